What follows belongs to an exercise in optimizing a design on an open flow for small area; a production flow would make more cautious choices. RTL that was checked went through simulation tests only; none was proved equivalent to the original. Order is by start time. A run may have started before the one above it ended, and the first run may already hold edits. The series may have gaps, and a smaller design here may also do less where the tests do not look. For runs 1 to 6 and 15, only the layout was checked, not whether the RTL still works. Power is estimated from default activity; no workload was simulated.

[flow/sdio_cis_rom.hex]
20
04
00
01
00
00
21
02
0C
00
22
06
00
08
00
02
00
00
FF
21
02
0C
00
21
02
00
00
00
01
00
00
00
00
00
00
00
64
02
08
00
22
2A
01
08
00
02
FF
00
0A
0A
0A
0A
0A
0A
00
00
00
00
00
00
0A
0A
00
32
00
32
00
14
00
14
FF
FF
FF
FF
FF
FF
FF
00
00
00
[flow/run.sh]
#!/bin/bash
# synth_recipe.tcl (not shown) runs the flow's synth.tcl, then flattens the netlist and writes it again
# the make line also repeats each setting of config.mk as NAME=value (left out here)
make -C /OpenROAD-flow-scripts/flow DESIGN_CONFIG=/design/flow/config.mk WORK_HOME=/design/flow/orfs CLKGATE_MAP_FILE= SYNTH_SCRIPT=/design/flow/synth_recipe.tcl finish
[flow/config.mk]
export PLATFORM = sky130hd
export DESIGN_NAME = sdio_device_stack
export DESIGN_NICKNAME = sdio_device_stack
export VERILOG_FILES = /design/flow/design.v
export SDC_FILE = /design/flow/constraint.sdc
export NUM_CORES = 4
export LEC_CHECK = 0
export CAP_MARGIN = 20
export CORE_MARGIN = 2
export CORE_UTILIZATION = 40
export SLEW_MARGIN = 20
[flow/constraint.sdc]
create_clock -name core_clock -period 10.0 [get_ports {sdio_clk}]
set_input_delay 2.0000 -clock core_clock [delete_from_list [all_inputs] [get_ports {sdio_clk}]]
set_output_delay 2.0000 -clock core_clock [all_outputs]
set_load 0.01 [all_outputs]
[flow/design.v]
module crc7 #(
  parameter             POLYNOMIAL  =   8'h09,
  parameter             SEED        =   8'h00
)(
  input                 clk,
  input                 rst,
  input                 i_bit,
  output reg    [6:0]   crc,
  input                 en
);
wire          inv;
assign  inv = i_bit ^ crc[6];                    
always @ (posedge clk) begin
  if (rst) begin
    crc  <=  SEED;
  end
  else begin
    if (en) begin
      crc[6] <=  crc[5];
      crc[5] <=  crc[4];
      crc[4] <=  crc[3];
      crc[3] <=  crc[2] ^ inv;
      crc[2] <=  crc[1];
      crc[1] <=  crc[0];
      crc[0] <=  inv;
    end
  end
end
endmodule
module crc16_2bit #(
  parameter             POLYNOMIAL  =   16'h1021,
  parameter             SEED        =   16'h0000
)(
  input                 clk,
  input                 rst,
  input                 en,
  input                 bit0,
  input                 bit1,
  output  reg   [15:0]  crc
);
wire         inv0;
wire         inv1;
assign inv1 = bit1 ^ crc[15];
assign inv0 = (bit0 ^ crc[14]);
always @ (posedge clk) begin
  if (rst) begin
    crc  <=  0;
  end
  else begin
    if (en) begin
      crc[15] <= crc[13];
      crc[14] <= crc[12];
      crc[13] <= crc[11] ^ inv1;
      crc[12] <= crc[10] ^ inv0;
      crc[11] <= crc[9];
      crc[10] <= crc[8];
      crc[9]  <= crc[7];
      crc[8]  <= crc[6];
      crc[7]  <= crc[5];
      crc[6]  <= crc[4] ^ inv1;
      crc[5]  <= crc[3] ^ inv0;
      crc[4]  <= crc[2];
      crc[3]  <= crc[1];
      crc[2]  <= crc[0];
      crc[1]  <= inv1;
      crc[0]  <= inv0;
    end
  end
end
endmodule
module sdio_data_phy (
  input                   clk,
  input                   rst,
  input                   i_posedge_stb,
  input                   i_interrupt,
  input                   i_ddr_en,
  input                   i_spi_phy,
  input                   i_sd1_phy,
  input                   i_sd4_phy,
  input                   i_activate,
  output  reg             o_finished,
  input                   i_write_flag,
  input           [12:0]  i_data_count,
  output  reg             o_data_wr_stb,
  output          [7:0]   o_data_wr_data,
  input                   i_data_rd_stb,
  input           [7:0]   i_data_rd_data,
  output  reg             o_data_hst_rdy,  
  input                   i_data_com_rdy,
  output  reg             o_data_crc_good,
  output  reg             o_sdio_data_dir,
  input           [7:0]   i_sdio_data_in,
  output  reg     [7:0]   o_sdio_data_out
);
localparam      IDLE      = 4'h0;
localparam      START     = 4'h1;
localparam      WRITE     = 4'h2;
localparam      READ      = 4'h3;
localparam      CRC       = 4'h4;
localparam      WRITE_CRC = 4'h5;
localparam      FINISHED  = 4'h6;
localparam      PROCESS_CRC = 4'h1;
reg               [3:0]   state;
reg               [3:0]   crc_state;
reg               [12:0]  data_count;
wire                      data_crc_good;
reg               [3:0]   crc_bit;
wire              [15:0]  crc_out [0:3];
reg                       crc_rst;
wire                      crc_main_rst;
wire                      crc_main_en;
reg               [15:0]  host_crc [0:3];
wire              [15:0]  host_crc0;
wire              [15:0]  host_crc1;
wire              [15:0]  host_crc2;
wire              [15:0]  host_crc3;
wire              [15:0]  crc_out0;
wire              [15:0]  crc_out1;
wire              [15:0]  crc_out2;
wire              [15:0]  crc_out3;
reg               [7:0]   read_data;
reg               [7:0]   crc_data;
wire                      sdio_data1;
wire                      sdio_data2;
wire                      sdio_data3;
reg                       capture_crc;
reg                       enable_crc;
reg                       prev_clk_edge;
wire                      posege_clk;
reg                       buffered_read_stb;
reg               [7:0]   buffered_read_data;
integer                   i;
genvar g;
generate
for (g = 0; g < 4; g = g + 1) begin : data_crc
crc16_2bit crc(
  .clk                (clk                          ),
  .rst                (crc_main_rst                 ),
  .en                 (crc_main_en                  ),
  .bit1               (crc_data[g]                  ),
  .bit0               (crc_data[g + 4]              ),
  .crc                (crc_out[g]                   )
);
end
endgenerate
assign  crc_main_rst  = i_data_rd_stb ? 1'b0 : crc_rst;
assign  crc_main_en   = i_data_rd_stb ? 1'b1 : enable_crc;
assign  crc_out0      = crc_out[0];
assign  crc_out1      = crc_out[1];
assign  crc_out2      = crc_out[2];
assign  crc_out3      = crc_out[3];
assign  host_crc0     = host_crc[0];
assign  host_crc1     = host_crc[1];
assign  host_crc2     = host_crc[2];
assign  host_crc3     = host_crc[3];
assign  o_data_wr_data= o_sdio_data_dir ? 8'h00 : i_sdio_data_in;
assign  data_crc_good =  ( (host_crc[0] == crc_out[0]) &&
                           (host_crc[1] == crc_out[1]) &&
                           (host_crc[2] == crc_out[2]) &&
                           (host_crc[3] == crc_out[3]));
reg     top_flag;
always @ (posedge clk) begin
  if (rst) begin
    crc_rst                   <=  1;
    crc_state                 <=  IDLE;
    enable_crc                <=  0;
    crc_data                  <=  0;
    top_flag                  <=  0;
  end
  else begin
    case (crc_state)
      IDLE: begin
        crc_rst               <=  1;
        crc_data              <=  0;
        if (capture_crc) begin
          top_flag            <=  1;
          crc_rst             <=  0;
          crc_state           <=  PROCESS_CRC;
          enable_crc          <=  1;
        end
      end
      PROCESS_CRC: begin
        if (i_write_flag) begin
          crc_data[0]         <=  i_sdio_data_in[4'h3];
          crc_data[1]         <=  i_sdio_data_in[4'h2];
          crc_data[2]         <=  i_sdio_data_in[4'h1];
          crc_data[3]         <=  i_sdio_data_in[4'h0];
          crc_data[4]         <=  i_sdio_data_in[4'h7];
          crc_data[5]         <=  i_sdio_data_in[4'h6];
          crc_data[6]         <=  i_sdio_data_in[4'h5];
          crc_data[7]         <=  i_sdio_data_in[4'h4];
        end
        else begin
          crc_data[0]         <=  i_data_rd_data[4'h3];
          crc_data[1]         <=  i_data_rd_data[4'h3];
          crc_data[2]         <=  i_data_rd_data[4'h1];
          crc_data[3]         <=  i_data_rd_data[4'h0];
          crc_data[4]         <=  i_data_rd_data[4'h7];
          crc_data[5]         <=  i_data_rd_data[4'h6];
          crc_data[6]         <=  i_data_rd_data[4'h5];
          crc_data[7]         <=  i_data_rd_data[4'h4];
        end
        if (!capture_crc) begin
          crc_state           <=  FINISHED;
          enable_crc          <=  0;
        end
      end
      FINISHED: begin
        if (state == IDLE) begin
          crc_state           <=  IDLE;
        end
      end
    endcase
    top_flag                  <=  ~top_flag;
  end
end
always @ (posedge clk)begin
  if (rst) begin
    buffered_read_stb         <=  1'b0;
    buffered_read_data        <=  8'h00;
  end
  else begin
    buffered_read_stb         <=  i_data_rd_stb;
    buffered_read_data        <=  i_data_rd_data;
  end
end
always @ (posedge clk) begin
  if (rst) begin
    o_sdio_data_out           <=  8'hFF;
  end
  else begin
    o_sdio_data_out           <=  read_data;
  end
end
always @ (posedge clk) begin
  o_data_wr_stb               <=  0;
  if (rst) begin
    o_data_crc_good           <=  0;
    state                     <=  IDLE;
    o_data_hst_rdy            <=  0;
    data_count                <=  0;
    o_sdio_data_dir           <=  0;
    capture_crc               <=  0;
    read_data                 <=  0;
    o_finished                <=  0;
    for (i = 0; i < 4; i = i + 1) begin
      host_crc[i]             <=  0;
    end
  end
  else begin
    read_data                 <=  i_data_rd_data;
    case (state)
      IDLE: begin
        o_finished            <=  0;
        data_count            <=  0;
        if (i_interrupt) begin
          o_sdio_data_dir     <=  1;
          read_data           <=  8'hFD;
        end
        else begin
          o_sdio_data_dir     <=  0;
          read_data           <=  8'hFF;
        end
        o_data_hst_rdy        <=  0;
        if (i_activate) begin
          o_sdio_data_dir     <=  0;
          o_data_crc_good     <=  0;
          for (i = 0; i < 4; i = i + 1) begin
            host_crc[i]       <=  0;
          end
          state               <=  START;
        end
      end
      START: begin
        read_data             <=  8'hFF;
        if (i_write_flag) begin
          o_data_hst_rdy      <= 1;
          if (i_sdio_data_in[0] == 0) begin
            capture_crc       <= 1;
            state             <=  WRITE;
          end
          else begin
          end
        end
        else begin
          if (i_sdio_data_in[2]) begin
            o_data_hst_rdy      <=  1;
            if (i_data_com_rdy) begin
              o_sdio_data_dir   <=  1;
              state             <=  READ;
            end
          end
        end
        if (!i_activate) begin
          state               <=  IDLE;
        end
      end
      WRITE: begin
        o_data_wr_stb           <=  1;
        if (data_count == i_data_count - 1) begin
        end
        if (data_count < i_data_count) begin
          data_count            <= data_count + 1;
        end
        else begin
          o_data_wr_stb         <= 0;
          capture_crc           <= 0;
          state                 <= CRC;
          data_count            <= 0;
          host_crc[0]           <=  {host_crc[0][13:0], i_sdio_data_in[7], i_sdio_data_in[3]};
          host_crc[1]           <=  {host_crc[1][13:0], i_sdio_data_in[6], i_sdio_data_in[2]};
          host_crc[2]           <=  {host_crc[2][13:0], i_sdio_data_in[5], i_sdio_data_in[1]};
          host_crc[3]           <=  {host_crc[3][13:0], i_sdio_data_in[4], i_sdio_data_in[0]};
        end
        if (!i_activate) begin
          state                 <=  IDLE;
        end
      end
      READ: begin
        if (i_data_rd_stb) begin
          host_crc[0]           <=  crc_out[0];
          host_crc[1]           <=  crc_out[1];
          host_crc[2]           <=  crc_out[2];
          host_crc[3]           <=  crc_out[3];
        end
        if (!i_activate) begin
          state                 <=  IDLE;
        end
        if (data_count < i_data_count) begin
          if (!buffered_read_stb) begin
            read_data           <=  8'hFF;
          end
          if (i_data_rd_stb && !buffered_read_stb) begin
            read_data           <=  8'h00;
          end
          if (buffered_read_stb) begin
            read_data           <=  buffered_read_data;
            data_count          <=  data_count + 1;
          end
        end
        if (data_count >= i_data_count) begin
          capture_crc           <=  0;
          state                 <=  WRITE_CRC;
          data_count            <=  0;
          read_data             <=  {host_crc0[15], host_crc1[15], host_crc2[15], host_crc3[15],
                                     host_crc0[14], host_crc1[14], host_crc2[14], host_crc3[14]};
          host_crc[0]           <=  {host_crc[0][13:0], 2'b00};
          host_crc[1]           <=  {host_crc[1][13:0], 2'b00};
          host_crc[2]           <=  {host_crc[2][13:0], 2'b00};
          host_crc[3]           <=  {host_crc[3][13:0], 2'b00};
        end
      end
      CRC: begin
        if (data_count < (8 - 1)) begin
          data_count            <=  data_count + 1;
          host_crc[0]           <=  {host_crc[0][13:0], i_sdio_data_in[7], i_sdio_data_in[3]};
          host_crc[1]           <=  {host_crc[1][13:0], i_sdio_data_in[6], i_sdio_data_in[2]};
          host_crc[2]           <=  {host_crc[2][13:0], i_sdio_data_in[5], i_sdio_data_in[1]};
          host_crc[3]           <=  {host_crc[3][13:0], i_sdio_data_in[4], i_sdio_data_in[0]};
        end
        else begin
          state                 <=  FINISHED;
        end
      end
      WRITE_CRC: begin
        if (data_count < 8) begin
          data_count            <=  data_count + 1;
          read_data             <=  {host_crc[0][15], host_crc[1][15], host_crc[2][15], host_crc[3][15],
                                     host_crc[0][14], host_crc[1][14], host_crc[2][14], host_crc[3][14]};
          host_crc[0]           <=  {host_crc[0][13:0], 2'b00};
          host_crc[1]           <=  {host_crc[1][13:0], 2'b00};
          host_crc[2]           <=  {host_crc[2][13:0], 2'b00};
          host_crc[3]           <=  {host_crc[3][13:0], 2'b00};
        end
        else begin
          read_data             <=  8'hFF;
          state                 <=  FINISHED;
        end
      end
      FINISHED: begin
        o_finished              <=  1;
        o_data_hst_rdy          <=  0;
        read_data               <=  8'hFF;
        o_sdio_data_dir         <=  0;
        o_data_crc_good         <=  data_crc_good;
        if (!i_activate) begin
          state                 <=  IDLE;
        end
      end
      default: begin
        if (!i_activate) begin
          state                 <=  IDLE;
        end
      end
    endcase
  end
end
endmodule
module sdio_device_phy (
  input               rst,
  input               i_posedge_stb,
  input               i_ddr_en,
  input               i_spi_phy,
  input               i_sd1_phy,
  input               i_sd4_phy,
  output              o_cmd_phy_idle,
  output  reg         o_cmd_phy,
  output  reg         o_cmd_stb,
  output  reg         o_cmd_crc_good_stb,
  output  reg [5:0]   o_cmd,
  output  reg [31:0]  o_cmd_arg,
  input               i_rsps_stb,
  input       [39:0]  i_rsps,
  input       [7:0]   i_rsps_len,
  input               i_rsps_fail,
  output  reg         o_rsps_idle,
  input               i_interrupt,
  input               i_data_activate,
  output              o_data_finished,
  input               i_write_flag,
  input       [12:0]  i_data_count,
  output              o_data_wr_stb,
  output      [7:0]   o_data_wr_data,
  input               i_data_rd_stb,
  input       [7:0]   i_data_rd_data,
  output              o_data_hst_rdy,
  input               i_data_com_rdy,
  input               i_sdio_clk,
  input               i_sdio_clk_x2,
  output  reg         o_sdio_cmd_dir,
  input               i_sdio_cmd_in,
  output  reg         o_sdio_cmd_out,
  output              o_sdio_data_dir,
  input   [7:0]       i_sdio_data_in,
  output  [7:0]       o_sdio_data_out
);
localparam            IDLE              = 4'h0;
localparam            READ_COMMAND      = 4'h1;
localparam            RESPONSE_DIR_BIT  = 4'h2;
localparam            WAIT_FOR_RESPONSE = 4'h3;
localparam            RESPONSE          = 4'h4;
localparam            RESPONSE_FIRST_CRC= 4'h5;
localparam            RESPONSE_CRC      = 4'h6;
localparam            RESPONSE_FINISHED = 4'h7;
reg   [3:0]           state;
reg   [3:0]           phy_mode;
reg   [7:0]           bit_count;
reg                   txrx_dir;
reg   [6:0]           r_crc;
wire  [6:0]           crc;
wire  [6:0]           crc_good;
wire                  busy;
wire                  crc_bit;
reg                   crc_en;
reg                   crc_rst;
reg   [39:0]          lcl_rsps;
crc7 crc_gen (
  .clk                (i_sdio_clk      ),
  .rst                (crc_rst         ),
  .i_bit              (crc_bit         ),
  .crc                (crc             ),
  .en                 (crc_en          )
);
sdio_data_phy data_phy(
  .clk                (i_sdio_clk      ),
  .rst                (rst             ),
  .i_interrupt        (i_interrupt     ),
  .i_posedge_stb      (i_posedge_stb   ),
  .i_ddr_en           (i_ddr_en        ),
  .i_spi_phy          (i_spi_phy       ),
  .i_sd1_phy          (i_sd1_phy       ),
  .i_sd4_phy          (i_sd4_phy       ),
  .i_activate         (i_data_activate ),
  .o_finished         (o_data_finished ),
  .i_write_flag       (i_write_flag    ),
  .i_data_count       (i_data_count    ),
  .o_data_wr_stb      (o_data_wr_stb   ),
  .o_data_wr_data     (o_data_wr_data  ),
  .i_data_rd_stb      (i_data_rd_stb   ),
  .i_data_rd_data     (i_data_rd_data  ),
  .o_data_hst_rdy     (o_data_hst_rdy  ),
  .i_data_com_rdy     (i_data_com_rdy  ),
  .o_sdio_data_dir    (o_sdio_data_dir ),
  .i_sdio_data_in     (i_sdio_data_in  ),
  .o_sdio_data_out    (o_sdio_data_out )
);
assign  busy          = ((state != IDLE) || !i_sdio_cmd_in);
assign  crc_bit       = o_sdio_cmd_dir ? o_sdio_cmd_out: i_sdio_cmd_in;
assign  o_cmd_phy_idle  = !busy;
always @ (posedge i_sdio_clk) begin
  if (rst) begin
    bit_count         <=  0;
    txrx_dir          <=  0;
    state             <=  IDLE;
    o_rsps_idle       <=  0;
    o_cmd_stb         <=  0;
    o_cmd             <=  0;
    o_cmd_arg         <=  0;
    r_crc             <=  0;
    o_sdio_cmd_out    <=  1;
    o_sdio_cmd_dir    <=  0;
    crc_en            <=  0;
    crc_rst           <=  1;
    lcl_rsps          <=  0;
  end
  else begin
    o_cmd_stb         <=  0;
    o_cmd_crc_good_stb<=  0;
    crc_rst           <=  0;
    if (busy) begin
      bit_count         <=  bit_count + 1;
    end
    else begin
      bit_count         <=  0;
    end
    case (state)
      IDLE: begin
        o_rsps_idle     <=  1;
        o_sdio_cmd_out  <=  1;
        o_sdio_cmd_dir  <=  0;
        crc_en          <=  0;
        crc_rst         <=  0;
        if (!i_sdio_cmd_in) begin
          o_rsps_idle   <=  0;
          crc_en        <=  1;
          state         <=  READ_COMMAND;
        end
        else begin
          crc_rst       <=  1;
        end
      end
      READ_COMMAND: begin
        if (bit_count == 39) begin
          crc_en        <=  0;
        end
        if (bit_count == 1)
          txrx_dir      <= i_sdio_cmd_in;
        else if ((bit_count >= 2) && (bit_count <= 7))
          o_cmd         <=  {o_cmd[4:0], i_sdio_cmd_in};
        else if ((bit_count >= 8) && (bit_count <= 39))
          o_cmd_arg     <=  {o_cmd_arg[30:0], i_sdio_cmd_in};
        else if ((bit_count >= 40) && (bit_count <= 46))
          r_crc         <=  {r_crc[5:0], i_sdio_cmd_in};
        else begin     
          state         <=  RESPONSE_DIR_BIT;
        end
      end
      RESPONSE_DIR_BIT: begin
        if (r_crc == crc) begin
          o_cmd_crc_good_stb    <=  1;
          crc_rst               <=  1;
        end
        o_cmd_stb               <=  1;
        o_sdio_cmd_out          <=  1;
        o_sdio_cmd_dir          <=  1;
        state                   <=  WAIT_FOR_RESPONSE;
      end
      WAIT_FOR_RESPONSE: begin
        if (i_rsps_stb) begin
          lcl_rsps                <=  i_rsps;
          state                   <=  RESPONSE;
          bit_count               <=  0;
          o_sdio_cmd_out          <=  0;   
        end
      end
      RESPONSE: begin
        crc_en                  <=  1;
        o_sdio_cmd_out          <=  lcl_rsps[39];
        lcl_rsps                <=  {lcl_rsps[38:0], 1'b0};
        if (bit_count >= i_rsps_len) begin
          crc_en                <=  0;
          state                 <=  RESPONSE_FIRST_CRC;
          bit_count             <=  0;
        end
      end
      RESPONSE_FIRST_CRC: begin
        o_sdio_cmd_out          <=  crc[6];
        r_crc                   <=  {crc[5:0], 1'b0};
        state                   <=  RESPONSE_CRC;
      end
      RESPONSE_CRC: begin
        o_sdio_cmd_out          <=  r_crc[6];
        r_crc                   <=  {r_crc[5:0], 1'b0};
        if (bit_count >= 8'h6) begin
          state                 <=  RESPONSE_FINISHED;
        end
      end
      RESPONSE_FINISHED: begin
        o_sdio_cmd_out          <=  1'b1;
        state                   <=  IDLE;
      end
      default: begin
        o_sdio_cmd_dir          <=  0;
        state                   <=  IDLE;
      end
    endcase
    if (i_rsps_fail) begin
      state                     <=  IDLE;
    end
  end
end
endmodule
module sdio_card_control (
  input                     sdio_clk,
  input                     rst,
  input                     i_soft_reset,
  input         [7:0]       i_func_interrupt,
  input         [7:0]       i_func_interrupt_en,
  output                    o_interrupt,
  output                    o_mem_en,
  output  reg               o_func_activate,
  input                     i_func_finished,
  output  reg   [3:0]       o_func_num,
  output  reg               o_func_inc_addr,
  output  reg               o_func_block_mode,
  output  reg               o_func_write_flag,       
  output  reg               o_func_rd_after_wr,
  output  reg   [17:0]      o_func_addr,
  output  reg   [12:0]      o_func_data_count,
  output  reg               o_cmd_bus_sel,
  output  reg   [7:0]       o_func_write_data,
  input         [7:0]       i_func_read_data,
  output  reg               o_tunning_block,
  input                     i_cmd_stb,
  input                     i_cmd_crc_good_stb,
  input         [5:0]       i_cmd,
  input         [31:0]      i_cmd_arg,
  input                     i_cmd_phy_idle,
  input                     i_chip_select_n,
  output  reg               o_rsps_stb,
  output        [39:0]      o_rsps,
  output        [7:0]       o_rsps_len,
  output  reg               o_rsps_fail,
  input                     i_rsps_idle
);
localparam      NORMAL_RESPONSE     = 1'b0;
localparam      EXTENDED_RESPONSE   = 1'b1;
localparam      RESET               = 4'h0;
localparam      INITIALIZE          = 4'h1;
localparam      STANDBY             = 4'h2;
localparam      COMMAND             = 4'h3;
localparam      TRANSFER            = 4'h4;
localparam      INACTIVE            = 4'h5;
localparam      R1                  = 4'h1;
localparam      R2                  = 4'h2;
localparam      R3                  = 4'h3;
localparam      R4                  = 4'h4;
localparam      R5                  = 4'h5;
localparam      R6                  = 4'h6;
localparam      R7                  = 4'h7;
reg             [3:0]       state;
reg             [47:0]      response_value;
reg                         response_type;
reg             [15:0]      register_card_address;   
reg             [23:0]      voltage_select;
reg                         v1p8_sel;
reg                         bad_crc;
reg                         cmd_arg_out_of_range;
reg                         illegal_command;
reg                         card_error;
reg             [3:0]       response_index;
wire            [1:0]       r5_cmd;
wire            [15:0]      max_f0_block_size;
wire                        enable_async_interrupt;
wire                        data_txrx_in_progress_flag;
reg             [3:0]       component_select;
reg                         rsps_stb;
reg                         direct_read_write;   
reg             [17:0]      data_count;
reg             [7:0]       cmd_data;
assign  o_rsps      = response_value[47:8];
assign  o_rsps_len  = 40;
assign  r5_cmd      = (state == RESET) || (state == INITIALIZE) || (state == STANDBY) || (state == INACTIVE) ? 2'b00 :
                      (state == COMMAND)                                                                     ? 2'b01 :
                      (state == TRANSFER)                                                                    ? 2'b10 :
                                                                                                               2'b11;
assign  o_mem_en      = 1'b0;
assign  o_interrupt   = ((i_func_interrupt & i_func_interrupt_en) > 0);
always @ (posedge sdio_clk) begin
  o_rsps_stb                <=  0;
  if (rst) begin
    response_type           <=  NORMAL_RESPONSE;
    response_value          <=  48'h00000000;
  end
  else if (rsps_stb) begin
    o_rsps_stb                                <=  1;
    case (response_index)
      R1: begin
        response_type                         <=  NORMAL_RESPONSE;
        response_value                        <=  48'h0;
        response_value[45:40]          <=  i_cmd;
        response_value[(39)]      <=  cmd_arg_out_of_range;
        response_value[(38)]     <=  bad_crc;
        response_value[(37)]   <=  illegal_command;
        response_value[(19)]             <=  card_error;
        response_value[12:9]     <=  4'hF;
      end
      R4: begin
        response_type                         <=  NORMAL_RESPONSE;
        response_value                        <=  48'h0;
        response_value[45:40]             <=  6'h3F;
        response_value[(39)       ]             <=  1'b1;
        response_value[38:36      ]         <=  1;
        response_value[(35)       ]       <=  0;
        response_value[(34)       ]   <=  0;
        response_value[(32)       ]              <=  v1p8_sel;
        response_value[31:8       ]            <=  24'hFFFF00     ;
      end
      R5: begin
        response_type                         <=  NORMAL_RESPONSE;
        response_value                        <=  48'h0;
        response_value[45:40]          <=  i_cmd;
        response_value[(15)]    <=  bad_crc;
        response_value[(14)]       <=  illegal_command;
        response_value[13:12]   <=  r5_cmd;
        response_value[(11)]        <=  card_error;
        response_value[15:8]              <=  cmd_data;
      end
      R6: begin
        response_type                         <=  NORMAL_RESPONSE;
        response_value                        <=  48'h0;
        response_value[45:40]          <=  i_cmd;
        response_value[39:24]          <=  register_card_address;
        response_value[(23)]  <=  bad_crc;
        response_value[(22)]   <=  illegal_command;
        response_value[(21)]         <=  card_error;
      end
      R7: begin
        response_type                         <=  NORMAL_RESPONSE;
        response_value                        <=  48'h0;
        response_value[45:40]          <=  i_cmd;
        response_value[19:16]               <=  i_cmd_arg[15:8];
        response_value[15:8]           <=  i_cmd_arg[7:0];
      end
      default: begin
        response_value                        <=  48'h0;
      end
    endcase
  end
end
always @ (posedge sdio_clk) begin
  rsps_stb                          <=  0;
  o_func_activate                   <=  0;
  if (rst || i_soft_reset) begin
    state                           <=  INITIALIZE;
    register_card_address           <=  16'h0001;        
    voltage_select                  <=  24'hFFFF00     ;
    v1p8_sel                        <=  0;
    bad_crc                         <=  0;
    cmd_arg_out_of_range            <=  0;
    illegal_command                 <=  0;               
    card_error                      <=  0;               
    o_func_inc_addr                 <=  0;
    o_func_block_mode               <=  0;
    o_func_num                      <=  4'h0;
    o_func_write_flag               <=  0;               
    o_func_rd_after_wr              <=  0;
    o_func_addr                     <=  18'h0;
    o_func_write_data               <=  8'h00;
    o_func_data_count               <=  12'h00;
    data_count                      <=  0;
    response_index                  <=  0;
    o_tunning_block                 <=  0;
    cmd_data                        <=  0;
    o_cmd_bus_sel                   <=  1;
    o_rsps_fail                     <=  0;
  end
  else if (i_cmd_stb && !i_cmd_crc_good_stb) begin
    bad_crc                         <=  1;
    o_rsps_fail                     <=  1;
  end
  else     
    if (rsps_stb) begin
      bad_crc                       <=  0;
      cmd_arg_out_of_range          <=  0;
      illegal_command               <=  0;
      card_error                    <=  0;   
      o_rsps_fail                   <=  0;
    end
    case (state)
      RESET: begin
        o_cmd_bus_sel               <= 1;
        state                       <= INITIALIZE;
      end
      INITIALIZE: begin
        o_cmd_bus_sel               <= 1;
        if (i_cmd_stb) begin
          case (i_cmd)
            (6'd5 ): begin
              v1p8_sel              <=  i_cmd_arg[(24)];
              voltage_select        <=  24'hFFFF00     ;
              response_index        <=  R4;
              rsps_stb              <=  1;
            end
            (6'd3 ): begin
              state                 <=  STANDBY;
              response_index        <=  R6;
              rsps_stb              <=  1;
            end
            (6'd15): begin
              state                 <=  INACTIVE;
            end
            default: begin
              illegal_command       <=  1;
              o_rsps_fail           <=  1;
            end
          endcase
        end
      end
      STANDBY: begin
        o_cmd_bus_sel               <= 1;
        if (i_cmd_stb) begin
          case (i_cmd)
            (6'd3 ): begin
              $display("SD CMD Send Relative Address");
              state                 <=  STANDBY;
              response_index        <=  R6;
              rsps_stb              <=  1;
            end
            (6'd7 ): begin
              response_index        <=  R1;
              if (register_card_address == i_cmd_arg[31:16]) begin
                $display("SD CMD Send Relative Address: Card Selected");
                state               <= COMMAND;
                rsps_stb            <=  1;
              end
              else begin
                $display("SD CMD Send Relative Address: Incorrect Address");
                o_rsps_fail         <=  1;
              end
            end
            (6'd15): begin
              $display("SD CMD Go to inactive state");
              state                 <=  INACTIVE;
            end
            default: begin
              illegal_command       <=  1;
              o_rsps_fail           <=  1;
            end
          endcase
        end
      end
      COMMAND: begin
        o_cmd_bus_sel               <= 1;
        data_count                  <= 0;
        if (i_cmd_stb) begin
          direct_read_write         <= 0;
          case (i_cmd)
            (6'd52): begin
              $display("SD CMD IO RW");
              o_func_write_flag     <= i_cmd_arg[31      ];
              o_func_rd_after_wr    <= i_cmd_arg[26     ];
              o_func_num            <= i_cmd_arg[30:27    ];
              o_func_addr           <= i_cmd_arg[25:9];
              o_func_write_data     <= i_cmd_arg[7:0 ];
              o_func_inc_addr       <= 0;
              o_func_data_count     <= 1;
              state                 <= TRANSFER;
              direct_read_write     <= 1;
              response_index        <= R5;
              cmd_data              <= 0;
              o_func_activate       <= 1;
            end
            (6'd53): begin
              $display("SD CMD IO RW Extended");
              o_func_write_flag     <= i_cmd_arg[31   ];
              o_func_rd_after_wr    <= 0;
              o_func_num            <= i_cmd_arg[30:28      ];
              o_func_addr           <= i_cmd_arg[25:9  ];
              o_func_data_count     <= {4'h0, i_cmd_arg[8:0]};
              o_func_block_mode     <= i_cmd_arg[27];
              o_func_inc_addr       <= i_cmd_arg[26  ];
              rsps_stb              <= 1;
              state                 <= TRANSFER;
              response_index        <=  R5;
              o_cmd_bus_sel         <=  0;
            end
            (6'd7 ): begin
              if (register_card_address != i_cmd_arg[31:16]) begin
                $display("Card Deselected");
                state               <= STANDBY;
              end
              response_index        <= R1;
              rsps_stb              <= 1;
            end
            (6'd19): begin
              $display("SD CMD Send tunning block");
              response_index        <= R1;
              rsps_stb              <= 1;
              o_tunning_block       <= 1;
            end
            (6'd15): begin
              $display("SD CMD Go to inactive state");
              state                 <= INACTIVE;
            end
            default: begin
              illegal_command       <= 1;
              o_rsps_fail           <= 1;
            end
          endcase
        end
      end
      TRANSFER: begin
        if (o_cmd_bus_sel) begin
          o_func_activate             <= 1;
          if (i_func_finished) begin
            o_func_activate           <= 0;
            rsps_stb                  <= 1;
            if (o_func_rd_after_wr || !o_func_write_flag) begin
              cmd_data                <= i_func_read_data;
            end
            else begin
              cmd_data                <= 0;
            end
            state                     <= COMMAND;
          end
        end
        else if (i_rsps_idle) begin
          o_func_activate           <=  1;
          if (i_func_finished) begin
            o_func_activate         <=  0;
            state                   <= COMMAND;
          end
        end
        if (i_cmd_stb) begin
          case (i_cmd)
            (6'd52): begin
              $display("Direct Read/Write");
              o_func_write_flag     <= i_cmd_arg[31      ];
              o_func_rd_after_wr    <= i_cmd_arg[26     ];
              o_func_num            <= i_cmd_arg[30:27    ];
              o_func_addr           <= i_cmd_arg[25:9];
              o_func_write_data     <= i_cmd_arg[7:0 ];
              o_func_activate       <= 0;
              rsps_stb              <= 1;
              o_func_data_count     <= 1;
              cmd_data              <= 0;
            end
            default: begin
              illegal_command       <= 1;
              o_rsps_fail           <= 1;
            end
          endcase
        end
      end
      INACTIVE: begin
        o_rsps_fail                 <= 1;
      end
      default: begin
      end
    endcase
    if (i_cmd_stb) begin
      case (i_cmd)
        (6'd0 ): begin
          $display ("Initialize SD or SPI Mode, SPI MODE NOT SUPPORTED NOW!!");
          o_rsps_fail               <=  0;
          illegal_command           <=  0;
          response_index            <=  R1;
          if (!i_chip_select_n) begin
          end
          else begin
            rsps_stb                <=  1;
          end
        end
        (6'd8 ): begin
          $display ("Send Interface Condition");
          o_rsps_fail               <=  0;
          illegal_command           <=  0;
          response_index            <=  R7;
          if (i_cmd_arg[15:8] == (4'b0001)) begin
            rsps_stb                <=  1;
          end
        end
        (6'd11): begin
          $display ("Voltage Mode Switch");
          o_rsps_fail               <=  0;
          illegal_command           <=  0;
          response_index            <=  R1;
          rsps_stb                  <=  1;
        end
        default: begin
        end
      endcase
  end
end
endmodule
module sdio_data_control #(
  parameter                 DEFAULT_MIN_READ_COOLDOWN = 400
)(
  input                     clk,
  input                     rst,
  output                    o_data_bus_busy,
  output                    o_data_read_avail,
  input                     i_write_flg,
  input                     i_block_mode_flg,
  input           [12:0]    i_data_cnt,
  output  reg     [12:0]    o_total_data_cnt,
  input                     i_inc_addr_flg,
  input           [17:0]    i_cmd_address,
  output  reg     [17:0]    o_address,
  input                     i_activate,
  output  reg               o_finished,
  input                     i_cmd_bus_sel,   
  input                     i_mem_sel,
  input           [3:0]     i_func_sel,
  input           [7:0]     i_cmd_wr_data,
  output          [7:0]     o_cmd_rd_data,
  input                     i_data_phy_wr_stb,
  input           [7:0]     i_data_phy_wr_data,
  output                    o_data_phy_rd_stb,
  output          [7:0]     o_data_phy_rd_data,
  input                     i_data_phy_hst_rdy,   
  output                    o_data_phy_com_rdy,
  output                    o_data_phy_activate,
  input                     i_data_phy_finished,
  output  reg               o_cia_wr_stb,
  output  reg     [7:0]     o_cia_wr_data,
  input                     i_cia_rd_stb,
  input           [7:0]     i_cia_rd_data,
  output  reg               o_cia_hst_rdy,
  input                     i_cia_com_rdy,
  output  reg               o_cia_activate,
  input           [15:0]    i_cia_block_size,
  output  reg               o_func1_wr_stb,
  output  reg     [7:0]     o_func1_wr_data,
  input                     i_func1_rd_stb,
  input           [7:0]     i_func1_rd_data,
  output  reg               o_func1_hst_rdy,
  input                     i_func1_com_rdy,
  output  reg               o_func1_activate,
  input           [15:0]    i_func1_block_size,
  output  reg               o_func2_wr_stb,
  output  reg     [7:0]     o_func2_wr_data,
  input                     i_func2_rd_stb,
  input           [7:0]     i_func2_rd_data,
  output  reg               o_func2_hst_rdy,
  input                     i_func2_com_rdy,
  output  reg               o_func2_activate,
  input           [15:0]    i_func2_block_size,
  output  reg               o_func3_wr_stb,
  output  reg     [7:0]     o_func3_wr_data,
  input                     i_func3_rd_stb,
  input           [7:0]     i_func3_rd_data,
  output  reg               o_func3_hst_rdy,
  input                     i_func3_com_rdy,
  output  reg               o_func3_activate,
  input           [15:0]    i_func3_block_size,
  output  reg               o_func4_wr_stb,
  output  reg     [7:0]     o_func4_wr_data,
  input                     i_func4_rd_stb,
  input           [7:0]     i_func4_rd_data,
  output  reg               o_func4_hst_rdy,
  input                     i_func4_com_rdy,
  output  reg               o_func4_activate,
  input           [15:0]    i_func4_block_size,
  output  reg               o_func5_wr_stb,
  output  reg     [7:0]     o_func5_wr_data,
  input                     i_func5_rd_stb,
  input           [7:0]     i_func5_rd_data,
  output  reg               o_func5_hst_rdy,
  input                     i_func5_com_rdy,
  output  reg               o_func5_activate,
  input           [15:0]    i_func5_block_size,
  output  reg               o_func6_wr_stb,
  output  reg     [7:0]     o_func6_wr_data,
  input                     i_func6_rd_stb,
  input           [7:0]     i_func6_rd_data,
  output  reg               o_func6_hst_rdy,
  input                     i_func6_com_rdy,
  output  reg               o_func6_activate,
  input           [15:0]    i_func6_block_size,
  output  reg               o_func7_wr_stb,
  output  reg     [7:0]     o_func7_wr_data,
  input                     i_func7_rd_stb,
  input           [7:0]     i_func7_rd_data,
  output  reg               o_func7_hst_rdy,
  input                     i_func7_com_rdy,
  output  reg               o_func7_activate,
  input           [15:0]    i_func7_block_size,
  output  reg               o_mem_wr_stb,
  output  reg     [7:0]     o_mem_wr_data,
  input                     i_mem_rd_stb,
  input           [7:0]     i_mem_rd_data,
  output  reg               o_mem_hst_rdy,
  input                     i_mem_com_rdy,
  output  reg               o_mem_activate,
  input           [15:0]    i_mem_block_size
);
localparam                  IDLE          = 4'h0;
localparam                  CONFIG        = 4'h1;
localparam                  ACTIVATE      = 4'h2;
localparam                  WRITE         = 4'h3;
localparam                  READ          = 4'h4;
localparam                  WAIT_FOR_PHY  = 4'h5;
localparam                  READ_COOLDOWN = 4'h6;
localparam                  FINISHED      = 4'h7;
reg           rd_stb;
reg   [7:0]   rd_data;
wire          wr_stb;
wire  [7:0]   wr_data;
reg           com_rdy;
wire  [3:0]   func_select;
reg   [15:0]  block_size;
reg   [9:0]   total_block_count;     
reg   [9:0]   block_count;
reg   [9:0]   data_count;            
reg           continuous;            
reg           data_cntrl_rdy;
reg           data_activate;
reg   [31:0]  read_cooldown;
reg           lcl_wr_stb;
wire          lcl_rd_stb;
reg           lcl_hst_rdy;
reg           lcl_activate;
wire          d_activate;
reg   [3:0] state;
reg   [3:0] ld_state;
assign  lcl_rd_stb          = i_cmd_bus_sel   ? rd_stb        : 1'b0;
assign  o_cmd_rd_data       = i_cmd_bus_sel   ? rd_data       : 8'h00;
assign  o_data_phy_rd_stb   = !i_cmd_bus_sel  ? rd_stb        : 1'b0;
assign  o_data_phy_rd_data  = !i_cmd_bus_sel  ? rd_data       : 8'h00;
assign  o_data_phy_com_rdy  = !i_cmd_bus_sel  ? com_rdy       : 1'b0;
assign  o_data_phy_activate = !i_cmd_bus_sel  ? data_activate : 1'b0;
assign  wr_stb              = i_cmd_bus_sel   ? lcl_wr_stb    : i_data_phy_wr_stb;
assign  wr_data             = i_cmd_bus_sel   ? i_cmd_wr_data : i_data_phy_wr_data;
assign  d_activate          = i_cmd_bus_sel   ? i_activate    : data_activate;
assign  func_select         = i_mem_sel       ? 4'h8          : {1'b0, i_func_sel};
assign  o_data_bus_busy     = (state == ACTIVATE);
assign  o_data_read_avail   = 1'b0;
always @ (*) begin
  if (rst) begin
    o_cia_wr_stb             = 0;
    o_cia_wr_data            = 0;
    o_cia_hst_rdy            = 0;
    o_func1_wr_stb           = 0;
    o_func1_wr_data          = 0;
    o_func1_hst_rdy          = 0;
    o_func2_wr_stb           = 0;
    o_func2_wr_data          = 0;
    o_func2_hst_rdy          = 0;
    o_func3_wr_stb           = 0;
    o_func3_wr_data          = 0;
    o_func3_hst_rdy          = 0;
    o_func4_wr_stb           = 0;
    o_func4_wr_data          = 0;
    o_func4_hst_rdy          = 0;
    o_func5_wr_stb           = 0;
    o_func5_wr_data          = 0;
    o_func5_hst_rdy          = 0;
    o_func6_wr_stb           = 0;
    o_func6_wr_data          = 0;
    o_func6_hst_rdy          = 0;
    o_func7_wr_stb           = 0;
    o_func7_wr_data          = 0;
    o_func7_hst_rdy          = 0;
    o_mem_wr_stb             = 0;
    o_mem_wr_data            = 0;
    o_mem_hst_rdy            = 0;
    o_cia_activate           = 0;
    o_func1_activate         = 0;
    o_func2_activate         = 0;
    o_func3_activate         = 0;
    o_func4_activate         = 0;
    o_func5_activate         = 0;
    o_func6_activate         = 0;
    o_func7_activate         = 0;
    o_mem_activate           = 0;
  end
  else begin
    o_cia_wr_stb             = 0;
    o_cia_wr_data            = 0;
    o_cia_hst_rdy            = 0;
    o_cia_activate           = 0;
    o_func1_wr_stb           = 0;
    o_func1_wr_data          = 0;
    o_func1_hst_rdy          = 0;
    o_func1_activate         = 0;
    o_func2_wr_stb           = 0;
    o_func2_wr_data          = 0;
    o_func2_hst_rdy          = 0;
    o_func2_activate         = 0;
    o_func3_wr_stb           = 0;
    o_func3_wr_data          = 0;
    o_func3_hst_rdy          = 0;
    o_func3_activate         = 0;
    o_func4_wr_stb           = 0;
    o_func4_wr_data          = 0;
    o_func4_hst_rdy          = 0;
    o_func4_activate         = 0;
    o_func5_wr_stb           = 0;
    o_func5_wr_data          = 0;
    o_func5_hst_rdy          = 0;
    o_func5_activate         = 0;
    o_func6_wr_stb           = 0;
    o_func6_wr_data          = 0;
    o_func6_hst_rdy          = 0;
    o_func6_activate         = 0;
    o_func7_wr_stb           = 0;
    o_func7_wr_data          = 0;
    o_func7_hst_rdy          = 0;
    o_func7_activate         = 0;
    o_mem_wr_stb             = 0;
    o_mem_wr_data            = 0;
    o_mem_hst_rdy            = 0;
    o_mem_activate           = 0;
    case (func_select)
      0: begin
        o_cia_wr_stb         = wr_stb;
        o_cia_wr_data        = wr_data;
        o_cia_hst_rdy        = data_cntrl_rdy;
        o_cia_activate       = d_activate;
      end
      1: begin
        o_func1_wr_stb       = wr_stb;
        o_func1_wr_data      = wr_data;
        o_func1_hst_rdy      = data_cntrl_rdy;
        o_func1_activate     = d_activate;
      end
      2: begin
        o_func2_wr_stb       = wr_stb;
        o_func2_wr_data      = wr_data;
        o_func2_hst_rdy      = data_cntrl_rdy;
        o_func2_activate     = d_activate;
      end
      3: begin
        o_func3_wr_stb       = wr_stb;
        o_func3_wr_data      = wr_data;
        o_func3_hst_rdy      = data_cntrl_rdy;
        o_func3_activate     = d_activate;
      end
      4: begin
        o_func4_wr_stb       = wr_stb;
        o_func4_wr_data      = wr_data;
        o_func4_hst_rdy      = data_cntrl_rdy;
        o_func4_activate     = d_activate;
      end
      5: begin
        o_func5_wr_stb       = wr_stb;
        o_func5_wr_data      = wr_data;
        o_func5_hst_rdy      = data_cntrl_rdy;
        o_func5_activate     = d_activate;
      end
      6: begin
        o_func6_wr_stb       = wr_stb;
        o_func6_wr_data      = wr_data;
        o_func6_hst_rdy      = data_cntrl_rdy;
        o_func6_activate     = d_activate;
      end
      7: begin
        o_func7_wr_stb       = wr_stb;
        o_func7_wr_data      = wr_data;
        o_func7_hst_rdy      = data_cntrl_rdy;
        o_func7_activate     = d_activate;
      end
      8: begin
        o_mem_wr_stb         = wr_stb;
        o_mem_wr_data        = wr_data;
        o_mem_hst_rdy        = data_cntrl_rdy;
        o_mem_activate       = d_activate;
      end
      default: begin
      end
    endcase
  end
end
always @ (*) begin
  if (rst) begin
    rd_stb                  = 0;
    rd_data                 = 0;
    com_rdy                 = 0;
    block_size              = 0;
  end
  else begin
    case (func_select)
      0: begin
        rd_stb            = i_cia_rd_stb;
        rd_data           = i_cia_rd_data;
        com_rdy           = i_cia_com_rdy & data_cntrl_rdy;
        block_size        = i_cia_block_size;
      end
      1: begin
        rd_stb            = i_func1_rd_stb;
        rd_data           = i_func1_rd_data;
        com_rdy           = i_func1_com_rdy & data_cntrl_rdy;
        block_size        = i_func1_block_size;
      end
      2: begin
        rd_stb            = i_func2_rd_stb;
        rd_data           = i_func2_rd_data;
        com_rdy           = i_func2_com_rdy & data_cntrl_rdy;
        block_size        = i_func2_block_size;
      end
      3: begin
        rd_stb            = i_func3_rd_stb;
        rd_data           = i_func3_rd_data;
        com_rdy           = i_func3_com_rdy & data_cntrl_rdy;
        block_size        = i_func3_block_size;
      end
      4: begin
        rd_stb            = i_func4_rd_stb;
        rd_data           = i_func4_rd_data;
        com_rdy           = i_func4_com_rdy & data_cntrl_rdy;
        block_size        = i_func4_block_size;
      end
      5: begin
        rd_stb            = i_func5_rd_stb;
        rd_data           = i_func5_rd_data;
        com_rdy           = i_func5_com_rdy & data_cntrl_rdy;
        block_size        = i_func5_block_size;
      end
      6: begin
        rd_stb            = i_func6_rd_stb;
        rd_data           = i_func6_rd_data;
        com_rdy           = i_func6_com_rdy & data_cntrl_rdy;
        block_size        = i_func6_block_size;
      end
      7: begin
        rd_stb            = i_func7_rd_stb;
        rd_data           = i_func7_rd_data;
        com_rdy           = i_func7_com_rdy & data_cntrl_rdy;
        block_size        = i_func7_block_size;
      end
      8: begin
        rd_stb            = i_mem_rd_stb;
        rd_data           = i_mem_rd_data;
        com_rdy           = i_mem_com_rdy & data_cntrl_rdy;
        block_size        = i_mem_block_size;
      end
      default: begin
        rd_stb            = 1'b0;
        rd_data           = 8'h0;
        com_rdy           = 1'b0;
        block_size        = 16'h0000;
      end
    endcase
  end
end
always @ (posedge clk) begin
  if (rst) begin
    state                       <=  IDLE;
    o_finished                  <=  0;
    total_block_count           <=  0;
    o_total_data_cnt            <=  0;
    block_count                 <=  0;
    data_count                  <=  0;
    continuous                  <=  0;
    data_cntrl_rdy              <=  0;
    o_address                   <=  0;
    data_activate               <=  0;
    read_cooldown               <=  DEFAULT_MIN_READ_COOLDOWN;
  end
  else begin
    case (state)
      IDLE: begin
        o_finished              <=  0;
        continuous              <=  0;
        total_block_count       <=  0;
        o_total_data_cnt        <=  0;
        data_count              <=  0;
        block_count             <=  0;
        data_cntrl_rdy          <=  0;
        o_address               <=  i_cmd_address;
        data_activate           <=  0;
        if (i_block_mode_flg) begin
          if (i_data_cnt == 0) begin
            continuous          <=  1;
            total_block_count   <=  0;
          end
          else begin
            total_block_count   <=  i_data_cnt;
          end
        end
        else begin
          total_block_count     <=  0;
        end
        if (i_activate) begin
          state                 <=  CONFIG;
        end
      end
      CONFIG: begin
        data_count              <=  0;
        if (i_block_mode_flg) begin
          o_total_data_cnt      <=  block_size;
          if (!continuous) begin
            block_count         <=  block_count + 1;
          end
        end
        else begin
          if (i_data_cnt == 0) begin
            o_total_data_cnt    <=  512;
          end
          else begin
            o_total_data_cnt    <=  i_data_cnt;
          end
        end
        state                   <=  ACTIVATE;
      end
      ACTIVATE: begin
        data_activate             <=  1;
        if (i_cmd_bus_sel || i_data_phy_hst_rdy) begin
          data_cntrl_rdy          <=  1;
          if (data_count < o_total_data_cnt) begin
            if (wr_stb || rd_stb) begin
              data_count          <=  data_count + 1;
              if (i_inc_addr_flg) begin
                o_address         <=  o_address + 1;
              end
            end
          end
          else begin
            data_cntrl_rdy        <=  0;
            if (i_block_mode_flg) begin
              if (i_write_flg) begin
                state             <= WAIT_FOR_PHY;
              end
              else begin
                data_count        <= 0;
                state             <= READ_COOLDOWN;
              end
            end
            else begin
              state               <= FINISHED;
            end
          end
        end
      end
      WAIT_FOR_PHY: begin
        if (i_data_phy_finished) begin
          if (continuous || (block_count < total_block_count)) begin
            state               <= CONFIG;
          end
          else begin
            state               <= FINISHED;
          end
          data_activate         <=  0;
        end
      end
      READ_COOLDOWN: begin
        if (data_count < read_cooldown) begin
          data_count            <=  data_count + 1;
        end
        else begin
          data_activate         <=  0;
          if (continuous || (block_count < total_block_count)) begin
            state               <= CONFIG;
          end
          else begin
            state               <= FINISHED;
          end
        end
      end
      FINISHED: begin
        data_activate           <=  0;
        o_finished              <=  1;
      end
      default: begin
        state                   <=  FINISHED;
      end
    endcase
    if (!i_activate) begin
      state                   <=  IDLE;
    end
  end
end
always @ (posedge clk) begin
  lcl_wr_stb              <=  0;
  if (rst) begin
    ld_state              <=  IDLE;
    lcl_hst_rdy           <=  0;
  end
  else begin
    case (ld_state)
      IDLE: begin
        lcl_hst_rdy       <=  0;
        if (i_cmd_bus_sel) begin
          if (i_activate) begin
            if (i_write_flg) begin
              lcl_hst_rdy <=  1;
              ld_state    <=  WRITE;
            end
            else begin
              ld_state    <=  READ;
            end
          end
        end
      end
      WRITE: begin
        if (com_rdy) begin
          lcl_wr_stb      <=  1;
          ld_state        <=  FINISHED;
        end
      end
      READ: begin
        lcl_hst_rdy       <=  1;
        if (lcl_rd_stb) begin
          ld_state        <=  FINISHED;
        end
      end
      FINISHED: begin
        lcl_hst_rdy       <=  0;
        if (!i_activate) begin
          ld_state        <=  IDLE;
        end
      end
      default: begin
        ld_state          <=  FINISHED;
      end
    endcase
  end
end
endmodule
module sdio_cccr (
  input                     clk,
  input                     rst,
  input                     i_activate,
  input                     i_write_flag,
  input         [7:0]       i_address,
  input                     i_data_stb,
  input         [7:0]       i_data_in,
  output        [7:0]       o_data_out,
  output  reg   [7:0]       o_func_enable,
  input         [7:0]       i_func_ready,
  output  reg   [7:0]       o_func_int_enable,
  input         [7:0]       i_func_int_pending,
  output  reg               o_soft_reset,
  output  reg   [2:0]       o_func_abort_stb,
  output  reg               o_en_card_detect_n,
  output  reg               o_en_4bit_block_int,  
  input                     i_data_bus_busy,
  output  reg               o_bus_release_req_stb,
  output  reg   [3:0]       o_func_select,
  input                     i_data_read_avail,
  input         [7:0]       i_func_exec_status,
  input         [7:0]       i_func_ready_for_data,
  output  reg   [15:0]      o_f0_block_size,
  output                    o_1_bit_mode,
  output                    o_4_bit_mode,
  output                    o_8_bit_mode,
  output                    o_sdr_12,
  output                    o_sdr_25,
  output                    o_sdr_50,
  output                    o_ddr_50,
  output                    o_sdr_104,
  output                    o_driver_type_a,
  output                    o_driver_type_b,
  output                    o_driver_type_c,
  output                    o_driver_type_d,
  output  reg               o_enable_spi_interrupt,
  output  reg               o_enable_async_interrupt
);
localparam     IDLE         = 4'h0;
localparam     READ         = 4'h1;
localparam     WRITE        = 4'h2;
reg             [1:0]       driver_type;
reg             [3:0]       state;
wire            [7:0]       cccr_map [0:22];
reg             [1:0]       bus_width;
reg             [2:0]       bus_speed_select;
reg             [2:0]       abort_sel;
wire            [17:0]      reg_addr;
wire            [17:0]      main_cis_addr;
assign  main_cis_addr   = (18'h01000);
assign  o_data_out      = (i_address < 8'd23) ? cccr_map[i_address[4:0]] : 8'h00;
assign  o_1_bit_mode    = (bus_width == 2'b00);
assign  o_4_bit_mode    = (bus_width == 2'b10);
assign  o_8_bit_mode    = (bus_width == 2'b11);
assign  o_sdr_12        = (bus_speed_select == 3'b000   );
assign  o_sdr_25        = (bus_speed_select == 3'b001   );
assign  o_sdr_50        = (bus_speed_select == 3'b010   );
assign  o_ddr_50        = (bus_speed_select == 3'b100   );
assign  o_sdr_104       = (bus_speed_select == 3'b011   );
assign  o_driver_type_a = (driver_type == 2'b01);
assign  o_driver_type_b = (driver_type == 2'b00);
assign  o_driver_type_c = (driver_type == 2'b10);
assign  o_driver_type_d = (driver_type == 2'b11);
assign  cccr_map[18'h000   ] = {4'h4     , 4'h3     };
assign  cccr_map[18'h001         ] = {4'h0, 4'h3     };
assign  cccr_map[18'h002  ] = o_func_enable;
assign  cccr_map[18'h003   ] = i_func_ready;
assign  cccr_map[18'h004      ] = o_func_int_enable;
assign  cccr_map[18'h005     ] = i_func_int_pending;
assign  cccr_map[18'h006        ] = {4'h0, o_soft_reset, abort_sel};
assign  cccr_map[18'h007  ] = {o_en_card_detect_n, 1'b0     , 2'b00, o_enable_spi_interrupt, 1'b0     , bus_width};
assign  cccr_map[18'h008     ] = {1'b0     , 1'b0     , o_en_4bit_block_int, 1'b1     , 1'b1     , 1'b1     , 1'b1     , 1'b1     };
assign  cccr_map[18'h009    ] = main_cis_addr[7:0];
assign  cccr_map[18'h00A    ] = main_cis_addr[15:8];
assign  cccr_map[18'h00B   ] = {6'b000000, main_cis_addr[17:16]};
assign  cccr_map[18'h00C     ] = {6'b000000, o_bus_release_req_stb, i_data_bus_busy};
assign  cccr_map[18'h00D     ] = {i_data_read_avail, 3'b000, o_func_select};
assign  cccr_map[18'h00E     ] = {i_func_exec_status};
assign  cccr_map[18'h00F    ] = {i_func_ready_for_data};
assign  cccr_map[18'h010] = {o_f0_block_size[7:0]};
assign  cccr_map[18'h011] = {o_f0_block_size[15:8]};
assign  cccr_map[18'h012   ] = {4'h0, 3'b000  ,1'b0    , 1'b0     };
assign  cccr_map[18'h013  ] = {4'h0, bus_speed_select, 1'b1     };
assign  cccr_map[18'h014   ] = {5'h0, 1'b0     , 1'b0     , 1'b0     };
assign  cccr_map[18'h015  ] = {2'b00, driver_type, 1'b0, 1'b0     , 1'b0     , 1'b0     };
assign  cccr_map[18'h016   ] = {6'h00, o_enable_async_interrupt, 1'b1     };
always @ (posedge clk) begin
  o_soft_reset              <=  0;
  o_func_abort_stb          <=  8'h0;
  abort_sel                 <=  0;
  o_bus_release_req_stb     <=  0;
  if (rst) begin
    state                   <=  IDLE;
    o_func_enable           <=  8'h0;  
    o_func_int_enable       <=  8'h0;  
    o_en_4bit_block_int     <=  0;
    o_en_card_detect_n      <=  0;
    o_en_4bit_block_int     <=  0;
    o_en_4bit_block_int     <=  0;   
    o_func_select           <=  0;
    o_f0_block_size     <=  0;   
    bus_speed_select        <=  0;
    driver_type             <=  0;
    o_enable_async_interrupt<=  0;
    o_enable_spi_interrupt  <=  0;
    bus_width               <=  0;
  end
  else begin
    if (abort_sel == 0) begin
      o_func_abort_stb                    <=  0;
    end
    else begin
      if (abort_sel < 3'd3) begin
        o_func_abort_stb[abort_sel[1:0]]  <=  1;
      end
    end
    if (i_activate) begin
      if (i_data_stb) begin
        if (i_write_flag) begin
          case (i_address)
            18'h002:
              o_func_enable             <=  i_data_in;
            18'h004:
              o_func_int_enable         <=  i_data_in;
            18'h006: begin
              o_soft_reset              <=  i_data_in[3];
              abort_sel                 <=  i_data_in[2:0];
            end
            18'h007: begin
              o_en_card_detect_n        <=  i_data_in[7];
              bus_width                 <=  i_data_in[1:0];
              o_enable_spi_interrupt    <=  i_data_in[5];
            end
            18'h00C:
              o_bus_release_req_stb     <=  i_data_in[1];
            18'h00D:
              o_func_select             <=  i_data_in[3:0];
            18'h010:
              o_f0_block_size[7:0]      <=  i_data_in;
            18'h011:
              o_f0_block_size[15:8]     <=  i_data_in;
            18'h013:
              bus_speed_select          <=  i_data_in[3:1];
            18'h015:
              driver_type               <=  i_data_in[6:4];
            18'h016:
              o_enable_async_interrupt  <=  i_data_in[1];
            default: begin
            end
          endcase
        end
      end
    end
  end
end
endmodule
module sdio_cis #(
  parameter                 FILE_LENGTH = 10,
  parameter                 FILENAME = "cis.rom"
)(
  input                     clk,
  input                     rst,
  input                     i_activate,
  input         [17:0]      i_address,
  input                     i_data_stb,
  output  reg   [7:0]       o_data_out
);
reg   [7:0]                 rom [0:FILE_LENGTH - 1];
wire  [17:0]                cis_index = i_address - (18'h01000);
initial begin
  $readmemh("sdio_cis_rom.hex", rom, 0, FILE_LENGTH - 1);
end
always @ (posedge clk) begin
  if (rst) begin
    o_data_out          <=  0;
  end
  else begin
    if (i_activate) begin
      if (i_data_stb) begin
        o_data_out      <=  (cis_index < FILE_LENGTH) ? rom[cis_index[6:0]] : 8'h00;
      end
    end
  end
end
endmodule
module sdio_fbr #(
    parameter               INDEX           =   0,
    parameter               FUNC_TYPE       =   4'h0,
    parameter               FUNC_TYPE_EXT   =   4'h0,
    parameter               SUPPORT_PWR_SEL =   1'b0,
    parameter               CSA_SUPPORT     =   0,
    parameter               CSA_OFFSET      =   0,
    parameter               CIS_OFFSET      =   0,
    parameter               BLOCK_SIZE      =   256
)(
  input                     clk,
  input                     rst,
  output  reg               o_csa_en,
  output  reg   [3:0]       o_pwr_mode,
  output  reg   [15:0]      o_block_size,
  input                     i_activate,
  input                     i_write_flag,
  input         [7:0]       i_address,
  input                     i_data_stb,
  input         [7:0]       i_data_in,
  output  reg   [7:0]       o_data_out
);
localparam     PARAM1  = 32'h00000000;
wire            [7:0]       fbr [18:0];
wire            [23:0]      cis_addr;
wire            [15:0]      vendor_id = 1;
wire            [15:0]      product_id  = 0; 
wire                        csa_support = CSA_SUPPORT;
wire            [3:0]       func_type_ext = FUNC_TYPE_EXT;
wire                        support_pwr_sel = SUPPORT_PWR_SEL;
assign  cis_addr                        = CIS_OFFSET;
assign  fbr[0]          = {o_csa_en, csa_support, 2'b00, FUNC_TYPE};
assign  fbr[1]      = {4'h0, func_type_ext};
assign  fbr[2]     = {o_pwr_mode, 3'b000, support_pwr_sel};
assign  fbr[3]    = {8'h00};
assign  fbr[4]      = {vendor_id[15:8]};
assign  fbr[5]     = {vendor_id[7:0]};
assign  fbr[6]      = {product_id[15:8]};
assign  fbr[7]     = {product_id[7:0]};
assign  fbr[8]       = {8'h00};
assign  fbr[9]          = {cis_addr[23:16]};
assign  fbr[10]          = {cis_addr[23:16]};
assign  fbr[11]         = {cis_addr[23:16]};
assign  fbr[12]          = {8'h00};  
assign  fbr[13]          = {8'h00};  
assign  fbr[14]         = {8'h00};  
assign  fbr[15]         = {8'h00};  
assign  fbr[16]   = {o_block_size[7:0]};
assign  fbr[17]  = {o_block_size[15:8]};
assign  fbr[18]                        = 8'h00;
always @ (posedge clk) begin
  if (rst) begin
    o_pwr_mode              <=  0;
    o_data_out              <=  0;
    o_csa_en                <=  0;
    o_block_size            <=  BLOCK_SIZE;
  end
  else begin
    if (i_activate) begin
      if (i_data_stb) begin
        if (i_write_flag) begin
          case(i_address)
            0:
              o_csa_en            <=  i_data_in[3];
            2:
              o_pwr_mode          <=  i_data_in[7:5];
            16:
              o_block_size[7:0]   <=  i_data_in;
            17:
              o_block_size[15:8]  <=  i_data_in;
            default: begin
            end 
          endcase
        end
        else begin
          o_data_out          <=  (i_address < 8'd18) ? fbr[i_address[4:0]] : 8'h00;
        end
      end
    end
  end
end
endmodule
module sdio_cia (
  input                     clk,     
  input                     rst,
  output  reg               o_ready,
  input                     i_activate,
  input                     i_ready,
  output  reg               o_finished,
  input                     i_write_flag,
  input                     i_inc_addr,
  input         [17:0]      i_address,
  input                     i_data_stb,
  input         [12:0]      i_data_count,
  input         [7:0]       i_data_in,
  output        [7:0]       o_data_out,
  output  reg               o_data_stb,   
  output                    o_fbr1_csa_en,
  output        [3:0]       o_fbr1_pwr_mode,
  output        [15:0]      o_fbr1_block_size,
  output                    o_fbr2_csa_en,
  output        [3:0]       o_fbr2_pwr_mode,
  output        [15:0]      o_fbr2_block_size,
  output                    o_fbr3_csa_en,
  output        [3:0]       o_fbr3_pwr_mode,
  output        [15:0]      o_fbr3_block_size,
  output                    o_fbr4_csa_en,
  output        [3:0]       o_fbr4_pwr_mode,
  output        [15:0]      o_fbr4_block_size,
  output                    o_fbr5_csa_en,
  output        [3:0]       o_fbr5_pwr_mode,
  output        [15:0]      o_fbr5_block_size,
  output                    o_fbr6_csa_en,
  output        [3:0]       o_fbr6_pwr_mode,
  output        [15:0]      o_fbr6_block_size,
  output                    o_fbr7_csa_en,
  output        [3:0]       o_fbr7_pwr_mode,
  output        [15:0]      o_fbr7_block_size,
  output                    o_fbr_activate,
  output                    o_fbr_ready,
  output                    o_fbr_write_flag,
  output                    o_fbr_addr_in,
  output        [17:0]      o_fbr_address,
  output                    o_fbr_data_stb,
  output        [12:0]      o_fbr_data_count,
  output        [7:0]       o_fbr_data_in,
  output                    o_fbr1_en,
  output                    o_fbr2_en,
  output                    o_fbr3_en,
  output                    o_fbr4_en,
  output                    o_fbr5_en,
  output                    o_fbr6_en,
  output                    o_fbr7_en,
  output        [7:0]       o_func_enable,
  input         [7:0]       i_func_ready,
  output        [7:0]       o_func_int_enable,
  input         [7:0]       i_func_int_pending,
  output                    o_soft_reset,
  output        [2:0]       o_func_abort_stb,
  output                    o_en_card_detect_n,
  output                    o_en_4bit_block_int,  
  input                     i_data_bus_busy,
  output                    o_bus_release_req_stb,
  output        [3:0]       o_func_select,
  input                     i_data_read_avail,
  input         [7:0]       i_func_exec_status,
  input         [7:0]       i_func_ready_for_data,
  output        [15:0]      o_f0_block_size,
  output                    o_1_bit_mode,
  output                    o_4_bit_mode,
  output                    o_8_bit_mode,
  output                    o_sdr_12,
  output                    o_sdr_25,
  output                    o_sdr_50,
  output                    o_ddr_50,
  output                    o_sdr_104,
  output                    o_driver_type_a,
  output                    o_driver_type_b,
  output                    o_driver_type_c,
  output                    o_driver_type_d,
  output                    o_enable_async_interrupt
);
localparam                      IDLE        = 4'h0;
localparam                      WRITE_START = 4'h1;
localparam                      WRITE       = 4'h2;
localparam                      READ_DELAY1 = 4'h3;
localparam                      READ_DELAY2 = 4'h4;
localparam                      READ_START  = 4'h5;
localparam                      READ        = 4'h6;
localparam                      FINISHED    = 4'h7;
wire                            cia_i_activate[0:9 + 1];
wire            [7:0]           cia_o_data_out[0:9 + 1];
reg             [3:0]           func_sel;
reg             [3:0]           state;
reg             [17:0]          data_count;
wire            [17:0]          address;
sdio_cccr cccr (
  .clk                          (clk                          ),
  .rst                          (rst                          ),
  .i_activate                   (cia_i_activate[0]  ),
  .i_write_flag                 (i_write_flag                 ),
  .i_address                    (i_address[7:0]               ),
  .i_data_stb                   (i_data_stb                   ),
  .i_data_in                    (i_data_in                    ),
  .o_data_out                   (cia_o_data_out[0]  ),
  .o_func_enable                (o_func_enable                ),
  .i_func_ready                 (i_func_ready                 ),
  .o_func_int_enable            (o_func_int_enable            ),
  .i_func_int_pending           (i_func_int_pending           ),
  .o_soft_reset                 (o_soft_reset                 ),
  .o_func_abort_stb             (o_func_abort_stb             ),
  .o_en_card_detect_n           (o_en_card_detect_n           ),
  .o_en_4bit_block_int          (o_en_4bit_block_int          ),
  .i_data_bus_busy              (i_data_bus_busy              ),
  .o_bus_release_req_stb        (o_bus_release_req_stb        ),
  .o_func_select                (o_func_select                ),
  .i_data_read_avail            (i_data_read_avail            ),
  .i_func_exec_status           (i_func_exec_status           ),
  .i_func_ready_for_data        (i_func_ready_for_data        ),
  .o_f0_block_size              (o_f0_block_size              ),
  .o_1_bit_mode                 (o_1_bit_mode                 ),
  .o_4_bit_mode                 (o_4_bit_mode                 ),
  .o_8_bit_mode                 (o_8_bit_mode                 ),
  .o_sdr_12                     (o_sdr_12                     ),
  .o_sdr_25                     (o_sdr_25                     ),
  .o_sdr_50                     (o_sdr_50                     ),
  .o_ddr_50                     (o_ddr_50                     ),
  .o_sdr_104                    (o_sdr_104                    ),
  .o_driver_type_a              (o_driver_type_a              ),
  .o_driver_type_b              (o_driver_type_b              ),
  .o_driver_type_c              (o_driver_type_c              ),
  .o_driver_type_d              (o_driver_type_d              ),
  .o_enable_async_interrupt     (o_enable_async_interrupt     )
);
sdio_cis #(
  .FILE_LENGTH                  (80             ),
  .FILENAME                     ("sdio_cis_rom.rom"                )
)cis(
  .clk                          (clk                          ),
  .rst                          (rst                          ),
  .i_activate                   (i_activate                   ),
  .i_address                    (i_address                    ),
  .i_data_stb                   (i_data_stb                   ),
  .o_data_out                   (cia_o_data_out[8]   )
);
generate
if (1) begin
sdio_fbr #(
  .INDEX                        (1                            ),
  .FUNC_TYPE                    (4'h0                  ),
  .FUNC_TYPE_EXT                (4'h0                         ),     
  .SUPPORT_PWR_SEL              (1'b0                         ),     
  .CSA_SUPPORT                  (0                            ),     
  .CSA_OFFSET                   (0                            ),     
  .CIS_OFFSET                   ((18'h01000) + 18),
  .BLOCK_SIZE                   (16'h0800            )
) fbr1 (
  .clk                          (clk                          ),
  .rst                          (rst                          ),
  .o_csa_en                     (o_fbr1_csa_en                ),
  .o_pwr_mode                   (o_fbr1_pwr_mode              ),
  .o_block_size                 (o_fbr1_block_size            ),
  .i_activate                   (cia_i_activate[1] ),
  .i_write_flag                 (i_write_flag                 ),
  .i_address                    (i_address[7:0]               ),
  .i_data_stb                   (i_data_stb                   ),
  .i_data_in                    (i_data_in                    ),
  .o_data_out                   (cia_o_data_out[1] )
);
end
else begin
assign  cia_o_data_out[1]  = 8'h0;
assign  o_fbr1_csa_en                 = 1'b0;
assign  o_fbr1_pwr_mode               = 4'h0;
assign  o_fbr1_block_size             = 16'h0000;
end
endgenerate
generate
if (0) begin
sdio_fbr #(
  .INDEX                        (2                 ),
  .FUNC_TYPE                    (4'h0                  ),
  .FUNC_TYPE_EXT                (4'h0                         ),     
  .SUPPORT_PWR_SEL              (1'b0                         ),     
  .CSA_SUPPORT                  (0                            ),     
  .CSA_OFFSET                   (0                            ),     
  .CIS_OFFSET                   ((18'h01000) + 70),
  .BLOCK_SIZE                   (16'h0000            )
) fbr2 (
  .clk                          (clk                          ),
  .rst                          (rst                          ),
  .o_csa_en                     (o_fbr2_csa_en                ),
  .o_pwr_mode                   (o_fbr2_pwr_mode              ),
  .o_block_size                 (o_fbr2_block_size            ),
  .i_activate                   (cia_i_activate[2] ),
  .i_write_flag                 (i_write_flag                 ),
  .i_address                    (i_address[7:0]               ),
  .i_data_stb                   (i_data_stb                   ),
  .i_data_in                    (i_data_in                    ),
  .o_data_out                   (cia_o_data_out[2] )
);
end
else begin
assign  cia_o_data_out[2]  = 8'b0;
assign  o_fbr2_csa_en                 = 1'b0;
assign  o_fbr2_pwr_mode               = 4'h0;
assign  o_fbr2_block_size             = 16'h0000;
end
endgenerate
generate
if (0) begin
sdio_fbr #(
  .INDEX                        (1                            ),
  .FUNC_TYPE                    (4'h0                  ),
  .FUNC_TYPE_EXT                (4'h0                         ),     
  .SUPPORT_PWR_SEL              (1'b0                         ),     
  .CSA_SUPPORT                  (0                            ),     
  .CSA_OFFSET                   (0                            ),     
  .CIS_OFFSET                   ((18'h01000) + 70),
  .BLOCK_SIZE                   (16'h0000            )
) fbr3 (
  .clk                          (clk                          ),
  .rst                          (rst                          ),
  .o_csa_en                     (o_fbr3_csa_en                ),
  .o_pwr_mode                   (o_fbr3_pwr_mode              ),
  .o_block_size                 (o_fbr3_block_size            ),
  .i_activate                   (cia_i_activate[3] ),
  .i_write_flag                 (i_write_flag                 ),
  .i_address                    (i_address[7:0]               ),
  .i_data_stb                   (i_data_stb                   ),
  .i_data_in                    (i_data_in                    ),
  .o_data_out                   (cia_o_data_out[3] )
);
end
else begin
assign  cia_o_data_out[3]  =  8'b0;
assign  o_fbr3_csa_en                 = 1'b0;
assign  o_fbr3_pwr_mode               = 4'h0;
assign  o_fbr3_block_size             = 16'h0000;
end
endgenerate
generate
if (0) begin
sdio_fbr #(
  .INDEX                        (1                            ),
  .FUNC_TYPE                    (4'h0                  ),
  .FUNC_TYPE_EXT                (4'h0                         ),     
  .SUPPORT_PWR_SEL              (1'b0                         ),     
  .CSA_SUPPORT                  (0                            ),     
  .CSA_OFFSET                   (0                            ),     
  .CIS_OFFSET                   ((18'h01000) + 71),
  .BLOCK_SIZE                   (16'h0000            )
) fbr4 (
  .clk                          (clk                          ),
  .rst                          (rst                          ),
  .o_csa_en                     (o_fbr4_csa_en                ),
  .o_pwr_mode                   (o_fbr4_pwr_mode              ),
  .o_block_size                 (o_fbr4_block_size            ),
  .i_activate                   (cia_i_activate[4] ),
  .i_write_flag                 (i_write_flag                 ),
  .i_address                    (i_address[7:0]               ),
  .i_data_stb                   (i_data_stb                   ),
  .i_data_in                    (i_data_in                    ),
  .o_data_out                   (cia_o_data_out[4] )
);
end
else begin
assign  cia_o_data_out[4]  =  8'b0;
assign  o_fbr4_csa_en                 = 1'b0;
assign  o_fbr4_pwr_mode               = 4'h0;
assign  o_fbr4_block_size             = 16'h0000;
end
endgenerate
generate
if (0) begin
sdio_fbr #(
  .INDEX                        (1                            ),
  .FUNC_TYPE                    (4'h0                  ),
  .FUNC_TYPE_EXT                (4'h0                         ),     
  .SUPPORT_PWR_SEL              (1'b0                         ),     
  .CSA_SUPPORT                  (0                            ),     
  .CSA_OFFSET                   (0                            ),     
  .CIS_OFFSET                   ((18'h01000) + 72),
  .BLOCK_SIZE                   (16'h0000            )
) fbr5 (
  .clk                          (clk                          ),
  .rst                          (rst                          ),
  .o_csa_en                     (o_fbr5_csa_en                ),
  .o_pwr_mode                   (o_fbr5_pwr_mode              ),
  .o_block_size                 (o_fbr5_block_size            ),
  .i_activate                   (cia_i_activate[5] ),
  .i_write_flag                 (i_write_flag                 ),
  .i_address                    (i_address[7:0]               ),
  .i_data_stb                   (i_data_stb                   ),
  .i_data_in                    (i_data_in                    ),
  .o_data_out                   (cia_o_data_out[5] )
);
end
else begin
assign  cia_o_data_out[5]  =  8'b0;
assign  o_fbr5_csa_en                 = 1'b0;
assign  o_fbr5_pwr_mode               = 4'h0;
assign  o_fbr5_block_size             = 16'h0000;
end
endgenerate
generate
if (0) begin
sdio_fbr #(
  .INDEX                        (1                            ),
  .FUNC_TYPE                    (4'h0                  ),
  .FUNC_TYPE_EXT                (4'h0                         ),     
  .SUPPORT_PWR_SEL              (1'b0                         ),     
  .CSA_SUPPORT                  (0                            ),     
  .CSA_OFFSET                   (0                            ),     
  .CIS_OFFSET                   ((18'h01000) + 73),
  .BLOCK_SIZE                   (16'h0000            )
) fbr6 (
  .clk                          (clk                          ),
  .rst                          (rst                          ),
  .o_csa_en                     (o_fbr6_csa_en                ),
  .o_pwr_mode                   (o_fbr6_pwr_mode              ),
  .o_block_size                 (o_fbr6_block_size            ),
  .i_activate                   (cia_i_activate[6] ),
  .i_write_flag                 (i_write_flag                 ),
  .i_address                    (i_address[7:0]               ),
  .i_data_stb                   (i_data_stb                   ),
  .i_data_in                    (i_data_in                    ),
  .o_data_out                   (cia_o_data_out[6] )
);
end
else begin
assign  cia_o_data_out[6]  =  8'b0;
assign  o_fbr6_csa_en                 = 1'b0;
assign  o_fbr6_pwr_mode               = 4'h0;
assign  o_fbr6_block_size             = 16'h0000;
end
endgenerate
generate
if (0) begin
sdio_fbr #(
  .INDEX                        (1                            ),
  .FUNC_TYPE                    (4'h0                  ),
  .FUNC_TYPE_EXT                (4'h0                         ),     
  .SUPPORT_PWR_SEL              (1'b0                         ),     
  .CSA_SUPPORT                  (0                            ),     
  .CSA_OFFSET                   (0                            ),     
  .CIS_OFFSET                   ((18'h01000) + 74),
  .BLOCK_SIZE                   (16'h0000            )
) fbr7 (
  .clk                          (clk                          ),
  .rst                          (rst                          ),
  .o_csa_en                     (o_fbr7_csa_en                ),
  .o_pwr_mode                   (o_fbr7_pwr_mode              ),
  .o_block_size                 (o_fbr7_block_size            ),
  .i_activate                   (cia_i_activate[7] ),
  .i_write_flag                 (i_write_flag                 ),
  .i_address                    (i_address[7:0]               ),
  .i_data_stb                   (i_data_stb                   ),
  .i_data_in                    (i_data_in                    ),
  .o_data_out                   (cia_o_data_out[7] )
);
end
else begin
assign  cia_o_data_out[7]  =  8'b0;
assign  o_fbr7_csa_en                 = 1'b0;
assign  o_fbr7_pwr_mode               = 4'h0;
assign  o_fbr7_block_size             = 16'h0000;
assign  o_data_out                        =  cia_o_data_out[func_sel];
end
endgenerate
assign  address                 =   i_address + data_count;
always @ (*) begin
  if (rst || o_soft_reset) begin
    func_sel      <=  9;
  end
  else begin
    if      ((address >= (18'h00000))  && (address <= (18'h000FF) )) begin
      func_sel      <=  0;
    end
    else if ((address >= (18'h00100))     && (address <= (18'h001FF)    )) begin
      func_sel      <=  1;
    end
    else if ((address >= (18'h00200))     && (address <= (18'h002FF)    )) begin
      func_sel      <=  2;
    end
    else if ((address >= (18'h00300))     && (address <= (18'h003FF)    )) begin
      func_sel      <=  3;
    end
    else if ((address >= (18'h00400))     && (address <= (18'h004FF)    )) begin
      func_sel      <=  4;
    end
    else if ((address >= (18'h00500))     && (address <= (18'h005FF)    )) begin
      func_sel      <=  5;
    end
    else if ((address >= (18'h00600))     && (address <= (18'h006FF)    )) begin
      func_sel      <=  6;
    end
    else if ((address >= (18'h00700))     && (address <= (18'h007FF)    )) begin
      func_sel      <=  7;
    end
    else if ((address >= (18'h01000))  && (address <= (18'h17FFF)      )) begin
      func_sel      <=  8;
    end
    else begin
      func_sel      <=  9;
    end
  end
end
assign  cia_i_activate[0 ]      = (func_sel == 0 )    ? i_activate        : 1'b0;
assign  cia_i_activate[1]      = (func_sel == 1)    ? i_activate        : 1'b0;
assign  cia_i_activate[2]      = (func_sel == 2)    ? i_activate        : 1'b0;
assign  cia_i_activate[3]      = (func_sel == 3)    ? i_activate        : 1'b0;
assign  cia_i_activate[4]      = (func_sel == 4)    ? i_activate        : 1'b0;
assign  cia_i_activate[5]      = (func_sel == 5)    ? i_activate        : 1'b0;
assign  cia_i_activate[6]      = (func_sel == 6)    ? i_activate        : 1'b0;
assign  cia_i_activate[7]      = (func_sel == 7)    ? i_activate        : 1'b0;
assign  cia_i_activate[8  ]      = (func_sel == 8  )    ? i_activate        : 1'b0;
assign  cia_i_activate[9]  = 1'b0;
assign  cia_i_activate[9 + 1] = 1'b0;
assign  cia_o_data_out[9]  = 8'h00;
assign  cia_o_data_out[9 + 1] = 8'h00;
always @ (posedge clk) begin
  o_data_stb      <=  0;
  if (rst) begin
    state               <=  IDLE;
    data_count          <=  0;
    o_ready             <=  0;
    o_finished          <=  0;
  end
  else begin
    case (state)
      IDLE: begin
        o_finished      <=  0;
        data_count      <=  0;
        o_ready         <=  0;
        if (i_activate && i_ready) begin
          if (i_write_flag) begin
            state       <=  WRITE_START;
          end
          else begin
            state       <=  READ_DELAY1;
            o_ready     <=  1;
          end
        end
      end
      WRITE_START: begin
        o_ready         <=  1;
          state         <= WRITE;
      end
      WRITE: begin
        if (data_count < i_data_count) begin
          if (i_data_stb) begin
            data_count    <=  data_count + 1;
          end
        end
        else begin
          state         <=  FINISHED;
          o_ready       <=  0;
        end
      end
      READ_DELAY1: begin
        state           <=  READ_DELAY2;
      end
      READ_DELAY2: begin
        state           <=  READ_START;
      end
      READ_START: begin
        o_data_stb      <=  1;
        data_count      <=  1;
        state           <=  READ;
      end
      READ: begin
        if (data_count < i_data_count) begin
          o_data_stb    <=  1;
          data_count    <=  data_count + 1;
        end
        else begin
          state         <=  FINISHED;
        end
      end
      FINISHED: begin
      o_finished        <=  1;
      if (!i_activate) begin
        state           <=  IDLE;
      end
      end
    endcase
  end
end
endmodule
module sdio_device_stack (
  input                     sdio_clk,
  input                     sdio_clk_x2,
  input                     rst,
  output                    o_mem_en,
  output          [7:0]     o_func_enable,           
  input           [7:0]     i_func_ready,            
  output          [2:0]     o_func_abort_stb,
  input           [7:0]     i_func_exec_status,
  input           [7:0]     i_func_ready_for_data,
  output                    o_fbr1_csa_en,
  output          [3:0]     o_fbr1_pwr_mode,
  output          [15:0]    o_fbr1_block_size,
  output                    o_fbr2_csa_en,
  output          [3:0]     o_fbr2_pwr_mode,
  output          [15:0]    o_fbr2_block_size,
  output                    o_fbr3_csa_en,
  output          [3:0]     o_fbr3_pwr_mode,
  output          [15:0]    o_fbr3_block_size,
  output                    o_fbr4_csa_en,
  output          [3:0]     o_fbr4_pwr_mode,
  output          [15:0]    o_fbr4_block_size,
  output                    o_fbr5_csa_en,
  output          [3:0]     o_fbr5_pwr_mode,
  output          [15:0]    o_fbr5_block_size,
  output                    o_fbr6_csa_en,
  output          [3:0]     o_fbr6_pwr_mode,
  output          [15:0]    o_fbr6_block_size,
  output                    o_fbr7_csa_en,
  output          [3:0]     o_fbr7_pwr_mode,
  output          [15:0]    o_fbr7_block_size,
  output                    o_func1_wr_stb,
  output          [7:0]     o_func1_wr_data,
  input                     i_func1_rd_stb,
  input           [7:0]     i_func1_rd_data,
  output                    o_func1_hst_rdy,
  input                     i_func1_com_rdy,
  output                    o_func1_activate,
  output                    o_func2_wr_stb,
  output          [7:0]     o_func2_wr_data,
  input                     i_func2_rd_stb,
  input           [7:0]     i_func2_rd_data,
  output                    o_func2_hst_rdy,
  input                     i_func2_com_rdy,
  output                    o_func2_activate,
  output                    o_func3_wr_stb,
  output          [7:0]     o_func3_wr_data,
  input                     i_func3_rd_stb,
  input           [7:0]     i_func3_rd_data,
  output                    o_func3_hst_rdy,
  input                     i_func3_com_rdy,
  output                    o_func3_activate,
  output                    o_func4_wr_stb,
  output          [7:0]     o_func4_wr_data,
  input                     i_func4_rd_stb,
  input           [7:0]     i_func4_rd_data,
  output                    o_func4_hst_rdy,
  input                     i_func4_com_rdy,
  output                    o_func4_activate,
  output                    o_func5_wr_stb,
  output          [7:0]     o_func5_wr_data,
  input                     i_func5_rd_stb,
  input           [7:0]     i_func5_rd_data,
  output                    o_func5_hst_rdy,
  input                     i_func5_com_rdy,
  output                    o_func5_activate,
  output                    o_func6_wr_stb,
  output          [7:0]     o_func6_wr_data,
  input                     i_func6_rd_stb,
  input           [7:0]     i_func6_rd_data,
  output                    o_func6_hst_rdy,
  input                     i_func6_com_rdy,
  output                    o_func6_activate,
  output                    o_func7_wr_stb,
  output          [7:0]     o_func7_wr_data,
  input                     i_func7_rd_stb,
  input           [7:0]     i_func7_rd_data,
  output                    o_func7_hst_rdy,
  input                     i_func7_com_rdy,
  output                    o_func7_activate,
  output                    o_mem_wr_stb,
  output          [7:0]     o_mem_wr_data,
  input                     i_mem_rd_stb,
  input           [7:0]     i_mem_rd_data,
  output                    o_mem_hst_rdy,
  input                     i_mem_com_rdy,
  output                    o_mem_activate,
  output                    o_func_write_flag,
  output                    o_func_block_mode,
  output          [3:0]     o_func_num,
  output                    o_func_rd_after_wr,
  output                    o_func_inc_addr,
  output          [17:0]    o_func_addr,
  output          [12:0]    o_func_data_count,
  input           [7:0]     i_interrupt,
  input                     i_phy_posedge_stb,
  output                    o_sd_cmd_dir,
  input                     i_sd_cmd_in,
  output                    o_sd_cmd_out,
  output                    o_sd_data_dir,
  output          [7:0]     o_sd_data_out,
  input           [7:0]     i_sd_data_in
);
wire        [3:0]   sdio_state;
wire                sdio_cmd_in;
wire                sdio_cmd_out;
wire                sdio_cmd_dir;
wire        [3:0]   sdio_data_in;
wire        [3:0]   sdio_data_out;
wire                sdio_data_dir;
wire                spi_phy;
wire                sd1_phy;
wire                sd4_phy;
wire                cmd_phy_idle;
wire                cmd_stb;
wire                cmd_crc_stb;
wire        [5:0]   cmd;
wire        [31:0]  cmd_arg;
wire        [17:0]  cmd_addr;
wire        [12:0]  cmd_data_cnt;
wire        [39:0]  rsps;
wire        [7:0]   rsps_len;
wire                rsps_fail;
wire                rsps_idle;
wire                interrupt;
wire                chip_select_n;
wire                cmd_bus_sel;
wire                tunning_block;
wire                soft_reset;
wire                cmd_crc_good_stb;
wire                rsps_stb;
wire                en_card_detect_n;
wire                en_4bit_block_int;
wire                bus_release_req_stb;
wire        [15:0]  f0_block_size;
wire                cfg_1_bit_mode;
wire                cfg_4_bit_mode;
wire                cfg_8_bit_mode;
wire                sdr_12;
wire                sdr_25;
wire                sdr_50;
wire                ddr_50;
wire                sdr_104;
wire                driver_type_a;
wire                driver_type_b;
wire                driver_type_c;
wire                driver_type_d;
wire                enable_async_interrupt;
wire        [7:0]   func_int_enable;
wire        [7:0]   func_int_pending;
wire                data_bus_busy;
wire                data_read_avail;
wire        [7:0]   cmd_func_write_data;
wire        [7:0]   cmd_func_read_data;
wire                cmd_func_data_rdy;
wire                cmd_func_host_rdy;
wire        [17:0]  cmd_func_data_count;
wire                cmd_func_activate;
wire                cmd_func_finished;
wire                data_phy_activate;
wire                data_phy_finished;
wire                data_phy_wr_stb;
wire        [7:0]   data_phy_wr_data;
wire                data_phy_rd_stb;
wire        [7:0]   data_phy_rd_data;
wire                data_phy_hst_rdy;
wire                data_phy_com_rdy;
wire                cia_wr_stb;
wire        [7:0]   cia_wr_data;
wire                cia_rd_stb;
wire        [7:0]   cia_rd_data;
wire                cia_hst_rdy;
wire                cia_com_rdy;
wire                cia_activate;
wire                cia_finished;
sdio_card_control card_controller (
  .sdio_clk                 (sdio_clk                   ), 
  .rst                      (rst                        ),
  .i_soft_reset             (soft_reset                 ),
  .i_func_interrupt         (i_interrupt                ),
  .i_func_interrupt_en      (func_int_enable            ),
  .o_interrupt              (interrupt                  ),
  .o_mem_en                 (o_mem_en                   ),
  .o_func_num               (o_func_num                 ), 
  .o_func_inc_addr          (o_func_inc_addr            ), 
  .o_func_block_mode        (o_func_block_mode          ), 
  .o_func_write_flag        (o_func_write_flag          ), 
  .o_func_rd_after_wr       (o_func_rd_after_wr         ), 
  .o_func_addr              (cmd_addr                   ), 
  .o_func_data_count        (cmd_data_cnt               ), 
  .o_cmd_bus_sel            (cmd_bus_sel                ), 
  .o_func_activate          (cmd_func_activate          ), 
  .i_func_finished          (cmd_func_finished          ), 
  .o_func_write_data        (cmd_func_write_data        ), 
  .i_func_read_data         (cmd_func_read_data         ), 
  .o_tunning_block          (tunning_block              ),
  .i_cmd_phy_idle           (cmd_phy_idle               ), 
  .i_cmd_stb                (cmd_stb                    ), 
  .i_cmd_crc_good_stb       (cmd_crc_good_stb           ), 
  .i_cmd                    (cmd                        ), 
  .i_cmd_arg                (cmd_arg                    ), 
  .i_chip_select_n          (chip_select_n              ), 
  .o_rsps                   (rsps                       ), 
  .o_rsps_len               (rsps_len                   ), 
  .o_rsps_stb               (rsps_stb                   ),
  .o_rsps_fail              (rsps_fail                  ),
  .i_rsps_idle              (rsps_idle                  )
);
sdio_data_control data_bus_interconnect(
  .clk                      (sdio_clk                   ),
  .rst                      (rst                        ),
  .o_data_bus_busy          (data_bus_busy              ),
  .o_data_read_avail        (data_read_avail            ),
  .i_write_flg              (o_func_write_flag          ),   
  .i_block_mode_flg         (o_func_block_mode          ),   
  .i_data_cnt               (cmd_data_cnt               ),
  .o_total_data_cnt         (o_func_data_count          ),
  .i_inc_addr_flg           (o_func_inc_addr            ),
  .i_cmd_address            (cmd_addr                   ),
  .o_address                (o_func_addr                ),
  .i_activate               (cmd_func_activate          ),   
  .o_finished               (cmd_func_finished          ),   
  .i_cmd_bus_sel            (cmd_bus_sel                ),   
  .i_mem_sel                (o_mem_en                   ),   
  .i_func_sel               (o_func_num                 ),   
  .i_cmd_wr_data            (cmd_func_write_data        ),   
  .o_cmd_rd_data            (cmd_func_read_data         ),   
  .i_data_phy_wr_stb        (data_phy_wr_stb            ),
  .i_data_phy_wr_data       (data_phy_wr_data           ),
  .o_data_phy_rd_stb        (data_phy_rd_stb            ),
  .o_data_phy_rd_data       (data_phy_rd_data           ),
  .i_data_phy_hst_rdy       (data_phy_hst_rdy           ),  
  .o_data_phy_com_rdy       (data_phy_com_rdy           ),
  .o_data_phy_activate      (data_phy_activate          ),  
  .i_data_phy_finished      (data_phy_finished          ),
  .o_cia_wr_stb             (cia_wr_stb                 ),
  .o_cia_wr_data            (cia_wr_data                ),
  .i_cia_rd_stb             (cia_rd_stb                 ),
  .i_cia_rd_data            (cia_rd_data                ),
  .o_cia_hst_rdy            (cia_hst_rdy                ),
  .i_cia_com_rdy            (cia_com_rdy                ),
  .o_cia_activate           (cia_activate               ),
  .i_cia_block_size         (f0_block_size              ),
  .o_func1_wr_stb           (o_func1_wr_stb             ),
  .o_func1_wr_data          (o_func1_wr_data            ),
  .i_func1_rd_stb           (i_func1_rd_stb             ),
  .i_func1_rd_data          (i_func1_rd_data            ),
  .o_func1_hst_rdy          (o_func1_hst_rdy            ),
  .i_func1_com_rdy          (i_func1_com_rdy            ),
  .o_func1_activate         (o_func1_activate           ),
  .i_func1_block_size       (o_fbr1_block_size          ),
  .o_func2_wr_stb           (o_func2_wr_stb             ),
  .o_func2_wr_data          (o_func2_wr_data            ),
  .i_func2_rd_stb           (i_func2_rd_stb             ),
  .i_func2_rd_data          (i_func2_rd_data            ),
  .o_func2_hst_rdy          (o_func2_hst_rdy            ),
  .i_func2_com_rdy          (i_func2_com_rdy            ),
  .o_func2_activate         (o_func2_activate           ),
  .i_func2_block_size       (o_fbr2_block_size          ),
  .o_func3_wr_stb           (o_func3_wr_stb             ),
  .o_func3_wr_data          (o_func3_wr_data            ),
  .i_func3_rd_stb           (i_func3_rd_stb             ),
  .i_func3_rd_data          (i_func3_rd_data            ),
  .o_func3_hst_rdy          (o_func3_hst_rdy            ),
  .i_func3_com_rdy          (i_func3_com_rdy            ),
  .o_func3_activate         (o_func3_activate           ),
  .i_func3_block_size       (o_fbr3_block_size          ),
  .o_func4_wr_stb           (o_func4_wr_stb             ),
  .o_func4_wr_data          (o_func4_wr_data            ),
  .i_func4_rd_stb           (i_func4_rd_stb             ),
  .i_func4_rd_data          (i_func4_rd_data            ),
  .o_func4_hst_rdy          (o_func4_hst_rdy            ),
  .i_func4_com_rdy          (i_func4_com_rdy            ),
  .o_func4_activate         (o_func4_activate           ),
  .i_func4_block_size       (o_fbr4_block_size          ),
  .o_func5_wr_stb           (o_func5_wr_stb             ),
  .o_func5_wr_data          (o_func5_wr_data            ),
  .i_func5_rd_stb           (i_func5_rd_stb             ),
  .i_func5_rd_data          (i_func5_rd_data            ),
  .o_func5_hst_rdy          (o_func5_hst_rdy            ),
  .i_func5_com_rdy          (i_func5_com_rdy            ),
  .o_func5_activate         (o_func5_activate           ),
  .i_func5_block_size       (o_fbr5_block_size          ),
  .o_func6_wr_stb           (o_func6_wr_stb             ),
  .o_func6_wr_data          (o_func6_wr_data            ),
  .i_func6_rd_stb           (i_func6_rd_stb             ),
  .i_func6_rd_data          (i_func6_rd_data            ),
  .o_func6_hst_rdy          (o_func6_hst_rdy            ),
  .i_func6_com_rdy          (i_func6_com_rdy            ),
  .o_func6_activate         (o_func6_activate           ),
  .i_func6_block_size       (o_fbr6_block_size          ),
  .o_func7_wr_stb           (o_func7_wr_stb             ),
  .o_func7_wr_data          (o_func7_wr_data            ),
  .i_func7_rd_stb           (i_func7_rd_stb             ),
  .i_func7_rd_data          (i_func7_rd_data            ),
  .o_func7_hst_rdy          (o_func7_hst_rdy            ),
  .i_func7_com_rdy          (i_func7_com_rdy            ),
  .o_func7_activate         (o_func7_activate           ),
  .i_func7_block_size       (o_fbr7_block_size          ),
  .o_mem_wr_stb             (o_mem_wr_stb               ),
  .o_mem_wr_data            (o_mem_wr_data              ),
  .i_mem_rd_stb             (i_mem_rd_stb               ),
  .i_mem_rd_data            (i_mem_rd_data              ),
  .o_mem_hst_rdy            (o_mem_hst_rdy              ),
  .i_mem_com_rdy            (i_mem_com_rdy              ),
  .o_mem_activate           (o_mem_activate             ),
  .i_mem_block_size         (16'h0000                   )
);
sdio_cia cia (
  .clk                      (sdio_clk                   ),
  .rst                      (rst                        ),
  .i_write_flag             (o_func_write_flag          ),
  .i_address                (o_func_addr                ),
  .i_inc_addr               (o_func_inc_addr            ),
  .i_data_count             (o_func_data_count          ),
  .i_activate               (cia_activate               ),
  .o_finished               (cia_finished               ),
  .i_ready                  (cia_hst_rdy                ),
  .i_data_stb               (cia_wr_stb                 ),
  .i_data_in                (cia_wr_data                ),
  .o_ready                  (cia_com_rdy                ),
  .o_data_out               (cia_rd_data                ),
  .o_data_stb               (cia_rd_stb                 ),
  .o_fbr1_csa_en            (o_fbr1_csa_en              ),
  .o_fbr1_pwr_mode          (o_fbr1_pwr_mode            ),
  .o_fbr1_block_size        (o_fbr1_block_size          ),
  .o_fbr2_csa_en            (o_fbr2_csa_en              ),
  .o_fbr2_pwr_mode          (o_fbr2_pwr_mode            ),
  .o_fbr2_block_size        (o_fbr2_block_size          ),
  .o_fbr3_csa_en            (o_fbr3_csa_en              ),
  .o_fbr3_pwr_mode          (o_fbr3_pwr_mode            ),
  .o_fbr3_block_size        (o_fbr3_block_size          ),
  .o_fbr4_csa_en            (o_fbr4_csa_en              ),
  .o_fbr4_pwr_mode          (o_fbr4_pwr_mode            ),
  .o_fbr4_block_size        (o_fbr4_block_size          ),
  .o_fbr5_csa_en            (o_fbr5_csa_en              ),
  .o_fbr5_pwr_mode          (o_fbr5_pwr_mode            ),
  .o_fbr5_block_size        (o_fbr5_block_size          ),
  .o_fbr6_csa_en            (o_fbr6_csa_en              ),
  .o_fbr6_pwr_mode          (o_fbr6_pwr_mode            ),
  .o_fbr6_block_size        (o_fbr6_block_size          ),
  .o_fbr7_csa_en            (o_fbr7_csa_en              ),
  .o_fbr7_pwr_mode          (o_fbr7_pwr_mode            ),
  .o_fbr7_block_size        (o_fbr7_block_size          ),
  .o_func_enable            (o_func_enable              ),
  .i_func_ready             (i_func_ready               ),
  .o_func_int_enable        (func_int_enable            ),
  .i_func_int_pending       (func_int_pending           ),
  .i_func_ready_for_data    (i_func_ready_for_data      ),
  .o_func_abort_stb         (o_func_abort_stb           ),
  .i_func_exec_status       (i_func_exec_status         ),
  .i_data_bus_busy          (data_bus_busy              ),
  .o_en_card_detect_n       (en_card_detect_n           ),
  .o_en_4bit_block_int      (en_4bit_block_int          ),
  .o_bus_release_req_stb    (bus_release_req_stb        ),
  .o_soft_reset             (soft_reset                 ),
  .i_data_read_avail        (data_read_avail            ),
  .o_f0_block_size          (f0_block_size              ),
  .o_1_bit_mode             (cfg_1_bit_mode             ),
  .o_4_bit_mode             (cfg_4_bit_mode             ),
  .o_8_bit_mode             (cfg_8_bit_mode             ),
  .o_sdr_12                 (sdr_12                     ),
  .o_sdr_25                 (sdr_25                     ),
  .o_sdr_50                 (sdr_50                     ),
  .o_ddr_50                 (ddr_50                     ),
  .o_sdr_104                (sdr_104                    ),
  .o_driver_type_a          (driver_type_a              ),
  .o_driver_type_b          (driver_type_b              ),
  .o_driver_type_c          (driver_type_c              ),
  .o_driver_type_d          (driver_type_d              ),
  .o_enable_async_interrupt (enable_async_interrupt     )
);
sdio_device_phy phy(
  .rst                      (rst                        ),
  .i_posedge_stb            (i_phy_posedge_stb          ),
  .i_spi_phy                (spi_phy                    ), 
  .i_sd1_phy                (sd1_phy                    ), 
  .i_sd4_phy                (sd4_phy                    ), 
  .o_cmd_phy_idle           (cmd_phy_idle               ), 
  .o_cmd_stb                (cmd_stb                    ), 
  .o_cmd_crc_good_stb       (cmd_crc_good_stb           ), 
  .o_cmd                    (cmd                        ), 
  .o_cmd_arg                (cmd_arg                    ), 
  .i_rsps_stb               (rsps_stb                   ), 
  .i_rsps                   (rsps                       ), 
  .i_rsps_len               (rsps_len                   ), 
  .i_rsps_fail              (rsps_fail                  ), 
  .o_rsps_idle              (rsps_idle                  ), 
  .i_interrupt              (interrupt                  ), 
  .i_data_count             (o_func_data_count          ), 
  .i_data_activate          (data_phy_activate          ),
  .o_data_finished          (data_phy_finished          ),
  .i_write_flag             (o_func_write_flag          ),
  .o_data_wr_stb            (data_phy_wr_stb            ),
  .o_data_wr_data           (data_phy_wr_data           ),
  .i_data_rd_stb            (data_phy_rd_stb            ),
  .i_data_rd_data           (data_phy_rd_data           ),
  .o_data_hst_rdy           (data_phy_hst_rdy           ),
  .i_data_com_rdy           (data_phy_com_rdy           ),
  .i_sdio_clk               (sdio_clk                   ),
  .i_sdio_clk_x2            (sdio_clk_x2                ),
  .o_sdio_cmd_dir           (o_sd_cmd_dir               ),
  .i_sdio_cmd_in            (i_sd_cmd_in                ),
  .o_sdio_cmd_out           (o_sd_cmd_out               ),
  .o_sdio_data_dir          (o_sd_data_dir              ),
  .i_sdio_data_in           (i_sd_data_in               ),
  .o_sdio_data_out          (o_sd_data_out              )
);
assign  func_int_pending  = i_interrupt;
assign  chip_select_n     = i_sd_data_in[3];
assign  spi_phy           = 1'b0;
assign  sd1_phy           = 1'b0;
assign  sd4_phy           = 1'b1;
endmodule
==> results.txt, run 1 <==
Detail Route Antenna Nets 0; # setup viols final 0; post-CTS setup buffers 0; Die H 277 um; chip width 277 um; I/O Buffers 291; pin count of the biggest net entering global routing 141; htree depth 3; register area share after synthesis 0.388; syn avg cell area 8.07 um2; num ports 422; crit end category primary output; IR Drop Worst-Case VDD 0.110 mV; DRC Markers 0; Tightest Hold Check Type reg -> reg; status finished clean; largest area contributor in the netlist dfxtp_1; pwr dens 149 mW/mm2; Syn-to-layout area delta 18.2%; first-pass GRT wire length 157000 um; RSZ-0062 raised after global routing no; Pre-Repair DR Iteration Count 6; Worst-path clk slew 0.05 ns; CP top delay family buffers and inverters; CP bufs+invs 4; Post-Synthesis Cells 3703; yosys warns 12; Synth area leaders dfxtp_1 39%, nand2_1 6.2%, nor2_1 6.0%, a21oi_1 4.2%, mux2i_1 4.0%; GR Util All Layers 0.259; core area 0.0742 mm2; Site Rows 100; CTS hold repair buffers 0; Clock Tree Buf Depth 3; final setup TNS 0 ns; Synth Register Bits 578; drt total wl 104000 um; CTS tree yes; FFs w/ async S/R, synth 0; fin. max-slew vios 0; Final min period 6.52 ns; share of cells above drive strength 1 0.0615; Starting DRT DRC Count 2860; synth cell count leaders 576 x dfxtp_1, 492 x nand2_1, 477 x nor2_1; wire per inst 21.2 um; Cell variety after synth 96; synthesized area 0.0299 mm2; Fin Hold WS 0.412 ns; WS Path Type in -> out; Post-synth top flop dfxtp_1; number of CTS-inserted buffers 66; detailed placement HPWL 73000 um; Worst EP arrival 4.52 ns; Max FO, Critical Path 79; Static Leak 12.6 nW; post-CTS sizing 0; startpoint types input pin; Post-synth EDFFs 2; clk root buf clkbuf_16; cell with the most instances after synthesis dfxtp_1; GP Congestion 0.916; Least-Margin Pin Slew 1.12 ns; Worst path max stage delay 0.72 ns; post-synth top area share 0.386; via-per-instance ratio 5.73; routed vias 28.0k; initial antenna violation count 5; max-cap check violation count 0; Max Clock Freq 153 MHz; Ant. Diodes 0; later-pin clock latency in the skew report 0.62 ns; Worst Skew 0.0380 ns; vias in the first global route 25.7k; fin crit share 0.652; final core utilization 0.476; worst-path cell chain buf_8 > inv_2 > buf_4 > nand2_1 > nor2_1 > clkdlybuf4s50_1; Worst slew margin 0.251; Initial Utilization 0.403; total gr overflow 0; # nets final 4077; total clock sinks 578; slowest library cell on the worst path inv_2; die area 0.0769 mm2; Final Hold Vio Count 0; required time of the critical path 8.00 ns
-- sequential cells by signal, indices dropped and copies added, names as in the netlist, 10 cells and up --
register,flops
card_controller.o_func_addr,18
card_controller.o_func_data_count,13
card_controller.response_value,26
cia.cccr.o_f0_block_size,16
cia.data_count,18
cia.genblk1.fbr1.o_block_size,16
data_bus_interconnect.block_count,10
data_bus_interconnect.data_count,10
data_bus_interconnect.o_address,18
data_bus_interconnect.o_total_data_cnt,13
data_bus_interconnect.total_block_count,10
phy.data_phy.data_count,13
phy.data_phy.data_crc.crc.crc,64
phy.data_phy.host_crc,64
phy.lcl_rsps,40
phy.o_cmd_arg,32
-- kinds of logic after synthesis --
group | Yosys count | share of synthesized area
AOI/OAI and AO/OA | 982 | 0.224
xor gates and xnor gates | 74 | 0.0217
adders and majority gates | 79 | 0.0333
buffers and inverters | 449 | 0.0735
DFF | 578 | 0.388
muxes | 129 | 0.0440
other | 1 | 0.000125
and+or+nand+nor | 1411 | 0.215
-- path summary, 6_finish.rpt --
path | slack [ns] | from | cells after the start | endpoint
hold / removal | 0.41 | phy.data_phy.read_data[4]$_SDFF_PP0_ | 1 | phy.data_phy.o_sdio_data_out[4]$_SDFF_PP1_
setup reg to reg | 5.00 | data_bus_interconnect.o_address[1]$_SDFFE_PP0P_ | 12 | phy.data_phy.crc_data[3]$_SDFFE_PP0P_
setup / recovery | 3.48 | rst | 6 | o_func6_wr_data[5]
hold reg to reg | 0.41 | phy.data_phy.read_data[4]$_SDFF_PP0_ | 1 | phy.data_phy.o_sdio_data_out[4]$_SDFF_PP1_
-- report_power, final --
group	internal, W	total [W]	switching, W
Clock	0.00147	0.00246	0.000997
Combinational	0.000145	0.000385	0.000240
Sequential	0.00234	0.00242	0.0000786
Total	0.00395	0.00527	0.00132
-- cell type report --
cell class,instances,area [um2]
Clock buffer,97,1930
Sequential cell,578,11600
Clock inverter,16,234
Multi-Input combinational cell,2804,16700
Fill cell,7272,38900
Inverter,74,278
Timing Repair Buffer,349,3370
Tap cell,969,1210
-- metrics by stage --
step	setup WS [ns]	area (um2)	instances	power [W]
2_1_floorplan	4.97	30400	3831	0.00274
3_3_place_gp	3.50	33100	4773	0.00285
3_5_place_dp	3.53	33100	4774	0.00285
4_1_cts	3.53	35300	4887	0.00531
5_1_grt	3.38	35300	4887	0.00544
6_report	3.48	35300	4887	0.00527
-- cells in the final DEF (no fill, tap or decap), drive strengths merged, types with 39 or more instances in the layout --
cell type      netlist  routed
clkdlybuf4s50        0     290
clkbuf             211      97
o21ai              164     164
inv                 74      75
and3                50      50
ha                  78      78
nor3                70      70
nand2              493     493
a22oi              158     158
a21oi              252     252
nand3               83      83
o2bb2ai             65      65
buf                164      58
dfxtp              576     576
a22o                39      39
conb                 1     129
a211oi              48      48
xnor2               48      48
mux2i              119     119
nor2               477     477
-- layer usage --
metal  vias to the layer above  track usage  share of wire
li1                      13300            -              -
met1                     13300        0.358           0.45
met2                      1169        0.397           0.44
met3                       219       0.0503          0.081
met4                         2        0.102          0.037
met5                         -            0        0.00014
==> run 2, diff against run 1 <==
--- a/flow/config.mk
+++ b/flow/config.mk
@@ -5,6 +5,7 @@
 export SDC_FILE = /design/flow/constraint.sdc
 export NUM_CORES = 4
 export LEC_CHECK = 0
+export ABC_AREA = 1
 export CAP_MARGIN = 20
 export CORE_MARGIN = 2
 export CORE_UTILIZATION = 40
==> run 2 against run 1 <==
Net effect:
- global-route usage rose by 0.77 points
- critical path depth did not move
- via count rose by 12%
- largest power group unchanged
==> results.txt, run 2 <==
max-cap check violation count 0 (unchanged); synthesized area 0.0311 mm2 (+4.2%); chip width 283 um (+2.0%); Site Rows 102 (+2.0%); final setup TNS 0 ns (unchanged); clk root buf clkbuf_16; first-pass GRT wire length 168000 um (+7.4%); Tightest Hold Check Type reg -> reg; Post-synth EDFFs 2 (unchanged); Cell variety after synth 68 (-29%); GP Congestion 0.933 (+1.8%); pwr dens 166 mW/mm2 (+11%); synth cell count leaders 840 x nand2_1, 576 x dfxtp_1, 487 x inv_1; num ports 422 (unchanged); # nets final 4927 (+21%); commonest non-fill, non-tap cell in the layout nand2_1; via-per-instance ratio 5.41 (-5.6%); syn avg cell area 6.88 um2 (-15%); crit end category primary output; die area 0.0801 mm2 (+4.1%); FFs w/ async S/R, synth 0 (unchanged); detailed placement HPWL 80100 um (+9.7%); htree depth 3 (unchanged); Worst slew margin 0.270 (+0.0193); pin count of the biggest net entering global routing 103 (-27%); fin. max-slew vios 0 (unchanged); total gr overflow 0 (unchanged); total clock sinks 578 (unchanged); largest area contributor in the netlist dfxtp_1; routed vias 31.4k (+12%); # setup viols final 0 (unchanged); post-CTS sizing 0 (unchanged); DRC Markers 0 (unchanged); Synth area leaders dfxtp_1 37%, nand2_1 10%, o21ai_0 7.4%, a21oi_1 7.0%, inv_1 5.9%; Worst-path clk slew 0.05 ns (about the same); status finished clean; post-synth top area share 0.370 (-0.0155); wire per inst 19.2 um (-9.2%); Worst Skew 0.0282 ns (-0.00982 ns); Max Clock Freq 155 MHz (+1.3%); Final Hold Vio Count 0 (unchanged); startpoint types input pin; CTS hold repair buffers 0 (unchanged); post-CTS setup buffers 0 (unchanged); WS Path Type in -> out; vias in the first global route 28.5k (+11%); Max FO, Critical Path 10 (-87%); Synth Register Bits 578 (unchanged); Starting DRT DRC Count 2895 (+1.2%); yosys warns 12 (unchanged); Least-Margin Pin Slew 1.09 ns (-0.0215 ns); Fin Hold WS 0.407 ns (-0.00472 ns); later-pin clock latency in the skew report 0.62 ns (about the same); initial antenna violation count 5 (unchanged); core area 0.0772 mm2 (+4.1%); Worst EP arrival 4.44 ns (-0.08 ns); drt total wl 112000 um (+7.9%); biggest regs phy.data_phy.data_crc.crc.crc x64, phy.data_phy.host_crc x64, phy.lcl_rsps x40; Clock Tree Buf Depth 3 (unchanged); Post-synth top flop dfxtp_1; Pre-Repair DR Iteration Count 7 (+1); Detail Route Antenna Nets 0 (unchanged); Static Leak 14.0 nW (+12%); Syn-to-layout area delta 17.7%; cell with the most instances after synthesis nand2_1; most frequent cells in the layout 839 x nand2_1, 576 x dfxtp_1, 487 x inv_1; fin crit share 0.644 (-0.00837); Post-Synthesis Cells 4525 (+22%); register area share after synthesis 0.372 (-0.0156); required time of the critical path 8.00 ns (about the same); Final min period 6.44 ns (-0.0837 ns); number of CTS-inserted buffers 69 (+4.5%); RSZ-0062 raised after global routing no; share of cells above drive strength 1 0.0447 (-0.0168); I/O Buffers 291 (unchanged); Die H 283 um (+2.0%); Initial Utilization 0.403 (+0.000523); CTS tree yes; IR Drop Worst-Case VDD 0.113 mV (+2.6%); GR Util All Layers 0.267 (+0.00774)
[run 2: cell types whose count changed after synthesis, sizes merged, moves of 61 or more]
cell and change:
o21ai +323, nand3 +70, a22oi -153, o2bb2ai -64
o211ai +61, a21oi +186, mux2i -119, nand2 +358
inv +426
[run 2: power breakdown]
| group | switching, W | internal (W) | leakage [nW] | total [W] |
|---|---|---|---|---|
| logic | 0.000717 | 0.000296 | 8.25 | 0.00101 |
| clock network | 0.00103 | 0.00152 | 1.11 | 0.00254 |
| registers | 0.000103 | 0.00243 | 4.67 | 0.00253 |
| total | 0.00185 | 0.00424 | 14.0 | 0.00609 |
[run 2: cell families after synthesis]
| family | after synthesis | share of synthesized area |
|---|---|---|
| XOR/XNOR | 55 | 0.0155 |
| buffers and inverters | 857 | 0.121 |
| flip-flops | 578 | 0.372 |
| adder cells (fa/ha/maj) | 79 | 0.0320 |
| AND/OR/NAND/NOR | 1690 | 0.228 |
| AO/OA/AOI/OAI | 1265 | 0.231 |
| other | 1 | 0.000120 |
[run 2: cell type report]
class,instances,area (um2)
fill,7930,40600
multi-input combinational,3218,16300
sequential,578,11600
timing repair buffer,328,3190
clock buffer,100,2030
inverter,528,1990
tap,1040,1300
clock inverter,17,229
antenna,1,2.50
[run 2: path summary, 6_finish.rpt]
check,start,to,cells past startpoint,slack (ns)
hold reg to reg,phy.data_phy.read_data[6]$_SDFF_PP0_,phy.data_phy.o_sdio_data_out[6]$_SDFF_PP1_,1,0.41
setup reg to reg,card_controller.o_func_num[3]$_DFF_P_,phy.data_phy.data_crc[1].crc.crc[3]$_SDFFE_PP0P_,15,4.94
setup / recovery,i_sd_data_in[2],o_func6_wr_data[2],6,3.56
hold / removal,phy.data_phy.read_data[6]$_SDFF_PP0_,phy.data_phy.o_sdio_data_out[6]$_SDFF_PP1_,1,0.41
[run 2: critical path, stage by stage]
cell and delay, ns:
clkdlybuf4s50_1 0.63, inv_1 0.23, o21ai_0 0.27, clkinv_1 0.49, nor2_1 0.23, clkdlybuf4s50_1 0.57
[run 2: routing by layer]
metal	global-route usage	routed length [um]	vias to the layer above
li1	-	-	15400
met1	0.376	50800	14600
met2	0.400	47600	1243
met3	0.0567	9480	182
met4	0.0947	3810	0
met5	0	0	-
[run 2: metrics by stage]
step	area (um2)	std cells	power (W)	utilization	setup slack, ns
2_1_floorplan	31600	4653	0.00328	-	4.93
3_3_place_gp	34400	5692	0.00357	0.445	3.74
3_5_place_dp	34400	5692	0.00357	0.445	3.68
4_1_cts	36600	5809	0.00611	0.475	3.67
5_1_grt	36600	5809	0.00635	0.475	3.52
6_report	36700	5810	0.00609	0.475	3.56
==> run 3, diff against run 2 <==
--- a/flow/config.mk
+++ b/flow/config.mk
@@ -5,8 +5,8 @@
 export SDC_FILE = /design/flow/constraint.sdc
 export NUM_CORES = 4
 export LEC_CHECK = 0
-export ABC_AREA = 1
 export CAP_MARGIN = 20
 export CORE_MARGIN = 2
-export CORE_UTILIZATION = 40
+export CORE_UTILIZATION = 60
+export CTS_BUF_LIST = sky130_fd_sc_hd__clkbuf_2 sky130_fd_sc_hd__clkbuf_4
 export SLEW_MARGIN = 20
==> run 3 against run 2 <==
Net effect:
- final cell count fell by 19%
- still clean on timing, DRC and antenna
- largest cell class unchanged
- largest power group is now registers
- synthesized cell count fell by 18%
- critical path depth fell by 1
- highest routed layer unchanged
==> results.txt, run 3 <==
Post-synth top flop dfxtp_1; Least-Margin Pin Slew 1.14 ns (+0.0416 ns); Synth Register Bits 578 (unchanged); Worst path max stage delay 0.91 ns (+0.28 ns); GR Util All Layers 0.380 (+0.113); first element of the critical path card_controller.o_func_num[0]$_DFF_P_; FILL cells 4005 (-49%); Worst-path clk slew 0.06 ns (about the same); chip width 227 um (-20%); num ports 422 (unchanged); launching point of the worst reg2reg path data_bus_interconnect.o_address[1]$_SDFFE_PP0P_; core area 0.0491 mm2 (-36%); I/O Buffers 291 (unchanged); max-cap check violation count 0 (unchanged); Tightest Hold Check Type reg -> reg; Detail Route Antenna Nets 0 (unchanged); status finished clean; Die H 227 um (-20%); Cell variety after synth 96 (+41%); final setup TNS 0 ns (unchanged); first-pass GRT wire length 153000 um (-9.2%); Final Cell Area 0.0345 mm2 (-5.7%); # setup viols final 0 (unchanged); later-pin clock latency in the skew report 1.01 ns (+0.39 ns); CTS tree yes; CP Capture Point o_func7_wr_data[5]; Worst Skew 0.0731 ns (+0.0450 ns); Worst slew margin 0.240 (-0.0297); Pre-Repair DR Iteration Count 6 (-1); Max FO, Critical Path 17 (+7); Clock Tree Buf Depth 3 (unchanged); die area 0.0516 mm2 (-36%); most frequent cells in the layout 576 x dfxtp_1, 492 x nand2_1, 472 x nor2_1; fin. max-slew vios 0 (unchanged); RSZ-0062 raised after global routing no; Post-synth EDFFs 2 (unchanged); synth cell count leaders 576 x dfxtp_1, 492 x nand2_1, 477 x nor2_1; Static Leak 12.6 nW (-10%); post-CTS setup buffers 0 (unchanged); detailed placement HPWL 70100 um (-12%); yosys warns 12 (unchanged); post-CTS sizing 0 (unchanged); clk root buf clkbuf_4; register area share after synthesis 0.388 (+0.0156); total gr overflow 0 (unchanged); htree depth 4 (+1); IR Drop Worst-Case VDD 0.122 mV (+8.5%); Initial Utilization 0.609 (+0.206); startpoint types register; R2R Setup Slk 5.18 ns (+0.24 ns); cell with the most instances after synthesis dfxtp_1; share of cells above drive strength 1 0.0905 (+0.0458); crit end category primary output; syn avg cell area 8.07 um2 (+17%); total power 0.00484 W (-21%); worst-path cell chain nand2_1 > nor2_1 > nand2_1 > nor2_1 > clkdlybuf4s50_1; required time of the critical path 8.00 ns (about the same); Worst R2R End phy.data_phy.read_data[3]$_SDFF_PP0_; WS Path Type reg -> out; GP Congestion 0.970 (+4.0%); Starting DRT DRC Count 3394 (+17%); Final Hold Vio Count 0 (unchanged); Site Rows 81 (-21%); # nets final 4156 (-16%); fin crit share 0.653 (+0.00902); pin count of the biggest net entering global routing 101 (-1.9%); post-route setup slack 3.47 ns (-0.0902 ns); post-synth top area share 0.386 (+0.0155); FFs w/ async S/R, synth 0 (unchanged); vias in the first global route 27.5k (-3.2%); pwr dens 140 mW/mm2 (-16%); number of CTS-inserted buffers 151 (+120%); commonest non-fill, non-tap cell in the layout dfxtp_1; via-per-instance ratio 6.19 (+14%); dpl cells 4462 (-22%); largest area contributor in the netlist dfxtp_1; slowest library cell on the worst path nor2_1; Worst EP arrival 4.53 ns (+0.09 ns); Post-Synthesis Cells 3703 (-18%); Synth area leaders dfxtp_1 39%, nand2_1 6.2%, nor2_1 6.0%, a21oi_1 4.2%, mux2i_1 4.0%; drt total wl 99800 um (-11%); worst reg-to-reg path cell count 12 (-3); Non-Filler Instances 4727 (-19%); routed vias 29.3k (-6.9%); Max Clock Freq 153 MHz (-1.4%); Syn-to-layout area delta 15.6%; initial antenna violation count 3 (-2); wire per inst 21.1 um (+9.8%); biggest regs phy.data_phy.data_crc.crc.crc x64, phy.data_phy.host_crc x64, phy.lcl_rsps x40; synthesized area 0.0299 mm2 (-4.0%); DRC Markers 0 (unchanged); CTS hold repair buffers 0 (unchanged); pre-CTS setup slack 3.58 ns (-0.0984 ns); total clock sinks 578 (unchanged); post-place instance area 0.0327 mm2 (-5.0%); Final min period 6.53 ns (+0.0902 ns)
run 3: cell types whose count changed after synthesis, moves of 119 or more:
cell	before	now
mux2i_1	0	119
a22oi_1	5	158
o21ai_0	462	155
nand2_1	840	492
inv_1	487	74
a21oi_1	438	250
run 3: worst min-delay path by stage:
| stage | cells past startpoint | from | slack (ns) | end |
|---|---|---|---|---|
| after detailed placement | 1 | phy.data_phy.read_data[2]$_SDFF_PP0_ | 0.40 | phy.data_phy.o_sdio_data_out[2]$_SDFF_PP1_ |
| final | 1 | phy.data_phy.read_data[6]$_SDFF_PP0_ | 0.41 | phy.data_phy.o_sdio_data_out[6]$_SDFF_PP1_ |
| after global placement | 1 | phy.data_phy.read_data[5]$_SDFF_PP0_ | 0.40 | phy.data_phy.o_sdio_data_out[5]$_SDFF_PP1_ |
| after global routing | 1 | phy.data_phy.read_data[5]$_SDFF_PP0_ | 0.42 | phy.data_phy.o_sdio_data_out[5]$_SDFF_PP1_ |
| after floorplan | 1 | phy.data_phy.read_data[0]$_SDFF_PP0_ | 0.39 | phy.data_phy.o_sdio_data_out[0]$_SDFF_PP1_ |
| after CTS | 1 | phy.data_phy.read_data[4]$_SDFF_PP0_ | 0.41 | phy.data_phy.o_sdio_data_out[4]$_SDFF_PP1_ |
run 3: metal layers:
metal | GRT usage | vias up | routed length (um)
met5 | 0 | - | 0
met4 | 0.182 | 0 | 4000
met3 | 0.0906 | 265 | 10500
met2 | 0.570 | 1605 | 44300
met1 | 0.515 | 13800 | 41000
li1 | - | 13600 | -
run 3: logic make-up (layout without fill, tap and decap cells):
kind of cell | count (synthesis) | count (layout) | synth area share
mux | 129 | 129 | 0.0440
fa+ha+maj | 79 | 79 | 0.0333
compound gates | 982 | 982 | 0.224
simple gates | 1411 | 1411 | 0.215
xor+xnor | 74 | 74 | 0.0217
other cells | 1 | 135 | 0.000125
flops | 578 | 578 | 0.388
buf+inv | 449 | 675 | 0.0735
run 3: per-stage QoR:
stage | utilization | hold slack, ns
2_1_floorplan | - | 0.389
3_3_place_gp | 0.666 | 0.396
3_5_place_dp | 0.666 | 0.396
4_1_cts | 0.703 | 0.411
5_1_grt | 0.704 | 0.422
6_report | 0.704 | 0.410
run 3: power by group:
part           switching [W]  total, W  internal [W]
clock                0.00100   0.00203       0.00103
sequential         0.0000758   0.00242       0.00234
combinational       0.000241  0.000386      0.000145
run 3: critical path, delay by kind of cell (launching register included):
family / cells / cell delay, ns
simple gates: 4 / 2.17
flops: 1 / 0.82
buf+inv: 1 / 0.57
run 3: layout make-up:
cell class,count,area [um2],share of cell area
clock buffer,219,1640,0.0476
inverter,74,278,0.00804
clock inverter,39,195,0.00565
antenna,6,15.0,0.000435
tap,664,831,0.0241
multi-input combinational,2804,16700,0.483
sequential,578,11600,0.336
timing repair buffer,343,3310,0.0959
==> run 4, diff against run 3 <==
--- a/flow/config.mk
+++ b/flow/config.mk
@@ -7,6 +7,6 @@
 export LEC_CHECK = 0
 export CAP_MARGIN = 20
 export CORE_MARGIN = 2
-export CORE_UTILIZATION = 60
-export CTS_BUF_LIST = sky130_fd_sc_hd__clkbuf_2 sky130_fd_sc_hd__clkbuf_4
+export CORE_UTILIZATION = 40
+export CTS_BUF_LIST = sky130_fd_sc_hd__clkbuf_4 sky130_fd_sc_hd__clkbuf_8
 export SLEW_MARGIN = 20
==> run 4 against run 3 <==
Net effect:
- still clean on timing, DRC and antenna
- die area up 49%
- design area rose by 2.1%
- sequential share of layout area fell by 0.70 points
- synthesized area is the same
- worst setup slack got worse by 0.020 ns
- clock skew down 0.027 ns
- global-route usage fell by 12 points
- hold slack gained 0.0034 ns
- largest cell class unchanged
- largest power group unchanged
- highest routed layer unchanged
==> results.txt, run 4 <==
most frequent cells in the layout 576 x dfxtp_1, 492 x nand2_1, 471 x nor2_1; post-CTS setup buffers 0 (unchanged); synthesized area 0.0299 mm2 (unchanged); Final Cell Area 0.0353 mm2 (+2.1%); detailed placement HPWL 73000 um (+4.1%); FFs w/ async S/R, synth 0 (unchanged); pwr dens 144 mW/mm2 (+3.1%); clk root buf clkbuf_8; FILL cells 7299 (+82%); Cell variety after synth 96 (unchanged); syn avg cell area 8.07 um2 (unchanged); Post-synth EDFFs 2 (unchanged); # setup viols final 0 (unchanged); Starting DRT DRC Count 2840 (-16%); final setup TNS 0 ns (unchanged); Least-Margin Pin Slew 1.09 ns (-0.0438 ns); Final min period 6.55 ns (+0.0205 ns); Worst EP arrival 4.55 ns (+0.02 ns); I/O Buffers 291 (unchanged); GR Util All Layers 0.259 (-0.121); share of cells above drive strength 1 0.0816 (-0.00891); Post-Synthesis Cells 3703 (unchanged); Detail Route Antenna Nets 0 (unchanged); Worst Skew 0.0459 ns (-0.0272 ns); number of CTS-inserted buffers 101 (-33%); routed vias 28.2k (-3.7%); post-synth top area share 0.386 (unchanged); Clock Tree Buf Depth 3 (unchanged); startpoint types input pin; post-CTS sizing 0 (unchanged); fin crit share 0.655 (+0.00205); Non-Filler Instances 4955 (+4.8%); Tightest Hold Check Type reg -> reg; status finished clean; pin count of the biggest net entering global routing 141 (+40%); Pre-Repair DR Iteration Count 9 (+3); Synth area leaders dfxtp_1 39%, nand2_1 6.2%, nor2_1 6.0%, a21oi_1 4.2%, mux2i_1 4.0%; CTS hold repair buffers 0 (unchanged); fin. max-slew vios 0 (unchanged); post-place instance area 0.0331 mm2 (+1.5%); wire per inst 20.9 um (-0.83%); DRC Markers 0 (unchanged); register area share after synthesis 0.388 (unchanged); crit end category primary output; Max FO, Critical Path 79 (+62); later-pin clock latency in the skew report 0.73 ns (-0.28 ns); Post-synth top flop dfxtp_1; vias in the first global route 26.1k (-5.3%); commonest non-fill, non-tap cell in the layout dfxtp_1; dpl cells 4774 (+7.0%); Final Hold Vio Count 0 (unchanged); Static Leak 12.7 nW (+0.58%); worst-path cell chain buf_8 > inv_2 > buf_4 > nand2_1 > nor2_1 > clkdlybuf4s50_1; CTS tree yes; max-cap check violation count 0 (unchanged); total gr overflow 0 (unchanged); Fin Hold WS 0.414 ns (+0.00344 ns); sequential cell area 0.0116 mm2 (unchanged); cell with the most instances after synthesis dfxtp_1; yosys warns 12 (unchanged); Site Rows 100 (+23%); required time of the critical path 8.00 ns (about the same); core area 0.0742 mm2 (+51%); Worst path max stage delay 0.73 ns (-0.18 ns); largest area contributor in the netlist dfxtp_1; num ports 422 (unchanged); Max Clock Freq 153 MHz (-0.31%); slowest library cell on the worst path inv_2; drt total wl 104000 um (+4.0%); Worst slew margin 0.267 (+0.0264); Syn-to-layout area delta 18.0%; Synth Register Bits 578 (unchanged); total power 0.00509 W (+5.3%); synth cell count leaders 576 x dfxtp_1, 492 x nand2_1, 477 x nor2_1; # nets final 4112 (-1.1%); Worst-path clk slew 0.06 ns (about the same); htree depth 3 (-1); WS Path Type in -> out; RSZ-0062 raised after global routing no; GP Congestion 0.916 (-5.5%); chip width 277 um (+22%); via-per-instance ratio 5.69 (-8.1%); total clock sinks 578 (unchanged); first-pass GRT wire length 157000 um (+2.7%); Die H 277 um (+22%); initial antenna violation count 6 (+3); die area 0.0769 mm2 (+49%); Multi-input gate area 0.0167 mm2 (+0.17%); biggest regs phy.data_phy.data_crc.crc.crc x64, phy.data_phy.host_crc x64, phy.lcl_rsps x40; IR Drop Worst-Case VDD 0.0924 mV (-24%); Initial Utilization 0.403 (-0.206)
## run 4: cell counts after synthesis
No cell type changed its count.
## run 4: final timing paths
kind                                                         from                                         end  slack, ns  cells past startpoint
setup / recovery                                              rst                          o_func6_wr_data[5]       3.45                      6
hold / removal               phy.data_phy.read_data[4]$_SDFF_PP0_  phy.data_phy.o_sdio_data_out[4]$_SDFF_PP1_       0.41                      1
setup reg to reg  data_bus_interconnect.o_address[1]$_SDFFE_PP0P_        phy.data_phy.read_data[3]$_SDFF_PP0_       5.12                     11
hold reg to reg              phy.data_phy.read_data[4]$_SDFF_PP0_  phy.data_phy.o_sdio_data_out[4]$_SDFF_PP1_       0.41                      1
## run 4: per-stage QoR
stage               setup WS (ns)  utilization
finish                       3.45        0.475
global route                 3.38        0.475
CTS                          3.53        0.475
detailed placement           3.53        0.447
global placement             3.50        0.447
floorplan                    4.97            -
## run 4: metal layers
| metal | GRT usage | wire [um] | up-vias |
|---|---|---|---|
| li1 | - | - | 13400 |
| met1 | 0.357 | 45800 | 13400 |
| met2 | 0.401 | 45600 | 1209 |
| met3 | 0.0478 | 8620 | 203 |
| met4 | 0.101 | 3650 | 0 |
| met5 | 0 | 0 | - |
## run 4: cell families after synthesis
group | Yosys count | share of synthesized area
and+or+nand+nor | 1411 | 0.215
adders and majority gates | 79 | 0.0333
AOI/OAI and AO/OA | 982 | 0.224
other | 1 | 0.000125
DFF | 578 | 0.388
muxes | 129 | 0.0440
xor gates and xnor gates | 74 | 0.0217
buffers and inverters | 449 | 0.0735
## run 4: power by group
group	switching, W	total [W]	internal (W)
clock	0.00100	0.00228	0.00128
combinational	0.000239	0.000384	0.000145
sequential	0.0000785	0.00242	0.00234
## run 4: worst max-delay path: cells and delay by family
family | cells | cell delay [ns]
buffers and inverters | 4 | 1.91
AND/OR/NAND/NOR | 2 | 0.51
## run 4: cell type report
class,instances,share of cell area
flip-flops and latches,578,0.329
repair buffers,349,0.0955
clock buffers,159,0.0551
diodes,1,0.0000709
inverters,74,0.00787
clock inverters,21,0.00490
multi-input cells,2804,0.474
well taps,969,0.0344
==> run 5, diff against run 4 <==
--- a/flow/design.v
+++ b/flow/design.v
@@ -71,8 +71,8 @@
 module sdio_data_phy (
   input                   clk,
   input                   rst,
-  input                   i_posedge_stb,
   input                   i_interrupt,
+  input                   i_posedge_stb,
   input                   i_ddr_en,
   input                   i_spi_phy,
   input                   i_sd1_phy,
@@ -87,49 +87,40 @@
   input           [7:0]   i_data_rd_data,
   output  reg             o_data_hst_rdy,  
   input                   i_data_com_rdy,
-  output  reg             o_data_crc_good,
   output  reg             o_sdio_data_dir,
   input           [7:0]   i_sdio_data_in,
   output  reg     [7:0]   o_sdio_data_out
 );
-localparam      IDLE      = 4'h0;
-localparam      START     = 4'h1;
-localparam      WRITE     = 4'h2;
-localparam      READ      = 4'h3;
-localparam      CRC       = 4'h4;
-localparam      WRITE_CRC = 4'h5;
-localparam      FINISHED  = 4'h6;
-localparam      PROCESS_CRC = 4'h1;
-reg               [3:0]   state;
-reg               [3:0]   crc_state;
+localparam      IDLE      = 3'h0;
+localparam      START     = 3'h1;
+localparam      WRITE     = 3'h2;
+localparam      READ      = 3'h3;
+localparam      CRC       = 3'h4;
+localparam      WRITE_CRC = 3'h5;
+localparam      FINISHED  = 3'h6;
+localparam      C_IDLE    = 2'h0;
+localparam      C_FRESH   = 2'h1;
+localparam      C_PROC    = 2'h2;
+localparam      C_FIN     = 2'h3;
+reg               [2:0]   state;
+reg               [1:0]   crc_state;
 reg               [12:0]  data_count;
-wire                      data_crc_good;
-reg               [3:0]   crc_bit;
 wire              [15:0]  crc_out [0:3];
-reg                       crc_rst;
+wire                      crc_rst;
+wire                      enable_crc;
 wire                      crc_main_rst;
 wire                      crc_main_en;
-reg               [15:0]  host_crc [0:3];
-wire              [15:0]  host_crc0;
-wire              [15:0]  host_crc1;
-wire              [15:0]  host_crc2;
-wire              [15:0]  host_crc3;
-wire              [15:0]  crc_out0;
-wire              [15:0]  crc_out1;
-wire              [15:0]  crc_out2;
-wire              [15:0]  crc_out3;
+reg               [15:0]  host_crc0;
+reg               [15:0]  host_crc1;
+reg               [15:0]  host_crc2;
+reg               [15:0]  host_crc3;
 reg               [7:0]   read_data;
 reg               [7:0]   crc_data;
-wire                      sdio_data1;
-wire                      sdio_data2;
-wire                      sdio_data3;
 reg                       capture_crc;
-reg                       enable_crc;
-reg                       prev_clk_edge;
-wire                      posege_clk;
 reg                       buffered_read_stb;
 reg               [7:0]   buffered_read_data;
-integer                   i;
+wire              [7:0]   host_crc_top;
+wire                      more_data;
 genvar g;
 generate
 for (g = 0; g < 4; g = g + 1) begin : data_crc
@@ -143,86 +134,49 @@
 );
 end
 endgenerate
+assign  crc_rst       = (crc_state == C_IDLE);
+assign  enable_crc    = (crc_state == C_PROC);
 assign  crc_main_rst  = i_data_rd_stb ? 1'b0 : crc_rst;
 assign  crc_main_en   = i_data_rd_stb ? 1'b1 : enable_crc;
-assign  crc_out0      = crc_out[0];
-assign  crc_out1      = crc_out[1];
-assign  crc_out2      = crc_out[2];
-assign  crc_out3      = crc_out[3];
-assign  host_crc0     = host_crc[0];
-assign  host_crc1     = host_crc[1];
-assign  host_crc2     = host_crc[2];
-assign  host_crc3     = host_crc[3];
 assign  o_data_wr_data= o_sdio_data_dir ? 8'h00 : i_sdio_data_in;
-assign  data_crc_good =  ( (host_crc[0] == crc_out[0]) &&
-                           (host_crc[1] == crc_out[1]) &&
-                           (host_crc[2] == crc_out[2]) &&
-                           (host_crc[3] == crc_out[3]));
-reg     top_flag;
+assign  host_crc_top  = {host_crc0[15], host_crc1[15], host_crc2[15], host_crc3[15],
+                         host_crc0[14], host_crc1[14], host_crc2[14], host_crc3[14]};
+assign  more_data     = (data_count < i_data_count);
 always @ (posedge clk) begin
   if (rst) begin
-    crc_rst                   <=  1;
-    crc_state                 <=  IDLE;
-    enable_crc                <=  0;
+    crc_state                 <=  C_IDLE;
     crc_data                  <=  0;
-    top_flag                  <=  0;
   end
   else begin
     case (crc_state)
-      IDLE: begin
-        crc_rst               <=  1;
+      C_IDLE, C_FRESH: begin
         crc_data              <=  0;
-        if (capture_crc) begin
-          top_flag            <=  1;
-          crc_rst             <=  0;
-          crc_state           <=  PROCESS_CRC;
-          enable_crc          <=  1;
-        end
+        crc_state             <=  capture_crc ? C_PROC : C_IDLE;
       end
-      PROCESS_CRC: begin
+      C_PROC: begin
         if (i_write_flag) begin
-          crc_data[0]         <=  i_sdio_data_in[4'h3];
-          crc_data[1]         <=  i_sdio_data_in[4'h2];
-          crc_data[2]         <=  i_sdio_data_in[4'h1];
-          crc_data[3]         <=  i_sdio_data_in[4'h0];
-          crc_data[4]         <=  i_sdio_data_in[4'h7];
-          crc_data[5]         <=  i_sdio_data_in[4'h6];
-          crc_data[6]         <=  i_sdio_data_in[4'h5];
-          crc_data[7]         <=  i_sdio_data_in[4'h4];
+          crc_data            <=  {i_sdio_data_in[4], i_sdio_data_in[5], i_sdio_data_in[6], i_sdio_data_in[7],
+                                   i_sdio_data_in[0], i_sdio_data_in[1], i_sdio_data_in[2], i_sdio_data_in[3]};
         end
         else begin
-          crc_data[0]         <=  i_data_rd_data[4'h3];
-          crc_data[1]         <=  i_data_rd_data[4'h3];
-          crc_data[2]         <=  i_data_rd_data[4'h1];
-          crc_data[3]         <=  i_data_rd_data[4'h0];
-          crc_data[4]         <=  i_data_rd_data[4'h7];
-          crc_data[5]         <=  i_data_rd_data[4'h6];
-          crc_data[6]         <=  i_data_rd_data[4'h5];
-          crc_data[7]         <=  i_data_rd_data[4'h4];
+          crc_data            <=  {i_data_rd_data[4], i_data_rd_data[5], i_data_rd_data[6], i_data_rd_data[7],
+                                   i_data_rd_data[0], i_data_rd_data[1], i_data_rd_data[3], i_data_rd_data[3]};
         end
         if (!capture_crc) begin
-          crc_state           <=  FINISHED;
-          enable_crc          <=  0;
+          crc_state           <=  C_FIN;
         end
       end
-      FINISHED: begin
+      C_FIN: begin
         if (state == IDLE) begin
-          crc_state           <=  IDLE;
+          crc_state           <=  C_FRESH;
         end
       end
     endcase
-    top_flag                  <=  ~top_flag;
   end
 end
 always @ (posedge clk)begin
-  if (rst) begin
-    buffered_read_stb         <=  1'b0;
-    buffered_read_data        <=  8'h00;
-  end
-  else begin
-    buffered_read_stb         <=  i_data_rd_stb;
-    buffered_read_data        <=  i_data_rd_data;
-  end
+  buffered_read_stb           <=  i_data_rd_stb;
+  buffered_read_data          <=  i_data_rd_data;
 end
 always @ (posedge clk) begin
   if (rst) begin
@@ -233,19 +187,36 @@
   end
 end
 always @ (posedge clk) begin
+  if (state == IDLE) begin
+    if (i_activate) begin
+      host_crc0               <=  0;
+      host_crc1               <=  0;
+      host_crc2               <=  0;
+      host_crc3               <=  0;
+    end
+  end
+  else if ((state == READ && !more_data) || (state == WRITE_CRC && data_count < 8)) begin
+    host_crc0                 <=  {host_crc0[13:0], 2'b00};
+    host_crc1                 <=  {host_crc1[13:0], 2'b00};
+    host_crc2                 <=  {host_crc2[13:0], 2'b00};
+    host_crc3                 <=  {host_crc3[13:0], 2'b00};
+  end
+  else if (state == READ && i_data_rd_stb) begin
+    host_crc0                 <=  crc_out[0];
+    host_crc1                 <=  crc_out[1];
+    host_crc2                 <=  crc_out[2];
+    host_crc3                 <=  crc_out[3];
+  end
+end
+always @ (posedge clk) begin
   o_data_wr_stb               <=  0;
   if (rst) begin
-    o_data_crc_good           <=  0;
     state                     <=  IDLE;
     o_data_hst_rdy            <=  0;
-    data_count                <=  0;
     o_sdio_data_dir           <=  0;
     capture_crc               <=  0;
     read_data                 <=  0;
     o_finished                <=  0;
-    for (i = 0; i < 4; i = i + 1) begin
-      host_crc[i]             <=  0;
-    end
   end
   else begin
     read_data                 <=  i_data_rd_data;
@@ -264,10 +235,6 @@
         o_data_hst_rdy        <=  0;
         if (i_activate) begin
           o_sdio_data_dir     <=  0;
-          o_data_crc_good     <=  0;
-          for (i = 0; i < 4; i = i + 1) begin
-            host_crc[i]       <=  0;
-          end
           state               <=  START;
         end
       end
@@ -279,8 +246,6 @@
             capture_crc       <= 1;
             state             <=  WRITE;
           end
-          else begin
-          end
         end
         else begin
           if (i_sdio_data_in[2]) begin
@@ -297,9 +262,7 @@
       end
       WRITE: begin
         o_data_wr_stb           <=  1;
-        if (data_count == i_data_count - 1) begin
-        end
-        if (data_count < i_data_count) begin
+        if (more_data) begin
           data_count            <= data_count + 1;
         end
         else begin
@@ -307,56 +270,37 @@
           capture_crc           <= 0;
           state                 <= CRC;
           data_count            <= 0;
-          host_crc[0]           <=  {host_crc[0][13:0], i_sdio_data_in[7], i_sdio_data_in[3]};
-          host_crc[1]           <=  {host_crc[1][13:0], i_sdio_data_in[6], i_sdio_data_in[2]};
-          host_crc[2]           <=  {host_crc[2][13:0], i_sdio_data_in[5], i_sdio_data_in[1]};
-          host_crc[3]           <=  {host_crc[3][13:0], i_sdio_data_in[4], i_sdio_data_in[0]};
         end
         if (!i_activate) begin
           state                 <=  IDLE;
         end
       end
       READ: begin
-        if (i_data_rd_stb) begin
-          host_crc[0]           <=  crc_out[0];
-          host_crc[1]           <=  crc_out[1];
-          host_crc[2]           <=  crc_out[2];
-          host_crc[3]           <=  crc_out[3];
-        end
         if (!i_activate) begin
           state                 <=  IDLE;
         end
-        if (data_count < i_data_count) begin
-          if (!buffered_read_stb) begin
-            read_data           <=  8'hFF;
-          end
-          if (i_data_rd_stb && !buffered_read_stb) begin
-            read_data           <=  8'h00;
-          end
+        if (more_data) begin
           if (buffered_read_stb) begin
             read_data           <=  buffered_read_data;
             data_count          <=  data_count + 1;
           end
+          else if (i_data_rd_stb) begin
+            read_data           <=  8'h00;
+          end
+          else begin
+            read_data           <=  8'hFF;
+          end
         end
-        if (data_count >= i_data_count) begin
+        else begin
           capture_crc           <=  0;
           state                 <=  WRITE_CRC;
           data_count            <=  0;
-          read_data             <=  {host_crc0[15], host_crc1[15], host_crc2[15], host_crc3[15],
-                                     host_crc0[14], host_crc1[14], host_crc2[14], host_crc3[14]};
-          host_crc[0]           <=  {host_crc[0][13:0], 2'b00};
-          host_crc[1]           <=  {host_crc[1][13:0], 2'b00};
-          host_crc[2]           <=  {host_crc[2][13:0], 2'b00};
-          host_crc[3]           <=  {host_crc[3][13:0], 2'b00};
+          read_data             <=  host_crc_top;
         end
       end
       CRC: begin
         if (data_count < (8 - 1)) begin
           data_count            <=  data_count + 1;
-          host_crc[0]           <=  {host_crc[0][13:0], i_sdio_data_in[7], i_sdio_data_in[3]};
-          host_crc[1]           <=  {host_crc[1][13:0], i_sdio_data_in[6], i_sdio_data_in[2]};
-          host_crc[2]           <=  {host_crc[2][13:0], i_sdio_data_in[5], i_sdio_data_in[1]};
-          host_crc[3]           <=  {host_crc[3][13:0], i_sdio_data_in[4], i_sdio_data_in[0]};
         end
         else begin
           state                 <=  FINISHED;
@@ -365,12 +309,7 @@
       WRITE_CRC: begin
         if (data_count < 8) begin
           data_count            <=  data_count + 1;
-          read_data             <=  {host_crc[0][15], host_crc[1][15], host_crc[2][15], host_crc[3][15],
-                                     host_crc[0][14], host_crc[1][14], host_crc[2][14], host_crc[3][14]};
-          host_crc[0]           <=  {host_crc[0][13:0], 2'b00};
-          host_crc[1]           <=  {host_crc[1][13:0], 2'b00};
-          host_crc[2]           <=  {host_crc[2][13:0], 2'b00};
-          host_crc[3]           <=  {host_crc[3][13:0], 2'b00};
+          read_data             <=  host_crc_top;
         end
         else begin
           read_data             <=  8'hFF;
@@ -382,7 +321,6 @@
         o_data_hst_rdy          <=  0;
         read_data               <=  8'hFF;
         o_sdio_data_dir         <=  0;
-        o_data_crc_good         <=  data_crc_good;
         if (!i_activate) begin
           state                 <=  IDLE;
         end
@@ -410,6 +348,7 @@
   output  reg [5:0]   o_cmd,
   output  reg [31:0]  o_cmd_arg,
   input               i_rsps_stb,
+  input               i_rsps_load_req,
   input       [39:0]  i_rsps,
   input       [7:0]   i_rsps_len,
   input               i_rsps_fail,
@@ -453,7 +392,12 @@
 wire                  crc_bit;
 reg                   crc_en;
 reg                   crc_rst;
-reg   [39:0]          lcl_rsps;
+reg   [2:0]           rsps_type;
+reg                   rsps_crc_err;
+reg                   rsps_illegal;
+reg   [7:0]           rsps_data;
+reg   [47:0]          rsps_value;
+wire  [63:0]          rsps_bits;
 crc7 crc_gen (
   .clk                (i_sdio_clk      ),
   .rst                (crc_rst         ),
@@ -487,6 +431,48 @@
 assign  busy          = ((state != IDLE) || !i_sdio_cmd_in);
 assign  crc_bit       = o_sdio_cmd_dir ? o_sdio_cmd_out: i_sdio_cmd_in;
 assign  o_cmd_phy_idle  = !busy;
+wire                  rsps_load = i_rsps_load_req && !rst && !i_rsps_fail &&
+                                  ((state == RESPONSE_DIR_BIT) || ((state == WAIT_FOR_RESPONSE) && !i_rsps_stb));
+always @ (posedge i_sdio_clk) begin
+  if (rsps_load)
+    {rsps_type, rsps_crc_err, rsps_illegal, rsps_data} <= i_rsps[12:0];
+end
+always @ (*) begin
+  rsps_value                    = 48'h0;
+  case (rsps_type)
+    3'h1: begin
+      rsps_value[45:40]         = o_cmd;
+      rsps_value[38]            = rsps_crc_err;
+      rsps_value[37]            = rsps_illegal;
+      rsps_value[12:9]          = 4'hF;
+    end
+    3'h4: begin
+      rsps_value[45:40]         = 6'h3F;
+      rsps_value[39]            = 1'b1;
+      rsps_value[38:36]         = 3'h1;
+      rsps_value[32]            = rsps_data[0];
+      rsps_value[31:8]          = 24'hFFFF00;
+    end
+    3'h5: begin
+      rsps_value[45:40]         = o_cmd;
+      rsps_value[15:8]          = rsps_data;
+    end
+    3'h6: begin
+      rsps_value[45:40]         = o_cmd;
+      rsps_value[39:24]         = 16'h0001;
+      rsps_value[23]            = rsps_crc_err;
+      rsps_value[22]            = rsps_illegal;
+    end
+    3'h7: begin
+      rsps_value[45:40]         = o_cmd;
+      rsps_value[19:16]         = o_cmd_arg[11:8];
+      rsps_value[15:8]          = o_cmd_arg[7:0];
+    end
+    default: begin
+    end
+  endcase
+end
+assign  rsps_bits     = {rsps_value[47:8], 24'h0};
 always @ (posedge i_sdio_clk) begin
   if (rst) begin
     bit_count         <=  0;
@@ -501,7 +487,6 @@
     o_sdio_cmd_dir    <=  0;
     crc_en            <=  0;
     crc_rst           <=  1;
-    lcl_rsps          <=  0;
   end
   else begin
     o_cmd_stb         <=  0;
@@ -557,7 +542,6 @@
       end
       WAIT_FOR_RESPONSE: begin
         if (i_rsps_stb) begin
-          lcl_rsps                <=  i_rsps;
           state                   <=  RESPONSE;
           bit_count               <=  0;
           o_sdio_cmd_out          <=  0;   
@@ -565,8 +549,7 @@
       end
       RESPONSE: begin
         crc_en                  <=  1;
-        o_sdio_cmd_out          <=  lcl_rsps[39];
-        lcl_rsps                <=  {lcl_rsps[38:0], 1'b0};
+        o_sdio_cmd_out          <=  rsps_bits[6'd63 - bit_count[5:0]];
         if (bit_count >= i_rsps_len) begin
           crc_en                <=  0;
           state                 <=  RESPONSE_FIRST_CRC;
@@ -628,6 +611,7 @@
   input                     i_cmd_phy_idle,
   input                     i_chip_select_n,
   output  reg               o_rsps_stb,
+  output                    o_rsps_load_req,
   output        [39:0]      o_rsps,
   output        [7:0]       o_rsps_len,
   output  reg               o_rsps_fail,
@@ -649,7 +633,6 @@
 localparam      R6                  = 4'h6;
 localparam      R7                  = 4'h7;
 reg             [3:0]       state;
-reg             [47:0]      response_value;
 reg                         response_type;
 reg             [15:0]      register_card_address;   
 reg             [23:0]      voltage_select;
@@ -668,74 +651,20 @@
 reg                         direct_read_write;   
 reg             [17:0]      data_count;
 reg             [7:0]       cmd_data;
-assign  o_rsps      = response_value[47:8];
 assign  o_rsps_len  = 40;
+assign  o_rsps_load_req = !rst && rsps_stb;
 assign  r5_cmd      = (state == RESET) || (state == INITIALIZE) || (state == STANDBY) || (state == INACTIVE) ? 2'b00 :
                       (state == COMMAND)                                                                     ? 2'b01 :
                       (state == TRANSFER)                                                                    ? 2'b10 :
                                                                                                                2'b11;
 assign  o_mem_en      = 1'b0;
 assign  o_interrupt   = ((i_func_interrupt & i_func_interrupt_en) > 0);
+assign  o_rsps      = {27'h0, response_index[2:0], bad_crc, illegal_command,
+                       (response_index == R4) ? {7'h0, v1p8_sel} : cmd_data};
 always @ (posedge sdio_clk) begin
   o_rsps_stb                <=  0;
-  if (rst) begin
-    response_type           <=  NORMAL_RESPONSE;
-    response_value          <=  48'h00000000;
-  end
-  else if (rsps_stb) begin
-    o_rsps_stb                                <=  1;
-    case (response_index)
-      R1: begin
-        response_type                         <=  NORMAL_RESPONSE;
-        response_value                        <=  48'h0;
-        response_value[45:40]          <=  i_cmd;
-        response_value[(39)]      <=  cmd_arg_out_of_range;
-        response_value[(38)]     <=  bad_crc;
-        response_value[(37)]   <=  illegal_command;
-        response_value[(19)]             <=  card_error;
-        response_value[12:9]     <=  4'hF;
-      end
-      R4: begin
-        response_type                         <=  NORMAL_RESPONSE;
-        response_value                        <=  48'h0;
-        response_value[45:40]             <=  6'h3F;
-        response_value[(39)       ]             <=  1'b1;
-        response_value[38:36      ]         <=  1;
-        response_value[(35)       ]       <=  0;
-        response_value[(34)       ]   <=  0;
-        response_value[(32)       ]              <=  v1p8_sel;
-        response_value[31:8       ]            <=  24'hFFFF00     ;
-      end
-      R5: begin
-        response_type                         <=  NORMAL_RESPONSE;
-        response_value                        <=  48'h0;
-        response_value[45:40]          <=  i_cmd;
-        response_value[(15)]    <=  bad_crc;
-        response_value[(14)]       <=  illegal_command;
-        response_value[13:12]   <=  r5_cmd;
-        response_value[(11)]        <=  card_error;
-        response_value[15:8]              <=  cmd_data;
-      end
-      R6: begin
-        response_type                         <=  NORMAL_RESPONSE;
-        response_value                        <=  48'h0;
-        response_value[45:40]          <=  i_cmd;
-        response_value[39:24]          <=  register_card_address;
-        response_value[(23)]  <=  bad_crc;
-        response_value[(22)]   <=  illegal_command;
-        response_value[(21)]         <=  card_error;
-      end
-      R7: begin
-        response_type                         <=  NORMAL_RESPONSE;
-        response_value                        <=  48'h0;
-        response_value[45:40]          <=  i_cmd;
-        response_value[19:16]               <=  i_cmd_arg[15:8];
-        response_value[15:8]           <=  i_cmd_arg[7:0];
-      end
-      default: begin
-        response_value                        <=  48'h0;
-      end
-    endcase
+  if (!rst && rsps_stb) begin
+    o_rsps_stb              <=  1;
   end
 end
 always @ (posedge sdio_clk) begin
@@ -1869,7 +1798,7 @@
 wire            [7:0]           cia_o_data_out[0:9 + 1];
 reg             [3:0]           func_sel;
 reg             [3:0]           state;
-reg             [17:0]          data_count;
+reg             [12:0]          data_count;
 wire            [17:0]          address;
 sdio_cccr cccr (
   .clk                          (clk                          ),
@@ -2396,6 +2325,7 @@
 wire                soft_reset;
 wire                cmd_crc_good_stb;
 wire                rsps_stb;
+wire                rsps_load_req;
 wire                en_card_detect_n;
 wire                en_4bit_block_int;
 wire                bus_release_req_stb;
@@ -2470,6 +2400,7 @@
   .o_rsps                   (rsps                       ), 
   .o_rsps_len               (rsps_len                   ), 
   .o_rsps_stb               (rsps_stb                   ),
+  .o_rsps_load_req          (rsps_load_req              ),
   .o_rsps_fail              (rsps_fail                  ),
   .i_rsps_idle              (rsps_idle                  )
 );
@@ -2649,6 +2580,7 @@
   .o_cmd                    (cmd                        ), 
   .o_cmd_arg                (cmd_arg                    ), 
   .i_rsps_stb               (rsps_stb                   ), 
+  .i_rsps_load_req          (rsps_load_req              ),
   .i_rsps                   (rsps                       ), 
   .i_rsps_len               (rsps_len                   ), 
   .i_rsps_fail              (rsps_fail                  ), 
--- a/flow/config.mk
+++ b/flow/config.mk
@@ -8,5 +8,4 @@
 export CAP_MARGIN = 20
 export CORE_MARGIN = 2
 export CORE_UTILIZATION = 40
-export CTS_BUF_LIST = sky130_fd_sc_hd__clkbuf_4 sky130_fd_sc_hd__clkbuf_8
 export SLEW_MARGIN = 20
==> run 5 against run 4 <==
Net effect:
- synthesized cell count down 8.9%
- global-route usage up 0.13 points
- non-clock buffer count up 4
- register-to-register slack worse by 0.40 ns
- final cell count down 8.2%
- synthesized area down 6.0%
- die area down 5.9%
- first-iteration DRC count up 0.35%
- sequential power down 8%
- critical path depth unchanged
- clock-buffer cell count down 84
- clock power down 4%
- largest power group unchanged
==> results.txt, run 5 <==
worst-path cell chain buf_6 > inv_2 > buf_4 > nand2_1 > nor2_1 > clkdlybuf4s50_1; Final Hold Vio Count 0 (unchanged); Worst slew margin 0.261 (-0.00585); clk root buf clkbuf_16; Starting DRT DRC Count 2850 (+0.35%); GP Congestion 0.947 (+3.4%); Worst R2R End phy.data_phy.crc_data[7]$_SDFFE_PP0P_; Fin Hold WS 0.412 ns (-0.00165 ns); Max Clock Freq 154 MHz (+0.96%); commonest non-fill, non-tap cell in the layout dfxtp_1; CP bufs+invs 4 (unchanged); largest family of logic cells by synthesized area simple AND/OR/NAND/NOR gates; dpl cells 4443 (-6.9%); core area 0.0698 mm2 (-5.9%); Post-synth EDFFs 92 (+90); slowest library cell on the worst path clkdlybuf4s50_1; total gr overflow 0 (unchanged); status finished clean; drt total wl 97300 um (-6.1%); # setup viols final 0 (unchanged); Worst-path clk slew 0.06 ns (about the same); first-pass GRT wire length 145000 um (-7.6%); num ports 422 (unchanged); Worst Hold Depth 1 (unchanged); xor-xnor portion of the synthesized cell area 0.0221 (+0.000440); via-per-instance ratio 5.71 (+0.37%); Least-Margin Pin Slew 1.11 ns (+0.0172 ns); max-cap check violation count 0 (unchanged); largest area contributor in the netlist dfxtp_1; mux cell area share after synthesis 0.0455 (+0.00150); WS Path Type in -> out; post-CTS setup buffers 0 (unchanged); Detail Route Antenna Nets 0 (unchanged); biggest regs phy.data_phy.data_crc.crc.crc x64, phy.o_cmd_arg x32; Worst Skew 0.0426 ns (-0.00328 ns); # nets final 3758 (-8.6%); routed vias 26.0k (-7.8%); Non-Filler Instances 4551 (-8.2%); fin crit share 0.649 (-0.00624); launching point of the worst reg2reg path data_bus_interconnect.o_address[0]$_SDFFE_PP0P_; total clock sinks 517 (-11%); Synth area leaders dfxtp_1 30%, edfxtp_1 9.8%, nor2_1 5.5%, nand2_1 5.3%, a21oi_1 4.5%; Tightest Hold Check Type reg -> reg; Adder-Cell Fraction of Synth Area 0.0319 (-0.00145); vias in the first global route 23.6k (-9.5%); IR Drop Worst-Case VDD 0.109 mV (+18%); DRC Markers 0 (unchanged); Static Leak 12.0 nW (-5.6%); later-pin clock latency in the skew report 0.64 ns (-0.09 ns); crit end category primary output; synth cell count leaders 425 x dfxtp_1, 410 x nor2_1, 399 x nand2_1; yosys warns 10 (-2); Die H 269 um (-3.0%); number of CTS-inserted buffers 56 (-45%); worst reg-to-reg path cell count 13 (+2); most frequent cells in the layout 425 x dfxtp_1, 408 x nor2_1, 398 x nand2_1; detailed placement HPWL 70900 um (-2.9%); wire per inst 21.4 um (+2.2%); Worst EP arrival 4.49 ns (-0.06 ns); GR Util All Layers 0.261 (+0.00127); I/O Buffers 291 (unchanged); Final min period 6.49 ns (-0.0624 ns); R2R Setup Slk 4.72 ns (-0.40 ns); Pre-Repair DR Iteration Count 6 (-3); CTS hold repair buffers 0 (unchanged); Max FO, Critical Path 76 (-3.8%); cell with the most instances after synthesis dfxtp_1; syn avg cell area 8.33 um2 (+3.2%); Synth Register Bits 517 (-11%); Syn-to-layout area delta 18.8%; pin count of the biggest net entering global routing 78 (-45%); startpoint types input pin; CTS tree yes; register area share after synthesis 0.401 (+0.0132); htree depth 2 (-1); final core utilization 0.478 (+0.00288); Initial Utilization 0.403 (about the same); die area 0.0724 mm2 (-5.9%); pwr dens 142 mW/mm2 (-1.6%); initial antenna violation count 1 (-5); max reg flops 64; Synth Area in Compound Gates 0.211 (-0.0131); Post-Synthesis Cells 3374 (-8.9%); Site Rows 97 (-3.0%); required time of the critical path 8.00 ns (about the same); Cell variety after synth 92 (-4.2%); Clock Tree Buf Depth 3 (unchanged); register with the most flip-flops phy.data_phy.data_crc.crc.crc; chip width 269 um (-3.0%); RSZ-0062 raised after global routing no; Worst path max stage delay 0.57 ns (-0.16 ns); final setup TNS 0 ns (unchanged); Post-synth top flop dfxtp_1; fin. max-slew vios 0 (unchanged); hold path startpoint phy.data_phy.read_data[3]$_SDFF_PP0_; share of cells above drive strength 1 0.0662 (-0.0154); post-synth top area share 0.303 (-0.0831); Endpoint, Worst Hold phy.data_phy.o_sdio_data_out[3]$_SDFF_PP1_; synthesized area 0.0281 mm2 (-6.0%); FFs w/ async S/R, synth 0 (unchanged); CP top delay family buffers and inverters; post-synthesis simple-gate area fraction 0.214 (-0.00153); post-CTS sizing 0 (unchanged)
## run 5: cell types whose count changed after synthesis, sizes merged, moves of 55 or more
| cell | change |
|---|---|
| a22o | +55 |
| o2bb2ai | -64 |
| nand2 | -94 |
| dfxtp | -151 |
| edfxtp | +90 |
| a22oi | -90 |
| nor2 | -67 |
## run 5: through the flow
| stage | area [um2] | power [W] | worst slack [ns] |
|---|---|---|---|
| floorplan | 28600 | 0.00250 | 5.16 |
| global placement | 31400 | 0.00259 | 3.60 |
| detailed placement | 31400 | 0.00259 | 3.59 |
| CTS | 33300 | 0.00477 | 3.59 |
| global route | 33400 | 0.00489 | 3.50 |
| finish | 33400 | 0.00474 | 3.51 |
## run 5: how the worst max path moves through the flow
stage,from,to,cells past startpoint
finish,rst,o_func4_activate,6
global route,rst,o_func4_activate,6
CTS,rst,o_func4_activate,6
detailed placement,rst,o_func4_activate,6
global placement,rst,o_func4_activate,6
floorplan,i_func2_rd_stb,phy.data_phy.host_crc0[0]$_SDFFCE_PN0P_,8
## run 5: layout make-up
class	count	area [um2]
antenna	1	2.50
clock buffer	75	1590
clock inverter	31	353
fill	6851	36400
inverter	72	270
multi-input combinational	2562	15300
sequential	517	11300
tap	940	1180
timing repair buffer	353	3400
## run 5: where the power goes
part	switching, W	leakage (nW)	total, W	internal (W)
logic	0.000191	6.80	0.000333	0.000142
registers	0.0000723	4.20	0.00222	0.00215
clock network	0.000912	0.952	0.00219	0.00128
## run 5: logic make-up after synthesis
kind of cell / after synthesis
adders and majority gates: 71
DFF: 517
AOI/OAI and AO/OA: 877
and+or+nand+nor: 1293
buffers and inverters: 423
muxes: 121
other: 1
xor gates and xnor gates: 71
## run 5: per-layer routing
layer | wire length, um | GRT usage
met5 | 0 | 0
met3 | 7690 | 0.0451
met4 | 3210 | 0.0902
met2 | 44600 | 0.421
met1 | 41800 | 0.351
==> run 6, diff against run 5 <==
==> flow/flow/run.sh (new file) <==
#!/bin/bash
# Standard ORFS layout, with the port buffers made of the smallest buffer cell
# and clock-tree leaf clusters sized for fewer, larger clusters.
set -euo pipefail
bash standard.sh "BUFFER_PORTS_ARGS=-buffer_cell sky130_fd_sc_hd__buf_1" \
  "CTS_ARGS=-sink_clustering_enable -repair_clock_nets -sink_clustering_size 30 -sink_clustering_max_diameter 120 -dont_use_dummy_load" \
  finish > standard_flow.log 2>&1
==> flow/standard.sh (new file) <==
#!/bin/bash
# synth_recipe.tcl (not shown) runs the flow's synth.tcl, then flattens the netlist and writes it again
# the make line also repeats each setting of config.mk as NAME=value (left out here)
make -C /OpenROAD-flow-scripts/flow DESIGN_CONFIG=/design/flow/config.mk WORK_HOME=/design/flow/orfs CLKGATE_MAP_FILE= SYNTH_SCRIPT=/design/flow/synth_recipe.tcl "${@:-finish}"
removed: flow/run.sh
==> run 6 against run 5 <==
Net effect:
- largest cell class unchanged
- worst setup slack better by 0.31 ns
- flip-flop and latch count is the same
- clock skew rose by 0.0047 ns
- sequential power about the same
- routed wire length shrank 1.2%
- critical path depth is 4 higher
- synthesized cell count is the same
==> results.txt, run 6 <==
status finished clean; htree depth 1 (-1); first element of the critical path rst; Worst Skew 0.0473 ns (+0.00467 ns); Worst slew margin 0.212 (-0.0492); post-route setup slack 3.82 ns (+0.308 ns); core area 0.0698 mm2 (unchanged); synth cell count leaders 425 x dfxtp_1, 410 x nor2_1, 399 x nand2_1; required time of the critical path 10.46 ns (+2.46 ns); chip width 269 um (unchanged); Detail Route Antenna Nets 0 (unchanged); RSZ-0062 raised after global routing no; GP Congestion 0.949 (+0.19%); max-cap check violation count 0 (unchanged); share of cells above drive strength 1 0.0488 (-0.0174); routed vias 25.7k (-0.93%); clk root buf clkbuf_16; pwr dens 118 mW/mm2 (-17%); register area share after synthesis 0.401 (unchanged); R2R Setup Slk 4.58 ns (-0.14 ns); Static Leak 10.6 nW (-12%); total clock sinks 517 (unchanged); I/O Buffers 291 (unchanged); synthesized area 0.0281 mm2 (unchanged); later-pin clock latency in the skew report 0.60 ns (-0.04 ns); register with the most flip-flops phy.data_phy.data_crc.crc.crc; IR Drop Worst-Case VDD 0.0940 mV (-14%); launching point of the worst reg2reg path data_bus_interconnect.o_address[1]$_SDFFE_PP0P_; drt total wl 96200 um (-1.2%); GR Util All Layers 0.257 (-0.00348); biggest regs phy.data_phy.data_crc.crc.crc x64, phy.o_cmd_arg x32; Cell variety after synth 92 (unchanged); # nets final 3725 (-0.88%); die area 0.0724 mm2 (unchanged); Synth Register Bits 517 (unchanged); largest area contributor in the netlist dfxtp_1; Worst R2R End phy.data_phy.crc_data[7]$_SDFFE_PP0P_; FFs w/ async S/R, synth 0 (unchanged); total gr overflow 0 (unchanged); Clock Tree Buf Depth 3 (unchanged); fin. max-slew vios 0 (unchanged); Fin Hold WS 0.451 ns (+0.0387 ns); # setup viols final 0 (unchanged); most frequent cells in the layout 425 x dfxtp_1, 407 x nor2_1, 397 x nand2_1; DRC Markers 0 (unchanged); crit end category register; post-place instance area 0.0296 mm2 (-5.8%); Post-synth top flop dfxtp_1; worst reg-to-reg path cell count 12 (-1); first-pass GRT wire length 144000 um (-0.94%); Syn-to-layout area delta 7.31%; post-synth top area share 0.303 (unchanged); vias in the first global route 23.1k (-2.1%); num ports 422 (unchanged); wire per inst 21.5 um (+0.59%); max reg flops 64 (unchanged); Max Clock Freq 162 MHz (+5.0%); initial antenna violation count 2 (+1); Worst EP arrival 6.64 ns (+2.15 ns); final core utilization 0.432 (-0.0462); fin crit share 0.618 (-0.0308); Worst-path clk slew 0.12 ns (+0.06 ns); Post-synth EDFFs 92 (unchanged); Final Hold Vio Count 0 (unchanged); Die H 269 um (unchanged); syn avg cell area 8.33 um2 (unchanged); Initial Utilization 0.403 (unchanged); Max FO, Critical Path 33 (-57%); Least-Margin Pin Slew 1.17 ns (+0.0659 ns); Pre-Repair DR Iteration Count 6 (unchanged); Tightest Hold Check Type reg -> reg; via-per-instance ratio 5.76 (+0.89%); pin count of the biggest net entering global routing 81 (+3.8%); number of CTS-inserted buffers 21 (-63%); post-CTS sizing 0 (unchanged); Synth area leaders dfxtp_1 30%, edfxtp_1 9.8%, nor2_1 5.5%, nand2_1 5.3%, a21oi_1 4.5%; detailed placement HPWL 70900 um (about the same); cell with the most instances after synthesis dfxtp_1; Site Rows 97 (unchanged); Final min period 6.18 ns (-0.308 ns); Starting DRT DRC Count 3062 (+7.4%); post-CTS setup buffers 0 (unchanged); WS Path Type in -> reg; Final Cell Area 0.0302 mm2 (-9.6%); final setup TNS 0 ns (unchanged); pre-CTS setup slack 3.51 ns (-0.0779 ns); CTS hold repair buffers 0 (unchanged); CP Capture Point cia.cccr.o_f0_block_size[13]$_SDFFE_PP0P_; startpoint types input pin; Post-Synthesis Cells 3374 (unchanged); CTS tree yes; commonest non-fill, non-tap cell in the layout dfxtp_1; yosys warns 10 (unchanged)
[run 6: cell counts after synthesis]
Identical to the previous run, type by type.
[run 6: how the worst min path moves through the flow]
stage	startpoint	endpoint	slack, ns	cells after the start
2_1_floorplan	phy.data_phy.read_data[0]$_SDFF_PP0_	phy.data_phy.o_sdio_data_out[0]$_SDFF_PP1_	0.39	1
5_1_grt	card_controller.bad_crc$_SDFFE_PP0P_	phy.rsps_crc_err$_DFFE_PP_	0.47	0
6_report	card_controller.illegal_command$_DFF_P_	phy.rsps_illegal$_DFFE_PP_	0.45	0
4_1_cts	card_controller.illegal_command$_DFF_P_	phy.rsps_illegal$_DFFE_PP_	0.45	0
3_5_place_dp	card_controller.illegal_command$_DFF_P_	phy.rsps_illegal$_DFFE_PP_	0.42	0
3_3_place_gp	card_controller.bad_crc$_SDFFE_PP0P_	phy.rsps_crc_err$_DFFE_PP_	0.42	0
[run 6: per-stage QoR]
stage / total power (W) / instances
global route: 0.00370 / 4467
CTS: 0.00358 / 4464
global placement: 0.00256 / 4442
floorplan: 0.00250 / 3502
finish: 0.00356 / 4469
detailed placement: 0.00256 / 4443
[run 6: metal layers]
layer	global-route usage	up-vias	wire length, um
met2	0.416	1054	43900
met4	0.0824	0	3110
li1	-	12200	-
met3	0.0300	134	6830
met1	0.357	12400	42300
met5	0	-	0
[run 6: kinds of logic (layout without fill, tap and decap cells)]
| kind of cell | after synthesis | after routing | share of synthesized area |
|---|---|---|---|
| fa+ha+maj | 71 | 71 | 0.0319 |
| compound gates | 877 | 877 | 0.211 |
| xor+xnor | 71 | 71 | 0.0221 |
| other cells | 1 | 131 | 0.000133 |
| mux | 121 | 121 | 0.0455 |
| buf+inv | 423 | 448 | 0.0744 |
| flops | 517 | 517 | 0.401 |
| simple gates | 1293 | 1293 | 0.214 |
[run 6: critical path, stage by stage]
cell	delay [ns]
clkbuf_4	0.35
nor2_2	0.80
o211ai_1	0.23
a211oi_1	0.82
nand4_1	0.33
nor2_1	0.23
o31a_1	0.91
nand4_2	0.54
mux2i_1	0.30
nor2_1	0.05
[run 6: cell type report]
cell class	count	area [um2]
clock buffer	21	526
tap	940	1180
fill	7144	39600
inverter	72	270
sequential	517	11300
multi-input combinational	2562	15300
timing repair buffer	355	1600
antenna	2	5.00
[run 6: power by group]
part           total, W  switching [W]  leakage (nW)  internal (W)
registers       0.00222      0.0000733          4.20       0.00214
clock network   0.00105       0.000665         0.259      0.000382
logic          0.000301       0.000191          6.10      0.000110
==> run 7, diff against run 6 <==
--- a/flow/design.v
+++ b/flow/design.v
@@ -480,9 +480,6 @@
     state             <=  IDLE;
     o_rsps_idle       <=  0;
     o_cmd_stb         <=  0;
-    o_cmd             <=  0;
-    o_cmd_arg         <=  0;
-    r_crc             <=  0;
     o_sdio_cmd_out    <=  1;
     o_sdio_cmd_dir    <=  0;
     crc_en            <=  0;
@@ -598,8 +595,8 @@
   output  reg               o_func_block_mode,
   output  reg               o_func_write_flag,       
   output  reg               o_func_rd_after_wr,
-  output  reg   [17:0]      o_func_addr,
-  output  reg   [12:0]      o_func_data_count,
+  output        [17:0]      o_func_addr,
+  output        [12:0]      o_func_data_count,
   output  reg               o_cmd_bus_sel,
   output  reg   [7:0]       o_func_write_data,
   input         [7:0]       i_func_read_data,
@@ -632,7 +629,9 @@
 localparam      R5                  = 4'h5;
 localparam      R6                  = 4'h6;
 localparam      R7                  = 4'h7;
-reg             [3:0]       state;
+reg             [2:0]       state;
+reg             [8:0]       func_data_count;
+reg             [16:0]      func_addr;
 reg                         response_type;
 reg             [15:0]      register_card_address;   
 reg             [23:0]      voltage_select;
@@ -641,7 +640,7 @@
 reg                         cmd_arg_out_of_range;
 reg                         illegal_command;
 reg                         card_error;
-reg             [3:0]       response_index;
+reg             [2:0]       response_index;
 wire            [1:0]       r5_cmd;
 wire            [15:0]      max_f0_block_size;
 wire                        enable_async_interrupt;
@@ -658,8 +657,10 @@
                       (state == TRANSFER)                                                                    ? 2'b10 :
                                                                                                                2'b11;
 assign  o_mem_en      = 1'b0;
+assign  o_func_data_count = {4'h0, func_data_count};
+assign  o_func_addr   = {1'b0, func_addr};
 assign  o_interrupt   = ((i_func_interrupt & i_func_interrupt_en) > 0);
-assign  o_rsps      = {27'h0, response_index[2:0], bad_crc, illegal_command,
+assign  o_rsps      = {27'h0, response_index, bad_crc, illegal_command,
                        (response_index == R4) ? {7'h0, v1p8_sel} : cmd_data};
 always @ (posedge sdio_clk) begin
   o_rsps_stb                <=  0;
@@ -684,9 +685,9 @@
     o_func_num                      <=  4'h0;
     o_func_write_flag               <=  0;               
     o_func_rd_after_wr              <=  0;
-    o_func_addr                     <=  18'h0;
+    func_addr                     <=  17'h0;
     o_func_write_data               <=  8'h00;
-    o_func_data_count               <=  12'h00;
+    func_data_count               <=  12'h00;
     data_count                      <=  0;
     response_index                  <=  0;
     o_tunning_block                 <=  0;
@@ -780,10 +781,10 @@
               o_func_write_flag     <= i_cmd_arg[31      ];
               o_func_rd_after_wr    <= i_cmd_arg[26     ];
               o_func_num            <= i_cmd_arg[30:27    ];
-              o_func_addr           <= i_cmd_arg[25:9];
+              func_addr           <= i_cmd_arg[25:9];
               o_func_write_data     <= i_cmd_arg[7:0 ];
               o_func_inc_addr       <= 0;
-              o_func_data_count     <= 1;
+              func_data_count     <= 1;
               state                 <= TRANSFER;
               direct_read_write     <= 1;
               response_index        <= R5;
@@ -795,8 +796,8 @@
               o_func_write_flag     <= i_cmd_arg[31   ];
               o_func_rd_after_wr    <= 0;
               o_func_num            <= i_cmd_arg[30:28      ];
-              o_func_addr           <= i_cmd_arg[25:9  ];
-              o_func_data_count     <= {4'h0, i_cmd_arg[8:0]};
+              func_addr           <= i_cmd_arg[25:9  ];
+              func_data_count     <= i_cmd_arg[8:0];
               o_func_block_mode     <= i_cmd_arg[27];
               o_func_inc_addr       <= i_cmd_arg[26  ];
               rsps_stb              <= 1;
@@ -858,11 +859,11 @@
               o_func_write_flag     <= i_cmd_arg[31      ];
               o_func_rd_after_wr    <= i_cmd_arg[26     ];
               o_func_num            <= i_cmd_arg[30:27    ];
-              o_func_addr           <= i_cmd_arg[25:9];
+              func_addr           <= i_cmd_arg[25:9];
               o_func_write_data     <= i_cmd_arg[7:0 ];
               o_func_activate       <= 0;
               rsps_stb              <= 1;
-              o_func_data_count     <= 1;
+              func_data_count     <= 1;
               cmd_data              <= 0;
             end
             default: begin
@@ -1030,8 +1031,8 @@
 reg           com_rdy;
 wire  [3:0]   func_select;
 reg   [15:0]  block_size;
-reg   [9:0]   total_block_count;     
-reg   [9:0]   block_count;
+reg   [8:0]   total_block_count;     
+reg   [8:0]   block_count;
 reg   [9:0]   data_count;            
 reg           continuous;            
 reg           data_cntrl_rdy;
@@ -1268,11 +1269,7 @@
   if (rst) begin
     state                       <=  IDLE;
     o_finished                  <=  0;
-    total_block_count           <=  0;
     o_total_data_cnt            <=  0;
-    block_count                 <=  0;
-    data_count                  <=  0;
-    continuous                  <=  0;
     data_cntrl_rdy              <=  0;
     o_address                   <=  0;
     data_activate               <=  0;
@@ -1452,7 +1449,7 @@
   output  reg   [7:0]       o_func_int_enable,
   input         [7:0]       i_func_int_pending,
   output  reg               o_soft_reset,
-  output  reg   [2:0]       o_func_abort_stb,
+  output        [2:0]       o_func_abort_stb,
   output  reg               o_en_card_detect_n,
   output  reg               o_en_4bit_block_int,  
   input                     i_data_bus_busy,
@@ -1486,10 +1483,12 @@
 reg             [1:0]       bus_width;
 reg             [2:0]       bus_speed_select;
 reg             [2:0]       abort_sel;
+reg             [2:1]       abort_stb;
 wire            [17:0]      reg_addr;
 wire            [17:0]      main_cis_addr;
 assign  main_cis_addr   = (18'h01000);
 assign  o_data_out      = (i_address < 8'd23) ? cccr_map[i_address[4:0]] : 8'h00;
+assign  o_func_abort_stb= {abort_stb, 1'b0};
 assign  o_1_bit_mode    = (bus_width == 2'b00);
 assign  o_4_bit_mode    = (bus_width == 2'b10);
 assign  o_8_bit_mode    = (bus_width == 2'b11);
@@ -1527,7 +1526,7 @@
 assign  cccr_map[18'h016   ] = {6'h00, o_enable_async_interrupt, 1'b1     };
 always @ (posedge clk) begin
   o_soft_reset              <=  0;
-  o_func_abort_stb          <=  8'h0;
+  abort_stb                 <=  2'h0;
   abort_sel                 <=  0;
   o_bus_release_req_stb     <=  0;
   if (rst) begin
@@ -1547,14 +1546,8 @@
     bus_width               <=  0;
   end
   else begin
-    if (abort_sel == 0) begin
-      o_func_abort_stb                    <=  0;
-    end
-    else begin
-      if (abort_sel < 3'd3) begin
-        o_func_abort_stb[abort_sel[1:0]]  <=  1;
-      end
-    end
+    abort_stb[1]                          <=  (abort_sel == 3'd1);
+    abort_stb[2]                          <=  (abort_sel == 3'd2);
     if (i_activate) begin
       if (i_data_stb) begin
         if (i_write_flag) begin
==> flow/run.sh (new file) <==
#!/bin/bash
# synth_recipe.tcl (not shown) runs the flow's synth.tcl, then flattens the netlist and writes it again
# the make line also repeats each setting of config.mk as NAME=value (left out here)
make -C /OpenROAD-flow-scripts/flow DESIGN_CONFIG=/design/flow/config.mk WORK_HOME=/design/flow/orfs CLKGATE_MAP_FILE= SYNTH_SCRIPT=/design/flow/synth_recipe.tcl finish
--- a/flow/config.mk
+++ b/flow/config.mk
@@ -7,5 +7,5 @@
 export LEC_CHECK = 0
 export CAP_MARGIN = 20
 export CORE_MARGIN = 2
-export CORE_UTILIZATION = 40
+export CORE_UTILIZATION = 60
 export SLEW_MARGIN = 20
removed: flow/flow/run.sh
removed: flow/standard.sh
==> run 7 against run 6 <==
Net effect:
- worst setup slack worse by 0.15 ns
- final cell count down 9.7%
- total power up 30%
- fmax down 2.4%
- clock-buffer cell count up 40
- die area down 35%
- critical path type is now in -> out
- largest cell class unchanged
==> results.txt, run 7 <==
status finished clean; drt total wl 94200 um (-2.0%); FILL cells 3521 (-51%); max-cap check violation count 0 (unchanged); Least-Margin Pin Slew 1.16 ns (-0.0120 ns); Final Cell Area 0.0318 mm2 (+5.5%); Non-Filler Instances 4035 (-9.7%); # nets final 3588 (-3.7%); Clock Tree Buf Depth 3 (unchanged); vias in the first global route 23.6k (+2.0%); Post-synth top flop dfxtp_1; register area share after synthesis 0.432 (+0.0312); yosys warns 10 (unchanged); Worst-path clk slew 0.06 ns (-0.06 ns); largest area contributor in the netlist dfxtp_1; post-place instance area 0.0301 mm2 (+1.6%); Site Rows 78 (-20%); Worst Skew 0.0214 ns (-0.0258 ns); CTS tree yes; post-synth top area share 0.250 (-0.0529); most frequent cells in the layout 417 x nand2_1, 341 x dfxtp_1, 331 x nor2_1; Worst path max stage delay 0.77 ns (-0.14 ns); commonest non-fill, non-tap cell in the layout nand2_1; Tightest Hold Check Type reg -> reg; synthesized area 0.0273 mm2 (-2.8%); routed vias 25.9k (+0.61%); # setup viols final 0 (unchanged); core area 0.0452 mm2 (-35%); via-per-instance ratio 6.42 (+11%); post-CTS setup buffers 0 (unchanged); detailed placement HPWL 67100 um (-5.3%); Max FO, Critical Path 36 (+9.1%); htree depth 2 (+1); fin. max-slew vios 0 (unchanged); Post-Synthesis Cells 3222 (-4.5%); total clock sinks 507 (-1.9%); wire per inst 23.4 um (+8.5%); worst-path cell chain buf_4 > clkinv_2 > nand2_1 > nor2_1 > clkdlybuf4s50_1; first-pass GRT wire length 139000 um (-3.1%); Cell variety after synth 90 (-2.2%); crit end category primary output; biggest regs phy.data_phy.data_crc.crc.crc x64, phy.o_cmd_arg x32, data_bus_interconnect.o_address x18; initial antenna violation count 0 (-2); pin count of the biggest net entering global routing 72 (-11%); Detail Route Antenna Nets 0 (unchanged); GR Util All Layers 0.384 (+0.127); Synth Register Bits 507 (-1.9%); later-pin clock latency in the skew report 0.61 ns (about the same); share of cells above drive strength 1 0.0652 (+0.0164); IR Drop Worst-Case VDD 0.124 mV (+32%); CP top delay family buffers and inverters; post-CTS sizing 0 (unchanged); Starting DRT DRC Count 3975 (+30%); hold path startpoint phy.data_phy.read_data[5]$_SDFF_PP0_; first element of the critical path rst; CTS hold repair buffers 0 (unchanged); max reg flops 64 (unchanged); final setup TNS 0 ns (unchanged); CP bufs+invs 3 (+2); clk root buf clkbuf_16; Pre-Repair DR Iteration Count 7 (+1); Worst slew margin 0.225 (+0.0132); launching point of the worst reg2reg path data_bus_interconnect.o_address[0]$_SDFFE_PP0P_; Syn-to-layout area delta 16.5%; Synth area leaders dfxtp_1 25%, edfxtp_1 18%, nand2_1 5.8%, nor2_1 4.6%, o21ai_0 3.9%; Die H 217 um (-19%); pwr dens 145 mW/mm2 (+23%); Final Hold Vio Count 0 (unchanged); required time of the critical path 8.00 ns (-2.46 ns); GP Congestion 1.01 (+6.1%); Static Leak 11.2 nW (+6.2%); num ports 422 (unchanged); I/O Buffers 290 (-0.34%); total gr overflow 0 (unchanged); Worst EP arrival 4.33 ns (-2.31 ns); RSZ-0062 raised after global routing no; startpoint types input pin; chip width 217 um (-19%); syn avg cell area 8.48 um2 (+1.8%); Ant. Diodes 0 (-2); fin crit share 0.633 (+0.0153); slowest library cell on the worst path nand2_1; register with the most flip-flops phy.data_phy.data_crc.crc.crc; synth cell count leaders 420 x nand2_1, 341 x dfxtp_1, 335 x nor2_1; FFs w/ async S/R, synth 0 (unchanged); cell with the most instances after synthesis nand2_1; Initial Utilization 0.605 (+0.202); die area 0.0473 mm2 (-35%); Post-synth EDFFs 166 (+80%); DRC Markers 0 (unchanged); WS Path Type in -> out; dpl cells 3936 (-11%); Final min period 6.33 ns (+0.153 ns); number of CTS-inserted buffers 51 (+140%); Max Clock Freq 158 MHz (-2.4%)
## run 7: cells by family (layout without fill, tap and decap cells)
family          Yosys count  count (layout)  share of synthesized area
compound gates          794             794                      0.189
xor+xnor                 89              89                     0.0285
fa+ha+maj                70              70                     0.0323
buf+inv                 409             494                     0.0744
flops                   507             507                      0.432
mux                      68              68                     0.0271
other cells               1             129                   0.000137
simple gates           1284            1284                      0.217
## run 7: layer usage
metal | up-vias | global-route usage | routed length (um)
li1 | 11700 | - | -
met1 | 12300 | 0.514 | 36800
met2 | 1666 | 0.590 | 41600
met3 | 227 | 0.0965 | 11800
met4 | 0 | 0.168 | 4060
met5 | - | 0 | 0
## run 7: worst reg2reg max path, cell delays in order (launching register included)
cell and delay [ns]:
dfxtp_1 0.44, ha_1 0.30, fa_1 0.37, a211oi_1 0.28, o21a_1 0.17, o21ai_0 0.11, xor2_1 0.26, nor4_2 0.91
nand3_1 0.18, nor4_2 0.77, nand2_1 0.52, nand3_1 0.20, o21ai_0 0.12
## run 7: report_power, final
| part | internal (W) | leakage [nW] | total (W) | switching, W |
|---|---|---|---|---|
| registers | 0.00216 | 4.24 | 0.00225 | 0.0000912 |
| logic | 0.000162 | 6.12 | 0.000377 | 0.000215 |
| clock network | 0.00115 | 0.845 | 0.00200 | 0.000847 |
## run 7: final timing paths
| kind | to | slack, ns | cells past startpoint |
|---|---|---|---|
| setup / recovery | o_func4_wr_data[7] | 3.67 | 5 |
| hold / removal | phy.data_phy.o_sdio_data_out[5]$_SDFF_PP1_ | 0.44 | 1 |
| setup reg to reg | cia.cccr.o_f0_block_size[10]$_SDFFE_PP0P_ | 5.19 | 12 |
| hold reg to reg | phy.data_phy.o_sdio_data_out[5]$_SDFF_PP1_ | 0.44 | 1 |
## run 7: final cells by class
class                      count  area (um2)  area share
timing repair buffer         338        3260       0.102
clock inverter                34         369      0.0116
multi-input combinational   2434       14100       0.442
inverter                      61         230     0.00723
clock buffer                  61        1350      0.0425
sequential                   507       11800       0.371
tap                          600         751      0.0236
## run 7: through the flow
step,worst slack (ns),power [W],hold WS [ns],util
after global placement,3.77,0.00264,0.399,0.665
after CTS,3.70,0.00461,0.430,0.703
after global routing,3.62,0.00474,0.448,0.704
after detailed placement,3.72,0.00266,0.400,0.665
after floorplan,4.65,0.00256,0.389,-
final,3.67,0.00462,0.437,0.704
==> run 8, diff against run 7 <==
==> flow/flow/run.sh (new file) <==
#!/bin/bash
# The standard ORFS layout (standard.sh, unchanged synthesis), with two
# layout settings changed:
#  - the port buffers that buffer_ports inserts on every input and output are
#    the smallest buffer cell instead of the default clkdlybuf4s50_1;
#  - clock-tree leaf clusters are larger (fewer leaf buffers) and no dummy
#    loads are added for balancing.
# The full make output goes to standard_flow.log in the work folder; ORFS
# keeps its per-step logs under orfs/logs.
set -euo pipefail
bash standard.sh \
  "BUFFER_PORTS_ARGS=-buffer_cell sky130_fd_sc_hd__buf_1" \
  "CTS_ARGS=-sink_clustering_enable -repair_clock_nets -sink_clustering_size 25 -sink_clustering_max_diameter 100 -dont_use_dummy_load" \
  finish > standard_flow.log 2>&1
==> flow/standard.sh (new file) <==
#!/bin/bash
# synth_recipe.tcl (not shown) runs the flow's synth.tcl, then flattens the netlist and writes it again
# the make line also repeats each setting of config.mk as NAME=value (left out here)
make -C /OpenROAD-flow-scripts/flow DESIGN_CONFIG=/design/flow/config.mk WORK_HOME=/design/flow/orfs CLKGATE_MAP_FILE= SYNTH_SCRIPT=/design/flow/synth_recipe.tcl "${@:-finish}"
removed: flow/run.sh
==> run 8 against run 7 <==
Net effect:
- critical endpoint is now o_func4_wr_data[3]
- flip-flop and latch count stayed put
- largest cell class unchanged
- sequential share of layout area is 3.7 points higher
- still clean
- fmax is 1.5% lower
- sequential power hardly changed
==> results.txt, run 8 <==
# nets final 3565 (-0.64%); Final Hold Vio Count 0 (unchanged); startpoint types input pin; total power 0.00366 W (-21%); I/O Buffers 290 (unchanged); post-CTS sizing 0 (unchanged); num ports 422 (unchanged); post-CTS setup buffers 0 (unchanged); syn avg cell area 8.48 um2 (unchanged); status finished clean; most frequent cells in the layout 418 x nand2_1, 341 x dfxtp_1, 332 x nor2_1; later-pin clock latency in the skew report 0.60 ns (about the same); Cell variety after synth 90 (unchanged); FFs w/ async S/R, synth 0 (unchanged); die area 0.0473 mm2 (unchanged); worst-path cell chain clkbuf_4 > clkinv_2 > buf_4 > nand2_1 > nor2_1 > buf_1; first-pass GRT wire length 135000 um (-3.3%); via-per-instance ratio 6.35 (-1.1%); chip width 217 um (unchanged); slowest library cell on the worst path clkinv_2; biggest regs phy.data_phy.data_crc.crc.crc x64, phy.o_cmd_arg x32, data_bus_interconnect.o_address x18; DRC Markers 0 (unchanged); post-synth top area share 0.250 (unchanged); largest area contributor in the netlist dfxtp_1; Clock Tree Buf Depth 3 (unchanged); R2R Setup Slk 5.34 ns (+0.15 ns); Post-synth top flop dfxtp_1; Site Rows 78 (unchanged); core area 0.0452 mm2 (unchanged); launching point of the worst reg2reg path data_bus_interconnect.o_address[1]$_SDFFE_PP0P_; register with the most flip-flops phy.data_phy.data_crc.crc.crc; pin count of the biggest net entering global routing 65 (-9.7%); Max FO, Critical Path 53 (+47%); synthesized area 0.0273 mm2 (unchanged); hold path startpoint phy.data_phy.read_data[5]$_SDFF_PP0_; clk root buf clkbuf_16; number of CTS-inserted buffers 24 (-53%); CP top delay family buffers and inverters; CP bufs+invs 4 (+1); fin crit share 0.643 (+0.00972); WS Path Type in -> out; routed vias 25.2k (-2.8%); Worst EP arrival 4.43 ns (+0.10 ns); pwr dens 127 mW/mm2 (-13%); cell with the most instances after synthesis nand2_1; commonest non-fill, non-tap cell in the layout nand2_1; vias in the first global route 22.6k (-4.1%); RSZ-0062 raised after global routing no; htree depth 1 (-1); Pre-Repair DR Iteration Count 9 (+2); total clock sinks 507 (unchanged); Final min period 6.43 ns (+0.0972 ns); Worst Skew 0.0646 ns (+0.0431 ns); GP Congestion 0.993 (-1.4%); Die H 217 um (unchanged); Syn-to-layout area delta 5.83%; # setup viols final 0 (unchanged); IR Drop Worst-Case VDD 0.145 mV (+16%); max reg flops 64 (unchanged); first element of the critical path rst; drt total wl 90800 um (-3.7%); CTS hold repair buffers 0 (unchanged); Worst path max stage delay 0.65 ns (-0.12 ns); Starting DRT DRC Count 3067 (-23%); Synth Register Bits 507 (unchanged); Max Clock Freq 156 MHz (-1.5%); Post-synth EDFFs 166 (unchanged); sequential cell area 0.0118 mm2 (unchanged); GR Util All Layers 0.370 (-0.0135); wire per inst 22.9 um (-2.0%); Synth area leaders dfxtp_1 25%, edfxtp_1 18%, nand2_1 5.8%, nor2_1 4.6%, o21ai_0 3.9%; Post-Synthesis Cells 3222 (unchanged); crit end category primary output; required time of the critical path 8.00 ns (about the same); Ant. Diodes 0 (unchanged); Initial Utilization 0.605 (unchanged); final setup TNS 0 ns (unchanged); Tightest Hold Check Type reg -> reg; detailed placement HPWL 66600 um (-0.86%); CTS tree yes; Detail Route Antenna Nets 0 (unchanged); initial antenna violation count 4 (+4); yosys warns 10 (unchanged); FILL cells 3935 (+12%); Least-Margin Pin Slew 1.14 ns (-0.0243 ns); register area share after synthesis 0.432 (unchanged); total gr overflow 0 (unchanged); Multi-input gate area 0.0140 mm2 (about the same); Worst slew margin 0.241 (+0.0162); fin. max-slew vios 0 (unchanged); Worst-path clk slew 0.10 ns (+0.04 ns); share of cells above drive strength 1 0.0502 (-0.0150); synth cell count leaders 420 x nand2_1, 341 x dfxtp_1, 335 x nor2_1; Static Leak 9.96 nW (-11%); max-cap check violation count 0 (unchanged)
## run 8: cell counts after synthesis
Identical to the previous run, type by type.
## run 8: where the power goes
| part | internal (W) | leakage [nW] | switching (W) | total, W |
|---|---|---|---|---|
| Combinational | 0.000127 | 5.43 | 0.000213 | 0.000340 |
| Clock | 0.000431 | 0.296 | 0.000647 | 0.00108 |
| Sequential | 0.00215 | 4.24 | 0.0000887 | 0.00224 |
| Total | 0.00271 | 9.96 | 0.000950 | 0.00366 |
## run 8: worst register-to-register path: stages (launching register included)
cell      delay [ns]
dfxtp_1         0.73
ha_1            0.35
a211oi_2        0.22
o21ai_1         0.14
a211oi_2        0.31
nor3_1          0.12
or3_1           0.52
a211oi_4        0.50
nand2_4         0.24
or4_1           0.81
or3_1           0.47
a21oi_1         0.17
## run 8: final cells by class
class / instances / share of cell area
timing repair buffer: 342 / 0.0512
sequential: 507 / 0.408
multi-input combinational: 2434 / 0.486
clock buffer: 24 / 0.0208
inverter: 61 / 0.00796
tap: 600 / 0.0260
## run 8: final timing paths
check                                                              endpoint  cells after the start
worst max-delay path                                     o_func4_wr_data[3]                      6
worst min register to register   phy.data_phy.o_sdio_data_out[5]$_SDFF_PP1_                      1
worst max register to register  cia.genblk1.fbr1.o_data_out[7]$_SDFFE_PP0P_                     11
worst min-delay path             phy.data_phy.o_sdio_data_out[5]$_SDFF_PP1_                      1
## run 8: metal layers
layer	vias up	track usage	wire (um)
li1	11500	-	-
met1	12100	0.523	37700
met2	1338	0.551	39000
met3	213	0.0629	9250
met4	0	0.182	4810
met5	-	0	0
## run 8: cells by family after synthesis
| kind of cell | after synthesis | share of synthesized area |
|---|---|---|
| DFF | 507 | 0.432 |
| other | 1 | 0.000137 |
| adders and majority gates | 70 | 0.0323 |
| AOI/OAI and AO/OA | 794 | 0.189 |
| and+or+nand+nor | 1284 | 0.217 |
| muxes | 68 | 0.0271 |
| xor gates and xnor gates | 89 | 0.0285 |
| buffers and inverters | 409 | 0.0744 |
## run 8: per-stage QoR
stage | utilization | hold slack (ns) | instances | worst slack [ns] | instance area (um2)
final | 0.640 | 0.441 | 3968 | 3.57 | 28900
after global routing | 0.640 | 0.459 | 3968 | 3.45 | 28900
after CTS | 0.639 | 0.450 | 3963 | 3.62 | 28900
after detailed placement | 0.626 | 0.422 | 3939 | 3.62 | 28300
after global placement | 0.625 | 0.414 | 3936 | 3.65 | 28300
after floorplan | - | 0.389 | 3350 | 4.65 | 27800
==> run 9, diff against run 8 <==
--- a/flow/flow/run.sh
+++ b/flow/flow/run.sh
@@ -11,4 +11,5 @@
 bash standard.sh \
   "BUFFER_PORTS_ARGS=-buffer_cell sky130_fd_sc_hd__buf_1" \
   "CTS_ARGS=-sink_clustering_enable -repair_clock_nets -sink_clustering_size 25 -sink_clustering_max_diameter 100 -dont_use_dummy_load" \
+  "SKIP_REPAIR_TIE_FANOUT=1" \
   finish > standard_flow.log 2>&1
==> run 9 against run 8 <==
Net effect:
- sequential power is essentially flat
- synthesized area is the same
- fmax down 1.3%
- flip-flop and latch count unchanged
- non-clock buffer count did not move
- highest routed layer is now met5
- via count down 0.94%
- clock skew is 0.012 ns lower
- clock power barely moved
- combinational power is 2% higher
==> results.txt, run 9 <==
Worst-path clk slew 0.10 ns (about the same); most frequent cells in the layout 419 x nand2_1, 341 x dfxtp_1, 333 x nor2_1; htree depth 1 (unchanged); synthesized area 0.0273 mm2 (unchanged); synth cell count leaders 420 x nand2_1, 341 x dfxtp_1, 335 x nor2_1; Pre-Repair DR Iteration Count 8 (-1); Worst Hold Depth 1 (unchanged); worst reg-to-reg path cell count 12 (+1); CP top delay family buffers and inverters; biggest regs phy.data_phy.data_crc.crc.crc x64, phy.o_cmd_arg x32, data_bus_interconnect.o_address x18; Post-synth top flop dfxtp_1; Static Leak 9.57 nW (-4.0%); Max FO, Critical Path 57 (+7.5%); Worst path max stage delay 0.96 ns (+0.31 ns); vias in the first global route 22.8k (+0.95%); WS Path Type in -> out; post-CTS sizing 0 (unchanged); Synth Register Bits 507 (unchanged); Clock Tree Buf Depth 3 (unchanged); final core utilization 0.630 (-0.00972); pwr dens 130 mW/mm2 (+2.4%); Final Hold Vio Count 0 (unchanged); required time of the critical path 8.00 ns (about the same); post-CTS setup buffers 0 (unchanged); worst-path cell chain clkbuf_4 > clkinv_2 > nand4_1 > nor2_1 > buf_1; GP Congestion 0.994 (+0.15%); Final Cell Area 0.0285 mm2 (-1.5%); launching point of the worst reg2reg path card_controller.o_func_num[0]$_DFF_P_; Worst slew margin 0.204 (-0.0367); syn avg cell area 8.48 um2 (unchanged); pin count of the biggest net entering global routing 130 (+100%); fin. max-slew vios 0 (unchanged); Post-synth EDFFs 166 (unchanged); CP bufs+invs 3 (-1); RSZ-0062 raised after global routing no; final setup TNS 0 ns (unchanged); R2R Setup Slk 5.08 ns (-0.26 ns); initial antenna violation count 2 (-2); detailed placement HPWL 65000 um (-2.3%); CTS tree yes; drt total wl 90400 um (-0.44%); Ant. Diodes 0 (unchanged); Post-Synthesis Cells 3222 (unchanged); Cell variety after synth 90 (unchanged); Site Rows 78 (unchanged); Synth area leaders dfxtp_1 25%, edfxtp_1 18%, nand2_1 5.8%, nor2_1 4.6%, o21ai_0 3.9%; fin crit share 0.651 (+0.00848); total gr overflow 0 (unchanged); FFs w/ async S/R, synth 0 (unchanged); core area 0.0452 mm2 (unchanged); Worst Skew 0.0527 ns (-0.0119 ns); Worst path depth 5 (-1); chip width 217 um (unchanged); hold path startpoint phy.data_phy.read_data[1]$_SDFF_PP0_; # setup viols final 0 (unchanged); Worst R2R End phy.data_phy.host_crc3[3]$_SDFFCE_PP0P_; post-place instance area 0.0278 mm2 (-1.6%); max reg flops 64 (unchanged); total clock sinks 507 (unchanged); # nets final 3438 (-3.6%); later-pin clock latency in the skew report 0.60 ns (about the same); register area share after synthesis 0.432 (unchanged); cell with the most instances after synthesis nand2_1; Final min period 6.51 ns (+0.0848 ns); Die H 217 um (unchanged); max-cap check violation count 0 (unchanged); via-per-instance ratio 6.49 (+2.3%); Worst EP arrival 4.51 ns (+0.08 ns); post-synth top area share 0.250 (unchanged); yosys warns 10 (unchanged); first-pass GRT wire length 135000 um (+0.23%); status finished clean; IR Drop Worst-Case VDD 0.183 mV (+27%); Max Clock Freq 154 MHz (-1.3%); Syn-to-layout area delta 4.23%; crit end category primary output; Detail Route Antenna Nets 0 (unchanged); Fin Hold WS 0.425 ns (-0.0164 ns); DRC Markers 0 (unchanged); routed vias 24.9k (-0.94%); num ports 422 (unchanged); CTS hold repair buffers 0 (unchanged); die area 0.0473 mm2 (unchanged); commonest non-fill, non-tap cell in the layout nand2_1; Endpoint, Worst Hold phy.data_phy.o_sdio_data_out[1]$_SDFF_PP1_; wire per inst 23.5 um (+2.9%); slowest library cell on the worst path clkinv_2; number of CTS-inserted buffers 25 (+4.2%); clk root buf clkbuf_16; I/O Buffers 290 (unchanged); register with the most flip-flops phy.data_phy.data_crc.crc.crc; GR Util All Layers 0.369 (-0.00169); Tightest Hold Check Type reg -> reg; share of cells above drive strength 1 0.0518 (+0.00166); largest area contributor in the netlist dfxtp_1; Least-Margin Pin Slew 1.19 ns (+0.0550 ns); startpoint types input pin; Initial Utilization 0.605 (unchanged); Starting DRT DRC Count 3321 (+8.3%)
-- run 9: cell types whose count changed in the layout (fill, tap and decap cells not counted), sizes merged --
cell / change
buf: -1
clkbuf: +2
conb: -128
-- run 9: routing by layer --
metal  global-route usage  routed length (um)
met1                0.482               35600
met2                0.605               42000
met3               0.0533                7860
met4                0.174                4840
met5                    0                  27
-- run 9: logic make-up (layout without fill, tap and decap cells) --
family / Yosys count / in the layout / synth area share
simple gates: 1284 / 1284 / 0.217
compound gates: 794 / 794 / 0.189
flops: 507 / 507 / 0.432
buf+inv: 409 / 428 / 0.0744
xor+xnor: 89 / 89 / 0.0285
fa+ha+maj: 70 / 70 / 0.0323
mux: 68 / 68 / 0.0271
other cells: 1 / 1 / 0.000137
-- run 9: layout make-up --
cell class	count	area (um2)
clock buffer	25	626
fill	3976	16700
inverter	61	230
multi-input combinational	2306	13600
sequential	507	11800
tap	600	751
timing repair buffer	342	1480
-- run 9: worst max path at each step --
| stage | from | to | slack (ns) |
|---|---|---|---|
| 6_report | rst | o_func7_wr_data[7] | 3.49 |
| 2_1_floorplan | rst | phy.data_phy.data_count[0]$_DFFE_PP_ | 4.65 |
| 5_1_grt | rst | o_func7_wr_data[4] | 3.40 |
| 3_5_place_dp | rst | o_func7_wr_data[7] | 3.61 |
| 3_3_place_gp | rst | o_func7_wr_data[7] | 3.64 |
| 4_1_cts | rst | o_func7_wr_data[7] | 3.61 |
-- run 9: power by group --
group          switching (W)  total, W  internal, W
sequential         0.0000896   0.00224      0.00215
clock               0.000654   0.00110     0.000447
combinational       0.000220  0.000348     0.000127
-- run 9: per-stage QoR --
stage | std cells | worst slack (ns) | total power [W]
CTS | 3839 | 3.61 | 0.00369
floorplan | 3222 | 4.65 | 0.00256
finish | 3841 | 3.49 | 0.00369
detailed placement | 3814 | 3.61 | 0.00262
global placement | 3814 | 3.64 | 0.00261
global route | 3841 | 3.40 | 0.00381
==> run 10, diff against run 9 <==
--- a/flow/flow/run.sh
+++ b/flow/flow/run.sh
@@ -10,6 +10,5 @@
 set -euo pipefail
 bash standard.sh \
   "BUFFER_PORTS_ARGS=-buffer_cell sky130_fd_sc_hd__buf_1" \
-  "CTS_ARGS=-sink_clustering_enable -repair_clock_nets -sink_clustering_size 25 -sink_clustering_max_diameter 100 -dont_use_dummy_load" \
-  "SKIP_REPAIR_TIE_FANOUT=1" \
+  "CTS_ARGS=-sink_clustering_enable -repair_clock_nets -sink_clustering_size 12 -sink_clustering_max_diameter 60 -buf_list {sky130_fd_sc_hd__clkbuf_4 sky130_fd_sc_hd__clkbuf_8} -dont_use_dummy_load" \
   finish > standard_flow.log 2>&1
==> run 10 against run 9 <==
Net effect:
- highest routed layer unchanged
- still clean on timing, DRC and antenna
- critical path type unchanged
- utilization grew 1.2 points
- hold slack gained 0.020 ns
- largest cell class unchanged
- clock power grew 5%
- combinational power shrank 2%
- worst setup slack gained 0.051 ns
==> results.txt, run 10 <==
status finished clean; slowest library cell on the worst path clkinv_2; later-pin clock latency in the skew report 0.68 ns (+0.08 ns); CP Capture Point o_func4_wr_stb; GR Util All Layers 0.375 (+0.00645); Worst EP arrival 4.46 ns (-0.05 ns); post-synth top area share 0.250 (unchanged); cell with the most instances after synthesis nand2_1; Initial Utilization 0.605 (unchanged); num ports 422 (unchanged); first-pass GRT wire length 136000 um (+0.57%); Max FO, Critical Path 53 (-7.0%); share of cells above drive strength 1 0.0580 (+0.00617); die area 0.0473 mm2 (unchanged); crit end category primary output; Detail Route Antenna Nets 0 (unchanged); Post-synth EDFFs 166 (unchanged); Worst path depth 6 (+1); largest area contributor in the netlist dfxtp_1; post-CTS setup buffers 0 (unchanged); Site Rows 78 (unchanged); routed vias 25.3k (+1.5%); yosys warns 10 (unchanged); Least-Margin Pin Slew 1.09 ns (-0.103 ns); vias in the first global route 22.9k (+0.24%); Synth area leaders dfxtp_1 25%, edfxtp_1 18%, nand2_1 5.8%, nor2_1 4.6%, o21ai_0 3.9%; max reg flops 64 (unchanged); register area share after synthesis 0.432 (unchanged); GP Congestion 0.993 (-0.15%); Pre-Repair DR Iteration Count 7 (-1); # nets final 3593 (+4.5%); first element of the critical path rst; FILL cells 3906 (-1.8%); Static Leak 10.0 nW (+4.9%); WS Path Type in -> out; detailed placement HPWL 66600 um (+2.3%); IR Drop Worst-Case VDD 0.0988 mV (-46%); required time of the critical path 8.00 ns (about the same); htree depth 2 (+1); Post-synth top flop dfxtp_1; Worst Skew 0.0741 ns (+0.0214 ns); synth cell count leaders 420 x nand2_1, 341 x dfxtp_1, 335 x nor2_1; Fin Hold WS 0.444 ns (+0.0199 ns); biggest regs phy.data_phy.data_crc.crc.crc x64, phy.o_cmd_arg x32, data_bus_interconnect.o_address x18; number of CTS-inserted buffers 52 (+110%); final setup TNS 0 ns (unchanged); CTS hold repair buffers 0 (unchanged); post-CTS sizing 0 (unchanged); synthesized area 0.0273 mm2 (unchanged); Clock Tree Buf Depth 3 (unchanged); CP bufs+invs 4 (+1); register with the most flip-flops phy.data_phy.data_crc.crc.crc; core area 0.0452 mm2 (unchanged); worst-path cell chain clkbuf_4 > clkinv_2 > buf_4 > nand2_1 > nor2_1 > buf_1; Synth Register Bits 507 (unchanged); max-cap check violation count 0 (unchanged); Cell variety after synth 90 (unchanged); CTS tree yes; launching point of the worst reg2reg path card_controller.o_func_num[1]$_DFF_P_; syn avg cell area 8.48 um2 (unchanged); pwr dens 129 mW/mm2 (-0.83%); Post-Synthesis Cells 3222 (unchanged); FFs w/ async S/R, synth 0 (unchanged); worst reg-to-reg path cell count 12 (unchanged); via-per-instance ratio 6.33 (-2.5%); total clock sinks 507 (unchanged); chip width 217 um (unchanged); startpoint types input pin; RSZ-0062 raised after global routing no; Die H 217 um (unchanged); R2R Setup Slk 5.33 ns (+0.25 ns); total gr overflow 0 (unchanged); Final min period 6.46 ns (-0.0509 ns); Worst path max stage delay 0.65 ns (-0.31 ns); I/O Buffers 290 (unchanged); # setup viols final 0 (unchanged); Final Hold Vio Count 0 (unchanged); DRC Markers 0 (unchanged); Non-Filler Instances 3997 (+4.1%); Syn-to-layout area delta 6.26%; wire per inst 22.8 um (-2.9%); Starting DRT DRC Count 3146 (-5.3%); total power 0.00373 W (+1.1%); drt total wl 91300 um (+0.99%); most frequent cells in the layout 418 x nand2_1, 341 x dfxtp_1, 332 x nor2_1; clk root buf clkbuf_8; Max Clock Freq 155 MHz (+0.79%); dpl cells 3939 (+3.3%); Tightest Hold Check Type reg -> reg; Worst R2R End phy.data_phy.host_crc0[6]$_SDFFCE_PP0P_; CP top delay family buffers and inverters; Worst-path clk slew 0.09 ns (about the same); Worst slew margin 0.273 (+0.0684); pin count of the biggest net entering global routing 65 (-50%); initial antenna violation count 4 (+2); fin crit share 0.646 (-0.00509); commonest non-fill, non-tap cell in the layout nand2_1; fin. max-slew vios 0 (unchanged)
[run 10: worst register-to-register path: stages (launching register included)]
cell,delay (ns)
dfxtp_1,0.63
buf_4,0.39
nand2b_1,0.31
nor2_2,0.39
buf_4,0.34
a22o_1,0.21
a21oi_1,0.07
a221o_1,0.47
or2_2,0.38
nor2_1,0.10
o21ai_0,0.10
nand2_2,0.10
buf_4,0.68
[run 10: worst min-delay path by stage]
stage / start / end / slack (ns) / cells after the start
after floorplan: phy.data_phy.read_data[0]$_SDFF_PP0_ / phy.data_phy.o_sdio_data_out[0]$_SDFF_PP1_ / 0.39 / 1
after global placement: card_controller.bad_crc$_SDFFE_PP0P_ / phy.rsps_crc_err$_DFFE_PP_ / 0.41 / 0
after detailed placement: card_controller.bad_crc$_SDFFE_PP0P_ / phy.rsps_crc_err$_DFFE_PP_ / 0.42 / 0
after CTS: phy.o_cmd_arg[20]$_DFFE_PP_ / phy.o_cmd_arg[21]$_DFFE_PP_ / 0.43 / 0
after global routing: phy.o_cmd_arg[20]$_DFFE_PP_ / phy.o_cmd_arg[21]$_DFFE_PP_ / 0.45 / 0
final: phy.o_cmd_arg[16]$_DFFE_PP_ / phy.o_cmd_arg[17]$_DFFE_PP_ / 0.44 / 0
[run 10: logic make-up (layout without fill, tap and decap cells)]
family          Yosys count  after routing  share of synthesized area
fa+ha+maj                70             70                     0.0323
mux                      68             68                     0.0271
xor+xnor                 89             89                     0.0285
simple gates           1284           1284                      0.217
flops                   507            507                      0.432
compound gates          794            794                      0.189
buf+inv                 409            455                     0.0744
other cells               1            130                   0.000137
[run 10: final cells by class]
| type | instances | area (um2) | area share |
|---|---|---|---|
| timing repair buffer | 342 | 1480 | 0.0510 |
| clock buffer | 52 | 716 | 0.0246 |
| sequential | 507 | 11800 | 0.407 |
| tap | 600 | 751 | 0.0259 |
| antenna | 1 | 2.50 | 0.0000862 |
| multi-input combinational | 2434 | 14000 | 0.484 |
| inverter | 61 | 230 | 0.00793 |
[run 10: layer usage]
layer,part of all wire,track usage,vias up
met5,0.000077,0,-
met4,0.051,0.189,2
met3,0.11,0.0743,219
met2,0.43,0.558,1419
met1,0.41,0.522,12100
li1,-,-,11600
[run 10: metrics by stage]
stage | setup slack (ns) | cell area, um2 | util
after CTS | 3.62 | 29000 | 0.642
after detailed placement | 3.62 | 28300 | 0.626
after floorplan | 4.65 | 27800 | -
after global placement | 3.65 | 28300 | 0.625
final | 3.54 | 29000 | 0.643
after global routing | 3.45 | 29000 | 0.643
[run 10: report_power, final]
group          total, W  internal [W]  switching, W
logic          0.000341      0.000127      0.000213
clock network   0.00115      0.000461      0.000690
registers       0.00224       0.00215     0.0000886
==> run 11, diff against run 10 <==
==> flow/flow/run.sh (replaced) <==
#!/bin/bash
# The standard ORFS layout (standard.sh, unchanged synthesis), with two
# layout settings changed:
#  - the port buffers that buffer_ports inserts on every input and output are
#    the smallest buffer cell instead of the default clkdlybuf4s50_1;
#  - clock-tree leaf clusters are larger (fewer leaf buffers) and no dummy
#    loads are added for balancing;
#  - tie cells are not split per load: the one constant driver synthesis
#    makes drives all constant-0 outputs.
# The full make output goes to standard_flow.log in the work folder; ORFS
# keeps its per-step logs under orfs/logs.
set -euo pipefail
bash standard.sh \
  "BUFFER_PORTS_ARGS=-buffer_cell sky130_fd_sc_hd__buf_1" \
  "CTS_ARGS=-sink_clustering_enable -repair_clock_nets -sink_clustering_size 25 -sink_clustering_max_diameter 100 -dont_use_dummy_load" \
  "SKIP_REPAIR_TIE_FANOUT=1" \
  finish > standard_flow.log 2>&1
==> run 11 against run 10 <==
Net effect:
- hold slack lost 0.020 ns
- utilization down 1.2 points
- still clean
- routed wire length down 0.98%
- critical endpoint is now o_func7_wr_data[7]
- largest power group unchanged
==> results.txt, run 11 <==
sequential cell area 0.0118 mm2 (unchanged); RSZ-0062 raised after global routing no; Worst slew margin 0.204 (-0.0684); Detail Route Antenna Nets 0 (unchanged); htree depth 1 (-1); CTS hold repair buffers 0 (unchanged); later-pin clock latency in the skew report 0.60 ns (-0.08 ns); yosys warns 10 (unchanged); Post-synth top flop dfxtp_1; Worst path max stage delay 0.96 ns (+0.31 ns); drt total wl 90400 um (-0.98%); Multi-input gate area 0.0136 mm2 (-3.3%); syn avg cell area 8.48 um2 (unchanged); Clock Tree Buf Depth 3 (unchanged); Ant. Diodes 0 (-1); DRC Markers 0 (unchanged); startpoint types input pin; total gr overflow 0 (unchanged); register with the most flip-flops phy.data_phy.data_crc.crc.crc; FILL cells 3976 (+1.8%); total clock sinks 507 (unchanged); most frequent cells in the layout 419 x nand2_1, 341 x dfxtp_1, 333 x nor2_1; Sequential Power Share 0.608 (+0.007); pwr dens 130 mW/mm2 (+0.84%); wire per inst 23.5 um (+3.0%); Final min period 6.51 ns (+0.0509 ns); Tightest Hold Check Type reg -> reg; routed vias 24.9k (-1.5%); status finished clean; Max Clock Freq 154 MHz (-0.78%); final setup TNS 0 ns (unchanged); CTS tree yes; Worst Skew 0.0527 ns (-0.0214 ns); Syn-to-layout area delta 4.23%; slowest library cell on the worst path clkinv_2; combinational share of power 0.094 (+0.003); # setup viols final 0 (unchanged); vias in the first global route 22.8k (-0.24%); num ports 422 (unchanged); crit end category primary output; chip width 217 um (unchanged); share of cells above drive strength 1 0.0518 (-0.00617); register area share after synthesis 0.432 (unchanged); I/O Buffers 290 (unchanged); Cell variety after synth 90 (unchanged); core area 0.0452 mm2 (unchanged); Static Leak 9.57 nW (-4.7%); Least-Margin Pin Slew 1.19 ns (+0.103 ns); total power 0.00369 W (-1.1%); post-CTS sizing 0 (unchanged); Post-synth EDFFs 166 (unchanged); number of CTS-inserted buffers 25 (-52%); pin count of the biggest net entering global routing 130 (+100%); largest area contributor in the netlist dfxtp_1; GP Congestion 0.994 (+0.15%); required time of the critical path 8.00 ns (about the same); fin crit share 0.651 (+0.00509); Synth Register Bits 507 (unchanged); Switch Pwr 0.000964 W (-2.8%); Site Rows 78 (unchanged); synth cell count leaders 420 x nand2_1, 341 x dfxtp_1, 335 x nor2_1; initial antenna violation count 2 (-2); Starting DRT DRC Count 3321 (+5.6%); max reg flops 64 (unchanged); Pre-Repair DR Iteration Count 8 (+1); fin. max-slew vios 0 (unchanged); switch share 0.261 (-0.00447); Post-Synthesis Cells 3222 (unchanged); biggest regs phy.data_phy.data_crc.crc.crc x64, phy.o_cmd_arg x32, data_bus_interconnect.o_address x18; die area 0.0473 mm2 (unchanged); detailed placement HPWL 65000 um (-2.3%); commonest non-fill, non-tap cell in the layout nand2_1; cell with the most instances after synthesis nand2_1; worst-path cell chain clkbuf_4 > clkinv_2 > nand4_1 > nor2_1 > buf_1; Clock Power Share 0.298 (-0.010); first-pass GRT wire length 135000 um (-0.56%); P_int 0.00273 W (-0.49%); # nets final 3438 (-4.3%); Worst-path clk slew 0.10 ns (about the same); GR Util All Layers 0.369 (-0.00645); synthesized area 0.0273 mm2 (unchanged); WS Path Type in -> out; post-CTS setup buffers 0 (unchanged); Die H 217 um (unchanged); post-synth top area share 0.250 (unchanged); clk root buf clkbuf_16; Initial Utilization 0.605 (unchanged); IR Drop Worst-Case VDD 0.183 mV (+86%); Synth area leaders dfxtp_1 25%, edfxtp_1 18%, nand2_1 5.8%, nor2_1 4.6%, o21ai_0 3.9%; Worst EP arrival 4.51 ns (+0.05 ns); FFs w/ async S/R, synth 0 (unchanged); Max FO, Critical Path 57 (+7.5%); via-per-instance ratio 6.49 (+2.5%); max-cap check violation count 0 (unchanged); Final Hold Vio Count 0 (unchanged)
[run 11: cell counts after synthesis]
No cell type changed its count.
[run 11: final cells by class]
type | count | share of cell area
multi-input combinational | 2306 | 0.477
sequential | 507 | 0.415
timing repair buffer | 342 | 0.0521
tap | 600 | 0.0264
clock buffer | 25 | 0.0220
inverter | 61 | 0.00808
[run 11: logic make-up after synthesis]
kind of cell / count (synthesis) / share of synthesized area
compound gates: 794 / 0.189
xor+xnor: 89 / 0.0285
fa+ha+maj: 70 / 0.0323
buf+inv: 409 / 0.0744
flops: 507 / 0.432
mux: 68 / 0.0271
other cells: 1 / 0.000137
simple gates: 1284 / 0.217
[run 11: critical path: cells and delay by family]
kind,cells,cell delay [ns]
and+or+nand+nor,2,0.91
buffers and inverters,3,1.57
[run 11: metal layers]
metal,GRT usage,up-vias,share of wire
met1,0.482,11900,0.39
met5,0,-,0.00030
met3,0.0533,249,0.087
met4,0.174,4,0.054
li1,-,11400,-
met2,0.605,1332,0.46
[run 11: worst paths after layout]
kind,cells after the start,slack [ns],endpoint,from
worst min-delay path,1,0.42,phy.data_phy.o_sdio_data_out[1]$_SDFF_PP1_,phy.data_phy.read_data[1]$_SDFF_PP0_
worst max register to register,12,5.08,phy.data_phy.host_crc3[3]$_SDFFCE_PP0P_,card_controller.o_func_num[0]$_DFF_P_
worst max-delay path,5,3.49,o_func7_wr_data[7],rst
worst min register to register,1,0.42,phy.data_phy.o_sdio_data_out[1]$_SDFF_PP1_,phy.data_phy.read_data[1]$_SDFF_PP0_
[run 11: power groups by stage]
| stage | combinational (W) | sequential [W] | clock (W) |
|---|---|---|---|
| final | 0.000348 | 0.00224 | 0.00110 |
| after global routing | 0.000385 | 0.00225 | 0.00117 |
| after CTS | 0.000340 | 0.00224 | 0.00111 |
| after detailed placement | 0.000337 | 0.00229 | 0 |
| after global placement | 0.000325 | 0.00229 | 0 |
| after floorplan | 0.000334 | 0.00223 | 0 |
[run 11: metrics by stage]
step | instance area, um2 | cells | utilization | worst slack, ns | hold slack, ns
global route | 28500 | 3841 | 0.630 | 3.40 | 0.441
floorplan | 27300 | 3222 | - | 4.65 | 0.389
detailed placement | 27800 | 3814 | 0.616 | 3.61 | 0.404
CTS | 28400 | 3839 | 0.630 | 3.61 | 0.427
global placement | 27800 | 3814 | 0.616 | 3.64 | 0.394
finish | 28500 | 3841 | 0.630 | 3.49 | 0.425
==> run 12, diff against run 11 <==
--- a/flow/config.mk
+++ b/flow/config.mk
@@ -7,5 +7,5 @@
 export LEC_CHECK = 0
 export CAP_MARGIN = 20
 export CORE_MARGIN = 2
-export CORE_UTILIZATION = 60
+export CORE_UTILIZATION = 65
 export SLEW_MARGIN = 20
==> run 12 against run 11 <==
Net effect:
- critical path type unchanged
- utilization grew 4.9 points
- first-iteration DRC count grew 1.4%
- total power shrank 0.86%
- critical path depth grew 1
- sequential power is essentially flat
- worst setup slack gained 0.71 ns
- largest power group unchanged
- clock skew shrank 0.016 ns
- fmax grew 12%
==> results.txt, run 12 <==
status finished clean; synthesized area 0.0273 mm2 (unchanged); max reg flops 64 (unchanged); drt total wl 88200 um (-2.4%); Detail Route Antenna Nets 0 (unchanged); startpoint types input pin; total gr overflow 0 (unchanged); I/O Buffers 290 (unchanged); switch share 0.259 (-0.00255); later-pin clock latency in the skew report 0.59 ns (about the same); wire per inst 23.3 um (-0.78%); CP Capture Point o_func7_wr_stb; Final min period 5.80 ns (-0.708 ns); DRC Markers 0 (unchanged); max-cap check violation count 0 (unchanged); FFs w/ async S/R, synth 0 (unchanged); synth cell count leaders 420 x nand2_1, 341 x dfxtp_1, 335 x nor2_1; fin. max-slew vios 0 (unchanged); pin count of the biggest net entering global routing 130 (unchanged); htree depth 1 (unchanged); launching point of the worst reg2reg path data_bus_interconnect.o_address[0]$_SDFFE_PP0P_; Tightest Hold Check Type reg -> reg; Starting DRT DRC Count 3368 (+1.4%); worst reg-to-reg path cell count 12 (unchanged); post-route setup slack 4.20 ns (+0.708 ns); Final Cell Area 0.0284 mm2 (-0.42%); first-pass GRT wire length 132000 um (-2.2%); Worst EP arrival 3.80 ns (-0.71 ns); pwr dens 129 mW/mm2 (-0.45%); Clock Tree Buf Depth 3 (unchanged); # nets final 3436 (-0.058%); vias in the first global route 22.6k (-1.0%); GP Congestion 1.01 (+1.4%); final setup TNS 0 ns (unchanged); Syn-to-layout area delta 3.79%; Post-synth top flop dfxtp_1; initial antenna violation count 2 (unchanged); pre-CTS setup slack 4.31 ns (+0.696 ns); commonest non-fill, non-tap cell in the layout nand2_1; IR Drop Worst-Case VDD 0.153 mV (-17%); Switch Pwr 0.000947 W (-1.8%); post-place instance area 0.0277 mm2 (-0.30%); core area 0.0418 mm2 (-7.6%); die area 0.0437 mm2 (-7.6%); largest area contributor in the netlist dfxtp_1; Static Leak 9.54 nW (-0.24%); RSZ-0062 raised after global routing no; Max FO, Critical Path 44 (-23%); dpl cells 3753 (-1.6%); post-CTS setup buffers 0 (unchanged); Worst Skew 0.0371 ns (-0.0156 ns); CTS tree yes; yosys warns 10 (unchanged); # setup viols final 0 (unchanged); Clock Power Share 0.292 (-0.006); via-per-instance ratio 6.65 (+2.5%); Ant. Diodes 0 (unchanged); register area share after synthesis 0.432 (unchanged); R2R Setup Slk 4.98 ns (-0.10 ns); Site Rows 75 (-3.8%); Worst R2R End phy.data_phy.read_data[6]$_SDFF_PP0_; total clock sinks 507 (unchanged); post-CTS sizing 0 (unchanged); CTS hold repair buffers 0 (unchanged); Post-Synthesis Cells 3222 (unchanged); Non-Filler Instances 3778 (-1.6%); required time of the critical path 8.00 ns (about the same); final core utilization 0.679 (+0.0489); Initial Utilization 0.654 (+0.0496); P_int 0.00271 W (-0.52%); Sequential Power Share 0.613 (+0.005); combinational share of power 0.095 (about the same); GR Util All Layers 0.389 (+0.0199); biggest regs phy.data_phy.data_crc.crc.crc x64, phy.o_cmd_arg x32, data_bus_interconnect.o_address x18; fin crit share 0.580 (-0.0708); WS Path Type in -> out; detailed placement HPWL 64100 um (-1.4%); routed vias 25.1k (+0.78%); Pre-Repair DR Iteration Count 6 (-2); Max Clock Freq 172 MHz (+12%); Post-synth EDFFs 166 (unchanged); clk root buf clkbuf_16; number of CTS-inserted buffers 24 (-4.0%); cell with the most instances after synthesis nand2_1; Worst-path clk slew 0.09 ns (about the same); chip width 209 um (-3.9%); Least-Margin Pin Slew 1.27 ns (+0.0741 ns); num ports 422 (unchanged); first element of the critical path rst; most frequent cells in the layout 419 x nand2_1, 341 x dfxtp_1, 333 x nor2_1; Synth Register Bits 507 (unchanged); syn avg cell area 8.48 um2 (unchanged); Die H 209 um (-3.9%); Final Hold Vio Count 0 (unchanged); Worst slew margin 0.152 (-0.0525); crit end category primary output; share of cells above drive strength 1 0.0516 (-0.000277); post-synth top area share 0.250 (unchanged); Cell variety after synth 90 (unchanged); register with the most flip-flops phy.data_phy.data_crc.crc.crc; Synth area leaders dfxtp_1 25%, edfxtp_1 18%, nand2_1 5.8%, nor2_1 4.6%, o21ai_0 3.9%
[run 12: area by class of cell]
| type | count | area [um2] |
|---|---|---|
| Multi-Input combinational cell | 2306 | 13600 |
| Fill cell | 3445 | 13400 |
| Sequential cell | 507 | 11800 |
| Timing Repair Buffer | 341 | 1470 |
| Tap cell | 539 | 674 |
| Clock buffer | 24 | 601 |
| Inverter | 61 | 230 |
[run 12: layer usage]
| layer | track usage | share of wire |
|---|---|---|
| met1 | 0.511 | 0.38 |
| met4 | 0.187 | 0.056 |
| met5 | 0 | 0.00026 |
| met2 | 0.631 | 0.46 |
| met3 | 0.0600 | 0.10 |
[run 12: critical path, stage by stage]
cell and delay (ns):
clkbuf_4 0.24, clkinv_2 0.07, buf_4 0.46, nand4_1 0.59, nor2_1 0.27, buf_1 0.17
[run 12: worst min-delay path by stage]
stage / start / to / slack (ns) / cells past startpoint
6_report: phy.data_phy.read_data[0]$_SDFF_PP0_ / phy.data_phy.o_sdio_data_out[0]$_SDFF_PP1_ / 0.42 / 1
5_1_grt: phy.data_phy.read_data[0]$_SDFF_PP0_ / phy.data_phy.o_sdio_data_out[0]$_SDFF_PP1_ / 0.43 / 1
4_1_cts: phy.data_phy.read_data[0]$_SDFF_PP0_ / phy.data_phy.o_sdio_data_out[0]$_SDFF_PP1_ / 0.41 / 1
3_5_place_dp: phy.data_phy.read_data[0]$_SDFF_PP0_ / phy.data_phy.o_sdio_data_out[0]$_SDFF_PP1_ / 0.40 / 1
3_3_place_gp: phy.data_phy.read_data[0]$_SDFF_PP0_ / phy.data_phy.o_sdio_data_out[0]$_SDFF_PP1_ / 0.40 / 1
2_1_floorplan: phy.data_phy.read_data[0]$_SDFF_PP0_ / phy.data_phy.o_sdio_data_out[0]$_SDFF_PP1_ / 0.39 / 1
[run 12: cells by family (layout without fill, tap and decap cells)]
family | after synthesis | after routing | synth area share
AOI/OAI and AO/OA | 794 | 794 | 0.189
xor gates and xnor gates | 89 | 89 | 0.0285
adders and majority gates | 70 | 70 | 0.0323
buffers and inverters | 409 | 426 | 0.0744
DFF | 507 | 507 | 0.432
muxes | 68 | 68 | 0.0271
other | 1 | 1 | 0.000137
and+or+nand+nor | 1284 | 1284 | 0.217
[run 12: power groups by stage]
stage | sequential [W] | clock, W | combinational, W
final | 0.00224 | 0.00107 | 0.000347
after global routing | 0.00225 | 0.00113 | 0.000382
after CTS | 0.00224 | 0.00107 | 0.000338
after detailed placement | 0.00229 | 0 | 0.000336
after global placement | 0.00228 | 0 | 0.000326
after floorplan | 0.00223 | 0 | 0.000334
[run 12: through the flow]
step,total power (W),hold WS [ns]
floorplan,0.00256,0.389
CTS,0.00365,0.414
finish,0.00366,0.417
global route,0.00376,0.431
detailed placement,0.00262,0.396
global placement,0.00261,0.398
==> run 13, diff against run 12 <==
--- a/flow/flow/run.sh
+++ b/flow/flow/run.sh
@@ -14,4 +14,5 @@
   "BUFFER_PORTS_ARGS=-buffer_cell sky130_fd_sc_hd__buf_1" \
   "CTS_ARGS=-sink_clustering_enable -repair_clock_nets -sink_clustering_size 25 -sink_clustering_max_diameter 100 -dont_use_dummy_load" \
   "SKIP_REPAIR_TIE_FANOUT=1" \
+  "REMOVE_ABC_BUFFERS=1" \
   finish > standard_flow.log 2>&1
--- a/flow/config.mk
+++ b/flow/config.mk
@@ -7,5 +7,6 @@
 export LEC_CHECK = 0
 export CAP_MARGIN = 20
 export CORE_MARGIN = 2
-export CORE_UTILIZATION = 65
+export CORE_UTILIZATION = 60
+export GPL_TIMING_DRIVEN = 0
 export SLEW_MARGIN = 20
==> run 13 against run 12 <==
Net effect:
- sequential share of layout area shrank 0.45 points
- global-route usage shrank 3.4 points
- utilization shrank 4.4 points
- final cell count grew 1.3%
- flip-flop and latch count is the same
- die area grew 8.2%
- critical endpoint is now o_func7_activate
- largest cell class unchanged
==> results.txt, run 13 <==
Clock Tree Buf Depth 3 (unchanged); total clock sinks 507 (unchanged); Max FO, Critical Path 87 (+98%); post-synth top area share 0.250 (unchanged); wire per inst 22.6 um (-3.2%); max-cap check violation count 0 (unchanged); RSZ-0062 raised after global routing no; pin count of the biggest net entering global routing 130 (unchanged); Worst Skew 0.0474 ns (+0.0103 ns); die area 0.0473 mm2 (+8.2%); I/O Buffers 290 (unchanged); yosys warns 10 (unchanged); max reg flops 64 (unchanged); Post-Synthesis Cells 3222 (unchanged); total gr overflow 0 (unchanged); fin crit share 0.632 (+0.0511); routed vias 24.8k (-1.5%); GP Congestion 0.985 (-2.3%); register area share after synthesis 0.432 (unchanged); Final Hold Vio Count 0 (unchanged); # nets final 3425 (-0.32%); Die H 217 um (+4.0%); DRC Markers 0 (unchanged); clk root buf clkbuf_16; CTS hold repair buffers 0 (unchanged); Post-synth EDFFs 166 (unchanged); biggest regs phy.data_phy.data_crc.crc.crc x64, phy.o_cmd_arg x32, data_bus_interconnect.o_address x18; Worst-path clk slew 0.09 ns (about the same); Least-Margin Pin Slew 1.24 ns (-0.0320 ns); number of CTS-inserted buffers 24 (unchanged); vias in the first global route 22.3k (-1.5%); syn avg cell area 8.48 um2 (unchanged); Starting DRT DRC Count 3374 (+0.18%); Syn-to-layout area delta 5.00%; post-route setup slack 3.68 ns (-0.511 ns); pwr dens 128 mW/mm2 (-1.2%); Post-synth top flop dfxtp_1; status finished clean; pre-CTS setup slack 3.73 ns (-0.578 ns); chip width 217 um (+4.0%); Pre-Repair DR Iteration Count 7 (+1); CTS tree yes; register with the most flip-flops phy.data_phy.data_crc.crc.crc; synth cell count leaders 420 x nand2_1, 341 x dfxtp_1, 335 x nor2_1; # setup viols final 0 (unchanged); final setup TNS 0 ns (unchanged); Final min period 6.32 ns (+0.511 ns); Initial Utilization 0.605 (-0.0496); synthesized area 0.0273 mm2 (unchanged); most frequent cells in the layout 418 x nand2_1, 335 x dfxtp_1, 330 x nor2_1; Tightest Hold Check Type reg -> reg; post-CTS sizing 0 (unchanged); final core utilization 0.635 (-0.0442); WS Path Type in -> out; post-CTS setup buffers 0 (unchanged); crit end category primary output; FILL cells 3936 (+14%); initial antenna violation count 1 (-1); drt total wl 86600 um (-1.9%); total power 0.00366 W (about the same); Max Clock Freq 158 MHz (-8.1%); via-per-instance ratio 6.46 (-2.8%); cell with the most instances after synthesis nand2_1; largest area contributor in the netlist dfxtp_1; Worst EP arrival 4.32 ns (+0.52 ns); Worst slew margin 0.176 (+0.0245); htree depth 1 (unchanged); Detail Route Antenna Nets 0 (unchanged); detailed placement HPWL 64000 um (-0.26%); core area 0.0452 mm2 (+8.2%); IR Drop Worst-Case VDD 0.138 mV (-9.4%); Static Leak 9.57 nW (+0.28%); share of cells above drive strength 1 0.0561 (+0.00451); first-pass GRT wire length 131000 um (-0.99%); required time of the critical path 8.00 ns (about the same); Synth area leaders dfxtp_1 25%, edfxtp_1 18%, nand2_1 5.8%, nor2_1 4.6%, o21ai_0 3.9%; num ports 422 (unchanged); Cell variety after synth 90 (unchanged); Site Rows 78 (+4.0%); startpoint types input pin; GR Util All Layers 0.355 (-0.0338); FFs w/ async S/R, synth 0 (unchanged); later-pin clock latency in the skew report 0.59 ns (about the same); fin. max-slew vios 0 (unchanged); Synth Register Bits 507 (unchanged); commonest non-fill, non-tap cell in the layout nand2_1
[run 13: changes by cell type in the layout (fill, tap and decap cells not counted), sizes merged]
| cell | change |
|---|---|
| buf | -9 |
| clkbuf | -2 |
| diode | +1 |
[run 13: layer usage]
| layer | track usage | vias up | share of wire |
|---|---|---|---|
| met4 | 0.167 | 0 | 0.055 |
| met3 | 0.0442 | 220 | 0.088 |
| met1 | 0.492 | 11900 | 0.41 |
| met2 | 0.554 | 1288 | 0.44 |
| met5 | 0 | - | 0 |
| li1 | - | 11400 | - |
[run 13: metrics by stage]
stage               instance area (um2)  hold WS [ns]  cells
finish                            28700         0.421   3829
floorplan                         25500         0.389   2874
detailed placement                28100         0.397   3804
global route                      28700         0.452   3829
CTS                               28700         0.426   3828
global placement                  27400         0.396   3764
[run 13: final timing paths]
path	endpoint	depth (start not counted)	start	slack (ns)
worst max register to register	phy.data_phy.read_data[6]$_SDFF_PP0_	11	data_bus_interconnect.o_address[5]$_SDFFE_PP0P_	4.79
worst min register to register	phy.data_phy.o_sdio_data_out[1]$_SDFF_PP1_	1	phy.data_phy.read_data[1]$_SDFF_PP0_	0.42
worst min-delay path	phy.data_phy.o_sdio_data_out[1]$_SDFF_PP1_	1	phy.data_phy.read_data[1]$_SDFF_PP0_	0.42
worst max-delay path	o_func7_activate	7	rst	3.68
[run 13: cells by family (layout without fill, tap and decap cells)]
| family | after synthesis | in the layout | share of synthesized area |
|---|---|---|---|
| compound gates | 794 | 794 | 0.189 |
| fa+ha+maj | 70 | 70 | 0.0323 |
| flops | 507 | 507 | 0.432 |
| mux | 68 | 68 | 0.0271 |
| buf+inv | 409 | 415 | 0.0744 |
| other cells | 1 | 2 | 0.000137 |
| xor+xnor | 89 | 89 | 0.0285 |
| simple gates | 1284 | 1284 | 0.217 |
[run 13: critical path: stages]
cell and delay [ns]:
buf_2 0.23, buf_16 0.23, clkinv_4 0.21, buf_16 0.31, nand4_1 0.74, nor2_1 0.31, buf_1 0.17
[run 13: cell type report]
type                            instances  area [um2]  area share
Timing Repair Buffer                  330        1630      0.0568
Clock buffer                           24         601      0.0209
Inverter                               61         234     0.00815
Sequential cell                       507       11800       0.412
Antenna cell                            1        2.50   0.0000872
Multi-Input combinational cell       2306       13700       0.476
Tap cell                              600         751      0.0262
[run 13: report_power, final]
group          switching [W]  internal [W]  total (W)
Sequential         0.0000922       0.00215    0.00225
Clock               0.000643      0.000431    0.00107
Combinational       0.000210      0.000130   0.000340
==> run 14, diff against run 13 <==
--- a/flow/config.mk
+++ b/flow/config.mk
@@ -8,5 +8,6 @@
 export CAP_MARGIN = 20
 export CORE_MARGIN = 2
 export CORE_UTILIZATION = 60
+export GPL_ROUTABILITY_DRIVEN = 0
 export GPL_TIMING_DRIVEN = 0
 export SLEW_MARGIN = 20
==> run 14 against run 13 <==
Net effect:
- flip-flop and latch count did not move
- combinational power barely moved
- design area barely moved
- via count barely moved
- die area did not move
- fmax fell by 3.3%
- non-clock buffer count rose by 1
- critical endpoint unchanged
- largest cell class unchanged
==> results.txt, run 14 <==
WS Path Type in -> out; yosys warns 10 (unchanged); Worst-path clk slew 0.09 ns (about the same); Worst Skew 0.0907 ns (+0.0433 ns); core area 0.0452 mm2 (unchanged); final core utilization 0.635 (about the same); Final Cell Area 0.0287 mm2 (about the same); Pre-Repair DR Iteration Count 7 (unchanged); drt total wl 85800 um (-0.93%); Fin Hold WS 0.421 ns (+0.000104 ns); required time of the critical path 8.00 ns (about the same); Synth area leaders dfxtp_1 25%, edfxtp_1 18%, nand2_1 5.8%, nor2_1 4.6%, o21ai_0 3.9%; post-CTS sizing 0 (unchanged); Max Clock Freq 153 MHz (-3.3%); Site Rows 78 (unchanged); Post-synth EDFFs 166 (unchanged); Least-Margin Pin Slew 1.15 ns (-0.0880 ns); largest area contributor in the netlist dfxtp_1; final setup TNS 0 ns (unchanged); total clock sinks 507 (unchanged); chip width 217 um (unchanged); number of CTS-inserted buffers 24 (unchanged); biggest regs phy.data_phy.data_crc.crc.crc x64, phy.o_cmd_arg x32, data_bus_interconnect.o_address x18; later-pin clock latency in the skew report 0.61 ns (+0.02 ns); pre-CTS setup slack 3.53 ns (-0.204 ns); syn avg cell area 8.48 um2 (unchanged); synth cell count leaders 420 x nand2_1, 341 x dfxtp_1, 335 x nor2_1; max reg flops 64 (unchanged); Post-synth top flop dfxtp_1; IR Drop Worst-Case VDD 0.118 mV (-15%); die area 0.0473 mm2 (unchanged); I/O Buffers 290 (unchanged); Initial Utilization 0.605 (unchanged); wire per inst 22.4 um (-1.0%); Clock Tree Buf Depth 3 (unchanged); Syn-to-layout area delta 4.97% (about the same); first-pass GRT wire length 131000 um (about the same); FFs w/ async S/R, synth 0 (unchanged); GR Util All Layers 0.352 (-0.00239); crit end category primary output; Cell variety after synth 90 (unchanged); Synth Register Bits 507 (unchanged); htree depth 1 (unchanged); Static Leak 9.57 nW (about the same); register with the most flip-flops phy.data_phy.data_crc.crc.crc; fin. max-slew vios 0 (unchanged); Detail Route Antenna Nets 0 (unchanged); Max FO, Critical Path 57 (-34%); DRC Markers 0 (unchanged); Worst EP arrival 4.53 ns (+0.21 ns); Post-Synthesis Cells 3222 (unchanged); synthesized area 0.0273 mm2 (unchanged); initial antenna violation count 4 (+3); status finished clean; pin count of the biggest net entering global routing 130 (unchanged); CTS hold repair buffers 0 (unchanged); post-synth top area share 0.250 (unchanged); fin crit share 0.653 (+0.0214); post-CTS setup buffers 0 (unchanged); clk root buf clkbuf_16; post-place instance area 0.0281 mm2 (about the same); startpoint types input pin; Die H 217 um (unchanged); commonest non-fill, non-tap cell in the layout nand2_1; num ports 422 (unchanged); Starting DRT DRC Count 3390 (+0.47%); total gr overflow 0 (unchanged); pwr dens 127 mW/mm2 (about the same); worst reg-to-reg path cell count 10 (-1); post-route setup slack 3.47 ns (-0.214 ns); routed vias 24.8k (+0.073%); Final Hold Vio Count 0 (unchanged); Worst Hold Depth 1 (unchanged); register area share after synthesis 0.432 (unchanged); detailed placement HPWL 63200 um (-1.2%); Worst slew margin 0.229 (+0.0528); # nets final 3426 (+0.029%); via-per-instance ratio 6.46 (about the same); cell with the most instances after synthesis nand2_1; most frequent cells in the layout 417 x nand2_1, 335 x dfxtp_1, 331 x nor2_1; Tightest Hold Check Type reg -> reg; RSZ-0062 raised after global routing no; # setup viols final 0 (unchanged); max-cap check violation count 0 (unchanged); Final min period 6.53 ns (+0.214 ns); CTS tree yes; vias in the first global route 22.8k (+2.2%); share of cells above drive strength 1 0.0567 (+0.000602)
==> run 14: changes by cell type in the layout (fill, tap and decap cells not counted), sizes merged <==
cell	change
diode	+2
buf	+1
==> run 14: cell type report <==
class	instances	area, um2
diodes	3	7.51
clock buffers	24	601
fillers	3961	16500
inverters	61	234
multi-input cells	2306	13700
flip-flops and latches	507	11800
well taps	600	751
repair buffers	331	1610
==> run 14: where the power goes <==
| group | switching, W | leakage (nW) | total [W] | internal (W) |
|---|---|---|---|---|
| Sequential | 0.0000914 | 4.24 | 0.00224 | 0.00215 |
| Clock | 0.000641 | 0.296 | 0.00107 | 0.000431 |
| Combinational | 0.000209 | 5.03 | 0.000339 | 0.000130 |
==> run 14: logic make-up after synthesis <==
family          after synthesis  share of synthesized area
compound gates              794                      0.189
xor+xnor                     89                     0.0285
fa+ha+maj                    70                     0.0323
buf+inv                     409                     0.0744
flops                       507                      0.432
mux                          68                     0.0271
other cells                   1                   0.000137
simple gates               1284                      0.217
==> run 14: layer usage <==
metal | vias up | share of wire | global-route usage
li1 | 11400 | - | -
met1 | 11700 | 0.41 | 0.486
met2 | 1375 | 0.44 | 0.547
met3 | 270 | 0.090 | 0.0478
met4 | 4 | 0.057 | 0.174
met5 | - | 0.00026 | 0
==> run 14: stage by stage <==
stage / total power (W) / instances
6_report: 0.00366 / 3832
2_1_floorplan: 0.00250 / 2874
5_1_grt: 0.00378 / 3831
3_3_place_gp: 0.00260 / 3764
4_1_cts: 0.00366 / 3828
3_5_place_dp: 0.00262 / 3804
==> run 14: worst max-delay path, cell delays in order <==
cell and delay [ns]:
buf_2 0.63, clkinv_4 0.65, buf_12 0.39, nand4_1 0.54, nor2_1 0.12, buf_1 0.16
==> run 14: worst paths after layout <==
check | start | to | slack [ns]
worst max-delay path | rst | o_func7_activate | 3.47
worst min-delay path | phy.data_phy.read_data[6]$_SDFF_PP0_ | phy.data_phy.o_sdio_data_out[6]$_SDFF_PP1_ | 0.42
worst max register to register | card_controller.o_func_num[2]$_DFF_P_ | phy.data_phy.host_crc3[7]$_SDFFCE_PP0P_ | 4.94
worst min register to register | phy.data_phy.read_data[6]$_SDFF_PP0_ | phy.data_phy.o_sdio_data_out[6]$_SDFF_PP1_ | 0.42
==> run 15, diff against run 14 <==
--- a/flow/design.v
+++ b/flow/design.v
@@ -120,6 +120,7 @@
 reg                       buffered_read_stb;
 reg               [7:0]   buffered_read_data;
 wire              [7:0]   host_crc_top;
+reg                       host_crc_valid;    
 wire                      more_data;
 genvar g;
 generate
@@ -139,7 +140,8 @@
 assign  crc_main_rst  = i_data_rd_stb ? 1'b0 : crc_rst;
 assign  crc_main_en   = i_data_rd_stb ? 1'b1 : enable_crc;
 assign  o_data_wr_data= o_sdio_data_dir ? 8'h00 : i_sdio_data_in;
-assign  host_crc_top  = {host_crc0[15], host_crc1[15], host_crc2[15], host_crc3[15],
+assign  host_crc_top  = {8{host_crc_valid}} &
+                        {host_crc0[15], host_crc1[15], host_crc2[15], host_crc3[15],
                          host_crc0[14], host_crc1[14], host_crc2[14], host_crc3[14]};
 assign  more_data     = (data_count < i_data_count);
 always @ (posedge clk) begin
@@ -189,13 +191,15 @@
 always @ (posedge clk) begin
   if (state == IDLE) begin
     if (i_activate) begin
-      host_crc0               <=  0;
-      host_crc1               <=  0;
-      host_crc2               <=  0;
-      host_crc3               <=  0;
+      host_crc_valid          <=  0;
     end
   end
-  else if ((state == READ && !more_data) || (state == WRITE_CRC && data_count < 8)) begin
+  else if (state == READ && more_data && i_data_rd_stb) begin
+    host_crc_valid            <=  1;
+  end
+end
+always @ (posedge clk) begin
+  if ((state == READ && !more_data) || (state == WRITE_CRC && data_count < 8)) begin
     host_crc0                 <=  {host_crc0[13:0], 2'b00};
     host_crc1                 <=  {host_crc1[13:0], 2'b00};
     host_crc2                 <=  {host_crc2[13:0], 2'b00};
@@ -944,6 +948,8 @@
   output                    o_data_phy_activate,
   input                     i_data_phy_finished,
   output  reg               o_cia_wr_stb,
+  output          [7:0]     o_wr_data,       
+  output                    o_wr_rdy,        
   output  reg     [7:0]     o_cia_wr_data,
   input                     i_cia_rd_stb,
   input           [7:0]     i_cia_rd_data,
@@ -1057,6 +1063,8 @@
 assign  func_select         = i_mem_sel       ? 4'h8          : {1'b0, i_func_sel};
 assign  o_data_bus_busy     = (state == ACTIVATE);
 assign  o_data_read_avail   = 1'b0;
+assign  o_wr_data           = wr_data;
+assign  o_wr_rdy            = data_cntrl_rdy;
 always @ (*) begin
   if (rst) begin
     o_cia_wr_stb             = 0;
@@ -2425,10 +2433,12 @@
   .o_data_phy_activate      (data_phy_activate          ),  
   .i_data_phy_finished      (data_phy_finished          ),
   .o_cia_wr_stb             (cia_wr_stb                 ),
-  .o_cia_wr_data            (cia_wr_data                ),
+  .o_cia_wr_data            (                           ),
+  .o_wr_data                (cia_wr_data                ),
   .i_cia_rd_stb             (cia_rd_stb                 ),
   .i_cia_rd_data            (cia_rd_data                ),
-  .o_cia_hst_rdy            (cia_hst_rdy                ),
+  .o_cia_hst_rdy            (                           ),
+  .o_wr_rdy                 (cia_hst_rdy                ),
   .i_cia_com_rdy            (cia_com_rdy                ),
   .o_cia_activate           (cia_activate               ),
   .i_cia_block_size         (f0_block_size              ),
--- a/flow/flow/run.sh
+++ b/flow/flow/run.sh
@@ -14,5 +14,4 @@
   "BUFFER_PORTS_ARGS=-buffer_cell sky130_fd_sc_hd__buf_1" \
   "CTS_ARGS=-sink_clustering_enable -repair_clock_nets -sink_clustering_size 25 -sink_clustering_max_diameter 100 -dont_use_dummy_load" \
   "SKIP_REPAIR_TIE_FANOUT=1" \
-  "REMOVE_ABC_BUFFERS=1" \
   finish > standard_flow.log 2>&1
--- a/flow/config.mk
+++ b/flow/config.mk
@@ -8,6 +8,4 @@
 export CAP_MARGIN = 20
 export CORE_MARGIN = 2
 export CORE_UTILIZATION = 60
-export GPL_ROUTABILITY_DRIVEN = 0
-export GPL_TIMING_DRIVEN = 0
 export SLEW_MARGIN = 20
==> run 15 against run 14 <==
Net effect:
- still clean
- total power decreased by 0.66%
- die area increased by 2.0%
- utilization increased by 0.099 points
- first-iteration DRC count increased by 2.9%
- clock power about the same
- combinational power decreased by about 10%
- largest cell class unchanged
==> results.txt, run 15 <==
status finished clean; commonest non-fill, non-tap cell in the layout nand2_1; drt total wl 91200 um (+6.4%); dpl cells 3878 (+1.9%); share of cells above drive strength 1 0.0518 (-0.00489); slowest library cell on the worst path nor3_1; total power 0.00363 W (-0.66%); # setup viols final 0 (unchanged); num ports 422 (unchanged); post-CTS setup buffers 0 (unchanged); via-per-instance ratio 6.55 (+1.4%); RSZ-0062 raised after global routing no; largest area contributor in the netlist dfxtp_1; top routing layer in use met5; htree depth 1 (unchanged); Post-synth EDFFs 159 (-4.2%); Clock Tree Buf Depth 3 (unchanged); final setup TNS 0 ns (unchanged); Die H 220 um (+0.98%); CTS tree yes; R2R Setup Slk 4.99 ns (+0.05 ns); Post-Synthesis Cells 3283 (+1.9%); launching point of the worst reg2reg path data_bus_interconnect.o_address[3]$_SDFFE_PP0P_; syn avg cell area 8.49 um2 (+0.11%); fin. max-slew vios 0 (unchanged); cell with the most instances after synthesis nand2_1; Ant. Diodes 0 (-3); worst-path cell chain clkbuf_4 > inv_2 > buf_4 > nand2_1 > nor3_1 > buf_1; CP bufs+invs 4 (unchanged); Least-Margin Pin Slew 1.14 ns (-0.00918 ns); core area 0.0456 mm2 (+0.86%); worst reg-to-reg path cell count 12 (+2); required time of the critical path 8.00 ns (about the same); GR Util All Layers 0.365 (+0.0127); pin count of the biggest net entering global routing 130 (unchanged); yosys warns 10 (unchanged); # nets final 3499 (+2.1%); Starting DRT DRC Count 3487 (+2.9%); startpoint types input pin; CTS hold repair buffers 0 (unchanged); DR WL met3 9830 um (+27%); initial antenna violation count 2 (-2); crit end category primary output; FILL cells 3900 (-1.5%); Met1 Routed Length 37100 um (+4.6%); Worst slew margin 0.241 (+0.0120); total clock sinks 508 (+0.20%); DRC Markers 0 (unchanged); Worst-path clk slew 0.09 ns (about the same); clk root buf clkbuf_16; Detail Route Antenna Nets 0 (unchanged); Cell variety after synth 99 (+10%); Worst EP arrival 4.03 ns (-0.50 ns); biggest regs phy.data_phy.data_crc.crc.crc x64, phy.o_cmd_arg x32, data_bus_interconnect.o_address x18; post-synth top area share 0.251 (+0.000845); Max FO, Critical Path 41 (-28%); vias in the first global route 22.5k (-1.0%); Worst Hold Depth 1 (unchanged); register with the most flip-flops phy.data_phy.data_crc.crc.crc; IR Drop Worst-Case VDD 0.129 mV (+9.5%); pwr dens 125 mW/mm2 (-1.7%); register area share after synthesis 0.422 (-0.0103); Final Hold Vio Count 0 (unchanged); I/O Buffers 290 (unchanged); metal2 WL 39900 um (+5.9%); Tightest Hold Check Type reg -> reg; most frequent cells in the layout 427 x nand2_1, 389 x nor2_1, 348 x dfxtp_1; number of CTS-inserted buffers 24 (unchanged); Endpoint, Worst Hold phy.data_phy.o_sdio_data_out[5]$_SDFF_PP1_; Pre-Repair DR Iteration Count 7 (unchanged); later-pin clock latency in the skew report 0.62 ns (about the same); Worst Skew 0.0746 ns (-0.0162 ns); wire per inst 23.4 um (+4.5%); Worst path max stage delay 0.56 ns (-0.09 ns); first-pass GRT wire length 136000 um (+3.5%); WS Path Type in -> out; Initial Utilization 0.612 (+0.00682); detailed placement HPWL 66300 um (+5.0%); Syn-to-layout area delta 3.96%; GP Congestion 0.954; Static Leak 9.71 nW (+1.5%); post-CTS sizing 0 (unchanged); routed vias 25.6k (+3.2%); max reg flops 64 (unchanged); Worst R2R End phy.data_phy.read_data[5]$_SDFF_PP0_; Final min period 6.03 ns (-0.503 ns); chip width 220 um (+0.98%); fin crit share 0.603 (-0.0503); synth cell count leaders 429 x nand2_1, 390 x nor2_1, 349 x dfxtp_1; hold path startpoint phy.data_phy.read_data[5]$_SDFF_PP0_; die area 0.0482 mm2 (+2.0%); synthesized area 0.0279 mm2 (+2.0%); total gr overflow 0 (unchanged); Synth Register Bits 508 (+0.20%); Site Rows 78 (unchanged); Synth area leaders dfxtp_1 25%, edfxtp_1 17%, nand2_1 5.8%, nor2_1 5.3%, a21oi_1 3.9%; FFs w/ async S/R, synth 0 (unchanged); Max Clock Freq 166 MHz (+8.3%); Non-Filler Instances 3902 (+1.8%); Post-synth top flop dfxtp_1; max-cap check violation count 0 (unchanged); CP top delay family buffers and inverters
==> run 15: cell type report <==
class | count | area [um2] | area share
clock buffer | 24 | 601 | 0.0207
timing repair buffer | 346 | 1510 | 0.0522
multi-input combinational | 2356 | 14100 | 0.486
tap | 600 | 751 | 0.0259
sequential | 508 | 11800 | 0.406
inverter | 68 | 255 | 0.00881
==> run 15: power by group <==
part           switching [W]  leakage, nW  internal, W
Combinational       0.000185         5.22     0.000119
Clock               0.000658        0.296     0.000430
Sequential         0.0000896         4.19      0.00215
==> run 15: worst max-delay path by stage <==
stage               cells past startpoint  slack [ns]                          to  from
global placement                        6        4.11              o_func1_wr_stb   rst
floorplan                               3        4.74  phy.o_cmd_arg[0]$_DFFE_PP_   rst
detailed placement                      6        4.11              o_func1_wr_stb   rst
finish                                  6        3.97             o_func7_hst_rdy   rst
CTS                                     6        4.10              o_func1_wr_stb   rst
global route                            6        3.92             o_func7_hst_rdy   rst
==> run 15: stage by stage <==
step	hold slack, ns	utilization	instance area, um2	setup slack, ns
2_1_floorplan	0.389	-	27900	4.74
3_3_place_gp	0.400	0.622	28400	4.11
3_5_place_dp	0.394	0.622	28400	4.11
4_1_cts	0.433	0.635	29000	4.10
5_1_grt	0.460	0.636	29000	3.92
6_report	0.427	0.636	29000	3.97
==> run 15: logic make-up after synthesis <==
| kind of cell | synth area share |
|---|---|
| other | 0.000135 |
| flip-flops | 0.422 |
| AND/OR/NAND/NOR | 0.218 |
| multiplexers | 0.0257 |
| XOR/XNOR | 0.0245 |
| AO/OA/AOI/OAI | 0.202 |
| buffers and inverters | 0.0759 |
| adder cells (fa/ha/maj) | 0.0317 |
==> run 15: worst reg2reg max path, stage by stage (launching register included) <==
cell and delay, ns:
dfxtp_1 0.32, buf_4 0.43, ha_1 0.35, o211ai_1 0.25, a21o_1 0.23, a21oi_1 0.11, nor3_1 0.84, nor2_1 0.44
nor4_2 0.65, a221oi_1 0.13, o41ai_2 0.72, nor2_1 0.11, nor3_1 0.34
==> run 15: routing by layer <==
metal,vias to the layer above,GRT usage
li1,11700,-
met3,220,0.0755
met5,-,0.0115
met1,12200,0.515
met4,6,0.155
met2,1414,0.542

static timing again, ports no longer ideal:
The results above use ideal ports. As a check the final layouts listed here were re-extracted and re-timed, cells and wires unchanged. Step 1 (the two cells are an assumption about what drives the block):
set clk [get_ports {sdio_clk}]
set_driving_cell -lib_cell sky130_fd_sc_hd__clkbuf_16 $clk
set_driving_cell -lib_cell sky130_fd_sc_hd__buf_2 [delete_from_list [all_inputs] $clk]
Step 2 also shifts input and output timing later by t, the mid clock arrival at the registers, as if the neighbouring blocks saw the same clock. Three values: ideal ports, drivers, drivers and shift; two values: the first two.
run	shift t [ns]	slack for setup (ns)	slew at the worst register clock pin (ns)	pins driven straight from the clock port
run 1	0.664	3.479 / 3.436 / 3.436	0.07 / 0.07	1
run 2	0.674	3.563 / 3.510 / 3.510	0.06 / 0.06	1
run 3	1.037	3.472 / 3.414 / 3.448	0.08 / 0.08	1
run 4	0.768	3.452 / 3.409 / 3.409	0.07 / 0.07	1
run 5	0.684	3.514 / 3.479 / 3.474	0.07 / 0.07	1
run 6	0.640	3.822 / 3.864 / 3.224	0.12 / 0.12	1
run 7	0.656	3.669 / 3.632 / 3.632	0.07 / 0.07	1
run 8	0.630	3.572 / 3.548 / 3.548	0.11 / 0.11	1
run 9	0.633	3.487 / 3.443 / 3.443	0.11 / 0.11	1
run 10	0.701	3.538 / 3.514 / 3.514	0.09 / 0.09	1
run 11	0.633	3.487 / 3.443 / 3.443	0.11 / 0.11	1
run 12	0.628	4.195 / 4.147 / 4.147	0.11 / 0.11	1
run 13	0.622	3.684 / 3.661 / 3.661	0.11 / 0.11	1
run 14	0.619	3.470 / 3.441 / 3.441	0.11 / 0.11	1
run 15	0.645	3.973 / 3.953 / 3.953	0.11 / 0.11	1
After both steps setup and hold are still met in every run listed. For run 6, which loses most, drivers alone change the setup slack by +0.042 ns; drivers and shift together by -0.598 ns.
